From an optimization exercise on the open Yosys and OpenROAD flow, aimed at small area and a short achievable clock period; shortcuts taken in it are not production practice. RTL that was checked went through simulation tests only; none was proved equivalent to the original. Order is by start time. A run may have started before the one above it ended, and the first run may already hold edits. The series may have gaps, and a smaller design here may also do less where the tests do not look. Function not checked in runs 23 and 24: the RTL went through the layout flow alone.

$ cat flow/design.v
`timescale 10ns/1ns
module div_q15q16 (  
    input signed [15:0] a, b,  
    output signed [15:0] y_s,  
    output [31:0] y_u
);
	reg signed 	[15:0] reg_a_s, reg_b_s;
	reg 		[15:0] reg_a_u, reg_b_u;
	reg signed 	[31:0] reg_y_s;
	reg signed 	[31:0] reg_y_s_correct;
	reg 	 	[31:0] reg_y_u;
	always @* begin
		reg_a_s = a;
		reg_b_s = b;
		reg_a_u = a;
		reg_b_u = b;
	end
	always @* begin
        if (reg_b_u == 0)
            reg_y_u = 32'hFFFFFFFF;     
        else
            reg_y_u = (reg_a_u <<< 16) / reg_b_u;
        if (reg_b_s == 0)	
            reg_y_s = (reg_a_s[15]) ? -32768 : 32767;  
        else
			reg_y_s = (reg_a_s <<< 15) / reg_b_s;
		if (reg_y_s < -32768) 	 
				reg_y_s_correct = -32768;
         else if (reg_y_s > 32767)  
				reg_y_s_correct = 32767;
		else reg_y_s_correct = reg_y_s;
    end
   assign y_u = (reg_y_u > 32'h0000FFFF) ? 16'hFFFF : reg_y_u[15:0];  
	assign y_s = reg_y_s_correct[15:0];
endmodule
module DSP_modules
(
	input 					clk,
	input 					reset,
	output 					done,
	input 			[15:0] 	in_a,
	input 			[15:0] 	in_b,
	output 		 	[31:0] 	out_a,
	output 		 	[31:0] 	out_b
);
	reg		[15:0]	a_r, b_r;
	reg				valid_r;
	reg		[31:0]	out_a_r, out_b_r;
	reg				done_r;
	wire signed	[15:0]	y_s;
	wire		[31:0]	y_u;
	div_q15q16 div_q15q16_inst(
		.a(a_r),
		.b(b_r),
		.y_s(y_s),
		.y_u(y_u)
	);
	always @(posedge clk) begin
		a_r     <= in_a;
		b_r     <= in_b;
		out_a_r <= {{16{y_s[15]}}, y_s};
		out_b_r <= y_u;
		if (reset) begin
			valid_r <= 1'b0;
			done_r  <= 1'b0;
		end else begin
			valid_r <= 1'b1;
			done_r  <= valid_r;
		end
	end
	assign out_a = out_a_r;
	assign out_b = out_b_r;
	assign done  = done_r;
endmodule
$ cat flow/run.sh
#!/bin/bash
# synth_recipe.tcl (not shown) runs the flow's synth.tcl, then flattens the netlist and writes it again
# the make line also repeats each setting of config.mk as NAME=value (left out here)
make -C /OpenROAD-flow-scripts/flow DESIGN_CONFIG=/design/flow/config.mk WORK_HOME=/design/flow/orfs CLKGATE_MAP_FILE= SYNTH_SCRIPT=/design/flow/synth_recipe.tcl finish
$ cat flow/config.mk
export PLATFORM = sky130hd
export DESIGN_NAME = DSP_modules
export DESIGN_NICKNAME = DSP_modules
export VERILOG_FILES = /design/flow/design.v
export SDC_FILE = /design/flow/constraint.sdc
export NUM_CORES = 4
export LEC_CHECK = 0
export CAP_MARGIN = 20
export CORE_MARGIN = 2
export CORE_UTILIZATION = 40
export SLEW_MARGIN = 20
$ cat flow/constraint.sdc
create_clock -name core_clock -period 120.0 [get_ports {clk}]
set_input_delay 24.0000 -clock core_clock [delete_from_list [all_inputs] [get_ports {clk}]]
set_output_delay 24.0000 -clock core_clock [all_outputs]
set_load 0.01 [all_outputs]
==> summary.txt, run 1 <==
Status
  • Status: complete, no violations

Synth
  • Top cell type's share of synthesized area: 0.209
  • Mean Syn Cell Area: 6.87 sq um
  • Mapped Area: 0.0535 sq mm
  • Synth area leaders: ha_1 21%, a21oi_1 7.2%, xnor2_1 5.8%
  • #FFs+latches synth: 66
  • Sequential area share after synthesis: 0.0247
  • Main flop type after synthesis: dfxtp_1
  • Post-synth EDFFs: 0
  • Synth area leader: ha_1
  • Post-synth ARST share: 0
  • Synth cell types: 137
  • Ys Warns: 2
  • Cells after Synth: just under 8000

Placement
  • Dpl hpwl: 139 mm
  • Placed Cells incl. Taps: 9611
  • Port Buffer Count: around 80
  • Routability cong.: about 0.94
  • Pre-CTS setup slack: approximately 1.0 ns
  • Placed Instance Area: around 0.057 sq mm

Final layout
  • Layout Cells excl Fill: 9692
  • Nets: 8849
  • N_diodes: 0
  • Area delta synth->final: 9.04%
  • # fillers: 13800
  • Layout cells sized above 1: 0.0885
  • Finished Cell Area: 0.0583 sq mm
  • Leading cell types in the layout, fill and taps excluded: 892 x ha_1, 747 x a21oi_1, 725 x nor2_1
  • Commonest non-fill, non-tap cell in the layout: ha_1

STA
  • Max Transition Viols Final: 0
  • Final Cycle Share: 0.924
  • Worst-Margin Slew: 1.18 ns
  • Minimum clock period: 110.89 ns
  • Worst slew margin: 0.207
  • Fmax: 9.02 MHz
  • Clock Skews: 0.0323 ns
  • Setup WS post-layout: approximately 9.1 ns
  • Final setup vio count: 0
  • Final Hold Fails: 0
  • WHS: 0.436 ns

Critical path
  • Crit path top cell by count: o21a_1
  • CP peak stage delay: about 0.56 ns
  • Worst path top cell family by delay: compound AO/OA/AOI/OAI gates
  • CP arrival: 111.24 ns
  • Worst path bufs/invs: 22
  • FF-to-FF End: out_a_r[7]
  • Reg2reg path depth: 639
  • Kind of critical path: reg -> reg
  • Critical path's slowest cell: or4_1
  • CP Capture Point: out_a_r[7]
  • R2R Setup Slk: 9.11 ns
  • Worst Path Max Fanout: 53
  • WP depth: 639
  • Worst EP required: about 120 ns
  • Crit path launch: b_r[10]
  • Reg-to-Reg Start: b_r[10]
  • Crit end category: flip-flop
  • Crit start category: flip-flop

GRT
  • Grt total ovfl: 0
  • GRT Util Overall: 0.253
  • Largest net degree at the start of global routing: 54
  • First-pass GRT wire length: 284 mm
  • Vias in the first global route: ~53000
  • Antenna violations before repair: 1

Detailed routing
  • Routed Antenna Nets: 0
  • Via count: 57100
  • Via density: roughly 6
  • Final WL: 180 mm
  • DR pass1 iterations: 5
  • Remaining DRCs: 0
  • DR iter-0 viols: 4243
  • Wire length per cell: 18.6 um

Clock network
  • Worst-Skew Late Latency: 0.46 ns
  • CTS tree: built
  • H-Tree Level Count: 3
  • CTS Sinks: 66
  • Num CTS Buffers: 9
  • CTS root buf: clkbuf_16
  • Deepest clock path buffer count: 2
  • Clock slew seen by the registers of the worst setup and hold paths: 0.08 ns

Min path
  • Hold Crit Start: valid_r
  • Hold Crit Endpoint: done_r
  • Hold path cells: 1
  • Worst Hold Class: reg -> reg

Floorplan
  • # IOs: 99
  • Die width: 370 um
  • Initial Utilization: 0.402
  • Site Rows: 134
  • Die area: 0.137 sq mm
  • Die height: ~370 um
  • Core ar.: 0.133 sq mm

Job
  • Max cap viols: 0
## final cells by class
class                      count  area (sq um)  share of cell area
multi-input combinational   7165         50700               0.869
timing repair buffer         239          2130              0.0366
clock inverter                 4          51.3            0.000880
timing repair inverter         1          5.00           0.0000858
sequential                    66          1330              0.0228
clock buffer                  12           246             0.00423
inverter                     437          1670              0.0286
tap                         1768          2210              0.0379
## repair_timing
item                                    CTS  global route
endpoints found under the hold margin     0             0
endpoints found under the setup margin    0            19
setup buffers                             0            60
hold buffers                              0             0
resized for setup                         0           241
## routing by layer
layer  up-vias  wire, um  track usage
met3       272      9310       0.0220
met5         -         0            0
met2      1509     81900        0.422
met4         0      5280       0.0790
li1      28800         -            -
met1     26600     83600        0.341
## flip-flops by register name (all words and copies together) (netlist names)
name,cells
done_r,1
out_a_r,16
a_r,16
out_b_r,16
b_r,16
valid_r,1
## through the flow
stage               utilization  setup TNS (ns)
finish                    0.438               0
global placement          0.427               0
CTS                       0.429               0
floorplan                     -               0
global route              0.438           -3.15
detailed placement        0.427               0
## logic make-up (layout without fill, tap and decap cells)
logic type | count (synthesis) | after routing | synth area share
compound gates | 2555 | 2555 | 0.305
flops | 66 | 66 | 0.0247
other cells | 2 | 153 | 0.000140
buf+inv | 705 | 693 | 0.0526
fa+ha+maj | 896 | 896 | 0.210
mux | 304 | 304 | 0.0634
xor+xnor | 537 | 537 | 0.0886
simple gates | 2717 | 2720 | 0.255
## cells in the mapped netlist, types with 62 or more instances
| master | n |
|---|---|
| o21bai_1 | 62 |
| xor2_1 | 177 |
| xnor2_1 | 356 |
| a21o_1 | 390 |
| and2_1 | 95 |
| nand3_1 | 230 |
| o31ai_1 | 160 |
| dfxtp_1 | 66 |
| nor3_1 | 278 |
| nand2_1 | 560 |
| nand2b_1 | 277 |
| a21oi_1 | 767 |
| nor2_1 | 732 |
| clkbuf_1 | 179 |
| inv_1 | 433 |
| nor2b_1 | 64 |
| nand4_1 | 132 |
| ha_1 | 894 |
| o21ai_0 | 496 |
| o21a_1 | 238 |
| mux2_2 | 241 |
Power of run 1 is not shown: the default activity estimate is doubtful for this run.
==> run 2: changes to the inputs <==
==> flow/design.v (replaced) <==
module DSP_modules
(
	input			clk,
	input			reset,
	output			done,
	input	[15:0]	in_a,
	input	[15:0]	in_b,
	output	[31:0]	out_a,
	output	[31:0]	out_b
);
	reg [15:0] a_r, b_r;
	always @(posedge clk) begin
		a_r <= in_a;
		b_r <= in_b;
	end
	reg [4:0] vld;
	always @(posedge clk) begin
		if (reset) vld <= 5'd0;
		else vld <= {vld[3:0], 1'b1};
	end
	assign done = vld[4];
	wire a15 = a_r[15];
	wire b15 = b_r[15];
	wire [16:0] uc_c;
	assign uc_c[0] = 1'b1;
	genvar j;
	generate for (j = 0; j < 16; j = j + 1) begin : g_ucmp
		assign uc_c[j+1] = (a_r[j] & ~b_r[j]) | (a_r[j] & uc_c[j]) | (~b_r[j] & uc_c[j]);
	end endgenerate
	wire usat0 = uc_c[16];
	wire e1 = a15 & ~b15;
	wire [16:0] a1;
	wire [16:0] br;
	assign br[0] = e1;
	generate for (j = 0; j < 16; j = j + 1) begin : g_dec
		assign a1[j] = a_r[j] ^ br[j];
		assign br[j+1] = br[j] & ~a_r[j];
	end endgenerate
	assign a1[16] = a15 ^ br[16];
	wire [14:0] a1l = a1[14:0];
	wire inv1 = ~(a15 ^ b15);
	wire [15:0] x1 = b_r ^ {16{inv1}};
	wire [16:0] sc_c;
	assign sc_c[0] = ~a15 & ~b15;
	generate for (j = 0; j < 16; j = j + 1) begin : g_scmp
		assign sc_c[j+1] = (a1[j] & x1[j]) | (a1[j] & sc_c[j]) | (x1[j] & sc_c[j]);
	end endgenerate
	wire ssat0 = ~(a1[16] ^ x1[15] ^ sc_c[16] ^ a15);
	wire [15:0] u1_x = b_r ^ {16{1'b1}};
	wire [16:0] u1_c;
	wire [15:0] u1_r;
	assign u1_c[1] = 1'b1 & ~b_r[0];
	assign u1_r[0] = b_r[0];
	generate for (j = 1; j < 16; j = j + 1) begin : g_u1
		assign u1_r[j] = a_r[j-1] ^ u1_x[j] ^ u1_c[j];
		assign u1_c[j+1] = (a_r[j-1] & u1_x[j]) | (a_r[j-1] & u1_c[j]) | (u1_x[j] & u1_c[j]);
	end endgenerate
	wire u1_inv = ~(a_r[15] ^ 1'b1 ^ u1_c[16]);
	wire [15:0] u2_x = b_r ^ {16{u1_inv}};
	wire [16:0] u2_c;
	wire [15:0] u2_r;
	assign u2_c[1] = u1_inv & ~b_r[0];
	assign u2_r[0] = b_r[0];
	generate for (j = 1; j < 16; j = j + 1) begin : g_u2
		assign u2_r[j] = u1_r[j-1] ^ u2_x[j] ^ u2_c[j];
		assign u2_c[j+1] = (u1_r[j-1] & u2_x[j]) | (u1_r[j-1] & u2_c[j]) | (u2_x[j] & u2_c[j]);
	end endgenerate
	wire u2_inv = ~(u1_r[15] ^ u1_inv ^ u2_c[16]);
	wire [15:0] u3_x = b_r ^ {16{u2_inv}};
	wire [16:0] u3_c;
	wire [15:0] u3_r;
	assign u3_c[1] = u2_inv & ~b_r[0];
	assign u3_r[0] = b_r[0];
	generate for (j = 1; j < 16; j = j + 1) begin : g_u3
		assign u3_r[j] = u2_r[j-1] ^ u3_x[j] ^ u3_c[j];
		assign u3_c[j+1] = (u2_r[j-1] & u3_x[j]) | (u2_r[j-1] & u3_c[j]) | (u3_x[j] & u3_c[j]);
	end endgenerate
	wire u3_inv = ~(u2_r[15] ^ u2_inv ^ u3_c[16]);
	wire [15:0] u4_x = b_r ^ {16{u3_inv}};
	wire [16:0] u4_c;
	wire [15:0] u4_r;
	assign u4_c[1] = u3_inv & ~b_r[0];
	assign u4_r[0] = b_r[0];
	generate for (j = 1; j < 16; j = j + 1) begin : g_u4
		assign u4_r[j] = u3_r[j-1] ^ u4_x[j] ^ u4_c[j];
		assign u4_c[j+1] = (u3_r[j-1] & u4_x[j]) | (u3_r[j-1] & u4_c[j]) | (u4_x[j] & u4_c[j]);
	end endgenerate
	wire u4_inv = ~(u3_r[15] ^ u3_inv ^ u4_c[16]);
	wire [15:0] s1_x = b_r ^ {16{inv1}};
	wire [15:0] s1_c;
	wire [14:0] s1_r;
	assign s1_r[0] = ~b_r[15] ^ s1_x[0];
	assign s1_c[1] = ~b_r[15] & s1_x[0];
	generate for (j = 1; j < 15; j = j + 1) begin : g_s1
		assign s1_r[j] = a1l[j-1] ^ s1_x[j] ^ s1_c[j];
		assign s1_c[j+1] = (a1l[j-1] & s1_x[j]) | (a1l[j-1] & s1_c[j]) | (s1_x[j] & s1_c[j]);
	end endgenerate
	wire s1_inv = ~(a1l[14] ^ inv1 ^ s1_c[15]);
	wire [15:0] s2_x = b_r ^ {16{s1_inv}};
	wire [15:0] s2_c;
	wire [14:0] s2_r;
	assign s2_r[0] = a15 ^ b_r[0];
	assign s2_c[1] = (a15 & s2_x[0]) | (a15 & s1_inv) | (s2_x[0] & s1_inv);
	generate for (j = 1; j < 15; j = j + 1) begin : g_s2
		assign s2_r[j] = s1_r[j-1] ^ s2_x[j] ^ s2_c[j];
		assign s2_c[j+1] = (s1_r[j-1] & s2_x[j]) | (s1_r[j-1] & s2_c[j]) | (s2_x[j] & s2_c[j]);
	end endgenerate
	wire s2_inv = ~(s1_r[14] ^ s1_inv ^ s2_c[15]);
	wire [15:0] s3_x = b_r ^ {16{s2_inv}};
	wire [15:0] s3_c;
	wire [14:0] s3_r;
	assign s3_r[0] = a15 ^ b_r[0];
	assign s3_c[1] = (a15 & s3_x[0]) | (a15 & s2_inv) | (s3_x[0] & s2_inv);
	generate for (j = 1; j < 15; j = j + 1) begin : g_s3
		assign s3_r[j] = s2_r[j-1] ^ s3_x[j] ^ s3_c[j];
		assign s3_c[j+1] = (s2_r[j-1] & s3_x[j]) | (s2_r[j-1] & s3_c[j]) | (s3_x[j] & s3_c[j]);
	end endgenerate
	wire s3_inv = ~(s2_r[14] ^ s2_inv ^ s3_c[15]);
	wire [15:0] s4_x = b_r ^ {16{s3_inv}};
	wire [15:0] s4_c;
	wire [14:0] s4_r;
	assign s4_r[0] = a15 ^ b_r[0];
	assign s4_c[1] = (a15 & s4_x[0]) | (a15 & s3_inv) | (s4_x[0] & s3_inv);
	generate for (j = 1; j < 15; j = j + 1) begin : g_s4
		assign s4_r[j] = s3_r[j-1] ^ s4_x[j] ^ s4_c[j];
		assign s4_c[j+1] = (s3_r[j-1] & s4_x[j]) | (s3_r[j-1] & s4_c[j]) | (s4_x[j] & s4_c[j]);
	end endgenerate
	wire s4_inv = ~(s3_r[14] ^ s3_inv ^ s4_c[15]);
	reg [15:0] p1_ur;
	reg p1_uinv;
	reg p1_uq13;
	reg p1_uq14;
	reg p1_uq15;
	reg p1_usat;
	reg [14:0] p1_sr;
	reg p1_sinv;
	reg p1_sq12;
	reg p1_sq13;
	reg p1_sq14;
	reg p1_ssat;
	reg p1_a15;
	reg [15:0] p1_b;
	always @(posedge clk) begin
		p1_ur <= u4_r;
		p1_uinv <= u4_inv;
		p1_uq13 <= u3_inv;
		p1_uq14 <= u2_inv;
		p1_uq15 <= u1_inv;
		p1_usat <= usat0;
		p1_sr <= s4_r;
		p1_sinv <= s4_inv;
		p1_sq12 <= s3_inv;
		p1_sq13 <= s2_inv;
		p1_sq14 <= s1_inv;
		p1_ssat <= ssat0;
		p1_a15 <= a15;
		p1_b <= b_r;
	end
	wire [15:0] u5_x = p1_b ^ {16{p1_uinv}};
	wire [16:0] u5_c;
	wire [15:0] u5_r;
	assign u5_c[1] = p1_uinv & ~p1_b[0];
	assign u5_r[0] = p1_b[0];
	generate for (j = 1; j < 16; j = j + 1) begin : g_u5
		assign u5_r[j] = p1_ur[j-1] ^ u5_x[j] ^ u5_c[j];
		assign u5_c[j+1] = (p1_ur[j-1] & u5_x[j]) | (p1_ur[j-1] & u5_c[j]) | (u5_x[j] & u5_c[j]);
	end endgenerate
	wire u5_inv = ~(p1_ur[15] ^ p1_uinv ^ u5_c[16]);
	wire [15:0] u6_x = p1_b ^ {16{u5_inv}};
	wire [16:0] u6_c;
	wire [15:0] u6_r;
	assign u6_c[1] = u5_inv & ~p1_b[0];
	assign u6_r[0] = p1_b[0];
	generate for (j = 1; j < 16; j = j + 1) begin : g_u6
		assign u6_r[j] = u5_r[j-1] ^ u6_x[j] ^ u6_c[j];
		assign u6_c[j+1] = (u5_r[j-1] & u6_x[j]) | (u5_r[j-1] & u6_c[j]) | (u6_x[j] & u6_c[j]);
	end endgenerate
	wire u6_inv = ~(u5_r[15] ^ u5_inv ^ u6_c[16]);
	wire [15:0] u7_x = p1_b ^ {16{u6_inv}};
	wire [16:0] u7_c;
	wire [15:0] u7_r;
	assign u7_c[1] = u6_inv & ~p1_b[0];
	assign u7_r[0] = p1_b[0];
	generate for (j = 1; j < 16; j = j + 1) begin : g_u7
		assign u7_r[j] = u6_r[j-1] ^ u7_x[j] ^ u7_c[j];
		assign u7_c[j+1] = (u6_r[j-1] & u7_x[j]) | (u6_r[j-1] & u7_c[j]) | (u7_x[j] & u7_c[j]);
	end endgenerate
	wire u7_inv = ~(u6_r[15] ^ u6_inv ^ u7_c[16]);
	wire [15:0] u8_x = p1_b ^ {16{u7_inv}};
	wire [16:0] u8_c;
	wire [15:0] u8_r;
	assign u8_c[1] = u7_inv & ~p1_b[0];
	assign u8_r[0] = p1_b[0];
	generate for (j = 1; j < 16; j = j + 1) begin : g_u8
		assign u8_r[j] = u7_r[j-1] ^ u8_x[j] ^ u8_c[j];
		assign u8_c[j+1] = (u7_r[j-1] & u8_x[j]) | (u7_r[j-1] & u8_c[j]) | (u8_x[j] & u8_c[j]);
	end endgenerate
	wire u8_inv = ~(u7_r[15] ^ u7_inv ^ u8_c[16]);
	wire [15:0] s5_x = p1_b ^ {16{p1_sinv}};
	wire [15:0] s5_c;
	wire [14:0] s5_r;
	assign s5_r[0] = p1_a15 ^ p1_b[0];
	assign s5_c[1] = (p1_a15 & s5_x[0]) | (p1_a15 & p1_sinv) | (s5_x[0] & p1_sinv);
	generate for (j = 1; j < 15; j = j + 1) begin : g_s5
		assign s5_r[j] = p1_sr[j-1] ^ s5_x[j] ^ s5_c[j];
		assign s5_c[j+1] = (p1_sr[j-1] & s5_x[j]) | (p1_sr[j-1] & s5_c[j]) | (s5_x[j] & s5_c[j]);
	end endgenerate
	wire s5_inv = ~(p1_sr[14] ^ p1_sinv ^ s5_c[15]);
	wire [15:0] s6_x = p1_b ^ {16{s5_inv}};
	wire [15:0] s6_c;
	wire [14:0] s6_r;
	assign s6_r[0] = p1_a15 ^ p1_b[0];
	assign s6_c[1] = (p1_a15 & s6_x[0]) | (p1_a15 & s5_inv) | (s6_x[0] & s5_inv);
	generate for (j = 1; j < 15; j = j + 1) begin : g_s6
		assign s6_r[j] = s5_r[j-1] ^ s6_x[j] ^ s6_c[j];
		assign s6_c[j+1] = (s5_r[j-1] & s6_x[j]) | (s5_r[j-1] & s6_c[j]) | (s6_x[j] & s6_c[j]);
	end endgenerate
	wire s6_inv = ~(s5_r[14] ^ s5_inv ^ s6_c[15]);
	wire [15:0] s7_x = p1_b ^ {16{s6_inv}};
	wire [15:0] s7_c;
	wire [14:0] s7_r;
	assign s7_r[0] = p1_a15 ^ p1_b[0];
	assign s7_c[1] = (p1_a15 & s7_x[0]) | (p1_a15 & s6_inv) | (s7_x[0] & s6_inv);
	generate for (j = 1; j < 15; j = j + 1) begin : g_s7
		assign s7_r[j] = s6_r[j-1] ^ s7_x[j] ^ s7_c[j];
		assign s7_c[j+1] = (s6_r[j-1] & s7_x[j]) | (s6_r[j-1] & s7_c[j]) | (s7_x[j] & s7_c[j]);
	end endgenerate
	wire s7_inv = ~(s6_r[14] ^ s6_inv ^ s7_c[15]);
	wire [15:0] s8_x = p1_b ^ {16{s7_inv}};
	wire [15:0] s8_c;
	wire [14:0] s8_r;
	assign s8_r[0] = p1_a15 ^ p1_b[0];
	assign s8_c[1] = (p1_a15 & s8_x[0]) | (p1_a15 & s7_inv) | (s8_x[0] & s7_inv);
	generate for (j = 1; j < 15; j = j + 1) begin : g_s8
		assign s8_r[j] = s7_r[j-1] ^ s8_x[j] ^ s8_c[j];
		assign s8_c[j+1] = (s7_r[j-1] & s8_x[j]) | (s7_r[j-1] & s8_c[j]) | (s8_x[j] & s8_c[j]);
	end endgenerate
	wire s8_inv = ~(s7_r[14] ^ s7_inv ^ s8_c[15]);
	reg [15:0] p2_ur;
	reg p2_uinv;
	reg p2_uq9;
	reg p2_uq10;
	reg p2_uq11;
	reg p2_uq12;
	reg p2_uq13;
	reg p2_uq14;
	reg p2_uq15;
	reg p2_usat;
	reg [14:0] p2_sr;
	reg p2_sinv;
	reg p2_sq8;
	reg p2_sq9;
	reg p2_sq10;
	reg p2_sq11;
	reg p2_sq12;
	reg p2_sq13;
	reg p2_sq14;
	reg p2_ssat;
	reg p2_a15;
	reg [15:0] p2_b;
	always @(posedge clk) begin
		p2_ur <= u8_r;
		p2_uinv <= u8_inv;
		p2_uq9 <= u7_inv;
		p2_uq10 <= u6_inv;
		p2_uq11 <= u5_inv;
		p2_uq12 <= p1_uinv;
		p2_uq13 <= p1_uq13;
		p2_uq14 <= p1_uq14;
		p2_uq15 <= p1_uq15;
		p2_usat <= p1_usat;
		p2_sr <= s8_r;
		p2_sinv <= s8_inv;
		p2_sq8 <= s7_inv;
		p2_sq9 <= s6_inv;
		p2_sq10 <= s5_inv;
		p2_sq11 <= p1_sinv;
		p2_sq12 <= p1_sq12;
		p2_sq13 <= p1_sq13;
		p2_sq14 <= p1_sq14;
		p2_ssat <= p1_ssat;
		p2_a15 <= p1_a15;
		p2_b <= p1_b;
	end
	wire [15:0] u9_x = p2_b ^ {16{p2_uinv}};
	wire [16:0] u9_c;
	wire [15:0] u9_r;
	assign u9_c[1] = p2_uinv & ~p2_b[0];
	assign u9_r[0] = p2_b[0];
	generate for (j = 1; j < 16; j = j + 1) begin : g_u9
		assign u9_r[j] = p2_ur[j-1] ^ u9_x[j] ^ u9_c[j];
		assign u9_c[j+1] = (p2_ur[j-1] & u9_x[j]) | (p2_ur[j-1] & u9_c[j]) | (u9_x[j] & u9_c[j]);
	end endgenerate
	wire u9_inv = ~(p2_ur[15] ^ p2_uinv ^ u9_c[16]);
	wire [15:0] u10_x = p2_b ^ {16{u9_inv}};
	wire [16:0] u10_c;
	wire [15:0] u10_r;
	assign u10_c[1] = u9_inv & ~p2_b[0];
	assign u10_r[0] = p2_b[0];
	generate for (j = 1; j < 16; j = j + 1) begin : g_u10
		assign u10_r[j] = u9_r[j-1] ^ u10_x[j] ^ u10_c[j];
		assign u10_c[j+1] = (u9_r[j-1] & u10_x[j]) | (u9_r[j-1] & u10_c[j]) | (u10_x[j] & u10_c[j]);
	end endgenerate
	wire u10_inv = ~(u9_r[15] ^ u9_inv ^ u10_c[16]);
	wire [15:0] u11_x = p2_b ^ {16{u10_inv}};
	wire [16:0] u11_c;
	wire [15:0] u11_r;
	assign u11_c[1] = u10_inv & ~p2_b[0];
	assign u11_r[0] = p2_b[0];
	generate for (j = 1; j < 16; j = j + 1) begin : g_u11
		assign u11_r[j] = u10_r[j-1] ^ u11_x[j] ^ u11_c[j];
		assign u11_c[j+1] = (u10_r[j-1] & u11_x[j]) | (u10_r[j-1] & u11_c[j]) | (u11_x[j] & u11_c[j]);
	end endgenerate
	wire u11_inv = ~(u10_r[15] ^ u10_inv ^ u11_c[16]);
	wire [15:0] u12_x = p2_b ^ {16{u11_inv}};
	wire [16:0] u12_c;
	wire [15:0] u12_r;
	assign u12_c[1] = u11_inv & ~p2_b[0];
	assign u12_r[0] = p2_b[0];
	generate for (j = 1; j < 16; j = j + 1) begin : g_u12
		assign u12_r[j] = u11_r[j-1] ^ u12_x[j] ^ u12_c[j];
		assign u12_c[j+1] = (u11_r[j-1] & u12_x[j]) | (u11_r[j-1] & u12_c[j]) | (u12_x[j] & u12_c[j]);
	end endgenerate
	wire u12_inv = ~(u11_r[15] ^ u11_inv ^ u12_c[16]);
	wire [15:0] s9_x = p2_b ^ {16{p2_sinv}};
	wire [15:0] s9_c;
	wire [14:0] s9_r;
	assign s9_r[0] = p2_a15 ^ p2_b[0];
	assign s9_c[1] = (p2_a15 & s9_x[0]) | (p2_a15 & p2_sinv) | (s9_x[0] & p2_sinv);
	generate for (j = 1; j < 15; j = j + 1) begin : g_s9
		assign s9_r[j] = p2_sr[j-1] ^ s9_x[j] ^ s9_c[j];
		assign s9_c[j+1] = (p2_sr[j-1] & s9_x[j]) | (p2_sr[j-1] & s9_c[j]) | (s9_x[j] & s9_c[j]);
	end endgenerate
	wire s9_inv = ~(p2_sr[14] ^ p2_sinv ^ s9_c[15]);
	wire [15:0] s10_x = p2_b ^ {16{s9_inv}};
	wire [15:0] s10_c;
	wire [14:0] s10_r;
	assign s10_r[0] = p2_a15 ^ p2_b[0];
	assign s10_c[1] = (p2_a15 & s10_x[0]) | (p2_a15 & s9_inv) | (s10_x[0] & s9_inv);
	generate for (j = 1; j < 15; j = j + 1) begin : g_s10
		assign s10_r[j] = s9_r[j-1] ^ s10_x[j] ^ s10_c[j];
		assign s10_c[j+1] = (s9_r[j-1] & s10_x[j]) | (s9_r[j-1] & s10_c[j]) | (s10_x[j] & s10_c[j]);
	end endgenerate
	wire s10_inv = ~(s9_r[14] ^ s9_inv ^ s10_c[15]);
	wire [15:0] s11_x = p2_b ^ {16{s10_inv}};
	wire [15:0] s11_c;
	wire [14:0] s11_r;
	assign s11_r[0] = p2_a15 ^ p2_b[0];
	assign s11_c[1] = (p2_a15 & s11_x[0]) | (p2_a15 & s10_inv) | (s11_x[0] & s10_inv);
	generate for (j = 1; j < 15; j = j + 1) begin : g_s11
		assign s11_r[j] = s10_r[j-1] ^ s11_x[j] ^ s11_c[j];
		assign s11_c[j+1] = (s10_r[j-1] & s11_x[j]) | (s10_r[j-1] & s11_c[j]) | (s11_x[j] & s11_c[j]);
	end endgenerate
	wire s11_inv = ~(s10_r[14] ^ s10_inv ^ s11_c[15]);
	wire [15:0] s12_x = p2_b ^ {16{s11_inv}};
	wire [15:0] s12_c;
	wire [14:0] s12_r;
	assign s12_r[0] = p2_a15 ^ p2_b[0];
	assign s12_c[1] = (p2_a15 & s12_x[0]) | (p2_a15 & s11_inv) | (s12_x[0] & s11_inv);
	generate for (j = 1; j < 15; j = j + 1) begin : g_s12
		assign s12_r[j] = s11_r[j-1] ^ s12_x[j] ^ s12_c[j];
		assign s12_c[j+1] = (s11_r[j-1] & s12_x[j]) | (s11_r[j-1] & s12_c[j]) | (s12_x[j] & s12_c[j]);
	end endgenerate
	wire s12_inv = ~(s11_r[14] ^ s11_inv ^ s12_c[15]);
	reg [15:0] p3_ur;
	reg p3_uinv;
	reg p3_uq5;
	reg p3_uq6;
	reg p3_uq7;
	reg p3_uq8;
	reg p3_uq9;
	reg p3_uq10;
	reg p3_uq11;
	reg p3_uq12;
	reg p3_uq13;
	reg p3_uq14;
	reg p3_uq15;
	reg p3_usat;
	reg [14:0] p3_sr;
	reg p3_sinv;
	reg p3_sq4;
	reg p3_sq5;
	reg p3_sq6;
	reg p3_sq7;
	reg p3_sq8;
	reg p3_sq9;
	reg p3_sq10;
	reg p3_sq11;
	reg p3_sq12;
	reg p3_sq13;
	reg p3_sq14;
	reg p3_ssat;
	reg p3_a15;
	reg [15:0] p3_b;
	always @(posedge clk) begin
		p3_ur <= u12_r;
		p3_uinv <= u12_inv;
		p3_uq5 <= u11_inv;
		p3_uq6 <= u10_inv;
		p3_uq7 <= u9_inv;
		p3_uq8 <= p2_uinv;
		p3_uq9 <= p2_uq9;
		p3_uq10 <= p2_uq10;
		p3_uq11 <= p2_uq11;
		p3_uq12 <= p2_uq12;
		p3_uq13 <= p2_uq13;
		p3_uq14 <= p2_uq14;
		p3_uq15 <= p2_uq15;
		p3_usat <= p2_usat;
		p3_sr <= s12_r;
		p3_sinv <= s12_inv;
		p3_sq4 <= s11_inv;
		p3_sq5 <= s10_inv;
		p3_sq6 <= s9_inv;
		p3_sq7 <= p2_sinv;
		p3_sq8 <= p2_sq8;
		p3_sq9 <= p2_sq9;
		p3_sq10 <= p2_sq10;
		p3_sq11 <= p2_sq11;
		p3_sq12 <= p2_sq12;
		p3_sq13 <= p2_sq13;
		p3_sq14 <= p2_sq14;
		p3_ssat <= p2_ssat;
		p3_a15 <= p2_a15;
		p3_b <= p2_b;
	end
	wire [15:0] u13_x = p3_b ^ {16{p3_uinv}};
	wire [16:0] u13_c;
	wire [15:0] u13_r;
	assign u13_c[1] = p3_uinv & ~p3_b[0];
	assign u13_r[0] = p3_b[0];
	generate for (j = 1; j < 16; j = j + 1) begin : g_u13
		assign u13_r[j] = p3_ur[j-1] ^ u13_x[j] ^ u13_c[j];
		assign u13_c[j+1] = (p3_ur[j-1] & u13_x[j]) | (p3_ur[j-1] & u13_c[j]) | (u13_x[j] & u13_c[j]);
	end endgenerate
	wire u13_inv = ~(p3_ur[15] ^ p3_uinv ^ u13_c[16]);
	wire [15:0] u14_x = p3_b ^ {16{u13_inv}};
	wire [16:0] u14_c;
	wire [15:0] u14_r;
	assign u14_c[1] = u13_inv & ~p3_b[0];
	assign u14_r[0] = p3_b[0];
	generate for (j = 1; j < 16; j = j + 1) begin : g_u14
		assign u14_r[j] = u13_r[j-1] ^ u14_x[j] ^ u14_c[j];
		assign u14_c[j+1] = (u13_r[j-1] & u14_x[j]) | (u13_r[j-1] & u14_c[j]) | (u14_x[j] & u14_c[j]);
	end endgenerate
	wire u14_inv = ~(u13_r[15] ^ u13_inv ^ u14_c[16]);
	wire [15:0] u15_x = p3_b ^ {16{u14_inv}};
	wire [16:0] u15_c;
	wire [15:0] u15_r;
	assign u15_c[1] = u14_inv & ~p3_b[0];
	assign u15_r[0] = p3_b[0];
	generate for (j = 1; j < 16; j = j + 1) begin : g_u15
		assign u15_r[j] = u14_r[j-1] ^ u15_x[j] ^ u15_c[j];
		assign u15_c[j+1] = (u14_r[j-1] & u15_x[j]) | (u14_r[j-1] & u15_c[j]) | (u15_x[j] & u15_c[j]);
	end endgenerate
	wire u15_inv = ~(u14_r[15] ^ u14_inv ^ u15_c[16]);
	wire [15:0] u16_x = p3_b ^ {16{u15_inv}};
	wire [16:0] u16_c;
	wire [15:0] u16_r;
	assign u16_c[1] = u15_inv & ~p3_b[0];
	assign u16_r[0] = p3_b[0];
	generate for (j = 1; j < 16; j = j + 1) begin : g_u16
		assign u16_r[j] = u15_r[j-1] ^ u16_x[j] ^ u16_c[j];
		assign u16_c[j+1] = (u15_r[j-1] & u16_x[j]) | (u15_r[j-1] & u16_c[j]) | (u16_x[j] & u16_c[j]);
	end endgenerate
	wire u16_inv = ~(u15_r[15] ^ u15_inv ^ u16_c[16]);
	wire [15:0] s13_x = p3_b ^ {16{p3_sinv}};
	wire [15:0] s13_c;
	wire [14:0] s13_r;
	assign s13_r[0] = p3_a15 ^ p3_b[0];
	assign s13_c[1] = (p3_a15 & s13_x[0]) | (p3_a15 & p3_sinv) | (s13_x[0] & p3_sinv);
	generate for (j = 1; j < 15; j = j + 1) begin : g_s13
		assign s13_r[j] = p3_sr[j-1] ^ s13_x[j] ^ s13_c[j];
		assign s13_c[j+1] = (p3_sr[j-1] & s13_x[j]) | (p3_sr[j-1] & s13_c[j]) | (s13_x[j] & s13_c[j]);
	end endgenerate
	wire s13_inv = ~(p3_sr[14] ^ p3_sinv ^ s13_c[15]);
	wire [15:0] s14_x = p3_b ^ {16{s13_inv}};
	wire [15:0] s14_c;
	wire [14:0] s14_r;
	assign s14_r[0] = p3_a15 ^ p3_b[0];
	assign s14_c[1] = (p3_a15 & s14_x[0]) | (p3_a15 & s13_inv) | (s14_x[0] & s13_inv);
	generate for (j = 1; j < 15; j = j + 1) begin : g_s14
		assign s14_r[j] = s13_r[j-1] ^ s14_x[j] ^ s14_c[j];
		assign s14_c[j+1] = (s13_r[j-1] & s14_x[j]) | (s13_r[j-1] & s14_c[j]) | (s14_x[j] & s14_c[j]);
	end endgenerate
	wire s14_inv = ~(s13_r[14] ^ s13_inv ^ s14_c[15]);
	wire [15:0] s15_x = p3_b ^ {16{s14_inv}};
	wire [15:0] s15_c;
	wire [14:0] s15_r;
	assign s15_r[0] = p3_a15 ^ p3_b[0];
	assign s15_c[1] = (p3_a15 & s15_x[0]) | (p3_a15 & s14_inv) | (s15_x[0] & s14_inv);
	generate for (j = 1; j < 15; j = j + 1) begin : g_s15
		assign s15_r[j] = s14_r[j-1] ^ s15_x[j] ^ s15_c[j];
		assign s15_c[j+1] = (s14_r[j-1] & s15_x[j]) | (s14_r[j-1] & s15_c[j]) | (s15_x[j] & s15_c[j]);
	end endgenerate
	wire s15_inv = ~(s14_r[14] ^ s14_inv ^ s15_c[15]);
	wire neg = p3_a15 ^ p3_b[15];
	wire [14:0] sinvv = {p3_sq14, p3_sq13, p3_sq12, p3_sq11, p3_sq10, p3_sq9, p3_sq8, p3_sq7, p3_sq6, p3_sq5, p3_sq4, p3_sinv, s13_inv, s14_inv, s15_inv};
	wire [15:0] uqv = {p3_uq15, p3_uq14, p3_uq13, p3_uq12, p3_uq11, p3_uq10, p3_uq9, p3_uq8, p3_uq7, p3_uq6, p3_uq5, p3_uinv, u13_inv, u14_inv, u15_inv, u16_inv};
	wire [15:0] sinc;
	assign sinc[0] = neg;
	generate for (j = 1; j < 16; j = j + 1) begin : g_inc
		assign sinc[j] = neg & (&sinvv[j-1:0]);
	end endgenerate
	wire [15:0] smag = {neg, sinvv} ^ sinc;
	wire [15:0] ys = p3_ssat ? {neg, {15{~neg}}} : smag;
	wire [15:0] yu = uqv | {16{p3_usat}};
	reg [15:0] ya_r, yb_r;
	always @(posedge clk) begin
		ya_r <= ys;
		yb_r <= yu;
	end
	assign out_a = {{16{ya_r[15]}}, ya_r};
	assign out_b = {16'd0, yb_r};
endmodule
==> summary.txt, run 2 <==
Final layout
  • Leading cell types in the layout, fill and taps excluded: 421 x fa_1, 299 x xnor2_1, 280 x inv_1
  • Nets: 2485
  • Commonest non-fill, non-tap cell in the layout: fa_1
  • N_diodes: 0
  • Layout cells sized above 1: 0.0723
  • Area delta synth->final: 12.1%

Critical path
  • CP arrival: 28.01 ns
  • Crit path top cell by count: fa_1
  • Worst path top cell family by delay: adder cells
  • Worst path bufs/invs: 12
  • Worst Path Max Fanout: 18
  • WP depth: 84
  • Worst EP required: around 120 ns
  • Crit start category: flip-flop
  • Kind of critical path: reg -> reg
  • CP peak stage delay: 0.91 ns
  • Crit end category: flip-flop
  • Critical path's slowest cell: dfxtp_1
  • Reg2reg path depth: 84

Clock network
  • Clock slew seen by the registers of the worst setup and hold paths: 0.06 ns
  • Post-CTS setup buffers: 0
  • Hold_buf cts: 0
  • CTS tree: built
  • Deepest clock path buffer count: 3
  • H-Tree Level Count: 1
  • PostCTS Resize Cnt: 0
  • Num CTS Buffers: 30
  • CTS root buf: clkbuf_16
  • CTS Sinks: between 200 and 300
  • Worst-Skew Late Latency: 0.57 ns

Synth
  • Post-synthesis adder-cell area fraction: 0.388
  • Post-synth EDFFs: 0
  • Synth top cells by count: 421 x fa_1, 314 x xnor2_1, 280 x inv_1
  • Post-synthesis mux area share: 0.00357
  • Cells after Synth: 1975
  • Mapped Area: 0.0225 sq mm
  • Xor-xnor portion of the synthesized cell area: 0.209
  • Synth area leader: fa_1
  • Synth cell types: 73
  • Cell with the most instances after synthesis: fa_1
  • #FFs+latches synth: 264
  • Sequential area share after synthesis: 0.235
  • Synth Area in Compound Gates: 0.0499
  • Main flop type after synthesis: dfxtp_1
  • Ys Warns: 1
  • Post-synth ARST share: 0
  • Top cell type's share of synthesized area: 0.375
  • Mean Syn Cell Area: about 11 sq um
  • Largest family of logic cells by synthesized area: adder cells
  • Synth Area in Simple Gates: 0.0354
  • Synth area leaders: fa_1 38%, dfxtp_1 24%, xnor2_1 12%

STA
  • Fmax: 36.3 MHz
  • RSZ-0062 raised after global routing: no
  • Minimum clock period: between 20 and 30 ns
  • Clock Skews: 0.0118 ns
  • Worst slew margin: 0.311
  • TNS Setup: 0 ns
  • Final Hold Fails: 0
  • Final setup vio count: 0
  • Final Cycle Share: 0.230
  • Worst-Margin Slew: 1.03 ns
  • WHS: 0.326 ns
  • Max Transition Viols Final: 0

GRT
  • Vias in the first global route: about 14000
  • Antenna violations before repair: 0
  • Met1 Usage GRT: 0.189
  • Grt met2 use: 0.296
  • Grt total ovfl: 0
  • First-pass GRT wire length: just over 70 mm
  • GRT Util Overall: 0.157
  • GR Util met3: 0.0166
  • Largest net degree at the start of global routing: 31
  • GRT busiest layer: met2

Floorplan
  • Site Rows: between 80 and 90
  • # IOs: between 90 and 100
  • Die width: 241 um
  • Die area: 0.0581 sq mm
  • Core ar.: 0.0553 sq mm
  • Initial Utilization: 0.406
  • Die height: 241 um

Detailed routing
  • Remaining DRCs: 0
  • DR pass1 iterations: 5
  • DR iter-0 viols: 378
  • Final WL: 43.5 mm
  • Wire length per cell: 15.7 um
  • Via count: 12700
  • Routed Antenna Nets: 0
  • Via density: ~4.6

Min path
  • Worst Hold Class: reg -> reg
  • Hold path cells: 0

Placement
  • Routability cong.: 0.830
  • Port Buffer Count: 82
  • Dpl hpwl: 34.7 mm

Status
  • Status: complete, no violations

Job
  • Max cap viols: 0
## run 2: cell count changes after synthesis, moves of 219 or more
cell      delta
nand2b_1   -267
a21oi_1    -737
ha_1       -875
nand3_1    -219
o21ai_0    -471
a21o_1     -387
fa_1       +419
mux2_2     -241
nor3_1     -264
nor2_1     -694
nand2_1    -528
o21a_1     -238
## run 2: path summary, 6_finish.rpt
check,slack (ns),from,end
hold / removal,0.33,p2_usat,p3_usat
hold reg to reg,0.33,p2_usat,p3_usat
setup / recovery,92.44,p1_uinv,p2_uinv
setup reg to reg,92.44,p1_uinv,p2_uinv
## run 2: layer usage
metal	up-vias	part of all wire	routed length [um]
met3	67	0.028	1210
met2	172	0.53	23100
met1	6484	0.42	18100
met4	0	0.025	1080
li1	6010	-	-
met5	-	0	0
## run 2: cells by family after synthesis
| group | Yosys count |
|---|---|
| flip-flops | 264 |
| buffers and inverters | 432 |
| XOR/XNOR | 508 |
| AND/OR/NAND/NOR | 159 |
| other | 1 |
| multiplexers | 8 |
| adder cells (fa/ha/maj) | 445 |
| AO/OA/AOI/OAI | 158 |
## run 2: cell type report
| class | count | area [sq um] |
|---|---|---|
| tap | 748 | 936 |
| fill | 5180 | 30100 |
| multi-input combinational | 1294 | 15600 |
| clock inverter | 23 | 308 |
| inverter | 289 | 1080 |
| sequential | 264 | 5290 |
| timing repair buffer | 132 | 1200 |
| clock buffer | 31 | 764 |
## run 2: worst register-to-register path: cells and delay by family, from the launching register on
family     cells  cell delay [ns]
buf+inv       12             1.49
xor+xnor      12             2.15
fa+ha+maj     60            22.93
flops          1             0.91
## run 2: metrics by stage
step | util | setup WS, ns | area, sq um | cells
2_1_floorplan | - | 91.74 | 22500 | 1990
3_3_place_gp | 0.435 | 92.17 | 24100 | 2727
3_5_place_dp | 0.435 | 91.89 | 24100 | 2727
4_1_cts | 0.455 | 91.88 | 25100 | 2781
5_1_grt | 0.455 | 90.98 | 25200 | 2781
6_report | 0.455 | 92.44 | 25200 | 2781
Power of run 2 is left out: the tool's default activity adds up to more than one toggle a clock period on the data nets, which glitch-free logic cannot reach.
==> run 3: changes to the inputs <==
--- a/flow/config.mk
+++ b/flow/config.mk
@@ -9,3 +9,6 @@
 export CORE_MARGIN = 2
 export CORE_UTILIZATION = 40
+export CTS_BUF_LIST = sky130_fd_sc_hd__clkbuf_8
+export CTS_CLUSTER_DIAMETER = 60
+export CTS_CLUSTER_SIZE = 20
 export SLEW_MARGIN = 20
==> summary.txt, run 3 <==
Detailed routing
  • Final WL: 43.4 mm
  • DR iter-0 viols: approximately 380
  • Remaining DRCs: 0
  • Wire length per cell: 15.6 um
  • Via density: 4.58
  • Routed Antenna Nets: 0
  • Via count: 12700
  • DR pass1 iterations: 5

STA
  • Final setup vio count: 0
  • TNS Setup: 0 ns
  • Worst-Margin Slew: 1.06 ns
  • Final Cycle Share: 0.230
  • Minimum clock period: 27.57 ns
  • RSZ-0062 raised after global routing: no
  • Clock Skews: 0.0224 ns
  • Max Transition Viols Final: 0
  • Final Hold Fails: 0
  • Fmax: between 30 and 40 MHz
  • Worst slew margin: 0.290

Critical path
  • R2R Setup Slk: just over 90 ns
  • CP arrival: around 28 ns
  • Critical path's slowest cell: dfxtp_1
  • FF-to-FF End: p2_uinv
  • Reg2reg path depth: 84
  • Reg-to-Reg Start: p1_uinv
  • Worst Path Max Fanout: 18
  • Crit end category: flip-flop
  • CP peak stage delay: just over 0.9 ns
  • Crit start category: flip-flop
  • Worst EP required: 120.55 ns
  • Crit path top cell by count: fa_1
  • Kind of critical path: reg -> reg

Min path
  • Hold path cells: 0
  • Hold Crit Endpoint: p3_ssat
  • Hold Crit Start: p2_ssat
  • Worst Hold Class: reg -> reg

Final layout
  • Nets: about 2500
  • Layout cells sized above 1: 0.0709
  • # fillers: between 5000 and 6000
  • N_diodes: 0
  • Commonest non-fill, non-tap cell in the layout: fa_1
  • Multi-input logic area: about 0.016 sq mm
  • Area delta synth->final: 10.4%
  • Register area: about 0.0053 sq mm
  • Leading cell types in the layout, fill and taps excluded: 421 x fa_1, 299 x xnor2_1, 281 x inv_1

Synth
  • Top cell type's share of synthesized area: 0.375
  • #FFs+latches synth: ~260
  • Synth area leaders: fa_1 38%, dfxtp_1 24%, xnor2_1 12%
  • Post-synth ARST share: 0
  • Cell with the most instances after synthesis: fa_1
  • Ys Warns: 1
  • Mapped Area: 0.0225 sq mm
  • Post-synth EDFFs: 0
  • Synth top cells by count: 421 x fa_1, 314 x xnor2_1, 280 x inv_1
  • Mean Syn Cell Area: ~11 sq um
  • Sequential area share after synthesis: 0.235
  • Synth cell types: 73
  • Main flop type after synthesis: dfxtp_1
  • Cells after Synth: 1975
  • Synth area leader: fa_1

Clock network
  • Clock slew seen by the registers of the worst setup and hold paths: between 0.1 and 0.15 ns
  • Num CTS Buffers: 28
  • Post-CTS setup buffers: 0
  • Hold_buf cts: 0
  • CTS Sinks: 264
  • Worst-Skew Late Latency: 0.62 ns
  • CTS root buf: clkbuf_8
  • PostCTS Resize Cnt: 0
  • Deepest clock path buffer count: 3
  • CTS tree: built
  • H-Tree Level Count: 1

Floorplan
  • Core ar.: about 0.055 sq mm
  • Die area: 0.0581 sq mm
  • Die width: 241 um
  • Die height: between 200 and 250 um
  • Initial Utilization: 0.406
  • # IOs: just under 100
  • Site Rows: 86

Status
  • Status: complete, no violations

GRT
  • Vias in the first global route: 14100
  • Largest net degree at the start of global routing: 31
  • Grt total ovfl: 0
  • First-pass GRT wire length: 72.1 mm
  • GRT Util Overall: 0.157
  • Antenna violations before repair: 0

Placement
  • Dpl hpwl: 34.7 mm
  • Routability cong.: 0.830
  • Port Buffer Count: 82

Job
  • Max cap viols: 0
run 3: worst max-delay path: cells and delay by family (launching register included):
kind | cells | cell delay [ns]
DFF | 1 | 0.93
buffers and inverters | 12 | 1.50
xor gates and xnor gates | 12 | 2.17
adders and majority gates | 60 | 22.94
run 3: how the worst max path moves through the flow:
stage                     slack [ns]     from       to
after CTS                      91.86  p2_uinv  p3_uinv
after detailed placement       91.89  b_r[15]  p1_sinv
after floorplan                91.74  b_r[15]  p1_sinv
final                          92.43  p1_uinv  p2_uinv
after global routing           90.96  b_r[15]  p1_sinv
after global placement         92.17  b_r[15]  p1_sinv
run 3: per-layer routing:
metal,GRT usage,vias to the layer above,part of all wire
li1,-,6005,-
met1,0.190,6486,0.42
met2,0.295,172,0.53
met3,0.0151,63,0.028
met4,0.0445,0,0.024
met5,0,-,0
run 3: through the flow:
stage	hold slack [ns]	util	setup slack, ns	instance area, sq um	cells
after floorplan	0.310	-	91.74	22500	1990
after global placement	0.312	0.435	92.17	24100	2727
after detailed placement	0.312	0.435	91.89	24100	2727
after CTS	0.326	0.448	91.86	24800	2779
after global routing	0.327	0.448	90.96	24800	2779
final	0.323	0.448	92.43	24800	2779
run 3: logic make-up (layout without fill, tap and decap cells):
kind of cell | Yosys count | count (layout) | synth area share
AO/OA/AOI/OAI | 158 | 158 | 0.0499
XOR/XNOR | 508 | 508 | 0.209
adder cells (fa/ha/maj) | 445 | 445 | 0.388
buffers and inverters | 432 | 473 | 0.0790
flip-flops | 264 | 264 | 0.235
multiplexers | 8 | 8 | 0.00357
other | 1 | 16 | 0.000167
AND/OR/NAND/NOR | 159 | 159 | 0.0354
run 3: area by class of cell:
class,instances,share of cell area
multi-input cells,1294,0.629
flip-flops and latches,264,0.213
repair buffers,132,0.0483
inverters,289,0.0438
well taps,748,0.0378
clock buffers,30,0.0167
clock inverters,22,0.0111
Power of run 3 is left out for the same reason.
==> run 4: changes to the inputs <==
==> flow/flow/run.sh (new file) <==
#!/bin/bash
# Own flow: the standard layout, unchanged (probe run).
bash standard.sh > standard.log 2>&1
==> flow/standard.sh (new file) <==
#!/bin/bash
# synth_recipe.tcl (not shown) runs the flow's synth.tcl, then flattens the netlist and writes it again
# the make line also repeats each setting of config.mk as NAME=value (left out here)
make -C /OpenROAD-flow-scripts/flow DESIGN_CONFIG=/design/flow/config.mk WORK_HOME=/design/flow/orfs CLKGATE_MAP_FILE= SYNTH_SCRIPT=/design/flow/synth_recipe.tcl "${@:-finish}"
--- a/flow/config.mk
+++ b/flow/config.mk
@@ -9,6 +9,3 @@
 export CORE_MARGIN = 2
 export CORE_UTILIZATION = 40
-export CTS_BUF_LIST = sky130_fd_sc_hd__clkbuf_8
-export CTS_CLUSTER_DIAMETER = 60
-export CTS_CLUSTER_SIZE = 20
 export SLEW_MARGIN = 20
removed: flow/run.sh
==> summary.txt, run 4 <==
Floorplan
  • Initial Utilization: 0.406
  • Core ar.: 0.0553 sq mm
  • Die height: approximately 240 um
  • Die area: between 0.05 and 0.06 sq mm
  • Site Rows: between 80 and 90
  • Die width: 241 um
  • # IOs: 99

Clock network
  • PostCTS Resize Cnt: 0
  • CTS Sinks: roughly 260
  • Hold_buf cts: 0
  • CTS root buf: clkbuf_16
  • CTS tree: built
  • Clock slew seen by the registers of the worst setup and hold paths: about 0.060 ns
  • Post-CTS setup buffers: 0
  • Deepest clock path buffer count: 3
  • H-Tree Level Count: 1
  • Worst-Skew Late Latency: ~0.57 ns
  • Num CTS Buffers: 30

STA
  • Worst-Margin Slew: 1.03 ns
  • Worst slew margin: 0.311
  • Final Hold Fails: 0
  • Max Transition Viols Final: 0
  • TNS Setup: 0 ns
  • Final setup vio count: 0
  • Minimum clock period: 27.56 ns
  • Final Cycle Share: 0.230
  • Clock Skews: 0.0118 ns
  • Fmax: 36.3 MHz
  • RSZ-0062 raised after global routing: no

Critical path
  • Crit start category: flip-flop
  • Worst Path Max Fanout: 18
  • Crit end category: flip-flop
  • CP peak stage delay: 0.91 ns
  • CP arrival: 28.01 ns
  • Worst EP required: 120.45 ns
  • Kind of critical path: reg -> reg
  • Reg-to-Reg Start: p1_uinv
  • Crit path launch: p1_uinv
  • Critical path's slowest cell: dfxtp_1
  • Worst path bufs/invs: 12
  • Worst path top cell family by delay: adder cells
  • Crit path top cell by count: fa_1

Synth
  • Mean Syn Cell Area: 11.4 sq um
  • Post-synth EDFFs: 0
  • Post-synth ARST share: 0
  • Synth cell types: between 70 and 80
  • Synth area leaders: fa_1 38%, dfxtp_1 24%, xnor2_1 12%
  • Sequential area share after synthesis: 0.235
  • Mapped Area: 0.0225 sq mm
  • Synth top cells by count: 421 x fa_1, 314 x xnor2_1, 280 x inv_1
  • #FFs+latches synth: 264
  • Cells after Synth: 1975
  • Cell with the most instances after synthesis: fa_1
  • Ys Warns: 1
  • Main flop type after synthesis: dfxtp_1
  • Top cell type's share of synthesized area: 0.375
  • Synth area leader: fa_1

Final layout
  • N_diodes: 0
  • Finished Cell Area: approximately 0.025 sq mm
  • Leading cell types in the layout, fill and taps excluded: 421 x fa_1, 299 x xnor2_1, 280 x inv_1
  • Area delta synth->final: 12.1%
  • Layout cells sized above 1: 0.0723
  • Layout Cells excl Fill: 2781
  • Nets: 2485
  • Commonest non-fill, non-tap cell in the layout: fa_1

Status
  • Status: complete, no violations

Detailed routing
  • DR pass1 iterations: 5
  • Routed Antenna Nets: 0
  • DR iter-0 viols: 378
  • Final WL: 43.5 mm
  • Wire length per cell: ~16 um
  • Via count: 12700
  • Remaining DRCs: 0
  • Via density: 4.58

GRT
  • Antenna violations before repair: 0
  • Largest net degree at the start of global routing: 31
  • First-pass GRT wire length: roughly 72 mm
  • Grt total ovfl: 0
  • GRT Util Overall: 0.157
  • Vias in the first global route: 14100

Job
  • Max cap viols: 0

Placement
  • Placed Instance Area: 0.0241 sq mm
  • Routability cong.: 0.830
  • Placed Cells incl. Taps: between 2000 and 3000
  • Dpl hpwl: 34.7 mm
  • Port Buffer Count: 82

Min path
  • Hold Crit Start: p2_usat
  • Worst Hold Class: reg -> reg
run 4: cell counts after synthesis:
Identical to the previous run, type by type.
run 4: metal layers:
layer	global-route usage	vias to the layer above	share of wire
li1	-	6010	-
met1	0.189	6484	0.42
met2	0.296	172	0.53
met3	0.0166	67	0.028
met4	0.0451	0	0.025
met5	0	-	0
run 4: cell families (layout without fill, tap and decap cells):
| kind of cell | count (synthesis) | count (layout) | synth area share |
|---|---|---|---|
| flops | 264 | 264 | 0.235 |
| simple gates | 159 | 159 | 0.0354 |
| fa+ha+maj | 445 | 445 | 0.388 |
| mux | 8 | 8 | 0.00357 |
| xor+xnor | 508 | 508 | 0.209 |
| buf+inv | 432 | 475 | 0.0790 |
| other cells | 1 | 16 | 0.000167 |
| compound gates | 158 | 158 | 0.0499 |
run 4: path summary, 6_finish.rpt:
check / to / slack (ns) / depth (start not counted)
min reg2reg: p3_usat / 0.33 / 0
min: p3_usat / 0.33 / 0
max reg2reg: p2_uinv / 92.44 / 84
max: p2_uinv / 92.44 / 84
run 4: final cells by class:
class	instances	area, sq um
well taps	748	936
fillers	5180	30100
repair buffers	132	1200
inverters	289	1080
multi-input cells	1294	15600
clock inverters	23	308
clock buffers	31	764
flip-flops and latches	264	5290
run 4: per-stage QoR:
step	hold WS [ns]	setup slack, ns	utilization
final	0.326	92.44	0.455
after global routing	0.331	90.98	0.455
after CTS	0.327	91.88	0.455
after detailed placement	0.312	91.89	0.435
after global placement	0.312	92.17	0.435
after floorplan	0.310	91.74	-
Power of run 4 is left out for the same reason.
--- run 5: outline of the changes from run 4 ---
flow/design.v: 515 -> 3585 lines; modules unchanged: 0
  DSP_modules: edited, 515 -> 3585 lines, shown in part
==> module DSP_modules as of run 5, first 135 of 3585 lines <==
module DSP_modules
(
	input			clk,
	input			reset,
	output			done,
	input	[15:0]	in_a,
	input	[15:0]	in_b,
	output	[31:0]	out_a,
	output	[31:0]	out_b
);
	reg [15:0] a_r, b_r;
	always @(posedge clk) begin
		a_r <= in_a;
		b_r <= in_b;
	end
	reg [4:0] vld;
	always @(posedge clk) begin
		if (reset) vld <= 5'd0;
		else vld <= {vld[3:0], 1'b1};
	end
	assign done = vld[4];
	wire ucc0;
	wire ucc1;
	wire ucc2;
	wire ucc3;
	wire ucc4;
	wire ucc5;
	wire ucc6;
	wire ucc7;
	wire ucc8;
	wire ucc9;
	wire ucc10;
	wire ucc11;
	wire ucc12;
	wire ucc13;
	wire ucc14;
	wire ucc15;
	wire ucc16;
	wire usat;
	wire e1;
	wire br0;
	wire a1_0;
	wire br1;
	wire a1_1;
	wire br2;
	wire a1_2;
	wire br3;
	wire a1_3;
	wire br4;
	wire a1_4;
	wire br5;
	wire a1_5;
	wire br6;
	wire a1_6;
	wire br7;
	wire a1_7;
	wire br8;
	wire a1_8;
	wire br9;
	wire a1_9;
	wire br10;
	wire a1_10;
	wire br11;
	wire a1_11;
	wire br12;
	wire a1_12;
	wire br13;
	wire a1_13;
	wire br14;
	wire a1_14;
	wire br15;
	wire a1_15;
	wire br16;
	wire a1_16;
	wire inv1;
	wire x1_0;
	wire x1_1;
	wire x1_2;
	wire x1_3;
	wire x1_4;
	wire x1_5;
	wire x1_6;
	wire x1_7;
	wire x1_8;
	wire x1_9;
	wire x1_10;
	wire x1_11;
	wire x1_12;
	wire x1_13;
	wire x1_14;
	wire x1_15;
	wire scc0;
	wire scc1;
	wire scc2;
	wire scc3;
	wire scc4;
	wire scc5;
	wire scc6;
	wire scc7;
	wire scc8;
	wire scc9;
	wire scc10;
	wire scc11;
	wire scc12;
	wire scc13;
	wire scc14;
	wire scc15;
	wire scc16;
	wire ssat;
	wire u1_x1;
	wire u1_s1;
	wire u1_x2;
	wire u1_s2;
	wire u1_x3;
	wire u1_s3;
	wire u1_x4;
	wire u1_s4;
	wire u1_x5;
	wire u1_s5;
	wire u1_x6;
	wire u1_s6;
	wire u1_x7;
	wire u1_s7;
	wire u1_x8;
	wire u1_s8;
	wire u1_x9;
	wire u1_s9;
	wire u1_x10;
	wire u1_s10;
	wire u1_x11;
	wire u1_s11;
	wire u1_x12;
	wire u1_s12;
	wire u1_x13;
	wire u1_s13;
removed: flow/flow/run.sh
removed: flow/standard.sh
==> flow/run.sh (new file) <==
#!/bin/bash
# synth_recipe.tcl (not shown) runs the flow's synth.tcl, then flattens the netlist and writes it again
# the make line also repeats each setting of config.mk as NAME=value (left out here)
make -C /OpenROAD-flow-scripts/flow DESIGN_CONFIG=/design/flow/config.mk WORK_HOME=/design/flow/orfs CLKGATE_MAP_FILE= SYNTH_SCRIPT=/design/flow/synth_recipe.tcl finish
--- a/flow/config.mk
+++ b/flow/config.mk
@@ -9,3 +9,6 @@
 export CORE_MARGIN = 2
 export CORE_UTILIZATION = 40
+export CTS_BUF_LIST = sky130_fd_sc_hd__clkbuf_8
+export CTS_CLUSTER_DIAMETER = 60
+export CTS_CLUSTER_SIZE = 20
 export SLEW_MARGIN = 20
==> summary.txt, run 5 <==
Floorplan
  • Die width: 238 um
  • Core ar.: between 0.05 and 0.06 sq mm
  • Initial Utilization: 0.406
  • Die height: 238 um
  • Site Rows: 85
  • # IOs: 99
  • Die area: 0.0568 sq mm

GRT
  • Largest net degree at the start of global routing: 24
  • Antenna violations before repair: 0
  • Grt total ovfl: 0
  • Vias in the first global route: 13600
  • GRT Util Overall: 0.148
  • First-pass GRT wire length: 67.7 mm

STA
  • Fmax: 38.1 MHz
  • Worst slew margin: 0.381
  • RSZ-0062 raised after global routing: no
  • TNS Setup: 0 ns
  • WHS: around 0.32 ns
  • Worst-Margin Slew: 0.927 ns
  • Clock Skews: roughly 0.055 ns
  • Final setup vio count: 0
  • Setup WS post-layout: 93.77 ns
  • Final Cycle Share: 0.219
  • Max Transition Viols Final: 0
  • Minimum clock period: between 20 and 30 ns
  • Final Hold Fails: 0

Synth
  • Cell with the most instances after synthesis: fa_1
  • Synth area leader: fa_1
  • Mean Syn Cell Area: 11.6 sq um
  • Largest family of logic cells by synthesized area: adder cells
  • Xor-xnor portion of the synthesized cell area: 0.207
  • Post-synth EDFFs: 0
  • Post-synthesis mux area share: 0.00325
  • Synth Area in Compound Gates: 0.0348
  • Top cell type's share of synthesized area: 0.384
  • Synth cell types: 64
  • Main flop type after synthesis: dfxtp_1
  • Mapped Area: between 0.02 and 0.025 sq mm
  • Ys Warns: 1
  • Sequential area share after synthesis: 0.241
  • Post-synth ARST share: 0
  • Synth area leaders: fa_1 38%, dfxtp_1 24%, xnor2_1 12%
  • Synth top cells by count: 421 x fa_1, 309 x inv_1, 303 x xnor2_1
  • #FFs+latches synth: 264
  • Synth Area in Simple Gates: 0.0219
  • Post-synthesis adder-cell area fraction: 0.409
  • Cells after Synth: 1897

Status
  • Status: complete, no violations

Final layout
  • N_diodes: 0
  • Commonest non-fill, non-tap cell in the layout: fa_1
  • Layout cells sized above 1: 0.0770
  • # fillers: a little over 5000
  • Leading cell types in the layout, fill and taps excluded: 421 x fa_1, 310 x inv_1, 285 x xnor2_1
  • Multi-input logic area: approximately 0.015 sq mm
  • Area delta synth->final: 10.5%
  • Register area: 0.00529 sq mm
  • Nets: ~2400

Critical path
  • CP arrival: 26.76 ns
  • Crit start category: flip-flop
  • R2R Setup Slk: about 94 ns
  • Worst EP required: roughly 120 ns
  • Crit end category: flip-flop
  • Critical path's slowest cell: dfxtp_1
  • CP peak stage delay: 0.93 ns
  • Kind of critical path: reg -> reg
  • Worst Path Max Fanout: 18
  • Crit path top cell by count: fa_1

Placement
  • Port Buffer Count: 82
  • Routability cong.: roughly 0.86
  • Pre-CTS setup slack: approximately 93 ns
  • Dpl hpwl: ~32 mm

Clock network
  • Num CTS Buffers: 29
  • Deepest clock path buffer count: 3
  • CTS tree: built
  • Worst-Skew Late Latency: 0.64 ns
  • CTS Sinks: 264
  • Post-CTS setup buffers: 0
  • Hold_buf cts: 0
  • PostCTS Resize Cnt: 0
  • H-Tree Level Count: 1
  • CTS root buf: clkbuf_8
  • Clock slew seen by the registers of the worst setup and hold paths: between 0.1 and 0.15 ns

Detailed routing
  • Wire length per cell: 14.9 um
  • DR pass1 iterations: 7
  • DR iter-0 viols: 319
  • Routed Antenna Nets: 0
  • Remaining DRCs: 0
  • Via density: 4.51
  • Final WL: 39.6 mm
  • Via count: approximately 12000

Min path
  • Worst Hold Class: reg -> reg

Job
  • Max cap viols: 0
## run 5: worst paths after layout
| check | startpoint | end | cells after the start |
|---|---|---|---|
| max | r1_u4_inv | r2_u8_inv | 85 |
| min | r2_s1_inv | r3_s1_inv | 0 |
| max reg2reg | r1_u4_inv | r2_u8_inv | 85 |
| min reg2reg | r2_s1_inv | r3_s1_inv | 0 |
## run 5: metal layers
metal,up-vias,GRT usage,part of all wire
met1,6129,0.172,0.40
met3,77,0.0170,0.029
li1,5613,-,-
met4,0,0.0473,0.030
met5,-,0,0
met2,162,0.282,0.54
## run 5: worst max-delay path: cells and delay by family, from the launching register on
family,cells,cell delay [ns]
adders and majority gates,60,21.27
DFF,1,0.93
xor gates and xnor gates,12,2.52
buffers and inverters,13,1.34
## run 5: kinds of logic (layout without fill, tap and decap cells)
family                   after synthesis  count (layout)
AO/OA/AOI/OAI                        116             116
XOR/XNOR                             502             502
adder cells (fa/ha/maj)              468             468
buffers and inverters                444             492
flip-flops                           264             264
multiplexers                           7               7
other                                  1              16
AND/OR/NAND/NOR                       95              95
## run 5: area by class of cell
| type | count | share of cell area |
|---|---|---|
| Inverter | 310 | 0.0480 |
| Clock buffer | 30 | 0.0170 |
| Tap cell | 696 | 0.0359 |
| Clock inverter | 23 | 0.0120 |
| Timing Repair Buffer | 129 | 0.0484 |
| Multi-Input combinational cell | 1204 | 0.621 |
| Sequential cell | 264 | 0.218 |
## run 5: through the flow
| stage | cells | utilization | area (sq um) |
|---|---|---|---|
| after global placement | 2603 | 0.436 | 23500 |
| after CTS | 2656 | 0.449 | 24200 |
| final | 2656 | 0.449 | 24300 |
| after detailed placement | 2603 | 0.436 | 23500 |
| after floorplan | 1912 | - | 22000 |
| after global routing | 2656 | 0.449 | 24300 |
Power of run 5 is left out for the same reason.
==> run 6: changes to the inputs <==
==> flow/flow/run.sh (new file) <==
#!/bin/bash
# Own layout flow: the standard flow, with one netlist clean-up between
# synthesis and floorplan (flow/netopt.py: full-adder carry onto the CIN pin,
# a pure permutation of the adder's interchangeable inputs).
set -euo pipefail
R=$PWD/orfs/results/sky130hd/DSP_modules/base
bash standard.sh synth > synth.log 2>&1
cp $R/1_2_yosys.v $R/1_2_yosys.std.v
python3 flow/netopt.py $R/1_2_yosys.std.v $R/1_2_yosys.v --no-polarity > netopt.log 2>&1
touch $R/1_2_yosys.v
bash standard.sh > layout.log 2>&1
==> flow/flow/netopt.py (new file) <==
#!/usr/bin/env python3
"""Post-synthesis netlist clean-up for sky130hd full adders.

usage: netopt.py IN.v OUT.v [--no-polarity]

1. Polarity: a full adder is self-dual, FA(~a,~b,~c) = (~sum, ~cout), and
   xor2/xnor2 swap into each other when an input or the output is inverted.
   Greedily flip cells where that removes inverters.
2. Pin order: the three inputs of a full adder are interchangeable; put the
   input that comes from another adder's carry on CIN, the fastest pin.
Only combinational cells are touched; every flip-flop keeps its name, cell
and connections.
"""
import re, sys, collections

src = open(sys.argv[1]).read()
do_pol = '--no-polarity' not in sys.argv

# --- parse (yosys write_verilog -noattr style) ---
m = re.search(r'module\s+(\w+)', src)
head_end = None
cell_re = re.compile(r'\n(\s*)(sky130_fd_sc_hd__\w+)\s+(\S+)\s*\((.*?)\);', re.S)
cells = []          # dict(type, name, pins(OrderedDict))
spans = []
for mm in cell_re.finditer(src):
    pins = collections.OrderedDict((p, n.strip()) for p, n in re.findall(r'\.(\w+)\(([^()]*)\)', mm.group(4)))
    cells.append({'type': mm.group(2), 'name': mm.group(3), 'pins': pins})
    spans.append((mm.start(), mm.end()))
pre = src[:spans[0][0]]
post = src[spans[-1][1]:]
# text between cells (assigns etc.) kept in order
between = [src[spans[i][1]:spans[i + 1][0]] for i in range(len(spans) - 1)]
assert all(b.strip() == '' for b in between), 'unexpected text between cells'

OUTS = {'X', 'Y', 'Q', 'Q_N', 'COUT', 'SUM', 'HI', 'LO'}
def T(c): return c['type'][len('sky130_fd_sc_hd__'):]

alive = [True] * len(cells)
def rebuild():
    global drv, loads
    drv = {}
    loads = collections.defaultdict(list)
    for i, c in enumerate(cells):
        if not alive[i]:
            continue
        for p, n in c['pins'].items():
            if p in OUTS:
                drv[n] = (i, p)
            else:
                loads[n].append((i, p))
rebuild()

protected = set()
for line in re.findall(r'(?:input|output|inout)\s+(?:\[[^\]]*\]\s*)?([^;]+);', pre):
    for n in line.split(','):
        protected.add(n.strip())
for a, b in re.findall(r'assign\s+(.*?)\s*=\s*(.*?);', post + pre):
    protected.add(a.strip()); protected.add(b.strip())
def is_port(net):
    base = net.split('[')[0].strip()
    return base in protected or net in protected

newid = [0]
def fresh():
    newid[0] += 1
    return '_netopt_%d_' % newid[0]
inv_new = [0]

def is_inv(i):
    return alive[i] and T(cells[i]) in ('inv_1', 'clkinv_1', 'inv_2')

def flip_cost_delta(i):
    """Change in inverter count if cell i (fa / xor / xnor) is complemented on all
    inputs and outputs (fa) -- evaluated on the current netlist."""
    c = cells[i]
    d = 0
    for p, n in c['pins'].items():
        if p in OUTS:
            continue
        di = drv.get(n)
        if di and is_inv(di[0]):
            # net is ~m: we could take m directly; inverter dies if this is its only load
            if len(loads[n]) == 1:
                d -= 1
        else:
            d += 1  # need a new inverter (could share, ignore)
    for p, n in c['pins'].items():
        if p not in OUTS:
            continue
        ls = loads[n]
        if is_port(n):
            return 99
        if all(is_inv(j) for j, _ in ls) and ls:
            d -= len(ls)   # all loads are inverters: they vanish (their loads take our new output)
        else:
            d += 1         # need one inverter to restore
    return d

def complement_fa(i):
    c = cells[i]
    for p in list(c['pins']):
        n = c['pins'][p]
        if p in OUTS:
            continue
        di = drv.get(n)
        if di and is_inv(di[0]):
            c['pins'][p] = cells[di[0]]['pins']['A']
        else:
            nn = fresh()
            cells.append({'type': 'sky130_fd_sc_hd__inv_1', 'name': '_netopt_inv_%d_' % len(cells), 'pins': collections.OrderedDict([('A', n), ('Y', nn)])})
            alive.append(True)
            c['pins'][p] = nn
    for p in list(c['pins']):
        n = c['pins'][p]
        if p not in OUTS:
            continue
        ls = loads[n]
        if ls and all(is_inv(j) for j, _ in ls):
            # our output becomes the complement: the inverters' outputs are now our output
            keep = cells[ls[0][0]]['pins']['Y']
            c['pins'][p] = keep
            for j, _ in ls:
                y = cells[j]['pins']['Y']
                alive[j] = False
                if y != keep:
                    # merge net y into keep
                    for k, q in loads[y]:
                        cells[k]['pins'][q] = keep
            # old net n now has no driver and no loads
        else:
            nn = fresh()
            c['pins'][p] = nn
            cells.append({'type': 'sky130_fd_sc_hd__inv_1', 'name': '_netopt_inv_%d_' % len(cells), 'pins': collections.OrderedDict([('A', nn), ('Y', n)])})
            alive.append(True)
    rebuild()

def absorb_xor():
    """xor2/xnor2: drop inverters on inputs or on a sole-inverter output by swapping the type."""
    changed = False
    for i, c in enumerate(cells):
        if not alive[i] or T(c) not in ('xor2_1', 'xnor2_1'):
            continue
        for p in ('A', 'B'):
            n = c['pins'][p]
            di = drv.get(n)
            if di and is_inv(di[0]):
                c['pins'][p] = cells[di[0]]['pins']['A']
                c['type'] = 'sky130_fd_sc_hd__' + ('xnor2_1' if T(c) == 'xor2_1' else 'xor2_1')
                outp = 'X' if T(c) == 'xor2_1' else 'Y'
                # rename output pin
                pins = collections.OrderedDict()
                for q, v in c['pins'].items():
                    pins[{'X': 'Y', 'Y': 'X'}.get(q, q) if q in ('X', 'Y') else q] = v
                c['pins'] = pins
                changed = True
                rebuild()
                if len(loads[n]) == 0 and not is_port(n):
                    alive[di[0]] = False
                    rebuild()
        outp = 'X' if T(c) == 'xor2_1' else 'Y'
        n = c['pins'][outp]
        ls = loads[n]
        if len(ls) == 1 and is_inv(ls[0][0]) and not is_port(n):
            j = ls[0][0]
            c['pins'][outp] = cells[j]['pins']['Y']
            alive[j] = False
            c['type'] = 'sky130_fd_sc_hd__' + ('xnor2_1' if T(c) == 'xor2_1' else 'xor2_1')
            pins = collections.OrderedDict()
            for q, v in c['pins'].items():
                pins[{'X': 'Y', 'Y': 'X'}.get(q, q) if q in ('X', 'Y') else q] = v
            c['pins'] = pins
            changed = True
            rebuild()
    return changed

def remove_double_inv():
    changed = False
    for i, c in enumerate(cells):
        if not is_inv(i):
            continue
        a = c['pins']['A']
        di = drv.get(a)
        if di and is_inv(di[0]):
            src_net = cells[di[0]]['pins']['A']
            y = c['pins']['Y']
            if is_port(y):
                continue
            for k, q in loads[y]:
                cells[k]['pins'][q] = src_net
            alive[i] = False
            changed = True
            rebuild()
            if not loads[a] and not is_port(a):
                alive[di[0]] = False
                rebuild()
    return changed

def count_inv():
    return sum(1 for i in range(len(cells)) if is_inv(i))

before = count_inv()
if do_pol:
    for it in range(20):
        ch = False
        for i in range(len(cells)):
            if alive[i] and T(cells[i]) == 'fa_1':
                if flip_cost_delta(i) < 0:
                    complement_fa(i)
                    ch = True
        ch |= absorb_xor()
        ch |= remove_double_inv()
        if not ch:
            break
after = count_inv()

# --- pin order: carry onto CIN ---
def from_carry(n):
    d = drv.get(n)
    if not d:
        return False
    i, p = d
    if T(cells[i]) == 'fa_1' and p == 'COUT':
        return True
    return False
swaps = 0
for i, c in enumerate(cells):
    if not alive[i] or T(c) != 'fa_1':
        continue
    pins = c['pins']
    if from_carry(pins['CIN']):
        continue
    for p in ('A', 'B'):
        if from_carry(pins[p]):
            pins[p], pins['CIN'] = pins['CIN'], pins[p]
            swaps += 1
            break
rebuild()

# --- write ---
wires = set()
for i, c in enumerate(cells):
    if alive[i]:
        for n in c['pins'].values():
            if n.startswith('_netopt_'):
                wires.add(n)
out = [pre.rstrip('\n') + '\n']
for n in sorted(wires):
    out.append('  wire %s;\n' % n)
for i, c in enumerate(cells):
    if not alive[i]:
        continue
    out.append('  %s %s (\n%s\n  );\n' % (c['type'], c['name'], ',\n'.join('    .%s(%s%s)' % (p, n, ' ' if n.startswith('\\') else '') for p, n in c['pins'].items())))
out.append(post.lstrip('\n') if post.strip().startswith('endmodule') else post)
open(sys.argv[2], 'w').write(''.join(out))
sys.stderr.write('netopt: inverters %d -> %d, carry pin swaps %d\n' % (before, after, swaps))
==> flow/standard.sh (new file) <==
#!/bin/bash
# synth_recipe.tcl (not shown) runs the flow's synth.tcl, then flattens the netlist and writes it again
# the make line also repeats each setting of config.mk as NAME=value (left out here)
make -C /OpenROAD-flow-scripts/flow DESIGN_CONFIG=/design/flow/config.mk WORK_HOME=/design/flow/orfs CLKGATE_MAP_FILE= SYNTH_SCRIPT=/design/flow/synth_recipe.tcl "${@:-finish}"
removed: flow/run.sh
==> summary.txt, run 6 <==
Floorplan
  • Die area: 0.0568 sq mm
  • Core ar.: 0.0540 sq mm
  • Die width: 238 um
  • Site Rows: 85
  • # IOs: slightly below 100
  • Die height: between 200 and 250 um
  • Initial Utilization: 0.406

Job
  • Max cap viols: 0

Min path
  • Hold Crit Start: r1_usat
  • Worst Hold Class: reg -> reg
  • Hold Crit Endpoint: r2_usat
  • Hold path cells: 0

Clock network
  • Clock slew seen by the registers of the worst setup and hold paths: 0.10 ns
  • CTS tree: built
  • Deepest clock path buffer count: 3
  • H-Tree Level Count: 1
  • CTS Sinks: 264
  • PostCTS Resize Cnt: 0
  • Hold_buf cts: 0
  • Post-CTS setup buffers: 0
  • Num CTS Buffers: 26
  • Worst-Skew Late Latency: 0.62 ns
  • CTS root buf: clkbuf_8

Critical path
  • Kind of critical path: reg -> out
  • CP peak stage delay: about 0.63 ns
  • FF-to-FF End: r3_u12_inv
  • Reg2reg path depth: 86
  • Worst path top cell family by delay: buffers and inverters
  • Worst Path Max Fanout: 17
  • Crit path cell chain: clkdlybuf4s50_1
  • Critical path's slowest cell: clkdlybuf4s50_1
  • Worst EP required: approximately 96 ns
  • Crit end category: output port
  • Worst path bufs/invs: 1
  • Reg-to-Reg Start: r2_u8_inv
  • Crit start category: flip-flop
  • CP arrival: 1.84 ns
  • R2R Setup Slk: 94.92 ns

STA
  • Final Hold Fails: 0
  • Minimum clock period: 25.84 ns
  • TNS Setup: 0 ns
  • Fmax: 38.7 MHz
  • Final Cycle Share: 0.215
  • Max Transition Viols Final: 0
  • Worst slew margin: 0.313
  • RSZ-0062 raised after global routing: no
  • Worst-Margin Slew: a little over 1 ns
  • WHS: 0.329 ns
  • Final setup vio count: 0
  • Clock Skews: 0.0409 ns

Detailed routing
  • Routed Antenna Nets: 0
  • Via count: 11800
  • DR pass1 iterations: 4
  • DR iter-0 viols: 310
  • Remaining DRCs: 0
  • Final WL: 38.2 mm
  • Via density: 4.47
  • Wire length per cell: 14.5 um

Placement
  • Port Buffer Count: 82
  • Dpl hpwl: approximately 32 mm
  • Placed Cells incl. Taps: 2586
  • Routability cong.: 0.842

Synth
  • Post-synth ARST share: 0
  • Synth area leaders: fa_1 38%, dfxtp_1 24%, xnor2_1 12%
  • Post-synth EDFFs: 0
  • Synth cell types: 64
  • Ys Warns: 1
  • Cells after Synth: 1897
  • Main flop type after synthesis: dfxtp_1
  • Synth area leader: fa_1
  • Sequential area share after synthesis: 0.241
  • Top cell type's share of synthesized area: 0.384
  • Mapped Area: between 0.02 and 0.025 sq mm
  • Cell with the most instances after synthesis: fa_1
  • Mean Syn Cell Area: 11.6 sq um
  • #FFs+latches synth: about 260
  • Synth top cells by count: 421 x fa_1, 309 x inv_1, 303 x xnor2_1

Final layout
  • N_diodes: 0
  • Commonest non-fill, non-tap cell in the layout: fa_1
  • Layout cells sized above 1: 0.0671
  • Layout Cells excl Fill: 2634
  • Nets: around 2400
  • Area delta synth->final: 9.34%
  • Leading cell types in the layout, fill and taps excluded: 421 x fa_1, 309 x inv_1, 285 x xnor2_1

GRT
  • Antenna violations before repair: 0
  • GRT Util Overall: 0.144
  • First-pass GRT wire length: between 60 and 70 mm
  • Grt total ovfl: 0
  • GR Util met3: 0.0152
  • GRT busiest layer: met2
  • Vias in the first global route: 13600
  • Grt met2 use: 0.286
  • Met1 Usage GRT: 0.162
  • Largest net degree at the start of global routing: 24

Status
  • Status: complete, no violations
run 6: how the worst max path moves through the flow:
| stage | depth (start not counted) | to | slack, ns | start |
|---|---|---|---|---|
| 6_report | 1 | out_a[29] | 94.16 | ya_r[15] |
| 3_3_place_gp | 1 | out_a[15] | 94.84 | ya_r[15] |
| 4_1_cts | 1 | out_a[29] | 94.09 | ya_r[15] |
| 5_1_grt | 86 | r3_u12_inv | 93.58 | r2_u8_inv |
| 3_5_place_dp | 85 | r1_s4_inv | 94.71 | b_r[15] |
| 2_1_floorplan | 83 | r1_u4_inv | 94.50 | b_r[0] |
run 6: cells by family (layout without fill, tap and decap cells):
family,after synthesis,count (layout),share of synthesized area
xor gates and xnor gates,502,502,0.207
adders and majority gates,468,468,0.409
buffers and inverters,444,470,0.0831
DFF,264,264,0.241
AOI/OAI and AO/OA,116,116,0.0348
and+or+nand+nor,95,95,0.0219
muxes,7,7,0.00325
other,1,16,0.000171
run 6: final cells by class:
type | count | area [sq um]
Tap cell | 696 | 871
Inverter | 310 | 1160
Clock inverter | 21 | 231
Fill cell | 5052 | 30000
Multi-Input combinational cell | 1204 | 15000
Sequential cell | 264 | 5290
Timing Repair Buffer | 112 | 1050
Clock buffer | 27 | 372
run 6: through the flow:
| step | cell area (sq um) | setup slack (ns) | util |
|---|---|---|---|
| after CTS | 24000 | 94.09 | 0.444 |
| after global placement | 23400 | 94.84 | 0.433 |
| after detailed placement | 23400 | 94.71 | 0.433 |
| after global routing | 24000 | 93.58 | 0.444 |
| after floorplan | 22000 | 94.50 | - |
| final | 24000 | 94.16 | 0.444 |
run 6: routing by layer:
layer  routed length (um)  vias to the layer above
li1                     -                     5572
met1                15200                     6037
met2                21000                      103
met3                  762                       51
met4                 1200                        0
met5                    0                        -
Power of run 6 is left out for the same reason.
==> run 7: changes to the inputs <==
==> flow/flow/run.sh (replaced) <==
#!/bin/bash
# Own layout flow: the standard flow (standard.sh) with two changes.
#  1. Between synthesis and floorplan, flow/netopt.py puts each full adder's
#     carry input on the adder's fast CIN pin (the three adder inputs are
#     interchangeable, so the logic is unchanged).
#  2. Ports are buffered with sky130_fd_sc_hd__buf_1 instead of the cell
#     buffer_ports picks by default (every port still gets its own buffer).
# Each step's full output goes to its own log file here.
set -euo pipefail
R=$PWD/orfs/results/sky130hd/DSP_modules/base
bash standard.sh synth > synth.log 2>&1
cp $R/1_2_yosys.v $R/1_2_yosys.std.v
python3 flow/netopt.py $R/1_2_yosys.std.v $R/1_2_yosys.v --no-polarity > netopt.log 2>&1
touch $R/1_2_yosys.v
bash standard.sh BUFFER_PORTS_ARGS="-buffer_cell sky130_fd_sc_hd__buf_1" finish > layout.log 2>&1
==> summary.txt, run 7 <==
Status
  • Status: complete, no violations

Min path
  • Hold Crit Start: r2_s6_inv
  • Hold Crit Endpoint: r3_s6_inv
  • Worst Hold Class: reg -> reg
  • Hold path cells: 0

Critical path
  • Worst path bufs/invs: 1
  • FF-to-FF End: r3_u12_inv
  • Crit end category: output port
  • Worst Path Max Fanout: 17
  • Worst path top cell family by delay: flip-flops
  • R2R Setup Slk: 94.96 ns
  • Critical path's slowest cell: dfxtp_1
  • CP peak stage delay: 0.57 ns
  • CP arrival: ~1.4 ns
  • Crit path cell chain: buf_1
  • Reg-to-Reg Start: r2_u8_inv
  • Crit start category: flip-flop
  • Kind of critical path: reg -> out
  • Crit path launch: ya_r[15]
  • Reg2reg path depth: 86
  • Worst EP required: 96.00 ns

Clock network
  • Hold_buf cts: 0
  • Clock slew seen by the registers of the worst setup and hold paths: between 0.1 and 0.15 ns
  • Worst-Skew Late Latency: between 0.6 and 0.7 ns
  • PostCTS Resize Cnt: 0
  • CTS Sinks: 264
  • CTS root buf: clkbuf_8
  • CTS tree: built
  • Post-CTS setup buffers: 0
  • Deepest clock path buffer count: 3
  • H-Tree Level Count: 1
  • Num CTS Buffers: 26

Synth
  • Synth cell types: 64
  • #FFs+latches synth: 264
  • Sequential area share after synthesis: 0.241
  • Synth area leader: fa_1
  • Synth top cells by count: 421 x fa_1, 309 x inv_1, 303 x xnor2_1
  • Top cell type's share of synthesized area: 0.384
  • Synth area leaders: fa_1 38%, dfxtp_1 24%, xnor2_1 12%
  • Mean Syn Cell Area: 11.6 sq um
  • Cell with the most instances after synthesis: fa_1
  • Post-synth ARST share: 0
  • Post-synth EDFFs: 0
  • Cells after Synth: 1897
  • Ys Warns: 1
  • Mapped Area: 0.0220 sq mm
  • Main flop type after synthesis: dfxtp_1

Final layout
  • Layout cells sized above 1: 0.0661
  • N_diodes: 0
  • # fillers: 5097
  • Final Util: 0.436
  • Commonest non-fill, non-tap cell in the layout: fa_1
  • Area delta synth->final: 7.28%
  • Leading cell types in the layout, fill and taps excluded: 421 x fa_1, 309 x inv_1, 285 x xnor2_1
  • Nets: 2405

STA
  • Fmax: 39.4 MHz
  • Worst slew margin: 0.342
  • Max Transition Viols Final: 0
  • Worst-Margin Slew: 0.985 ns
  • TNS Setup: 0 ns
  • Final setup vio count: 0
  • Final Hold Fails: 0
  • Clock Skews: between 0.02 and 0.03 ns
  • Minimum clock period: approximately 25 ns
  • Final Cycle Share: 0.211
  • RSZ-0062 raised after global routing: no

GRT
  • Vias in the first global route: roughly 14000
  • Grt total ovfl: 0
  • First-pass GRT wire length: 67.8 mm
  • Largest net degree at the start of global routing: 24
  • Antenna violations before repair: 0
  • GRT Util Overall: 0.147

Detailed routing
  • Via count: ~12000
  • Final WL: 38.9 mm
  • DR iter-0 viols: 392
  • DR pass1 iterations: 5
  • Via density: 4.50
  • Wire length per cell: 14.8 um
  • Remaining DRCs: 0
  • Routed Antenna Nets: 0

Placement
  • Dpl hpwl: approximately 32 mm
  • Routability cong.: 0.837
  • Port Buffer Count: 82

Floorplan
  • Initial Utilization: 0.406
  • Die width: roughly 240 um
  • Die area: 0.0568 sq mm
  • Die height: 238 um
  • Site Rows: 85
  • # IOs: 99
  • Core ar.: between 0.05 and 0.06 sq mm

Job
  • Max cap viols: 0
[run 7: cell families (layout without fill, tap and decap cells)]
kind of cell	after synthesis	after routing	synth area share
xor+xnor	502	502	0.207
fa+ha+maj	468	468	0.409
buf+inv	444	468	0.0831
flops	264	264	0.241
compound gates	116	116	0.0348
simple gates	95	95	0.0219
mux	7	7	0.00325
other cells	1	16	0.000171
[run 7: how the worst max path moves through the flow]
stage                 endpoint  slack (ns)  depth (start not counted)
floorplan            r1_u4_inv       94.50                         83
global placement     r1_s4_inv       95.14                         84
detailed placement  r3_u12_inv       94.90                         86
CTS                  out_a[25]       94.54                          1
global route        r3_u12_inv       93.71                         86
finish               out_a[20]       94.63                          1
[run 7: through the flow]
step	instances	instance area, sq um	setup slack [ns]	hold WS [ns]
floorplan	1912	22000	94.50	0.310
global placement	2585	22900	95.14	0.313
detailed placement	2585	22900	94.90	0.313
CTS	2632	23600	94.54	0.326
global route	2632	23600	93.71	0.331
finish	2632	23600	94.63	0.324
[run 7: layer usage]
| metal | global-route usage | vias up | part of all wire | wire (um) |
|---|---|---|---|---|
| li1 | - | 5570 | - | - |
| met1 | 0.167 | 6092 | 0.40 | 15600 |
| met2 | 0.292 | 134 | 0.55 | 21600 |
| met3 | 0.0185 | 48 | 0.025 | 957 |
| met4 | 0.0297 | 0 | 0.020 | 789 |
| met5 | 0 | - | 0 | 0 |
[run 7: area by class of cell]
class | instances | area (sq um) | area share
sequential | 264 | 5290 | 0.224
inverter | 310 | 1160 | 0.0494
tap | 696 | 871 | 0.0370
multi-input combinational | 1204 | 15000 | 0.638
clock inverter | 18 | 273 | 0.0116
clock buffer | 29 | 399 | 0.0169
timing repair buffer | 111 | 526 | 0.0223
Power of run 7 is left out for the same reason.
==> run 8: changes to the inputs <==
==> flow/flow/run.sh (replaced) <==
#!/bin/bash
set -euo pipefail
R=$PWD/orfs/results/sky130hd/DSP_modules/base
bash standard.sh synth > synth.log 2>&1
cp $R/1_2_yosys.v $R/1_2_yosys.std.v
python3 flow/netopt.py $R/1_2_yosys.std.v $R/1_2_yosys.v > netopt.log 2>&1
touch $R/1_2_yosys.v
bash standard.sh BUFFER_PORTS_ARGS="-buffer_cell sky130_fd_sc_hd__buf_1" finish > layout.log 2>&1
==> flow/flow/netopt.py (replaced) <==
#!/usr/bin/env python3
"""Post-synthesis netlist clean-up for sky130hd full-adder arrays.

usage: netopt2.py IN.v OUT.v [--no-polarity] [--seed N]

Synthesis maps the adders to sky130_fd_sc_hd__fa_1 cells before the last
technology-mapping pass, which cannot see through them, so inverters and
buffers pile up around the adders. This pass:
 1. Collapses inverter/buffer chains into (source, parity) pairs.
 2. Chooses a polarity for every full adder (self-dual: FA(~a,~b,~c) =
    (~cout, ~sum)) and every xor/xnor cell (an inverted input or output only
    swaps xor2 <-> xnor2) so that as few inverters as possible are needed, then
    puts back one inverter per signal that still needs its complement.
    Buffers are left to the layout flow's repair_design.
 3. Puts each full adder's carry input on the fast CIN pin (the inputs are
    interchangeable).
Flip-flops, ports and every other cell keep their function and connections.
"""
import re, sys, collections, random

args = []
_skip = False
for _a in sys.argv[1:]:
    if _skip:
        _skip = False
        continue
    if _a in ('--seed', '--carry-weight', '--split'):
        _skip = True
        continue
    if _a.startswith('--'):
        continue
    args.append(_a)
do_pol = '--no-polarity' not in sys.argv
seed = 1
for i, a in enumerate(sys.argv):
    if a == '--seed':
        seed = int(sys.argv[i + 1])
random.seed(seed)
CARRY_W = 3
for i, a in enumerate(sys.argv):
    if a == "--carry-weight":
        CARRY_W = int(sys.argv[i + 1])
src = open(args[0]).read()

cell_re = re.compile(r'\n(\s*)(sky130_fd_sc_hd__\w+)\s+(\S+)\s*\((.*?)\);', re.S)
cells = []
spans = []
for mm in cell_re.finditer(src):
    pins = collections.OrderedDict((p, n.strip()) for p, n in re.findall(r'\.(\w+)\(([^()]*)\)', mm.group(4)))
    cells.append({'type': mm.group(2), 'name': mm.group(3), 'pins': pins})
    spans.append((mm.start(), mm.end()))
pre = src[:spans[0][0]]
post = src[spans[-1][1]:]
for i in range(len(spans) - 1):
    assert src[spans[i][1]:spans[i + 1][0]].strip() == '', 'unexpected text between cells'

OUTS = {'X', 'Y', 'Q', 'Q_N', 'COUT', 'SUM', 'HI', 'LO'}
def T(c): return c['type'][len('sky130_fd_sc_hd__'):]
def kind(c):
    t = T(c)
    if re.match(r'(clk)?inv_\d+$', t): return 'inv'
    if re.match(r'(clk)?buf_\d+$', t): return 'buf'
    if re.match(r'fa_\d+$', t): return 'fa'
    if re.match(r'x(n)?or[23]_\d+$', t): return 'xor'
    return 'fixed'

protected = set()
for decl in re.findall(r'\b(?:input|output|inout)\b([^;]*);', pre):
    for n in re.sub(r'\[[^\]]*\]', ' ', decl).replace(',', ' ').split():
        protected.add(n)
for a, b in re.findall(r'assign\s+(.*?)\s*=\s*(.*?);', pre + post):
    for n in re.findall(r'\\\S+|[A-Za-z_][\w$]*', a + ' ' + b):
        protected.add(n)
def is_prot(net):
    base = net.split('[')[0].strip() if not net.startswith('\\') else net.split(' ')[0]
    if base.startswith('\\'):
        base2 = base[1:].split('[')[0]
        return base in protected or base2 in protected
    return base in protected

drv = {}
loads = collections.defaultdict(list)
for i, c in enumerate(cells):
    for p, n in c['pins'].items():
        if p in OUTS:
            drv[n] = (i, p)
        else:
            loads[n].append((i, p))

# transparent cells: non-protected inverters and buffers
def transparent(i):
    c = cells[i]
    k = kind(c)
    if k not in ('inv', 'buf'):
        return False
    out = c['pins']['Y' if k == 'inv' else 'X']
    return not is_prot(out) and not is_prot(c['pins']['A'])

root_cache = {}
def root(n):
    if n in root_cache:
        return root_cache[n]
    d = drv.get(n)
    if d and transparent(d[0]):
        c = cells[d[0]]
        r, e = root(c['pins']['A'])
        res = (r, e ^ (1 if kind(c) == 'inv' else 0))
    else:
        res = (n, 0)
    root_cache[n] = res
    return res

# load list: (cell idx, pin, root, parity) for every non-transparent cell input
L = []
for i, c in enumerate(cells):
    if transparent(i):
        continue
    for p, n in c['pins'].items():
        if p in OUTS:
            continue
        r, e = root(n)
        L.append((i, p, r, e))
var = {}  # cell idx -> current flip
for i, c in enumerate(cells):
    if kind(c) in ('fa', 'xor'):
        outs = [n for p, n in c['pins'].items() if p in OUTS]
        if any(is_prot(n) for n in outs):
            continue
        # a transparent chain may lead from this output to a protected net: then keep it fixed
        var[i] = 0

loads_by_root = collections.defaultdict(list)
for (i, p, r, e) in L:
    loads_by_root[r].append((i, p, e))
# also protected nets reached through transparent chains act as loads needing their parity
for n in list(drv):
    pass
# root -> driving cell idx (or None)
def src_cell(r):
    d = drv.get(r)
    return d[0] if d else None
# any transparent chain ending at a protected/port net? transparent() excludes those, so a
# protected net is always a root or driven by a non-transparent cell: fine.

def p_of(i):
    return var.get(i, 0)
def need(r, i, e):
    """1 if load (cell i) on root r needs the complement of what r will carry."""
    if kind(cells[i]) == 'xor':
        return 0
    s = src_cell(r)
    return e ^ p_of(i) ^ (p_of(s) if s is not None else 0)
def cost(r):
    for (i, p, e) in loads_by_root[r]:
        if need(r, i, e):
            return 1
    return 0
roots_of_cell_in = collections.defaultdict(set)
for (i, p, r, e) in L:
    roots_of_cell_in[i].add(r)
roots_of_cell_out = collections.defaultdict(set)
for r in loads_by_root:
    s = src_cell(r)
    if s is not None:
        roots_of_cell_out[s].add(r)
def affected(i):
    a = set(roots_of_cell_out[i])
    if kind(cells[i]) == 'fa':
        a |= roots_of_cell_in[i]
    return a
def total():
    return sum(cost(r) for r in loads_by_root)

# groups: full adders joined by carry edges (COUT -> input of another adder)
parent = {}
def find(x):
    while parent.setdefault(x, x) != x:
        parent[x] = parent.setdefault(parent[x], parent[x])
        x = parent[x]
    return x
for (i, p, r, e) in L:
    s = src_cell(r)
    if s is not None and kind(cells[i]) == 'fa' and kind(cells[s]) == 'fa' and drv[r][1] == 'COUT' \
            and i in var and s in var:
        parent[find(i)] = find(s)
groups = collections.defaultdict(list)
for i in var:
    if kind(cells[i]) == 'fa':
        groups[find(i)].append(i)
group_list = [g for g in groups.values() if len(g) > 1]

def try_group(g):
    aff = set()
    for i in g:
        aff |= affected(i)
    before = sum(cost(r) for r in aff)
    for i in g:
        var[i] ^= 1
    after = sum(cost(r) for r in aff)
    if after < before:
        return True
    for i in g:
        var[i] ^= 1
    return False

start = total()
if do_pol:
    # weighted parity union-find: satisfy as many "no inverter" constraints as
    # possible, carry edges first (they are on the critical path)
    uf = {}
    par = {}
    def ufind(x):
        if uf.setdefault(x, x) == x:
            par.setdefault(x, 0)
            return x, 0
        r, pr = ufind(uf[x])
        par[x] ^= pr
        uf[x] = r
        return r, par[x]
    # chain position of every adder (number of adders before it along carries)
    carry_pred = {}
    for (i, p, r, e) in L:
        s = src_cell(r)
        if s is not None and kind(cells[i]) == 'fa' and kind(cells[s]) == 'fa' and drv[r][1] == 'COUT':
            carry_pred[i] = s
    pos_cache = {}
    def cpos(i):
        if i in pos_cache:
            return pos_cache[i]
        k = 0
        j = i
        while j in carry_pred and k < 64:
            j = carry_pred[j]
            k += 1
        pos_cache[i] = k
        return k
    SPLIT = None
    for ii, a in enumerate(sys.argv):
        if a == '--split':
            SPLIT = [int(x) for x in sys.argv[ii + 1].split(',')]
    edges = []
    for (i, p, r, e) in L:
        if kind(cells[i]) == 'xor':
            continue
        s = src_cell(r)
        u = i if i in var else 'ZERO'
        v = s if (s is not None and s in var) else 'ZERO'
        if u == v:
            continue
        w = 4 if 'ZERO' in (u, v) else 1
        if s is not None and kind(cells[s]) == 'fa' and drv[r][1] == 'COUT' and kind(cells[i]) == 'fa':
            w = int(CARRY_W)
            if SPLIT and cpos(i) in SPLIT:
                w = 5
                e ^= 1
        elif s is not None and kind(cells[s]) == 'fa' and kind(cells[i]) == 'fa':
            w = 2
        edges.append((w, u, v, e))
    edges.sort(key=lambda t: -t[0])
    for (w, u, v, e) in edges:
        ru, pu = ufind(u)
        rv, pv = ufind(v)
        if ru == rv:
            continue
        if ru == 'ZERO':
            ru, rv, pu, pv = rv, ru, pv, pu
        uf[ru] = rv
        par[ru] = pu ^ pv ^ e
    for i in var:
        r, pr = ufind(i)
        zr, zp = ufind('ZERO')
        var[i] = pr ^ zp if r == zr else pr
    for rnd in range(0 if SPLIT else 20):
        ch = False
        for g in group_list:
            ch |= try_group(g)
        for i in list(var):
            ch |= try_group([i])
        if not ch:
            break
    order = list(var)
    for rnd in range(0 if SPLIT else 60):
        improved = False
        random.shuffle(order)
        for i in order:
            aff = affected(i)
            before = sum(cost(r) for r in aff)
            var[i] ^= 1
            after = sum(cost(r) for r in aff)
            if after < before or (after == before and rnd < 40 and random.random() < 0.3):
                if after < before:
                    improved = True
            else:
                var[i] ^= 1
        if not improved and rnd >= 40:
            break
end = total()

# ---- rebuild ----
new_cells = []
inv_net = {}
wires = []
cnt = [0]
def inverted(r):
    if r not in inv_net:
        cnt[0] += 1
        nn = '_netopt_n%d_' % cnt[0]
        inv_net[r] = nn
        wires.append(nn)
        new_cells.append({'type': 'sky130_fd_sc_hd__inv_1', 'name': '_netopt_i%d_' % cnt[0],
                          'pins': collections.OrderedDict([('A', r), ('Y', nn)])})
    return inv_net[r]
xor_flip = collections.Counter()
for (i, p, r, e) in L:
    c = cells[i]
    s = src_cell(r)
    ps = p_of(s) if s is not None else 0
    if kind(c) == 'xor':
        c['pins'][p] = r
        xor_flip[i] ^= e ^ ps
    else:
        c['pins'][p] = inverted(r) if (e ^ p_of(i) ^ ps) else r
for i, c in enumerate(cells):
    if kind(c) == 'xor' and (xor_flip[i] ^ p_of(i)):
        t = T(c)
        m = re.match(r'(x(n)?or)([23])_(\d+)$', t)
        base, isn, nin, drive = m.group(1), m.group(2), m.group(3), m.group(4)
        nt = ('xor' if isn else 'xnor') + nin + '_' + drive
        # output pin names: xor2 X, xnor2 Y, xor3 X, xnor3 X
        oldout = [p for p in c['pins'] if p in OUTS][0]
        newout = 'Y' if nt.startswith('xnor2') else 'X'
        pins = collections.OrderedDict()
        for q, v in c['pins'].items():
            pins[newout if q == oldout else q] = v
        c['type'] = 'sky130_fd_sc_hd__' + nt
        c['pins'] = pins
out_cells = [c for i, c in enumerate(cells) if not transparent(i)] + new_cells

# ---- carry onto CIN ----
drv2 = {}
for i, c in enumerate(out_cells):
    for p, n in c['pins'].items():
        if p in OUTS:
            drv2[n] = (i, p)
def from_carry(n):
    d = drv2.get(n)
    if not d:
        return False
    i, p = d
    c = out_cells[i]
    if kind(c) == 'fa' and p == 'COUT':
        return True
    if kind(c) == 'inv':   # carry through one inverter still counts
        d2 = drv2.get(c['pins']['A'])
        return bool(d2) and kind(out_cells[d2[0]]) == 'fa' and d2[1] == 'COUT'
    return False
swaps = 0
for c in out_cells:
    if kind(c) != 'fa':
        continue
    pins = c['pins']
    if from_carry(pins['CIN']):
        continue
    for p in ('A', 'B'):
        if from_carry(pins[p]):
            pins[p], pins['CIN'] = pins['CIN'], pins[p]
            swaps += 1
            break

ninv0 = sum(1 for c in cells if kind(c) == 'inv')
nbuf0 = sum(1 for c in cells if kind(c) == 'buf')
ninv1 = sum(1 for c in out_cells if kind(c) == 'inv')
nbuf1 = sum(1 for c in out_cells if kind(c) == 'buf')

# ---- write ----
o = [pre.rstrip('\n') + '\n']
for n in wires:
    o.append('  wire %s;\n' % n)
for c in out_cells:
    o.append('  %s %s (\n%s\n  );\n' % (c['type'], c['name'], ',\n'.join(
        '    .%s(%s%s)' % (p, n, ' ' if n.startswith('\\') else '') for p, n in c['pins'].items())))
o.append(post.lstrip('\n'))
open(args[1], 'w').write(''.join(o))
sys.stderr.write('netopt2: inverters %d -> %d, buffers %d -> %d (cost %d -> %d), carry pin swaps %d\n'
                 % (ninv0, ninv1, nbuf0, nbuf1, start, end, swaps))
==> summary.txt, run 8 <==
Final layout
  • Final Util: 0.444
  • Multi-input logic area: about 0.015 sq mm
  • # fillers: 4768
  • Finished Cell Area: 0.0228 sq mm
  • Commonest non-fill, non-tap cell in the layout: fa_1
  • Area delta synth->final: 9.73%
  • Register area: 0.00529 sq mm
  • Leading cell types in the layout, fill and taps excluded: 421 x fa_1, 372 x xor2_1, 264 x dfxtp_1
  • N_diodes: 0
  • Layout cells sized above 1: 0.0723
  • Layout Cells excl Fill: 2408
  • Nets: 2197

Detailed routing
  • Via density: 4.57
  • Remaining DRCs: 0
  • DR pass1 iterations: 6
  • Wire length per cell: 15.4 um
  • Final WL: 37.1 mm
  • Via count: between 10000 and 15000
  • DR iter-0 viols: 290
  • Routed Antenna Nets: 0

GRT
  • First-pass GRT wire length: approximately 63 mm
  • Antenna violations before repair: 0
  • Grt total ovfl: 0
  • Vias in the first global route: between 10000 and 15000
  • GRT Util Overall: 0.146
  • Largest net degree at the start of global routing: 24

Clock network
  • Clock slew seen by the registers of the worst setup and hold paths: 0.11 ns
  • H-Tree Level Count: 1
  • CTS Sinks: roughly 260
  • CTS root buf: clkbuf_8
  • Deepest clock path buffer count: 3
  • Worst-Skew Late Latency: 0.61 ns
  • Post-CTS setup buffers: 0
  • Hold_buf cts: 0
  • CTS tree: built
  • Num CTS Buffers: 26
  • PostCTS Resize Cnt: 0

Critical path
  • Worst EP required: 120.47 ns
  • Critical path's slowest cell: dfxtp_1
  • Reg-to-Reg Start: r2_u8_inv
  • Crit end category: flip-flop
  • FF-to-FF End: r3_u12_inv
  • Kind of critical path: reg -> reg
  • Crit path top cell by count: fa_1
  • CP arrival: 29.32 ns
  • CP Capture Point: r3_u12_inv
  • CP peak stage delay: 0.97 ns
  • Crit path launch: r2_u8_inv
  • Worst Path Max Fanout: 18
  • Reg2reg path depth: 73
  • R2R Setup Slk: 91.15 ns
  • Crit start category: flip-flop

Floorplan
  • Site Rows: 83
  • Initial Utilization: 0.405
  • Die width: 232 um
  • Die area: 0.0537 sq mm
  • Core ar.: 0.0513 sq mm
  • Die height: 232 um
  • # IOs: 99

Synth
  • Mapped Area: 0.0208 sq mm
  • Mean Syn Cell Area: 13.1 sq um
  • Ys Warns: 1
  • Cells after Synth: 1589

Min path
  • Worst Hold Class: reg -> reg

Placement
  • Routability cong.: between 0.7 and 0.8
  • Dpl hpwl: 30.2 mm
  • Port Buffer Count: 82
  • Placed Instance Area: 0.0221 sq mm
  • Placed Cells incl. Taps: approximately 2400

STA
  • Worst slew margin: 0.324
  • RSZ-0062 raised after global routing: no
  • Final Hold Fails: 0
  • Final Cycle Share: 0.240
  • Worst-Margin Slew: 1.01 ns
  • TNS Setup: 0 ns
  • Max Transition Viols Final: 0
  • Final setup vio count: 0
  • Clock Skews: 0.0295 ns
  • Fmax: roughly 35 MHz
  • Minimum clock period: 28.85 ns

Job
  • Max cap viols: 0

Status
  • Status: complete, no violations
## run 8: worst min-delay path by stage
stage	startpoint	slack (ns)	to	depth (start not counted)
6_report	r2_s6_inv	0.33	r3_s6_inv	0
5_1_grt	r2_s2_inv	0.35	r3_s2_inv	0
4_1_cts	r2_s6_inv	0.33	r3_s6_inv	0
3_5_place_dp	r2_s1_inv	0.31	r3_s1_inv	0
3_3_place_gp	r2_usat	0.31	r3_usat	0
2_1_floorplan	r1_s1_inv	0.31	r2_s1_inv	0
## run 8: worst max-delay path: cells and delay by family (launching register included)
kind                       cells  cell delay, ns
adders and majority gates     60           23.78
xor gates and xnor gates      12            3.67
DFF                            1            0.97
buffers and inverters          1            0.28
## run 8: layout make-up
class                      count  share of cell area
sequential                   264               0.232
multi-input combinational   1204               0.661
tap                          680              0.0373
clock inverter                20              0.0137
timing repair buffer         109              0.0224
inverter                     104              0.0171
clock buffer                  27              0.0163
## run 8: through the flow
stage	hold slack, ns	worst slack [ns]
global placement	0.312	91.60
CTS	0.329	91.00
global route	0.345	89.94
detailed placement	0.312	91.01
floorplan	0.310	91.07
finish	0.325	91.15
## run 8: metal layers
metal,up-vias,wire length (um),global-route usage
met5,-,0,0
met4,0,627,0.0256
met3,36,738,0.0168
met2,100,20400,0.284
met1,5721,15300,0.173
li1,5146,-,-
Power of run 8 is left out for the same reason.
==> run 9: changes to the inputs <==
==> flow/flow/run.sh (replaced) <==
#!/bin/bash
set -euo pipefail
R=$PWD/orfs/results/sky130hd/DSP_modules/base
bash standard.sh synth > synth.log 2>&1
cp $R/1_2_yosys.v $R/1_2_yosys.std.v
python3 flow/netopt.py $R/1_2_yosys.std.v $R/1_2_yosys.v --carry-weight 1 --split 7 > netopt.log 2>&1
touch $R/1_2_yosys.v
bash standard.sh BUFFER_PORTS_ARGS="-buffer_cell sky130_fd_sc_hd__buf_1" finish > layout.log 2>&1
==> summary.txt, run 9 <==
Detailed routing
  • Met1 Wirelength: 15.5 mm
  • Wire length per cell: between 10 and 15 um
  • WL met2: 19.8 mm
  • Via density: 4.54
  • Via count: 11400
  • Max Used Layer: met4
  • WL met3: approximately 830 um
  • Final WL: 37.4 mm
  • DR pass1 iterations: 7
  • Remaining DRCs: 0
  • Routed Antenna Nets: 0
  • DR iter-0 viols: 309

Min path
  • Hold path cells: 0
  • Hold Crit Start: r2_usat
  • Hold Crit Endpoint: r3_usat
  • Worst Hold Class: reg -> reg

Placement
  • Placed Cells incl. Taps: 2466
  • Pre-CTS setup slack: 92.95 ns
  • Port Buffer Count: between 80 and 90
  • Dpl hpwl: 30.6 mm
  • Routability cong.: 0.812

Floorplan
  • Die width: 234 um
  • # IOs: 99
  • Die area: 0.0546 sq mm
  • Die height: around 230 um
  • Core ar.: 0.0523 sq mm
  • Initial Utilization: 0.403
  • Site Rows: 84

GRT
  • Grt total ovfl: 0
  • Antenna violations before repair: 0
  • Largest net degree at the start of global routing: 24
  • Vias in the first global route: 13100
  • GRT Util Overall: 0.146
  • First-pass GRT wire length: between 60 and 70 mm

Clock network
  • Post-CTS setup buffers: 0
  • CTS tree: built
  • H-Tree Level Count: 1
  • PostCTS Resize Cnt: 0
  • CTS root buf: clkbuf_8
  • Num CTS Buffers: 28
  • CTS Sinks: roughly 260
  • Deepest clock path buffer count: 3
  • Worst-Skew Late Latency: 0.63 ns
  • Clock slew seen by the registers of the worst setup and hold paths: 0.11 ns
  • Hold_buf cts: 0

Status
  • Status: complete, no violations

Synth
  • Mean Syn Cell Area: 12.5 sq um
  • Mapped Area: about 0.021 sq mm
  • Cells after Synth: 1683
  • Ys Warns: 1

Final layout
  • Layout Cells excl Fill: roughly 2500
  • Nets: between 2000 and 2500
  • Area delta synth->final: 9.71%
  • # fillers: 4855
  • Layout cells sized above 1: 0.0722
  • Commonest non-fill, non-tap cell in the layout: fa_1
  • N_diodes: 0
  • Leading cell types in the layout, fill and taps excluded: 421 x fa_1, 319 x xor2_1, 264 x dfxtp_1

STA
  • Clock Skews: 0.0275 ns
  • Final Cycle Share: 0.224
  • WHS: 0.324 ns
  • Worst slew margin: 0.495
  • Setup WS post-layout: 93.07 ns
  • RSZ-0062 raised after global routing: no
  • Minimum clock period: 26.93 ns
  • Final setup vio count: 0
  • TNS Setup: 0 ns
  • Final Hold Fails: 0
  • Fmax: 37.1 MHz
  • Worst-Margin Slew: 0.758 ns
  • Max Transition Viols Final: 0

Critical path
  • Critical path's slowest cell: dfxtp_1
  • CP arrival: between 20 and 30 ns
  • Crit start category: flip-flop
  • Worst path top cell family by delay: adder cells
  • R2R Setup Slk: 93.07 ns
  • Worst EP required: between 100 and 150 ns
  • CP peak stage delay: 0.75 ns
  • WP depth: 84
  • Reg-to-Reg Start: b_r[0]
  • Worst path bufs/invs: 14
  • Worst Path Max Fanout: 18
  • Reg2reg path depth: 84
  • FF-to-FF End: r1_u4_inv
  • Kind of critical path: reg -> reg
  • Crit path top cell by count: fa_1
  • Crit end category: flip-flop

Job
  • Max cap viols: 0
[run 9: area by class of cell]
class / count / area (sq um) / share of cell area
multi-input cells: 1204 / 15000 / 0.649
flip-flops and latches: 264 / 5290 / 0.228
well taps: 688 / 861 / 0.0372
inverters: 198 / 743 / 0.0321
repair buffers: 112 / 533 / 0.0230
clock buffers: 29 / 399 / 0.0172
clock inverters: 22 / 307 / 0.0132
[run 9: worst max path at each step]
| stage | startpoint | to | slack, ns |
|---|---|---|---|
| 5_1_grt | b_r[0] | r1_u4_inv | 91.79 |
| 2_1_floorplan | r2_u8_inv | r3_u12_inv | 91.82 |
| 4_1_cts | b_r[0] | r1_u4_inv | 92.92 |
| 6_report | b_r[0] | r1_u4_inv | 93.07 |
| 3_3_place_gp | b_r[0] | r1_u4_inv | 93.24 |
| 3_5_place_dp | b_r[0] | r1_u4_inv | 92.95 |
[run 9: layer usage]
| layer | global-route usage | vias to the layer above |
|---|---|---|
| met2 | 0.278 | 133 |
| met4 | 0.0429 | 0 |
| met3 | 0.0173 | 62 |
| li1 | - | 5359 |
| met5 | 0 | - |
| met1 | 0.173 | 5880 |
[run 9: through the flow]
step           area [sq um]  utilization
3_5_place_dp          22500        0.429
4_1_cts               23200        0.443
3_3_place_gp          22500        0.429
2_1_floorplan         21200            -
5_1_grt               23200        0.443
6_report              23200        0.443
[run 9: worst reg2reg max path: cells and delay by family (launching register included)]
kind / cells / cell delay, ns
xor+xnor: 9 / 1.54
fa+ha+maj: 60 / 22.50
buf+inv: 14 / 1.92
flops: 1 / 0.75
simple gates: 1 / 0.12
Power of run 9 is left out for the same reason.
==> run 10: changes to the inputs <==
==> flow/flow/run.sh (replaced) <==
#!/bin/bash
set -euo pipefail
R=$PWD/orfs/results/sky130hd/DSP_modules/base
bash standard.sh synth > synth.log 2>&1
cp $R/1_2_yosys.v $R/1_2_yosys.std.v
python3 flow/netopt.py $R/1_2_yosys.std.v $R/1_2_yosys.v --no-polarity --upsize-ff 14 > netopt.log 2>&1
touch $R/1_2_yosys.v
bash standard.sh BUFFER_PORTS_ARGS="-buffer_cell sky130_fd_sc_hd__buf_1" \
  CTS_ARGS="-sink_clustering_enable -repair_clock_nets -dont_use_dummy_load -buf_list sky130_fd_sc_hd__clkbuf_8 -sink_clustering_size 20 -sink_clustering_max_diameter 60" \
  finish > layout.log 2>&1
--- a/flow/flow/netopt.py
+++ b/flow/flow/netopt.py
@@ -25,5 +25,5 @@
         _skip = False
         continue
-    if _a in ('--seed', '--carry-weight', '--split'):
+    if _a in ('--seed', '--carry-weight', '--split', '--upsize-ff'):
         _skip = True
         continue
@@ -31,5 +31,5 @@
         continue
     args.append(_a)
-do_pol = '--no-polarity' not in sys.argv
+do_pol = '--no-polarity' not in sys.argv and '--pin-only' not in sys.argv
 seed = 1
 for i, a in enumerate(sys.argv):
@@ -89,5 +89,8 @@
 
 # transparent cells: non-protected inverters and buffers
+PIN_ONLY = '--pin-only' in sys.argv
 def transparent(i):
+    if PIN_ONLY:
+        return False
     c = cells[i]
     k = kind(c)
@@ -251,4 +254,7 @@
         if s is not None and kind(cells[s]) == 'fa' and drv[r][1] == 'COUT' and kind(cells[i]) == 'fa':
             w = int(CARRY_W)
+            if '--keep-chains' in sys.argv:
+                w = 10
+                e = 0
             if SPLIT and cpos(i) in SPLIT:
                 w = 5
@@ -271,5 +277,5 @@
         zr, zp = ufind('ZERO')
         var[i] = pr ^ zp if r == zr else pr
-    for rnd in range(0 if SPLIT else 20):
+    for rnd in range(0 if (SPLIT or '--keep-chains' in sys.argv) else 20):
         ch = False
         for g in group_list:
@@ -280,5 +286,5 @@
             break
     order = list(var)
-    for rnd in range(0 if SPLIT else 60):
+    for rnd in range(0 if (SPLIT or '--keep-chains' in sys.argv) else 60):
         improved = False
         random.shuffle(order)
@@ -368,4 +374,23 @@
             break
 
+# ---- flip-flops driving many loads: a stronger drive of the same cell ----
+UPSIZE = 0
+for ii, a in enumerate(sys.argv):
+    if a == '--upsize-ff':
+        UPSIZE = int(sys.argv[ii + 1])
+if UPSIZE:
+    fo = collections.Counter()
+    for c in out_cells:
+        for p, n in c['pins'].items():
+            if p not in OUTS:
+                fo[n] += 1
+    nup = 0
+    for c in out_cells:
+        if T(c) == 'dfxtp_1':
+            q = c['pins'].get('Q')
+            if q is not None and fo[q] >= UPSIZE:
+                c['type'] = 'sky130_fd_sc_hd__dfxtp_4' if fo[q] >= 2 * UPSIZE else 'sky130_fd_sc_hd__dfxtp_2'
+                nup += 1
+    sys.stderr.write('netopt2: upsized %d flip-flops\n' % nup)
 ninv0 = sum(1 for c in cells if kind(c) == 'inv')
 nbuf0 = sum(1 for c in cells if kind(c) == 'buf')
==> summary.txt, run 10 <==
GRT
  • GRT Util Overall: 0.143
  • Largest net degree at the start of global routing: 24
  • Antenna violations before repair: 1
  • Vias in the first global route: 13600
  • First-pass GRT wire length: ~65 mm
  • Grt total ovfl: 0

STA
  • Worst slew margin: 0.494
  • Max Transition Viols Final: 0
  • Final setup vio count: 0
  • RSZ-0062 raised after global routing: no
  • Final Cycle Share: 0.210
  • Worst-Margin Slew: 0.759 ns
  • TNS Setup: 0 ns
  • Final Hold Fails: 0
  • Fmax: 39.6 MHz
  • Clock Skews: 0.0749 ns
  • Minimum clock period: 25.23 ns

Synth
  • Ys Warns: 1
  • Cells after Synth: 1793
  • Mapped Area: 0.0215 sq mm
  • Mean Syn Cell Area: 12.0 sq um

Final layout
  • Layout Cells excl Fill: about 2600
  • Layout cells sized above 1: 0.0592
  • Nets: 2400
  • Commonest non-fill, non-tap cell in the layout: fa_1
  • Leading cell types in the layout, fill and taps excluded: 421 x fa_1, 308 x inv_1, 254 x dfxtp_1
  • Final Util: 0.434
  • Multi-input logic area: 0.0150 sq mm
  • N_diodes: 0
  • Area delta synth->final: 7.90%
  • Register area: 0.00530 sq mm
  • # fillers: 5083

Critical path
  • Worst Path Max Fanout: 17
  • Kind of critical path: reg -> out
  • Worst path bufs/invs: 1
  • WP depth: 1
  • Worst EP required: roughly 96 ns
  • Reg-to-Reg Start: r2_u8_inv
  • Crit end category: output port
  • R2R Setup Slk: 95.46 ns
  • FF-to-FF End: r3_u12_inv
  • CP peak stage delay: about 0.45 ns
  • Crit path cell chain: buf_1
  • Worst path top cell family by delay: flip-flops
  • Critical path's slowest cell: dfxtp_2
  • CP arrival: 1.23 ns
  • Crit start category: flip-flop
  • Reg2reg path depth: 86

Clock network
  • Deepest clock path buffer count: 3
  • Clock slew seen by the registers of the worst setup and hold paths: roughly 0.10 ns
  • Worst-Skew Late Latency: 0.63 ns
  • Num CTS Buffers: 29
  • Post-CTS setup buffers: 0
  • PostCTS Resize Cnt: 0
  • CTS root buf: clkbuf_8
  • CTS tree: built
  • H-Tree Level Count: 1
  • Hold_buf cts: 0
  • CTS Sinks: 264

Placement
  • Placed Cells incl. Taps: 2577
  • Port Buffer Count: 82
  • Routability cong.: approximately 0.84
  • Dpl hpwl: 31.0 mm

Floorplan
  • Core ar.: ~0.053 sq mm
  • Die area: 0.0557 sq mm
  • # IOs: 99
  • Die height: 236 um
  • Die width: roughly 240 um
  • Initial Utilization: 0.403
  • Site Rows: 85

Job
  • Max cap viols: 0

Min path
  • Worst Hold Class: reg -> reg
  • Hold path cells: 0
  • Hold Crit Endpoint: r2_u1_inv
  • Hold Crit Start: r1_u1_inv

Detailed routing
  • Final WL: between 30 and 40 mm
  • Via density: roughly 4.5
  • DR pass1 iterations: 6
  • Routed Antenna Nets: 0
  • DR iter-0 viols: 343
  • Wire length per cell: roughly 14 um
  • Via count: 11700
  • Remaining DRCs: 0

Status
  • Status: complete, no violations
[run 10: how the worst max path moves through the flow]
stage | startpoint | end | slack (ns)
finish | ya_r[15] | out_a[17] | 94.77
global route | b_r[1] | r1_u4_inv | 94.14
global placement | ya_r[15] | out_a[15] | 95.40
detailed placement | r2_u8_inv | r3_u12_inv | 95.36
CTS | ya_r[15] | out_a[30] | 94.69
floorplan | b_r[1] | r1_u4_inv | 94.64
[run 10: layout make-up]
class                   instances  area share
multi-input cells            1204       0.647
well taps                     696      0.0375
clock buffers                  29      0.0172
repair buffers                105      0.0207
flip-flops and latches        264       0.228
inverters                     308      0.0497
[run 10: per-layer routing]
metal / part of all wire / global-route usage / vias to the layer above / wire, um
li1: - / - / 5536 / -
met1: 0.40 / 0.164 / 5981 / 14900
met2: 0.55 / 0.277 / 117 / 20200
met3: 0.023 / 0.0179 / 67 / 858
met4: 0.027 / 0.0355 / 0 / 986
met5: 0 / 0 / - / 0
[run 10: through the flow]
step                      setup WS (ns)  area, sq um  hold WS, ns
after detailed placement          95.36        22800        0.312
after global routing              94.14        23200        0.287
after global placement            95.40        22800        0.311
after floorplan                   94.64        21600        0.310
final                             94.77        23200        0.276
after CTS                         94.69        23200        0.273
Power of run 10 is left out for the same reason.
==> run 11: changes to the inputs <==
--- a/flow/flow/run.sh
+++ b/flow/flow/run.sh
@@ -4,5 +4,5 @@
 bash standard.sh synth > synth.log 2>&1
 cp $R/1_2_yosys.v $R/1_2_yosys.std.v
-python3 flow/netopt.py $R/1_2_yosys.std.v $R/1_2_yosys.v --no-polarity --upsize-ff 14 > netopt.log 2>&1
+python3 flow/netopt.py $R/1_2_yosys.std.v $R/1_2_yosys.v --pin-only --upsize-ff 14 > netopt.log 2>&1
 touch $R/1_2_yosys.v
 bash standard.sh BUFFER_PORTS_ARGS="-buffer_cell sky130_fd_sc_hd__buf_1" \
==> summary.txt, run 11 <==
Floorplan
  • Site Rows: 85
  • Initial Utilization: 0.406
  • Die width: 238 um
  • Die height: about 240 um
  • Die area: 0.0568 sq mm
  • Core ar.: 0.0540 sq mm
  • # IOs: 99

Synth
  • #FFs+latches synth: 264
  • Post-synth ARST share: 0
  • Synth cell types: 64
  • Sequential area share after synthesis: 0.241
  • Ys Warns: 1
  • Mean Syn Cell Area: between 10 and 15 sq um
  • Mapped Area: 0.0220 sq mm
  • Synth top cells by count: 421 x fa_1, 309 x inv_1, 303 x xnor2_1
  • Cells after Synth: 1897
  • Cell with the most instances after synthesis: fa_1
  • Synth area leader: fa_1
  • Main flop type after synthesis: dfxtp_1
  • Post-synth EDFFs: 0
  • Top cell type's share of synthesized area: 0.384
  • Synth area leaders: fa_1 38%, dfxtp_1 24%, xnor2_1 12%

Critical path
  • Worst path bufs/invs: 1
  • Worst path top cell family by delay: flip-flops
  • Crit path cell chain: buf_1
  • CP arrival: 1.24 ns
  • Critical path's slowest cell: dfxtp_2
  • Crit start category: flip-flop
  • Worst EP required: 96.00 ns
  • Worst Path Max Fanout: 17
  • CP peak stage delay: 0.46 ns
  • Kind of critical path: reg -> out
  • Crit end category: output port

Placement
  • Dpl hpwl: between 30 and 40 mm
  • Placed Cells incl. Taps: 2586
  • Port Buffer Count: 82
  • Routability cong.: between 0.8 and 0.9

Detailed routing
  • Wire length per cell: 14.7 um
  • Remaining DRCs: 0
  • Via count: 11700
  • Routed Antenna Nets: 0
  • Via density: 4.48
  • DR iter-0 viols: 358
  • Final WL: 38.3 mm
  • DR pass1 iterations: 4

STA
  • Clock Skews: about 0.060 ns
  • Worst-Margin Slew: 1.02 ns
  • Final Hold Fails: 0
  • Max Transition Viols Final: 0
  • Minimum clock period: 25.24 ns
  • TNS Setup: 0 ns
  • RSZ-0062 raised after global routing: no
  • Final Cycle Share: 0.210
  • Fmax: 39.6 MHz
  • Final setup vio count: 0
  • Worst slew margin: 0.320

GRT
  • First-pass GRT wire length: around 66 mm
  • Grt total ovfl: 0
  • Antenna violations before repair: 0
  • Largest net degree at the start of global routing: 24
  • GRT Util Overall: 0.143
  • Vias in the first global route: 13400

Clock network
  • Num CTS Buffers: 25
  • PostCTS Resize Cnt: 0
  • Worst-Skew Late Latency: 0.60 ns
  • Hold_buf cts: 0
  • CTS root buf: clkbuf_8
  • Post-CTS setup buffers: 0
  • CTS tree: built
  • H-Tree Level Count: 1
  • CTS Sinks: 264
  • Deepest clock path buffer count: 3
  • Clock slew seen by the registers of the worst setup and hold paths: roughly 0.10 ns

Final layout
  • Commonest non-fill, non-tap cell in the layout: fa_1
  • Area delta synth->final: 5.82%
  • Layout Cells excl Fill: 2611
  • Layout cells sized above 1: 0.0564
  • Nets: 2405
  • Leading cell types in the layout, fill and taps excluded: 421 x fa_1, 309 x inv_1, 285 x xnor2_1
  • N_diodes: 0

Job
  • Max cap viols: 0

Status
  • Status: complete, no violations

Min path
  • Worst Hold Class: reg -> reg
==> run 11: layout make-up <==
cell class,instances,area (sq um)
fillers,5124,30800
multi-input cells,1204,15000
inverters,310,1160
flip-flops and latches,264,5290
repair buffers,112,533
clock buffers,25,344
well taps,696,871
==> run 11: worst register-to-register path: cells and delay by family (launching register included) <==
| family | cells | cell delay, ns |
|---|---|---|
| adder cells (fa/ha/maj) | 60 | 19.56 |
| XOR/XNOR | 12 | 2.39 |
| flip-flops | 1 | 1.00 |
| buffers and inverters | 14 | 1.57 |
==> run 11: worst paths after layout <==
check | end | from | slack [ns] | depth (start not counted)
worst max-delay path | out_a[19] | ya_r[15] | 94.76 | 1
worst min register to register | r2_u2_inv | r1_u2_inv | 0.32 | 0
worst min-delay path | r2_u2_inv | r1_u2_inv | 0.32 | 0
worst max register to register | r3_u12_inv | r2_u8_inv | 95.34 | 86
==> run 11: cells by family (layout without fill, tap and decap cells) <==
group                    count (synthesis)  count (layout)  synth area share
other                                    1              16          0.000171
AO/OA/AOI/OAI                          116             116            0.0348
adder cells (fa/ha/maj)                468             468             0.409
multiplexers                             7               7           0.00325
AND/OR/NAND/NOR                         95              95            0.0219
buffers and inverters                  444             447            0.0831
flip-flops                             264             264             0.241
XOR/XNOR                               502             502             0.207
==> run 11: through the flow <==
step / area (sq um) / worst slack (ns) / hold WS, ns / utilization
final: 23200 / 94.76 / 0.317 / 0.430
after global routing: 23200 / 94.10 / 0.328 / 0.430
after CTS: 23200 / 94.69 / 0.313 / 0.430
after detailed placement: 22900 / 95.22 / 0.312 / 0.424
after global placement: 22900 / 95.39 / 0.314 / 0.424
after floorplan: 22000 / 94.70 / 0.310 / -
==> run 11: metal layers <==
| metal | GRT usage | vias to the layer above | wire, um |
|---|---|---|---|
| met5 | 0 | - | 0 |
| met4 | 0.0345 | 0 | 989 |
| met3 | 0.0171 | 45 | 784 |
| met2 | 0.284 | 102 | 21100 |
| met1 | 0.162 | 6023 | 15400 |
| li1 | - | 5538 | - |
Power of run 11 is left out for the same reason.
==> run 12: changes to the inputs <==
--- a/flow/flow/run.sh
+++ b/flow/flow/run.sh
@@ -1,8 +1,21 @@
 #!/bin/bash
+# Own layout flow: the standard flow (standard.sh, unchanged synthesis)
+# with these changes:
+#  1. Between synthesis and floorplan, flow/netopt.py (see its header)
+#     - puts each full adder's carry input on the fast CIN pin (the three
+#       adder inputs are interchangeable),
+#     - drops buffers and double inverters that synthesis left around the
+#       adder cells (repair_design re-buffers as it needs),
+#     - uses a stronger drive of the same flip-flop cell for flip-flops that
+#       drive 14 or more pins.
+#     The logic and every register (name, cell type) stay as synthesized.
+#  2. Every port gets its own sky130_fd_sc_hd__buf_1 port buffer.
+#  3. Clock tree: clkbuf_8 buffers, no dummy load cells.
+# Each tool's full output goes to its own log file in this folder.
 set -euo pipefail
 R=$PWD/orfs/results/sky130hd/DSP_modules/base
 bash standard.sh synth > synth.log 2>&1
 cp $R/1_2_yosys.v $R/1_2_yosys.std.v
-python3 flow/netopt.py $R/1_2_yosys.std.v $R/1_2_yosys.v --pin-only --upsize-ff 14 > netopt.log 2>&1
+python3 flow/netopt.py $R/1_2_yosys.std.v $R/1_2_yosys.v --no-polarity --upsize-ff 14 > netopt.log 2>&1
 touch $R/1_2_yosys.v
 bash standard.sh BUFFER_PORTS_ARGS="-buffer_cell sky130_fd_sc_hd__buf_1" \
==> summary.txt, run 12 <==
Critical path
  • Critical path's slowest cell: dfxtp_2
  • Crit end category: output port
  • Reg-to-Reg Start: r2_u8_inv
  • Kind of critical path: reg -> out
  • Crit start category: flip-flop
  • CP arrival: 1.23 ns
  • Worst path top cell family by delay: flip-flops
  • Worst EP required: between 90 and 100 ns
  • Worst Path Max Fanout: 17
  • CP peak stage delay: 0.45 ns
  • Crit path launch: ya_r[15]
  • Crit path cell chain: buf_1
  • Worst path bufs/invs: 1

Final layout
  • Nets: 2400
  • Leading cell types in the layout, fill and taps excluded: 421 x fa_1, 308 x inv_1, 254 x dfxtp_1
  • Layout cells sized above 1: 0.0592
  • Final Util: 0.434
  • Area delta synth->final: 7.90%
  • Commonest non-fill, non-tap cell in the layout: fa_1
  • N_diodes: 0

Clock network
  • PostCTS Resize Cnt: 0
  • H-Tree Level Count: 1
  • Worst-Skew Late Latency: 0.63 ns
  • CTS Sinks: about 260
  • Post-CTS setup buffers: 0
  • Clock slew seen by the registers of the worst setup and hold paths: 0.10 ns
  • CTS tree: built
  • Hold_buf cts: 0
  • Num CTS Buffers: 29
  • Deepest clock path buffer count: 3
  • CTS root buf: clkbuf_8

Floorplan
  • Initial Utilization: 0.403
  • # IOs: 99
  • Core ar.: 0.0535 sq mm
  • Die area: 0.0557 sq mm
  • Site Rows: 85
  • Die width: 236 um
  • Die height: 236 um

GRT
  • Largest net degree at the start of global routing: 24
  • First-pass GRT wire length: 65.5 mm
  • Vias in the first global route: about 14000
  • Grt total ovfl: 0
  • GRT Util Overall: 0.143
  • Antenna violations before repair: 1

Synth
  • Cells after Synth: 1793
  • Ys Warns: 1
  • Mean Syn Cell Area: 12.0 sq um
  • Mapped Area: 0.0215 sq mm

Job
  • Max cap viols: 0

Detailed routing
  • Wire length per cell: 14.2 um
  • DR pass1 iterations: 6
  • Remaining DRCs: 0
  • Final WL: 37.0 mm
  • Routed Antenna Nets: 0
  • DR iter-0 viols: around 340
  • Via density: 4.49
  • Via count: roughly 12000

STA
  • RSZ-0062 raised after global routing: no
  • Max Transition Viols Final: 0
  • Final Cycle Share: 0.210
  • Worst slew margin: 0.494
  • Minimum clock period: 25.23 ns
  • Final Hold Fails: 0
  • Worst-Margin Slew: 0.759 ns
  • Fmax: 39.6 MHz
  • TNS Setup: 0 ns
  • WHS: 0.276 ns
  • Clock Skews: 0.0749 ns
  • Final setup vio count: 0

Placement
  • Dpl hpwl: 31.0 mm
  • Routability cong.: 0.841
  • Port Buffer Count: 82

Status
  • Status: complete, no violations

Min path
  • Hold Crit Start: r1_u1_inv
  • Worst Hold Class: reg -> reg
## run 12: through the flow
stage               setup WS (ns)  cells  area, sq um
CTS                         94.69   2606        23200
global placement            95.40   2577        22800
global route                94.14   2606        23200
detailed placement          95.36   2577        22800
finish                      94.77   2606        23200
floorplan                   94.64   1808        21600
## run 12: worst reg2reg max path: cells and delay by family (launching register included)
| family | cells | cell delay [ns] |
|---|---|---|
| XOR/XNOR | 12 | 2.40 |
| adder cells (fa/ha/maj) | 60 | 19.82 |
| buffers and inverters | 14 | 1.56 |
| flip-flops | 1 | 0.68 |
## run 12: worst paths after layout
path | cells past startpoint | slack (ns) | end
worst min-delay path | 0 | 0.28 | r2_u1_inv
worst min register to register | 0 | 0.28 | r2_u1_inv
worst max-delay path | 1 | 94.77 | out_a[17]
worst max register to register | 86 | 95.46 | r3_u12_inv
## run 12: metal layers
layer  wire, um  track usage  vias up
met5          0            0        -
met4        986       0.0355        0
met3        858       0.0179       67
met2      20200        0.277      117
met1      14900        0.164     5981
li1           -            -     5536
## run 12: cell type report
type	count	area [sq um]
clock buffer	29	399
inverter	308	1160
tap	696	871
fill	5083	30300
timing repair buffer	105	480
sequential	264	5300
multi-input combinational	1204	15000
Power of run 12 is left out for the same reason.
==> run 13: changes to the inputs <==
--- a/flow/flow/run.sh
+++ b/flow/flow/run.sh
@@ -17,5 +17,5 @@
 bash standard.sh synth > synth.log 2>&1
 cp $R/1_2_yosys.v $R/1_2_yosys.std.v
-python3 flow/netopt.py $R/1_2_yosys.std.v $R/1_2_yosys.v --no-polarity --upsize-ff 14 > netopt.log 2>&1
+python3 flow/netopt.py $R/1_2_yosys.std.v $R/1_2_yosys.v --no-polarity --upsize-ff 14 --downsize-xor > netopt.log 2>&1
 touch $R/1_2_yosys.v
 bash standard.sh BUFFER_PORTS_ARGS="-buffer_cell sky130_fd_sc_hd__buf_1" \
--- a/flow/flow/netopt.py
+++ b/flow/flow/netopt.py
@@ -390,7 +390,15 @@
             q = c['pins'].get('Q')
             if q is not None and fo[q] >= UPSIZE:
-                c['type'] = 'sky130_fd_sc_hd__dfxtp_4' if fo[q] >= 2 * UPSIZE else 'sky130_fd_sc_hd__dfxtp_2'
+                c['type'] = 'sky130_fd_sc_hd__dfxtp_4' if fo[q] >= UPSIZE + 3 else 'sky130_fd_sc_hd__dfxtp_2'
                 nup += 1
     sys.stderr.write('netopt2: upsized %d flip-flops\n' % nup)
+if '--downsize-xor' in sys.argv:
+    nd = 0
+    for c in out_cells:
+        m = re.match(r'(x(n)?or2)_[248]$', T(c))
+        if m:
+            c['type'] = 'sky130_fd_sc_hd__' + m.group(1) + '_1'
+            nd += 1
+    sys.stderr.write('netopt2: downsized %d xor/xnor cells\n' % nd)
 ninv0 = sum(1 for c in cells if kind(c) == 'inv')
 nbuf0 = sum(1 for c in cells if kind(c) == 'buf')
==> summary.txt, run 13 <==
Placement
  • Placed Cells incl. Taps: 2577
  • Routability cong.: 0.792
  • Port Buffer Count: 82
  • Placed Instance Area: 0.0228 sq mm
  • Dpl hpwl: between 30 and 40 mm

Detailed routing
  • Final WL: about 37 mm
  • Via count: 11700
  • DR iter-0 viols: 283
  • Via density: 4.49
  • DR pass1 iterations: 7
  • Routed Antenna Nets: 0
  • Remaining DRCs: 0
  • Wire length per cell: approximately 14 um

Critical path
  • Critical path's slowest cell: dfxtp_2
  • Crit start category: flip-flop
  • Crit end category: output port
  • FF-to-FF End: r1_s4_inv
  • R2R Setup Slk: 95.25 ns
  • Kind of critical path: reg -> out
  • CP arrival: between 1 and 1.5 ns
  • Reg2reg path depth: 84
  • Worst path top cell family by delay: flip-flops
  • Crit path cell chain: buf_1
  • Reg-to-Reg Start: b_r[15]
  • Worst EP required: 96.00 ns
  • Worst Path Max Fanout: 17
  • CP peak stage delay: 0.45 ns
  • Worst path bufs/invs: 1

Final layout
  • Layout Cells excl Fill: 2607
  • N_diodes: 0
  • Area delta synth->final: 8.08%
  • Nets: 2401
  • Layout cells sized above 1: 0.0586
  • Final Util: 0.435
  • Leading cell types in the layout, fill and taps excluded: 421 x fa_1, 308 x inv_1, 254 x dfxtp_1
  • # fillers: slightly above 5000
  • Commonest non-fill, non-tap cell in the layout: fa_1
  • Finished Cell Area: 0.0233 sq mm

GRT
  • Grt total ovfl: 0
  • Antenna violations before repair: 0
  • First-pass GRT wire length: approximately 66 mm
  • GRT Util Overall: 0.143
  • Largest net degree at the start of global routing: 24
  • Vias in the first global route: about 14000

Floorplan
  • Initial Utilization: 0.402
  • Die height: 236 um
  • Site Rows: 85
  • Core ar.: 0.0535 sq mm
  • Die width: 236 um
  • Die area: 0.0557 sq mm
  • # IOs: a little under 100

Min path
  • Hold Crit Start: r2_u5_inv
  • Hold Crit Endpoint: r3_u5_inv
  • Worst Hold Class: reg -> reg
  • Hold path cells: 0

STA
  • Clock Skews: roughly 0.064 ns
  • Final Cycle Share: 0.210
  • Worst slew margin: 0.349
  • Final setup vio count: 0
  • Minimum clock period: ~25 ns
  • RSZ-0062 raised after global routing: no
  • TNS Setup: 0 ns
  • Final Hold Fails: 0
  • Max Transition Viols Final: 0
  • Worst-Margin Slew: 0.969 ns
  • Fmax: 39.7 MHz

Status
  • Status: complete, no violations

Clock network
  • Clock slew seen by the registers of the worst setup and hold paths: 0.11 ns
  • Post-CTS setup buffers: 0
  • Hold_buf cts: 0
  • Num CTS Buffers: 30
  • Deepest clock path buffer count: 3
  • CTS tree: built
  • Worst-Skew Late Latency: 0.62 ns
  • CTS root buf: clkbuf_8
  • H-Tree Level Count: 1
  • CTS Sinks: about 260
  • PostCTS Resize Cnt: 0

Synth
  • Cells after Synth: about 1800
  • Mean Syn Cell Area: between 10 and 15 sq um
  • Mapped Area: 0.0215 sq mm
  • Ys Warns: 1

Job
  • Max cap viols: 0
[run 13: cell type report]
type | count | area (sq um) | share of cell area
well taps | 696 | 871 | 0.0374
inverters | 308 | 1160 | 0.0497
repair buffers | 105 | 480 | 0.0207
clock buffers | 30 | 413 | 0.0178
multi-input cells | 1204 | 15000 | 0.646
flip-flops and latches | 264 | 5320 | 0.229
[run 13: worst max path at each step]
stage          slack, ns  cells past startpoint  startpoint         to
6_report           94.79                      1    ya_r[15]  out_a[29]
5_1_grt            93.92                     84     b_r[15]  r1_s4_inv
4_1_cts            94.71                      1    ya_r[15]  out_a[29]
3_5_place_dp       95.03                     84     b_r[15]  r1_s4_inv
3_3_place_gp       95.26                     84     b_r[15]  r1_s4_inv
2_1_floorplan      94.12                     79      b_r[1]  r1_u4_inv
[run 13: layer usage]
metal / wire, um / global-route usage / share of wire
met1: 14800 / 0.163 / 0.40
met2: 20300 / 0.282 / 0.55
met3: 754 / 0.0163 / 0.021
met4: 843 / 0.0320 / 0.023
met5: 0 / 0 / 0
[run 13: per-stage QoR]
step                setup slack (ns)  hold WS [ns]
finish                         94.79         0.257
global route                   93.92         0.264
CTS                            94.71         0.261
detailed placement             95.03         0.312
global placement               95.26         0.311
floorplan                      94.12         0.309
Power of run 13 is left out for the same reason.
==> run 14: changes to the inputs <==
--- a/flow/flow/run.sh
+++ b/flow/flow/run.sh
@@ -17,5 +17,5 @@
 bash standard.sh synth > synth.log 2>&1
 cp $R/1_2_yosys.v $R/1_2_yosys.std.v
-python3 flow/netopt.py $R/1_2_yosys.std.v $R/1_2_yosys.v --no-polarity --upsize-ff 14 --downsize-xor > netopt.log 2>&1
+python3 flow/netopt.py $R/1_2_yosys.std.v $R/1_2_yosys.v --no-polarity --upsize-ff 14 > netopt.log 2>&1
 touch $R/1_2_yosys.v
 bash standard.sh BUFFER_PORTS_ARGS="-buffer_cell sky130_fd_sc_hd__buf_1" \
--- a/flow/config.mk
+++ b/flow/config.mk
@@ -8,7 +8,5 @@
 export CAP_MARGIN = 20
 export CORE_MARGIN = 2
-export CORE_UTILIZATION = 40
-export CTS_BUF_LIST = sky130_fd_sc_hd__clkbuf_8
-export CTS_CLUSTER_DIAMETER = 60
-export CTS_CLUSTER_SIZE = 20
+export CORE_UTILIZATION = 60
+export PLACE_DENSITY = 0.75
 export SLEW_MARGIN = 20
==> summary.txt, run 14 <==
Detailed routing
  • WL met3: about 710 um
  • Via density: 4.92
  • Routed Antenna Nets: 0
  • Max Used Layer: met4
  • WL met2: 20.2 mm
  • Wire length per cell: 14.8 um
  • Final WL: 35.1 mm
  • Remaining DRCs: 0
  • DR iter-0 viols: around 300
  • Via count: between 10000 and 15000
  • DR pass1 iterations: 4
  • Met1 Wirelength: 13.3 mm

Clock network
  • Post-CTS setup buffers: 0
  • CTS Sinks: 264
  • PostCTS Resize Cnt: 0
  • Hold_buf cts: 0
  • Clock slew seen by the registers of the worst setup and hold paths: 0.11 ns
  • Deepest clock path buffer count: 3
  • CTS tree: built
  • H-Tree Level Count: 1
  • CTS root buf: clkbuf_8
  • Num CTS Buffers: 25
  • Worst-Skew Late Latency: 0.60 ns

Synth
  • Mapped Area: 0.0216 sq mm
  • Mean Syn Cell Area: 12.0 sq um
  • Cells after Synth: 1793
  • Ys Warns: 1

Critical path
  • R2R Setup Slk: 95.26 ns
  • FF-to-FF End: r1_u4_inv
  • Crit end category: output port
  • Worst Path Max Fanout: 17
  • Reg2reg path depth: 82
  • Worst path top cell family by delay: flip-flops
  • Reg-to-Reg Start: b_r[1]
  • Crit path cell chain: buf_1
  • Critical path's slowest cell: dfxtp_2
  • Worst EP required: about 96 ns
  • CP peak stage delay: ~0.47 ns
  • CP arrival: 1.25 ns
  • Crit start category: flip-flop
  • Kind of critical path: reg -> out
  • Worst path bufs/invs: 1

Final layout
  • Commonest non-fill, non-tap cell in the layout: fa_1
  • Layout cells sized above 1: 0.0567
  • Nets: 2395
  • # fillers: 2776
  • Leading cell types in the layout, fill and taps excluded: 421 x fa_1, 308 x inv_1, 254 x dfxtp_1
  • Area delta synth->final: 6.24%
  • N_diodes: 0

Floorplan
  • Die width: just under 200 um
  • Die height: 194 um
  • Site Rows: 69
  • # IOs: 99
  • Core ar.: 0.0355 sq mm
  • Die area: 0.0375 sq mm
  • Initial Utilization: 0.608

Min path
  • Worst Hold Class: reg -> reg
  • Hold Crit Start: r2_u6_inv
  • Hold path cells: 0
  • Hold Crit Endpoint: r3_u6_inv

STA
  • Fmax: between 30 and 40 MHz
  • Final Cycle Share: 0.210
  • RSZ-0062 raised after global routing: no
  • Minimum clock period: between 20 and 30 ns
  • Clock Skews: 0.0691 ns
  • Worst-Margin Slew: 0.763 ns
  • TNS Setup: 0 ns
  • Final setup vio count: 0
  • Worst slew margin: 0.491
  • Max Transition Viols Final: 0
  • Final Hold Fails: 0

GRT
  • Grt total ovfl: 0
  • First-pass GRT wire length: 63.6 mm
  • Vias in the first global route: about 14000
  • Antenna violations before repair: 0
  • GRT Util Overall: 0.206
  • Largest net degree at the start of global routing: 24

Job
  • Max cap viols: 0

Status
  • Status: complete, no violations

Placement
  • Dpl hpwl: 29.4 mm
  • Port Buffer Count: 82
  • Routability cong.: between 0.7 and 0.8
==> run 14: cell count changes in the layout (fill, tap and decap cells not counted) <==
cell      delta
xor2_2       +1
xor2_1       -1
buf_4        -1
xnor2_1      -1
xnor2_2      +1
clkbuf_8     -5
==> run 14: layout make-up <==
class / instances / area, sq um / share of cell area
timing repair buffer: 104 / 473 / 0.0206
multi-input combinational: 1204 / 15000 / 0.657
sequential: 264 / 5320 / 0.232
clock buffer: 25 / 344 / 0.0150
inverter: 308 / 1160 / 0.0505
tap: 461 / 577 / 0.0252
==> run 14: worst max-delay path by stage <==
stage | startpoint | to | cells past startpoint
3_3_place_gp | ya_r[15] | out_a[19] | 1
4_1_cts | ya_r[15] | out_a[16] | 1
6_report | ya_r[15] | out_a[16] | 1
3_5_place_dp | b_r[1] | r1_u4_inv | 82
2_1_floorplan | b_r[1] | r1_u4_inv | 79
5_1_grt | b_r[0] | r1_u4_inv | 82
==> run 14: routing by layer <==
layer  GRT usage  vias up
met2       0.417      122
li1            -     5519
met5           0        -
met4      0.0503        0
met3      0.0230       50
met1       0.226     5943
==> run 14: metrics by stage <==
step,std cells,cell area [sq um],hold slack (ns),setup slack [ns],util
final,2366,22900,0.269,94.75,0.646
after global routing,2366,22900,0.267,94.00,0.646
after CTS,2366,22900,0.261,94.70,0.646
after detailed placement,2341,22600,0.312,95.18,0.636
after global placement,2341,22600,0.312,95.39,0.636
after floorplan,1808,21600,0.309,94.64,-
Power of run 14 is left out for the same reason.
==> run 15: changes to the inputs <==
--- a/flow/config.mk
+++ b/flow/config.mk
@@ -6,7 +6,6 @@
 export NUM_CORES = 4
 export LEC_CHECK = 0
-export CAP_MARGIN = 20
+export CAP_MARGIN = 0
 export CORE_MARGIN = 2
-export CORE_UTILIZATION = 60
-export PLACE_DENSITY = 0.75
-export SLEW_MARGIN = 20
+export CORE_UTILIZATION = 40
+export SLEW_MARGIN = 0
==> summary.txt, run 15 <==
Synth
  • Mean Syn Cell Area: 12.0 sq um
  • Ys Warns: 1
  • Cells after Synth: 1793
  • Mapped Area: about 0.022 sq mm

Detailed routing
  • Via density: roughly 4.5
  • Routed Antenna Nets: 0
  • DR iter-0 viols: around 320
  • Final WL: 36.8 mm
  • DR pass1 iterations: 4
  • Wire length per cell: 14.1 um
  • Remaining DRCs: 0
  • Via count: between 10000 and 15000

Final layout
  • Commonest non-fill, non-tap cell in the layout: fa_1
  • # fillers: about 5000
  • N_diodes: 0
  • Final Util: 0.434
  • Layout Cells excl Fill: between 2000 and 3000
  • Leading cell types in the layout, fill and taps excluded: 421 x fa_1, 308 x inv_1, 254 x dfxtp_1
  • Area delta synth->final: 7.89%
  • Nets: 2400
  • Finished Cell Area: 0.0233 sq mm
  • Layout cells sized above 1: 0.0592

STA
  • Clock Skews: roughly 0.08 ns
  • Worst slew margin: 0.404
  • TNS Setup: 0 ns
  • RSZ-0062 raised after global routing: no
  • Minimum clock period: 25.23 ns
  • Fmax: 39.6 MHz
  • Final setup vio count: 0
  • Final Cycle Share: 0.210
  • Worst-Margin Slew: 0.893 ns
  • Max Transition Viols Final: 0
  • Final Hold Fails: 0

Clock network
  • Worst-Skew Late Latency: approximately 0.63 ns
  • H-Tree Level Count: 1
  • Num CTS Buffers: 29
  • Clock slew seen by the registers of the worst setup and hold paths: around 0.11 ns
  • Hold_buf cts: 0
  • CTS tree: built
  • CTS root buf: clkbuf_8
  • CTS Sinks: 264
  • Post-CTS setup buffers: 0
  • PostCTS Resize Cnt: 0
  • Deepest clock path buffer count: 3

Critical path
  • CP peak stage delay: 0.45 ns
  • CP arrival: between 1 and 1.5 ns
  • Crit end category: output port
  • Kind of critical path: reg -> out
  • Critical path's slowest cell: dfxtp_2
  • Worst Path Max Fanout: 17
  • Crit path cell chain: buf_1
  • Worst path top cell family by delay: flip-flops
  • Crit start category: flip-flop
  • Worst path bufs/invs: 1
  • Worst EP required: 96.00 ns

Floorplan
  • Die area: 0.0558 sq mm
  • Die height: 236 um
  • Core ar.: 0.0536 sq mm
  • # IOs: 99
  • Site Rows: 85
  • Die width: 236 um
  • Initial Utilization: 0.402

Placement
  • Placed Instance Area: 0.0229 sq mm
  • Placed Cells incl. Taps: ~2600
  • Dpl hpwl: around 31 mm
  • Port Buffer Count: 82
  • Routability cong.: 0.797

GRT
  • Grt total ovfl: 0
  • Antenna violations before repair: 0
  • First-pass GRT wire length: ~65 mm
  • Largest net degree at the start of global routing: 24
  • Vias in the first global route: approximately 14000
  • GRT Util Overall: 0.142

Min path
  • Worst Hold Class: reg -> reg

Job
  • Max cap viols: 0

Status
  • Status: complete, no violations
run 15: layout make-up:
cell class,instances,area [sq um],area share
Clock buffer,29,399,0.0172
Inverter,308,1160,0.0497
Multi-Input combinational cell,1204,15000,0.647
Sequential cell,264,5320,0.228
Tap cell,696,871,0.0374
Timing Repair Buffer,105,480,0.0207
run 15: per-stage QoR:
stage	hold slack, ns	setup slack [ns]
3_3_place_gp	0.311	95.26
5_1_grt	0.244	93.99
2_1_floorplan	0.309	94.64
4_1_cts	0.247	94.68
6_report	0.248	94.77
3_5_place_dp	0.312	95.06
run 15: path summary, 6_finish.rpt:
kind | from | endpoint | slack (ns) | cells past startpoint
max | ya_r[15] | out_a[24] | 94.77 | 1
min | r2_u5_inv | r3_u5_inv | 0.25 | 0
max reg2reg | b_r[15] | r1_s4_inv | 95.33 | 84
min reg2reg | r2_u5_inv | r3_u5_inv | 0.25 | 0
run 15: metal layers:
| metal | routed length [um] | share of wire | global-route usage |
|---|---|---|---|
| met5 | 0 | 0 | 0 |
| met4 | 1080 | 0.029 | 0.0403 |
| met3 | 912 | 0.025 | 0.0167 |
| met2 | 20100 | 0.55 | 0.274 |
| met1 | 14700 | 0.40 | 0.164 |
Power of run 15 is left out for the same reason.
==> run 16: changes to the inputs <==
--- a/flow/flow/run.sh
+++ b/flow/flow/run.sh
@@ -20,4 +20,4 @@
 touch $R/1_2_yosys.v
 bash standard.sh BUFFER_PORTS_ARGS="-buffer_cell sky130_fd_sc_hd__buf_1" \
-  CTS_ARGS="-sink_clustering_enable -repair_clock_nets -dont_use_dummy_load -buf_list sky130_fd_sc_hd__clkbuf_8 -sink_clustering_size 20 -sink_clustering_max_diameter 60" \
+  CTS_ARGS="-sink_clustering_enable -repair_clock_nets -dont_use_dummy_load -buf_list sky130_fd_sc_hd__clkbuf_16 -sink_clustering_size 30 -sink_clustering_max_diameter 100" \
   finish > layout.log 2>&1
--- a/flow/config.mk
+++ b/flow/config.mk
@@ -6,6 +6,9 @@
 export NUM_CORES = 4
 export LEC_CHECK = 0
-export CAP_MARGIN = 0
+export CAP_MARGIN = 20
 export CORE_MARGIN = 2
 export CORE_UTILIZATION = 40
-export SLEW_MARGIN = 0
+export CTS_BUF_LIST = sky130_fd_sc_hd__clkbuf_8
+export CTS_CLUSTER_DIAMETER = 60
+export CTS_CLUSTER_SIZE = 20
+export SLEW_MARGIN = 20
==> summary.txt, run 16 <==
Final layout
  • Finished Cell Area: 0.0233 sq mm
  • Multi-input logic area: 0.0150 sq mm
  • # fillers: 5101
  • Area delta synth->final: 8.25%
  • N_diodes: 0
  • Leading cell types in the layout, fill and taps excluded: 421 x fa_1, 308 x inv_1, 254 x dfxtp_1
  • Register area: 0.00532 sq mm
  • Commonest non-fill, non-tap cell in the layout: fa_1
  • Nets: 2390
  • Layout cells sized above 1: 0.0542
  • Layout Cells excl Fill: 2596

Critical path
  • Crit path cell chain: buf_1
  • Worst path top cell family by delay: flip-flops
  • Worst Path Max Fanout: 17
  • Worst path bufs/invs: 1
  • Crit start category: flip-flop
  • Kind of critical path: reg -> out
  • CP peak stage delay: 0.45 ns
  • Critical path's slowest cell: dfxtp_2
  • Crit end category: output port
  • Worst EP required: between 90 and 100 ns
  • CP arrival: 1.12 ns

Floorplan
  • Die height: 236 um
  • Die area: 0.0558 sq mm
  • Initial Utilization: 0.402
  • Die width: ~240 um
  • Core ar.: 0.0536 sq mm
  • # IOs: 99
  • Site Rows: 85

STA
  • Minimum clock period: 25.12 ns
  • Clock Skews: ~0.065 ns
  • Worst-Margin Slew: 0.899 ns
  • Final Cycle Share: 0.209
  • Fmax: 39.8 MHz
  • RSZ-0062 raised after global routing: no
  • TNS Setup: 0 ns
  • Final Hold Fails: 0
  • Max Transition Viols Final: 0
  • Worst slew margin: 0.401
  • Final setup vio count: 0

Min path
  • Worst Hold Class: reg -> reg

Placement
  • Placed Cells incl. Taps: 2577
  • Dpl hpwl: 30.9 mm
  • Routability cong.: 0.797
  • Port Buffer Count: 82
  • Placed Instance Area: 0.0229 sq mm

Clock network
  • Clock slew seen by the registers of the worst setup and hold paths: around 0.10 ns
  • Post-CTS setup buffers: 0
  • CTS Sinks: between 200 and 300
  • PostCTS Resize Cnt: 0
  • Hold_buf cts: 0
  • CTS tree: built
  • Worst-Skew Late Latency: 0.54 ns
  • Deepest clock path buffer count: 3
  • CTS root buf: clkbuf_16
  • Num CTS Buffers: 19
  • H-Tree Level Count: 1

Detailed routing
  • DR iter-0 viols: 301
  • DR pass1 iterations: 5
  • Final WL: 37.0 mm
  • Via density: between 4 and 5
  • Wire length per cell: 14.3 um
  • Remaining DRCs: 0
  • Via count: 11700
  • Routed Antenna Nets: 0

GRT
  • Vias in the first global route: between 10000 and 15000
  • Grt met2 use: 0.279
  • GR Util met3: 0.0156
  • Grt total ovfl: 0
  • GRT Util Overall: 0.143
  • GRT busiest layer: met2
  • Antenna violations before repair: 0
  • Largest net degree at the start of global routing: 31
  • Met1 Usage GRT: 0.166
  • First-pass GRT wire length: around 66 mm

Job
  • Max cap viols: 0

Synth
  • Mapped Area: 0.0216 sq mm
  • Mean Syn Cell Area: 12.0 sq um
  • Ys Warns: 1
  • Cells after Synth: 1793

Status
  • Status: complete, no violations
run 16: final timing paths:
check	start	endpoint	slack [ns]	cells after the start
hold reg to reg	r2_usat	r3_usat	0.30	0
hold / removal	r2_usat	r3_usat	0.30	0
setup reg to reg	b_r[15]	r1_s4_inv	95.31	84
setup / recovery	ya_r[15]	out_a[24]	94.88	1
run 16: per-stage QoR:
stage               hold WS [ns]  worst slack [ns]  utilization
floorplan                  0.309             94.64            -
global placement           0.311             95.26        0.427
detailed placement         0.312             95.06        0.427
CTS                        0.302             94.84        0.435
global route               0.303             94.00        0.435
finish                     0.304             94.88        0.435
run 16: cell type report:
cell class | instances | area share
clock buffer | 19 | 0.0204
multi-input combinational | 1204 | 0.644
inverter | 308 | 0.0495
tap | 696 | 0.0373
timing repair buffer | 105 | 0.0206
sequential | 264 | 0.228
run 16: worst reg2reg max path, delay by kind of cell (launching register included):
kind / cells / cell delay, ns
flip-flops: 1 / 0.69
buffers and inverters: 14 / 1.76
AND/OR/NAND/NOR: 2 / 0.45
adder cells (fa/ha/maj): 57 / 19.76
XOR/XNOR: 11 / 1.95
run 16: per-layer routing:
metal / vias up / part of all wire / wire, um
li1: 5525 / - / -
met1: 6035 / 0.40 / 14900
met3: 48 / 0.021 / 791
met5: - / 0 / 0
met4: 0 / 0.024 / 889
met2: 129 / 0.55 / 20400
Power of run 16 is left out for the same reason.
==> run 17: changes to the inputs <==
--- a/flow/flow/run.sh
+++ b/flow/flow/run.sh
@@ -17,7 +17,7 @@
 bash standard.sh synth > synth.log 2>&1
 cp $R/1_2_yosys.v $R/1_2_yosys.std.v
-python3 flow/netopt.py $R/1_2_yosys.std.v $R/1_2_yosys.v --no-polarity --upsize-ff 14 > netopt.log 2>&1
+python3 flow/netopt.py $R/1_2_yosys.std.v $R/1_2_yosys.v --band 8 --carry-weight 3 --upsize-ff 14 > netopt.log 2>&1
 touch $R/1_2_yosys.v
 bash standard.sh BUFFER_PORTS_ARGS="-buffer_cell sky130_fd_sc_hd__buf_1" \
-  CTS_ARGS="-sink_clustering_enable -repair_clock_nets -dont_use_dummy_load -buf_list sky130_fd_sc_hd__clkbuf_16 -sink_clustering_size 30 -sink_clustering_max_diameter 100" \
+  CTS_ARGS="-sink_clustering_enable -repair_clock_nets -dont_use_dummy_load -buf_list sky130_fd_sc_hd__clkbuf_8 -sink_clustering_size 20 -sink_clustering_max_diameter 60" \
   finish > layout.log 2>&1
--- a/flow/flow/netopt.py
+++ b/flow/flow/netopt.py
@@ -25,5 +25,5 @@
         _skip = False
         continue
-    if _a in ('--seed', '--carry-weight', '--split', '--upsize-ff'):
+    if _a in ('--seed', '--carry-weight', '--split', '--upsize-ff', '--band'):
         _skip = True
         continue
@@ -208,4 +208,17 @@
 
 start = total()
+if '--chain-groups' in sys.argv:
+    # keep every carry edge as it is (timing): only flip whole carry-connected
+    # groups of adders, and xor output polarities, when that saves inverters
+    do_pol = False
+    xors = [i for i in var if kind(cells[i]) == 'xor']
+    for rnd in range(30):
+        ch = False
+        for g in group_list + [[i] for i in var if kind(cells[i]) == 'fa' and find(i) == i and len(groups[find(i)]) == 1]:
+            ch |= try_group(g)
+        for i in xors:
+            ch |= try_group([i])
+        if not ch:
+            break
 if do_pol:
     # weighted parity union-find: satisfy as many "no inverter" constraints as
@@ -277,5 +290,43 @@
         zr, zp = ufind('ZERO')
         var[i] = pr ^ zp if r == zr else pr
-    for rnd in range(0 if (SPLIT or '--keep-chains' in sys.argv) else 20):
+    BAND = None
+    for ii, a in enumerate(sys.argv):
+        if a == '--band':
+            BAND = int(sys.argv[ii + 1])
+    if BAND is not None:
+        # flip a diagonal band of every adder array (cells with chain position
+        # minus row >= BAND): the carry chain of each row then changes polarity
+        # once, near its middle, so no row's carry ripples all-falling; sum
+        # edges run along the diagonals and need no inverter.
+        sum_pred = {}
+        for (i, p, r, e) in L:
+            s_ = src_cell(r)
+            if s_ is not None and kind(cells[i]) == 'fa' and kind(cells[s_]) == 'fa' and drv[r][1] == 'SUM':
+                sum_pred[i] = s_
+        row_cache = {}
+        def crow(i):
+            if i in row_cache:
+                return row_cache[i]
+            k = 0
+            j = i
+            while j in sum_pred and k < 64:
+                j = sum_pred[j]
+                k += 1
+            row_cache[i] = k
+            return k
+        nb = 0
+        for i in var:
+            if kind(cells[i]) == 'fa' and cpos(i) - crow(i) >= BAND:
+                var[i] ^= 1
+                nb += 1
+        sys.stderr.write('netopt2: band %d flips %d adders\n' % (BAND, nb))
+        for rnd in range(10):
+            ch = False
+            for i in var:
+                if kind(cells[i]) == 'xor':
+                    ch |= try_group([i])
+            if not ch:
+                break
+    for rnd in range(0 if (SPLIT or '--keep-chains' in sys.argv or '--band' in sys.argv) else 20):
         ch = False
         for g in group_list:
@@ -286,5 +337,5 @@
             break
     order = list(var)
-    for rnd in range(0 if (SPLIT or '--keep-chains' in sys.argv) else 60):
+    for rnd in range(0 if (SPLIT or '--keep-chains' in sys.argv or '--band' in sys.argv) else 60):
         improved = False
         random.shuffle(order)
==> summary.txt, run 17 <==
Clock network
  • Worst-Skew Late Latency: 0.63 ns
  • Num CTS Buffers: 27
  • CTS tree: built
  • Clock slew seen by the registers of the worst setup and hold paths: approximately 0.090 ns
  • CTS root buf: clkbuf_8
  • H-Tree Level Count: 1
  • Hold_buf cts: 0
  • CTS Sinks: 264
  • Post-CTS setup buffers: 0
  • PostCTS Resize Cnt: 0
  • Deepest clock path buffer count: 3

STA
  • Final Hold Fails: 0
  • Clock Skews: between 0.08 and 0.09 ns
  • Final setup vio count: 0
  • Worst-Margin Slew: between 0.8 and 0.9 ns
  • Max Transition Viols Final: 0
  • Fmax: 39.6 MHz
  • Final Cycle Share: 0.210
  • RSZ-0062 raised after global routing: no
  • Minimum clock period: 25.23 ns
  • Worst slew margin: 0.411
  • TNS Setup: 0 ns

Floorplan
  • Die area: about 0.055 sq mm
  • Die height: 234 um
  • Core ar.: about 0.052 sq mm
  • Initial Utilization: 0.404
  • Site Rows: 84
  • Die width: 234 um
  • # IOs: 99

Synth
  • Ys Warns: 1
  • Mapped Area: 0.0212 sq mm
  • Mean Syn Cell Area: 12.5 sq um
  • Cells after Synth: 1694

Final layout
  • Commonest non-fill, non-tap cell in the layout: fa_1
  • N_diodes: 0
  • Leading cell types in the layout, fill and taps excluded: 421 x fa_1, 254 x dfxtp_1, 249 x xor2_1
  • Layout Cells excl Fill: about 2500
  • Nets: about 2300
  • Layout cells sized above 1: 0.0614
  • Area delta synth->final: 7.85%

Critical path
  • Worst Path Max Fanout: 17
  • Critical path's slowest cell: dfxtp_2
  • Crit start category: flip-flop
  • CP peak stage delay: 0.45 ns
  • Worst path top cell family by delay: flip-flops
  • Reg-to-Reg Start: b_r[15]
  • Crit path cell chain: buf_1
  • Worst EP required: 96.00 ns
  • Crit end category: output port
  • Worst path bufs/invs: 1
  • Crit path launch: ya_r[15]
  • CP arrival: ~1.2 ns
  • Kind of critical path: reg -> out

Detailed routing
  • Wire length per cell: 14.0 um
  • Routed Antenna Nets: 0
  • Via density: ~4.5
  • Via count: 11200
  • Remaining DRCs: 0
  • DR pass1 iterations: 6
  • Final WL: 35.0 mm
  • DR iter-0 viols: between 300 and 400

Placement
  • Port Buffer Count: 82
  • Placed Cells incl. Taps: 2470
  • Dpl hpwl: roughly 30 mm
  • Routability cong.: between 0.7 and 0.8

GRT
  • Grt total ovfl: 0
  • First-pass GRT wire length: 62.8 mm
  • Largest net degree at the start of global routing: 24
  • Vias in the first global route: 13200
  • Antenna violations before repair: 0
  • GRT Util Overall: 0.139

Status
  • Status: complete, no violations

Min path
  • Worst Hold Class: reg -> reg
  • Hold Crit Start: r2_s6_inv

Job
  • Max cap viols: 0
## run 17: final timing paths
check	end	slack, ns	cells past startpoint
max	out_a[15]	94.77	1
min	r3_s6_inv	0.31	0
max reg2reg	r1_s4_s14	96.14	78
min reg2reg	r3_s6_inv	0.31	0
## run 17: area by class of cell
cell class              count  area, sq um
well taps                 688          861
flip-flops and latches    264         5320
clock buffers              27          372
repair buffers            105          480
multi-input cells        1204        15000
fillers                  4937        29600
inverters                 209          785
## run 17: layer usage
metal	GRT usage	wire (um)
met1	0.160	14100
met2	0.273	19300
met3	0.0173	832
met4	0.0320	831
met5	0	0
## run 17: through the flow
| step | util | hold slack (ns) | setup slack (ns) | instance area [sq um] |
|---|---|---|---|---|
| floorplan | - | 0.309 | 95.37 | 21200 |
| global placement | 0.429 | 0.313 | 95.40 | 22500 |
| detailed placement | 0.429 | 0.312 | 95.38 | 22500 |
| CTS | 0.436 | 0.320 | 94.69 | 22900 |
| global route | 0.436 | 0.334 | 94.63 | 22900 |
| finish | 0.436 | 0.313 | 94.77 | 22900 |
Power of run 17 is left out for the same reason.
==> run 18: changes to the inputs <==
--- a/flow/flow/run.sh
+++ b/flow/flow/run.sh
@@ -17,5 +17,5 @@
 bash standard.sh synth > synth.log 2>&1
 cp $R/1_2_yosys.v $R/1_2_yosys.std.v
-python3 flow/netopt.py $R/1_2_yosys.std.v $R/1_2_yosys.v --band 8 --carry-weight 3 --upsize-ff 14 > netopt.log 2>&1
+python3 flow/netopt.py $R/1_2_yosys.std.v $R/1_2_yosys.v --band 6 --carry-weight 3 --upsize-ff 14 > netopt.log 2>&1
 touch $R/1_2_yosys.v
 bash standard.sh BUFFER_PORTS_ARGS="-buffer_cell sky130_fd_sc_hd__buf_1" \
==> summary.txt, run 18 <==
GRT
  • Largest net degree at the start of global routing: 24
  • Grt total ovfl: 0
  • Vias in the first global route: between 10000 and 15000
  • First-pass GRT wire length: 63.7 mm
  • Antenna violations before repair: 0
  • GRT Util Overall: 0.137

STA
  • RSZ-0062 raised after global routing: no
  • Minimum clock period: approximately 25 ns
  • Clock Skews: 0.0982 ns
  • TNS Setup: 0 ns
  • Final Cycle Share: 0.210
  • Max Transition Viols Final: 0
  • Worst-Margin Slew: around 0.87 ns
  • WHS: 0.276 ns
  • Setup WS post-layout: ~95 ns
  • Worst slew margin: 0.423
  • Fmax: 39.6 MHz
  • Final Hold Fails: 0
  • Final setup vio count: 0

Floorplan
  • # IOs: 99
  • Initial Utilization: 0.405
  • Site Rows: 84
  • Die width: 235 um
  • Core ar.: 0.0526 sq mm
  • Die height: about 230 um
  • Die area: 0.0551 sq mm

Detailed routing
  • Final WL: 35.2 mm
  • DR iter-0 viols: 277
  • DR pass1 iterations: 6
  • Wire length per cell: about 14 um
  • Via density: 4.50
  • Routed Antenna Nets: 0
  • Remaining DRCs: 0
  • Via count: 11400

Clock network
  • CTS Sinks: 264
  • Worst-Skew Late Latency: 0.63 ns
  • Clock slew seen by the registers of the worst setup and hold paths: approximately 0.10 ns
  • CTS tree: built
  • Deepest clock path buffer count: 3
  • Hold_buf cts: 0
  • Post-CTS setup buffers: 0
  • PostCTS Resize Cnt: 0
  • Num CTS Buffers: 28
  • H-Tree Level Count: 1
  • CTS root buf: clkbuf_8

Critical path
  • Worst EP required: 96.00 ns
  • Worst path top cell family by delay: flip-flops
  • CP arrival: 1.26 ns
  • Crit start category: flip-flop
  • Reg2reg path depth: 78
  • Worst path bufs/invs: 1
  • Reg-to-Reg Start: b_r[15]
  • Kind of critical path: reg -> out
  • R2R Setup Slk: just under 100 ns
  • Crit path cell chain: buf_1
  • FF-to-FF End: r1_s4_s14
  • Crit end category: output port
  • Critical path's slowest cell: dfxtp_2
  • CP peak stage delay: 0.46 ns
  • Worst Path Max Fanout: 17

Final layout
  • Layout Cells excl Fill: 2526
  • Commonest non-fill, non-tap cell in the layout: fa_1
  • Area delta synth->final: 7.88%
  • Nets: 2328
  • Leading cell types in the layout, fill and taps excluded: 421 x fa_1, 254 x dfxtp_1, 251 x xnor2_1
  • N_diodes: 0
  • Layout cells sized above 1: 0.0609

Min path
  • Worst Hold Class: reg -> reg
  • Hold Crit Start: r2_s6_inv
  • Hold path cells: 0
  • Hold Crit Endpoint: r3_s6_inv

Synth
  • Mean Syn Cell Area: 12.4 sq um
  • Mapped Area: 0.0213 sq mm
  • Ys Warns: 1
  • Cells after Synth: about 1700

Placement
  • Routability cong.: 0.761
  • Pre-CTS setup slack: between 90 and 100 ns
  • Dpl hpwl: 29.6 mm
  • Placed Cells incl. Taps: 2498
  • Port Buffer Count: 82

Job
  • Max cap viols: 0

Status
  • Status: complete, no violations
-- run 18: changes by cell type in the layout (fill, tap and decap cells not counted) --
| cell | change |
|---|---|
| clkbuf_8 | +1 |
| xnor2_1 | +28 |
| xor2_1 | -28 |
| inv_1 | +28 |
-- run 18: cell type report --
| cell class | count | area [sq um] |
|---|---|---|
| fill | 4937 | 29600 |
| multi-input combinational | 1204 | 15000 |
| sequential | 264 | 5320 |
| inverter | 237 | 890 |
| tap | 688 | 861 |
| timing repair buffer | 105 | 480 |
| clock buffer | 28 | 385 |
-- run 18: how the worst max path moves through the flow --
stage,from,end,slack (ns),cells after the start
6_report,ya_r[15],out_a[26],94.74,1
3_3_place_gp,ya_r[15],out_a[15],95.39,1
3_5_place_dp,ya_r[15],out_a[26],95.37,1
5_1_grt,ya_r[15],out_a[21],94.64,1
4_1_cts,ya_r[15],out_a[26],94.67,1
2_1_floorplan,ya_r[15],out_a[16],95.37,1
-- run 18: metrics by stage --
step	instance area, sq um	utilization
global route	23000	0.437
CTS	23000	0.437
detailed placement	22600	0.430
global placement	22600	0.430
floorplan	21400	-
finish	23000	0.437
-- run 18: layer usage --
metal,GRT usage,up-vias,wire length [um],part of all wire
li1,-,5387,-,-
met1,0.157,5817,14300,0.41
met2,0.268,103,19400,0.55
met3,0.0172,50,771,0.022
met4,0.0290,0,708,0.020
met5,0,-,0,0
Power of run 18 is left out for the same reason.
==> run 19: changes to the inputs <==
--- a/flow/flow/run.sh
+++ b/flow/flow/run.sh
@@ -17,5 +17,5 @@
 bash standard.sh synth > synth.log 2>&1
 cp $R/1_2_yosys.v $R/1_2_yosys.std.v
-python3 flow/netopt.py $R/1_2_yosys.std.v $R/1_2_yosys.v --band 6 --carry-weight 3 --upsize-ff 14 > netopt.log 2>&1
+python3 flow/netopt.py $R/1_2_yosys.std.v $R/1_2_yosys.v --band 10 --carry-weight 3 --upsize-ff 14 > netopt.log 2>&1
 touch $R/1_2_yosys.v
 bash standard.sh BUFFER_PORTS_ARGS="-buffer_cell sky130_fd_sc_hd__buf_1" \
--- a/flow/flow/netopt.py
+++ b/flow/flow/netopt.py
@@ -441,5 +441,5 @@
             q = c['pins'].get('Q')
             if q is not None and fo[q] >= UPSIZE:
-                c['type'] = 'sky130_fd_sc_hd__dfxtp_4' if fo[q] >= UPSIZE + 3 else 'sky130_fd_sc_hd__dfxtp_2'
+                c['type'] = 'sky130_fd_sc_hd__dfxtp_4' if fo[q] >= UPSIZE + 2 else 'sky130_fd_sc_hd__dfxtp_2'
                 nup += 1
     sys.stderr.write('netopt2: upsized %d flip-flops\n' % nup)
==> summary.txt, run 19 <==
Synth
  • Mapped Area: about 0.021 sq mm
  • Cells after Synth: 1665
  • Ys Warns: 1
  • Mean Syn Cell Area: roughly 13 sq um

Clock network
  • CTS tree: built
  • Post-CTS setup buffers: 0
  • H-Tree Level Count: 1
  • Worst-Skew Late Latency: 0.61 ns
  • CTS Sinks: 264
  • PostCTS Resize Cnt: 0
  • Clock slew seen by the registers of the worst setup and hold paths: 0.11 ns
  • CTS root buf: clkbuf_8
  • Num CTS Buffers: 25
  • Deepest clock path buffer count: 3
  • Hold_buf cts: 0

Final layout
  • Leading cell types in the layout, fill and taps excluded: 421 x fa_1, 279 x xor2_1, 254 x dfxtp_1
  • Commonest non-fill, non-tap cell in the layout: fa_1
  • Finished Cell Area: ~0.023 sq mm
  • Layout cells sized above 1: 0.0618
  • # fillers: between 4000 and 5000
  • Layout Cells excl Fill: ~2500
  • Final Util: 0.434
  • Area delta synth->final: 7.85%
  • Nets: about 2300
  • N_diodes: 0

Floorplan
  • Core ar.: 0.0523 sq mm
  • Site Rows: 84
  • # IOs: 99
  • Die height: 234 um
  • Die width: 234 um
  • Die area: approximately 0.055 sq mm
  • Initial Utilization: 0.403

Min path
  • Hold Crit Endpoint: r3_u6_inv
  • Worst Hold Class: reg -> reg
  • Hold path cells: 0
  • Hold Crit Start: r2_u6_inv

Detailed routing
  • DR pass1 iterations: 4
  • Routed Antenna Nets: 0
  • DR iter-0 viols: 292
  • Final WL: ~36 mm
  • Via density: around 4.5
  • Via count: ~11000
  • Wire length per cell: ~15 um
  • Remaining DRCs: 0

STA
  • Final setup vio count: 0
  • Worst-Margin Slew: 0.882 ns
  • Final Hold Fails: 0
  • TNS Setup: 0 ns
  • Final Cycle Share: 0.214
  • Fmax: 38.9 MHz
  • Minimum clock period: 25.72 ns
  • Clock Skews: 0.0831 ns
  • Worst slew margin: 0.412
  • Max Transition Viols Final: 0
  • RSZ-0062 raised after global routing: no

Placement
  • Placed Instance Area: 0.0224 sq mm
  • Port Buffer Count: 82
  • Routability cong.: 0.796
  • Placed Cells incl. Taps: 2442
  • Dpl hpwl: 30.4 mm

Job
  • Max cap viols: 0

Critical path
  • CP arrival: 26.20 ns
  • FF-to-FF End: r1_s4_s14
  • Kind of critical path: reg -> reg
  • Critical path's slowest cell: ha_1
  • Crit path top cell by count: fa_1
  • Crit start category: flip-flop
  • Reg-to-Reg Start: a_r[15]
  • R2R Setup Slk: 94.28 ns
  • Reg2reg path depth: 77
  • Worst Path Max Fanout: 18
  • CP peak stage delay: 0.95 ns
  • Worst EP required: 120.48 ns
  • Crit end category: flip-flop

GRT
  • Largest net degree at the start of global routing: 24
  • Vias in the first global route: between 10000 and 15000
  • GRT Util Overall: 0.143
  • Antenna violations before repair: 0
  • Grt total ovfl: 0
  • First-pass GRT wire length: roughly 63 mm

Status
  • Status: complete, no violations
-- run 19: cell types whose count changed in the layout (fill, tap and decap cells not counted) --
cell	delta
buf_4	+1
clkbuf_8	-3
dfxtp_2	-2
dfxtp_4	+2
inv_1	-57
xnor2_1	-58
xnor2_2	-1
xnor2_4	+1
xor2_1	+58
-- run 19: per-stage QoR --
| stage | hold WS, ns | setup WS [ns] |
|---|---|---|
| 3_5_place_dp | 0.312 | 94.13 |
| 2_1_floorplan | 0.309 | 93.88 |
| 6_report | 0.296 | 94.28 |
| 4_1_cts | 0.296 | 94.06 |
| 5_1_grt | 0.297 | 92.91 |
| 3_3_place_gp | 0.312 | 94.10 |
-- run 19: per-layer routing --
metal,track usage,wire (um)
met1,0.167,14800
met2,0.279,20100
met3,0.0170,835
met4,0.0273,716
met5,0,0
-- run 19: worst max path at each step --
stage,startpoint,endpoint,cells past startpoint
3_3_place_gp,a_r[15],r1_s4_s14,77
6_report,a_r[15],r1_s4_s14,77
4_1_cts,a_r[15],r1_s4_inv,78
2_1_floorplan,b_r[15],r1_s4_inv,76
5_1_grt,a_r[15],r1_s4_inv,78
3_5_place_dp,a_r[15],r1_s4_inv,78
-- run 19: area by class of cell --
class,count,area (sq um),share of cell area
well taps,688,861,0.0379
inverters,180,676,0.0297
clock buffers,25,344,0.0151
repair buffers,106,488,0.0215
multi-input cells,1204,15100,0.662
flip-flops and latches,264,5320,0.234
-- run 19: worst max-delay path: cells and delay by family, from the launching register on --
| kind | cells | cell delay (ns) |
|---|---|---|
| flops | 1 | 0.72 |
| xor+xnor | 7 | 1.59 |
| compound gates | 2 | 0.34 |
| buf+inv | 9 | 1.33 |
| simple gates | 2 | 0.45 |
| fa+ha+maj | 57 | 21.17 |
Power of run 19 is left out for the same reason.
==> run 20: changes to the inputs <==
--- a/flow/flow/run.sh
+++ b/flow/flow/run.sh
@@ -17,5 +17,5 @@
 bash standard.sh synth > synth.log 2>&1
 cp $R/1_2_yosys.v $R/1_2_yosys.std.v
-python3 flow/netopt.py $R/1_2_yosys.std.v $R/1_2_yosys.v --band 10 --carry-weight 3 --upsize-ff 14 > netopt.log 2>&1
+python3 flow/netopt.py $R/1_2_yosys.std.v $R/1_2_yosys.v --band 8 --carry-weight 3 --upsize-ff 14 > netopt.log 2>&1
 touch $R/1_2_yosys.v
 bash standard.sh BUFFER_PORTS_ARGS="-buffer_cell sky130_fd_sc_hd__buf_1" \
==> summary.txt, run 20 <==
Final layout
  • Leading cell types in the layout, fill and taps excluded: 421 x fa_1, 254 x dfxtp_1, 249 x xor2_1
  • Nets: 2299
  • N_diodes: 0
  • Layout cells sized above 1: 0.0614
  • # fillers: 4915
  • Area delta synth->final: 7.85%
  • Commonest non-fill, non-tap cell in the layout: fa_1

GRT
  • First-pass GRT wire length: 62.9 mm
  • Met1 Usage GRT: 0.157
  • Vias in the first global route: 13200
  • GRT busiest layer: met2
  • Grt met2 use: 0.277
  • Antenna violations before repair: 0
  • Largest net degree at the start of global routing: 24
  • GRT Util Overall: 0.140
  • Grt total ovfl: 0
  • GR Util met3: 0.0191

STA
  • Final Hold Fails: 0
  • Fmax: 39.7 MHz
  • Max Transition Viols Final: 0
  • Minimum clock period: 25.21 ns
  • Clock Skews: 0.0982 ns
  • RSZ-0062 raised after global routing: no
  • Final setup vio count: 0
  • Worst slew margin: 0.440
  • TNS Setup: 0 ns
  • Final Cycle Share: 0.210
  • Worst-Margin Slew: roughly 0.84 ns

Critical path
  • CP peak stage delay: roughly 0.42 ns
  • Crit path cell chain: buf_1
  • Worst EP required: 96.00 ns
  • Worst path bufs/invs: 1
  • R2R Setup Slk: 96.23 ns
  • Worst Path Max Fanout: 17
  • Worst path top cell family by delay: flip-flops
  • Reg2reg path depth: 79
  • Crit end category: output port
  • Critical path's slowest cell: dfxtp_4
  • Crit start category: flip-flop
  • FF-to-FF End: r1_s4_inv
  • Kind of critical path: reg -> out
  • Reg-to-Reg Start: b_r[15]
  • CP arrival: 1.21 ns

Synth
  • Mapped Area: roughly 0.021 sq mm
  • Mean Syn Cell Area: about 13 sq um
  • Cells after Synth: approximately 1700
  • Ys Warns: 1

Clock network
  • CTS tree: built
  • Clock slew seen by the registers of the worst setup and hold paths: 0.11 ns
  • Post-CTS setup buffers: 0
  • CTS root buf: clkbuf_8
  • Deepest clock path buffer count: 3
  • Num CTS Buffers: 27
  • CTS Sinks: 264
  • Worst-Skew Late Latency: 0.63 ns
  • PostCTS Resize Cnt: 0
  • Hold_buf cts: 0
  • H-Tree Level Count: 1

Detailed routing
  • Wire length per cell: around 14 um
  • DR pass1 iterations: 4
  • Routed Antenna Nets: 0
  • Final WL: 35.6 mm
  • DR iter-0 viols: approximately 300
  • Via count: 11300
  • Via density: 4.53
  • Remaining DRCs: 0

Min path
  • Hold Crit Start: r2_u5_inv
  • Hold path cells: 0
  • Worst Hold Class: reg -> reg
  • Hold Crit Endpoint: r3_u5_inv

Floorplan
  • Site Rows: 84
  • Die area: 0.0548 sq mm
  • Core ar.: 0.0524 sq mm
  • Die height: 234 um
  • Initial Utilization: 0.404
  • # IOs: 99
  • Die width: 234 um

Placement
  • Port Buffer Count: 82
  • Routability cong.: 0.781
  • Dpl hpwl: 30.0 mm

Job
  • Max cap viols: 0

Status
  • Status: complete, no violations
==> run 20: layer usage <==
layer / vias up / routed length, um
li1: 5326 / -
met1: 5827 / 14200
met2: 111 / 19700
met3: 45 / 868
met4: 0 / 876
met5: - / 0
==> run 20: final cells by class <==
type	count	area, sq um	area share
flip-flops and latches	264	5320	0.233
inverters	209	785	0.0343
well taps	688	861	0.0377
multi-input cells	1204	15000	0.658
repair buffers	105	480	0.0210
clock buffers	27	372	0.0163
==> run 20: how the worst max path moves through the flow <==
stage | to | cells past startpoint | start
global placement | out_a[21] | 1 | ya_r[15]
finish | out_a[17] | 1 | ya_r[15]
global route | out_a[15] | 1 | ya_r[15]
CTS | out_a[17] | 1 | ya_r[15]
floorplan | out_a[16] | 1 | ya_r[15]
detailed placement | out_a[17] | 1 | ya_r[15]
==> run 20: per-stage QoR <==
stage / area (sq um) / setup slack [ns] / hold slack (ns) / std cells / util
2_1_floorplan: 21300 / 95.45 / 0.309 / 1709 / -
3_3_place_gp: 22500 / 95.44 / 0.313 / 2470 / 0.429
3_5_place_dp: 22500 / 95.43 / 0.312 / 2470 / 0.429
4_1_cts: 22900 / 94.72 / 0.300 / 2497 / 0.436
5_1_grt: 22900 / 94.66 / 0.306 / 2497 / 0.436
6_report: 22900 / 94.79 / 0.285 / 2497 / 0.436
Power of run 20 is left out for the same reason.
==> run 21: changes to the inputs <==
--- a/flow/flow/run.sh
+++ b/flow/flow/run.sh
@@ -20,4 +20,4 @@
 touch $R/1_2_yosys.v
 bash standard.sh BUFFER_PORTS_ARGS="-buffer_cell sky130_fd_sc_hd__buf_1" \
-  CTS_ARGS="-sink_clustering_enable -repair_clock_nets -dont_use_dummy_load -buf_list sky130_fd_sc_hd__clkbuf_8 -sink_clustering_size 20 -sink_clustering_max_diameter 60" \
+  CTS_ARGS="-sink_clustering_enable -repair_clock_nets -dont_use_dummy_load -root_buf sky130_fd_sc_hd__clkbuf_16 -buf_list sky130_fd_sc_hd__clkbuf_8 -sink_clustering_size 20 -sink_clustering_max_diameter 60" \
   finish > layout.log 2>&1
==> summary.txt, run 21 <==
Detailed routing
  • Remaining DRCs: 0
  • Wire length per cell: 14.3 um
  • Final WL: 35.6 mm
  • Via count: ~11000
  • DR iter-0 viols: approximately 300
  • Routed Antenna Nets: 0
  • DR pass1 iterations: 6
  • Via density: roughly 4.5

Final layout
  • Area delta synth->final: 8.01%
  • Leading cell types in the layout, fill and taps excluded: 421 x fa_1, 254 x dfxtp_1, 249 x xor2_1
  • Layout cells sized above 1: 0.0614
  • # fillers: 4914
  • Commonest non-fill, non-tap cell in the layout: fa_1
  • Nets: 2299
  • N_diodes: 0

STA
  • Clock Skews: slightly above 0.08 ns
  • Worst-Margin Slew: between 0.8 and 0.9 ns
  • Final Hold Fails: 0
  • Worst slew margin: 0.439
  • Fmax: 39.8 MHz
  • Minimum clock period: 25.13 ns
  • RSZ-0062 raised after global routing: no
  • Max Transition Viols Final: 0
  • Final setup vio count: 0
  • TNS Setup: 0 ns
  • Final Cycle Share: 0.209

Critical path
  • CP arrival: 1.13 ns
  • Worst Path Max Fanout: 17
  • Worst path top cell family by delay: flip-flops
  • Crit path cell chain: buf_1
  • CP peak stage delay: approximately 0.42 ns
  • Critical path's slowest cell: dfxtp_4
  • Kind of critical path: reg -> out
  • Worst path bufs/invs: 1
  • Crit start category: flip-flop
  • Crit end category: output port
  • Worst EP required: 96.00 ns

Clock network
  • CTS Sinks: 264
  • H-Tree Level Count: 1
  • Hold_buf cts: 0
  • CTS root buf: clkbuf_16
  • PostCTS Resize Cnt: 0
  • Num CTS Buffers: 27
  • Deepest clock path buffer count: 3
  • Post-CTS setup buffers: 0
  • CTS tree: built
  • Worst-Skew Late Latency: 0.55 ns
  • Clock slew seen by the registers of the worst setup and hold paths: 0.11 ns

Job
  • Max cap viols: 0

GRT
  • Antenna violations before repair: 0
  • Vias in the first global route: 13200
  • Largest net degree at the start of global routing: 24
  • First-pass GRT wire length: 63.0 mm
  • Grt total ovfl: 0
  • GRT Util Overall: 0.140

Floorplan
  • Initial Utilization: 0.404
  • Die height: 234 um
  • Site Rows: between 80 and 90
  • Die area: ~0.055 sq mm
  • Core ar.: around 0.052 sq mm
  • # IOs: 99
  • Die width: approximately 230 um

Synth
  • Mapped Area: 0.0212 sq mm
  • Mean Syn Cell Area: between 10 and 15 sq um
  • Ys Warns: 1
  • Cells after Synth: 1694

Placement
  • Dpl hpwl: 30.0 mm
  • Port Buffer Count: 82
  • Routability cong.: roughly 0.8

Min path
  • Worst Hold Class: reg -> reg

Status
  • Status: complete, no violations
## run 21: cell count changes in the layout (fill, tap and decap cells not counted)
cell,delta
clkbuf_16,+3
clkbuf_8,-3
## run 21: final cells by class
cell class / count / area [sq um] / share of cell area
flip-flops and latches: 264 / 5320 / 0.232
inverters: 209 / 785 / 0.0343
well taps: 688 / 861 / 0.0376
repair buffers: 105 / 480 / 0.0210
multi-input cells: 1204 / 15000 / 0.657
clock buffers: 27 / 405 / 0.0177
## run 21: through the flow
stage	instances	hold WS [ns]	setup slack, ns	area, sq um	utilization
after detailed placement	2470	0.312	95.43	22500	0.429
after CTS	2497	0.313	94.82	22900	0.436
after global placement	2470	0.313	95.44	22500	0.429
after global routing	2497	0.317	94.76	22900	0.436
after floorplan	1709	0.309	95.45	21300	-
final	2497	0.301	94.87	22900	0.436
## run 21: metal layers
metal,global-route usage,vias to the layer above,wire [um]
met5,0,-,0
met4,0.0324,0,819
met1,0.157,5815,14200
met2,0.278,116,19700
li1,-,5327,-
met3,0.0196,44,903
## run 21: final timing paths
kind,start,endpoint,slack [ns],cells after the start
min,r2_u5_inv,r3_u5_inv,0.30,0
max,ya_r[15],out_a[17],94.87,1
max reg2reg,b_r[15],r1_s4_inv,96.22,79
min reg2reg,r2_u5_inv,r3_u5_inv,0.30,0
Power of run 21 is left out for the same reason.
==> run 22: changes to the inputs <==
--- a/flow/flow/run.sh
+++ b/flow/flow/run.sh
@@ -20,4 +20,4 @@
 touch $R/1_2_yosys.v
 bash standard.sh BUFFER_PORTS_ARGS="-buffer_cell sky130_fd_sc_hd__buf_1" \
-  CTS_ARGS="-sink_clustering_enable -repair_clock_nets -dont_use_dummy_load -root_buf sky130_fd_sc_hd__clkbuf_16 -buf_list sky130_fd_sc_hd__clkbuf_8 -sink_clustering_size 20 -sink_clustering_max_diameter 60" \
+  CTS_ARGS="-sink_clustering_enable -repair_clock_nets -dont_use_dummy_load -buf_list {sky130_fd_sc_hd__clkbuf_8 sky130_fd_sc_hd__clkbuf_16} -sink_clustering_size 20 -sink_clustering_max_diameter 60" \
   finish > layout.log 2>&1
==> summary.txt, run 22 <==
Min path
  • Worst Hold Class: reg -> reg
  • Hold Crit Start: r2_u5_inv

Clock network
  • Worst-Skew Late Latency: 0.57 ns
  • Deepest clock path buffer count: 3
  • Clock slew seen by the registers of the worst setup and hold paths: 0.08 ns
  • Hold_buf cts: 0
  • Post-CTS setup buffers: 0
  • CTS Sinks: 264
  • CTS root buf: clkbuf_16
  • H-Tree Level Count: 1
  • Num CTS Buffers: 27
  • PostCTS Resize Cnt: 0
  • CTS tree: built

GRT
  • Grt total ovfl: 0
  • First-pass GRT wire length: 63.2 mm
  • Antenna violations before repair: 0
  • GRT Util Overall: 0.141
  • Vias in the first global route: roughly 13000
  • Largest net degree at the start of global routing: 24

STA
  • Final Cycle Share: 0.210
  • Worst-Margin Slew: 0.841 ns
  • TNS Setup: 0 ns
  • Final Hold Fails: 0
  • Worst slew margin: 0.439
  • RSZ-0062 raised after global routing: no
  • Final setup vio count: 0
  • Max Transition Viols Final: 0
  • Fmax: 39.8 MHz
  • Clock Skews: 0.0635 ns
  • Minimum clock period: 25.14 ns

Final layout
  • N_diodes: 0
  • Area delta synth->final: 9.29%
  • Layout Cells excl Fill: roughly 2500
  • Commonest non-fill, non-tap cell in the layout: fa_1
  • Layout cells sized above 1: 0.0614
  • Nets: 2299
  • Leading cell types in the layout, fill and taps excluded: 421 x fa_1, 254 x dfxtp_1, 249 x xor2_1

Placement
  • Port Buffer Count: 82
  • Routability cong.: 0.781
  • Dpl hpwl: roughly 30 mm
  • Placed Cells incl. Taps: 2470

Detailed routing
  • Via density: 4.54
  • Final WL: ~36 mm
  • DR iter-0 viols: 271
  • Via count: 11300
  • DR pass1 iterations: 6
  • Wire length per cell: 14.3 um
  • Routed Antenna Nets: 0
  • Remaining DRCs: 0

Critical path
  • Crit start category: flip-flop
  • CP peak stage delay: between 0.4 and 0.5 ns
  • Worst path bufs/invs: 1
  • Crit path cell chain: buf_1
  • CP arrival: 1.14 ns
  • Critical path's slowest cell: dfxtp_4
  • Crit path launch: ya_r[15]
  • Reg-to-Reg Start: b_r[15]
  • Crit end category: output port
  • Worst Path Max Fanout: 17
  • Worst path top cell family by delay: flip-flops
  • Worst EP required: between 90 and 100 ns
  • Kind of critical path: reg -> out

Synth
  • Mapped Area: 0.0212 sq mm
  • Mean Syn Cell Area: ~13 sq um
  • Cells after Synth: between 1500 and 2000
  • Ys Warns: 1

Floorplan
  • Die width: ~230 um
  • Site Rows: 84
  • Die height: 234 um
  • Die area: 0.0548 sq mm
  • # IOs: 99
  • Core ar.: 0.0524 sq mm
  • Initial Utilization: 0.404

Status
  • Status: complete, no violations

Job
  • Max cap viols: 0
run 22: cell types whose count changed in the layout (fill, tap and decap cells not counted):
cell       previous run  this run
clkbuf_16             3        27
clkbuf_8             24         0
run 22: through the flow:
stage | setup WS [ns] | util | hold WS [ns] | area, sq um
after CTS | 94.81 | 0.442 | 0.305 | 23200
after detailed placement | 95.43 | 0.429 | 0.312 | 22500
final | 94.86 | 0.442 | 0.294 | 23200
after global routing | 94.75 | 0.442 | 0.311 | 23200
after global placement | 95.44 | 0.429 | 0.313 | 22500
after floorplan | 95.45 | - | 0.309 | 21300
run 22: layer usage:
layer | GRT usage | up-vias | share of wire
met4 | 0.0342 | 0 | 0.026
met5 | 0 | - | 0
met3 | 0.0184 | 49 | 0.023
li1 | - | 5338 | -
met2 | 0.280 | 118 | 0.56
met1 | 0.157 | 5841 | 0.39
run 22: layout make-up:
type                            count  area (sq um)
Fill cell                        4868         29300
Multi-Input combinational cell   1204         15000
Sequential cell                   264          5320
Tap cell                          688           861
Inverter                          209           785
Clock buffer                       27           676
Timing Repair Buffer              105           480
run 22: final timing paths:
kind / endpoint / slack (ns) / cells after the start
setup / recovery: out_a[17] / 94.86 / 1
hold / removal: r3_u5_inv / 0.29 / 0
setup reg to reg: r1_s4_inv / 96.23 / 79
hold reg to reg: r3_u5_inv / 0.29 / 0
Power of run 22 is left out for the same reason.
==> run 23: changes to the inputs <==
--- a/flow/design.v
+++ b/flow/design.v
@@ -1119,4 +1119,7 @@
 	wire ys15;
 	wire yu15;
+	wire sall;
+	wire sgn1;
+	wire sgn2;
 	wire u1_c1;
 	wire u1_c2;
@@ -3576,10 +3579,16 @@
 	assign ys15 = r3_ssat ? neg : smag15;
 	assign yu15 = r3_u1_inv | r3_usat;
+	assign sall = s15_inv & s14_inv & s13_inv & r3_s12_inv & r3_s11_inv & r3_s10_inv & r3_s9_inv & r3_s8_inv & r3_s7_inv & r3_s6_inv & r3_s5_inv & r3_s4_inv & r3_s3_inv & r3_s2_inv & r3_s1_inv;
+	assign sgn1 = neg & (r3_ssat | ~sall);
+	assign sgn2 = (r3_ssat & neg) | (neg & ~sall);
 	reg [15:0] ya_r, yb_r;
+	reg sg1_r, sg2_r;
 	always @(posedge clk) begin
 		ya_r <= {ys15, ys14, ys13, ys12, ys11, ys10, ys9, ys8, ys7, ys6, ys5, ys4, ys3, ys2, ys1, ys0};
 		yb_r <= {yu15, yu14, yu13, yu12, yu11, yu10, yu9, yu8, yu7, yu6, yu5, yu4, yu3, yu2, yu1, yu0};
+		sg1_r <= sgn1;
+		sg2_r <= sgn2;
 	end
-	assign out_a = {{16{ya_r[15]}}, ya_r};
+	assign out_a = {{5{sg2_r}}, {6{sg1_r}}, {5{ya_r[15]}}, ya_r};
 	assign out_b = {16'd0, yb_r};
 endmodule
--- a/flow/flow/run.sh
+++ b/flow/flow/run.sh
@@ -17,7 +17,7 @@
 bash standard.sh synth > synth.log 2>&1
 cp $R/1_2_yosys.v $R/1_2_yosys.std.v
-python3 flow/netopt.py $R/1_2_yosys.std.v $R/1_2_yosys.v --band 8 --carry-weight 3 --upsize-ff 14 > netopt.log 2>&1
+python3 flow/netopt.py $R/1_2_yosys.std.v $R/1_2_yosys.v --band 7 --carry-weight 3 --upsize-ff 14 > netopt.log 2>&1
 touch $R/1_2_yosys.v
 bash standard.sh BUFFER_PORTS_ARGS="-buffer_cell sky130_fd_sc_hd__buf_1" \
-  CTS_ARGS="-sink_clustering_enable -repair_clock_nets -dont_use_dummy_load -buf_list {sky130_fd_sc_hd__clkbuf_8 sky130_fd_sc_hd__clkbuf_16} -sink_clustering_size 20 -sink_clustering_max_diameter 60" \
+  CTS_ARGS="-sink_clustering_enable -repair_clock_nets -dont_use_dummy_load -root_buf sky130_fd_sc_hd__clkbuf_16 -buf_list sky130_fd_sc_hd__clkbuf_8 -sink_clustering_size 20 -sink_clustering_max_diameter 60" \
   finish > layout.log 2>&1
==> summary.txt, run 23 <==
Clock network
  • CTS root buf: clkbuf_16
  • Clock slew seen by the registers of the worst setup and hold paths: ~0.09 ns
  • PostCTS Resize Cnt: 0
  • Worst-Skew Late Latency: 0.53 ns
  • CTS tree: built
  • Num CTS Buffers: 27
  • Hold_buf cts: 0
  • Post-CTS setup buffers: 0
  • H-Tree Level Count: 1
  • CTS Sinks: 266
  • Deepest clock path buffer count: 3

STA
  • Fmax: 39.9 MHz
  • RSZ-0062 raised after global routing: no
  • Clock Skews: 0.0631 ns
  • Final Hold Fails: 0
  • Worst slew margin: 0.335
  • Final setup vio count: 0
  • Max Transition Viols Final: 0
  • Worst-Margin Slew: 0.984 ns
  • Minimum clock period: roughly 25 ns
  • TNS Setup: 0 ns
  • Final Cycle Share: 0.209

Floorplan
  • Die area: 0.0560 sq mm
  • Initial Utilization: 0.403
  • Die height: approximately 240 um
  • Site Rows: 85
  • # IOs: a little under 100
  • Die width: 237 um
  • Core ar.: 0.0537 sq mm

Critical path
  • Kind of critical path: reg -> out
  • Worst path bufs/invs: 1
  • WP depth: 1
  • Crit path cell chain: buf_1
  • Crit start category: flip-flop
  • CP peak stage delay: 0.40 ns
  • Worst Path Max Fanout: 6
  • CP arrival: 1.07 ns
  • Worst EP required: 96.00 ns
  • Crit end category: output port
  • Reg2reg path depth: 79
  • Worst path top cell family by delay: flip-flops
  • Critical path's slowest cell: dfxtp_1

Detailed routing
  • DR iter-0 viols: between 300 and 400
  • Wire length per cell: between 10 and 15 um
  • Via count: 12100
  • Routed Antenna Nets: 0
  • Remaining DRCs: 0
  • Final WL: about 37 mm
  • DR pass1 iterations: 4
  • Via density: 4.65

Synth
  • Ys Warns: 1
  • Mean Syn Cell Area: 12.1 sq um
  • Cells after Synth: 1787
  • Mapped Area: 0.0217 sq mm

Status
  • Status: complete, no violations

Placement
  • Routability cong.: ~0.76
  • Dpl hpwl: 31.3 mm
  • Port Buffer Count: 82

Min path
  • Worst Hold Class: reg -> reg
  • Hold path cells: 0

Final layout
  • Commonest non-fill, non-tap cell in the layout: fa_1
  • Register area: 0.00536 sq mm
  • Layout cells sized above 1: 0.0551
  • N_diodes: 0
  • Area delta synth->final: 7.78%
  • Nets: around 2400
  • Multi-input logic area: 0.0153 sq mm
  • Final Util: 0.435
  • Leading cell types in the layout, fill and taps excluded: 421 x fa_1, 255 x dfxtp_1, 238 x xnor2_1
  • # fillers: 5034

GRT
  • Antenna violations before repair: 2
  • First-pass GRT wire length: 66.3 mm
  • Largest net degree at the start of global routing: 24
  • Grt total ovfl: 0
  • Vias in the first global route: 13800
  • GRT Util Overall: 0.143

Job
  • Max cap viols: 0
## run 23: worst paths after layout
path	to	startpoint	slack (ns)
hold / removal	r3_u2_inv	r2_u2_inv	0.32
setup / recovery	out_a[25]	sg1_r	94.93
setup reg to reg	r2_u8_inv	r1_b1	97.37
hold reg to reg	r3_u2_inv	r2_u2_inv	0.32
## run 23: stage by stage
| stage | instances | setup slack [ns] | area, sq um | hold slack, ns |
|---|---|---|---|---|
| 2_1_floorplan | 1802 | 95.43 | 21700 | 0.309 |
| 3_3_place_gp | 2573 | 95.46 | 22900 | 0.311 |
| 3_5_place_dp | 2573 | 95.44 | 22900 | 0.312 |
| 4_1_cts | 2600 | 94.87 | 23300 | 0.317 |
| 5_1_grt | 2600 | 94.85 | 23300 | 0.330 |
| 6_report | 2600 | 94.93 | 23300 | 0.319 |
## run 23: layout make-up
cell class	instances	area share
multi-input cells	1275	0.658
flip-flops and latches	266	0.230
well taps	696	0.0373
inverters	229	0.0368
repair buffers	107	0.0212
clock buffers	27	0.0174
## run 23: per-layer routing
metal / routed length (um) / part of all wire / GRT usage / up-vias
li1: - / - / - / 5673
met1: 15000 / 0.40 / 0.164 / 6173
met3: 960 / 0.026 / 0.0182 / 62
met5: 0 / 0 / 0 / -
met2: 20400 / 0.55 / 0.278 / 173
met4: 922 / 0.025 / 0.0330 / 0
Power of run 23 is left out for the same reason.
==> run 24: changes to the inputs <==
--- a/flow/flow/run.sh
+++ b/flow/flow/run.sh
@@ -17,5 +17,5 @@
 bash standard.sh synth > synth.log 2>&1
 cp $R/1_2_yosys.v $R/1_2_yosys.std.v
-python3 flow/netopt.py $R/1_2_yosys.std.v $R/1_2_yosys.v --band 7 --carry-weight 3 --upsize-ff 14 > netopt.log 2>&1
+python3 flow/netopt.py $R/1_2_yosys.std.v $R/1_2_yosys.v --band 8 --carry-weight 3 --upsize-ff 14 > netopt.log 2>&1
 touch $R/1_2_yosys.v
 bash standard.sh BUFFER_PORTS_ARGS="-buffer_cell sky130_fd_sc_hd__buf_1" \
==> summary.txt, run 24 <==
Min path
  • Worst Hold Class: reg -> reg
  • Hold path cells: 0

GRT
  • First-pass GRT wire length: about 66 mm
  • Antenna violations before repair: 1
  • GRT Util Overall: 0.144
  • Largest net degree at the start of global routing: 24
  • Grt total ovfl: 0
  • Vias in the first global route: between 10000 and 15000

STA
  • WHS: 0.289 ns
  • Minimum clock period: approximately 25 ns
  • Final Cycle Share: 0.209
  • TNS Setup: 0 ns
  • RSZ-0062 raised after global routing: no
  • Worst-Margin Slew: 1.04 ns
  • Fmax: 39.8 MHz
  • Final Hold Fails: 0
  • Max Transition Viols Final: 0
  • Final setup vio count: 0
  • Worst slew margin: 0.295
  • Clock Skews: approximately 0.08 ns

Synth
  • Ys Warns: 1
  • Mapped Area: 0.0216 sq mm
  • Cells after Synth: 1769
  • Mean Syn Cell Area: around 12 sq um

Final layout
  • N_diodes: 0
  • Leading cell types in the layout, fill and taps excluded: 421 x fa_1, 255 x dfxtp_1, 247 x xor2_1
  • Nets: 2377
  • # fillers: 5049
  • Commonest non-fill, non-tap cell in the layout: fa_1
  • Layout cells sized above 1: 0.0562
  • Area delta synth->final: 7.90%

Clock network
  • CTS root buf: clkbuf_16
  • CTS tree: built
  • Worst-Skew Late Latency: between 0.5 and 0.6 ns
  • CTS Sinks: between 200 and 300
  • PostCTS Resize Cnt: 0
  • Num CTS Buffers: 29
  • Hold_buf cts: 0
  • Post-CTS setup buffers: 0
  • Deepest clock path buffer count: 3
  • Clock slew seen by the registers of the worst setup and hold paths: roughly 0.11 ns
  • H-Tree Level Count: 1

Detailed routing
  • Routed Antenna Nets: 0
  • DR iter-0 viols: 348
  • Remaining DRCs: 0
  • DR pass1 iterations: 4
  • Final WL: 37.6 mm
  • Wire length per cell: 14.6 um
  • Via density: 4.61
  • Via count: 11900

Placement
  • Port Buffer Count: 82
  • Routability cong.: 0.748
  • Dpl hpwl: between 30 and 40 mm

Critical path
  • Worst EP required: about 96 ns
  • Critical path's slowest cell: dfxtp_1
  • Reg2reg path depth: 79
  • Worst path bufs/invs: 1
  • Worst Path Max Fanout: 6
  • Worst path top cell family by delay: flip-flops
  • Crit path cell chain: buf_1
  • CP peak stage delay: 0.40 ns
  • Kind of critical path: reg -> out
  • Crit start category: flip-flop
  • CP arrival: 1.10 ns
  • WP depth: 1
  • Crit end category: output port

Status
  • Status: complete, no violations

Floorplan
  • Die height: 236 um
  • Die width: ~240 um
  • Core ar.: 0.0536 sq mm
  • Initial Utilization: 0.403
  • Die area: 0.0558 sq mm
  • # IOs: 99
  • Site Rows: 85

Job
  • Max cap viols: 0
run 24: path summary, 6_finish.rpt:
check	slack, ns	from	endpoint
max reg2reg	96.77	r2_b0	r3_u12_inv
max	94.90	sg1_r	out_a[25]
min reg2reg	0.29	r2_s6_inv	r3_s6_inv
min	0.29	r2_s6_inv	r3_s6_inv
run 24: area by class of cell:
| cell class | count | area [sq um] | share of cell area |
|---|---|---|---|
| clock buffers | 29 | 433 | 0.0186 |
| inverters | 211 | 792 | 0.0340 |
| multi-input cells | 1275 | 15300 | 0.659 |
| flip-flops and latches | 266 | 5360 | 0.230 |
| well taps | 696 | 871 | 0.0374 |
| repair buffers | 106 | 488 | 0.0210 |
run 24: metrics by stage:
stage / instances / worst slack, ns / area, sq um / utilization
4_1_cts: 2583 / 94.86 / 23300 / 0.434
5_1_grt: 2583 / 94.83 / 23300 / 0.435
2_1_floorplan: 1784 / 95.43 / 21600 / -
6_report: 2583 / 94.90 / 23300 / 0.435
3_3_place_gp: 2554 / 95.47 / 22800 / 0.426
3_5_place_dp: 2554 / 95.44 / 22800 / 0.426
run 24: per-layer routing:
layer / wire (um) / part of all wire / GRT usage / vias up
met5: 0 / 0 / 0 / -
met4: 957 / 0.025 / 0.0355 / 0
met3: 1000 / 0.027 / 0.0167 / 59
met2: 20500 / 0.55 / 0.279 / 167
met1: 15100 / 0.40 / 0.166 / 6057
li1: - / - / - / 5623
Power of run 24 is left out for the same reason.
==> run 25: changes to the inputs <==
--- a/flow/design.v
+++ b/flow/design.v
@@ -1119,7 +1119,4 @@
 	wire ys15;
 	wire yu15;
-	wire sall;
-	wire sgn1;
-	wire sgn2;
 	wire u1_c1;
 	wire u1_c2;
@@ -3579,16 +3576,10 @@
 	assign ys15 = r3_ssat ? neg : smag15;
 	assign yu15 = r3_u1_inv | r3_usat;
-	assign sall = s15_inv & s14_inv & s13_inv & r3_s12_inv & r3_s11_inv & r3_s10_inv & r3_s9_inv & r3_s8_inv & r3_s7_inv & r3_s6_inv & r3_s5_inv & r3_s4_inv & r3_s3_inv & r3_s2_inv & r3_s1_inv;
-	assign sgn1 = neg & (r3_ssat | ~sall);
-	assign sgn2 = (r3_ssat & neg) | (neg & ~sall);
 	reg [15:0] ya_r, yb_r;
-	reg sg1_r, sg2_r;
 	always @(posedge clk) begin
 		ya_r <= {ys15, ys14, ys13, ys12, ys11, ys10, ys9, ys8, ys7, ys6, ys5, ys4, ys3, ys2, ys1, ys0};
 		yb_r <= {yu15, yu14, yu13, yu12, yu11, yu10, yu9, yu8, yu7, yu6, yu5, yu4, yu3, yu2, yu1, yu0};
-		sg1_r <= sgn1;
-		sg2_r <= sgn2;
 	end
-	assign out_a = {{5{sg2_r}}, {6{sg1_r}}, {5{ya_r[15]}}, ya_r};
+	assign out_a = {{16{ya_r[15]}}, ya_r};
 	assign out_b = {16'd0, yb_r};
 endmodule
==> flow/flow/run.sh (replaced) <==
#!/bin/bash
# Own layout flow: the standard flow (standard.sh, with its synthesis
# unchanged) plus these changes:
#  1. Between synthesis and floorplan, flow/netopt.py rewrites the synthesized
#     netlist without changing its logic or any register (name, cell type):
#     - full adders are self-dual, so it chooses each adder's polarity (and
#       swaps xor2/xnor2 to absorb inversions) to drop most of the inverters
#       that synthesis left between adder cells, keeping one polarity change
#       in the middle of every carry chain (a diagonal band of the adder
#       array, --band 8) so no carry ripples through a long run of slow
#       falling edges;
#     - drops the buffers synthesis put in (repair_design re-buffers);
#     - puts each adder's carry input on the fast CIN pin (the three inputs
#       are interchangeable);
#     - uses a stronger drive of the same flip-flop cell (dfxtp_2/_4) for
#       flip-flops that drive 14 or more pins.
#  2. Every port gets its own sky130_fd_sc_hd__buf_1 port buffer.
#  3. Clock tree: clkbuf_16 root, clkbuf_8 buffers, no dummy load cells.
# Each tool's full output goes to its own log file in this folder.
set -euo pipefail
R=$PWD/orfs/results/sky130hd/DSP_modules/base
bash standard.sh synth > synth.log 2>&1
cp $R/1_2_yosys.v $R/1_2_yosys.std.v
python3 flow/netopt.py $R/1_2_yosys.std.v $R/1_2_yosys.v --band 8 --carry-weight 3 --upsize-ff 14 > netopt.log 2>&1
touch $R/1_2_yosys.v
bash standard.sh BUFFER_PORTS_ARGS="-buffer_cell sky130_fd_sc_hd__buf_1" \
  CTS_ARGS="-sink_clustering_enable -repair_clock_nets -dont_use_dummy_load -root_buf sky130_fd_sc_hd__clkbuf_16 -buf_list sky130_fd_sc_hd__clkbuf_8 -sink_clustering_size 20 -sink_clustering_max_diameter 60" \
  finish > layout.log 2>&1
==> summary.txt, run 25 <==
Placement
  • Routability cong.: 0.781
  • Port Buffer Count: 82
  • Placed Cells incl. Taps: roughly 2500
  • Dpl hpwl: 30.0 mm

STA
  • Final Hold Fails: 0
  • Worst slew margin: 0.439
  • Minimum clock period: roughly 25 ns
  • Clock Skews: approximately 0.083 ns
  • Fmax: 39.8 MHz
  • Worst-Margin Slew: 0.841 ns
  • TNS Setup: 0 ns
  • Final Cycle Share: 0.209
  • RSZ-0062 raised after global routing: no
  • WHS: 0.301 ns
  • Final setup vio count: 0
  • Max Transition Viols Final: 0

Synth
  • Mapped Area: 0.0212 sq mm
  • Cells after Synth: 1694
  • Mean Syn Cell Area: 12.5 sq um
  • Ys Warns: 1

Critical path
  • Worst Path Max Fanout: 17
  • CP peak stage delay: ~0.42 ns
  • Crit path cell chain: buf_1
  • Worst path top cell family by delay: flip-flops
  • Kind of critical path: reg -> out
  • Worst path bufs/invs: 1
  • Critical path's slowest cell: dfxtp_4
  • CP arrival: 1.13 ns
  • Worst EP required: 96.00 ns
  • Crit start category: flip-flop
  • Crit end category: output port

Min path
  • Worst Hold Class: reg -> reg

Final layout
  • Layout cells sized above 1: 0.0614
  • Area delta synth->final: 8.01%
  • Nets: about 2300
  • Multi-input logic area: between 0.015 and 0.02 sq mm
  • Register area: 0.00532 sq mm
  • Layout Cells excl Fill: ~2500
  • Commonest non-fill, non-tap cell in the layout: fa_1
  • Leading cell types in the layout, fill and taps excluded: 421 x fa_1, 254 x dfxtp_1, 249 x xor2_1
  • N_diodes: 0
  • # fillers: just under 5000

Detailed routing
  • Remaining DRCs: 0
  • Via count: 11300
  • Routed Antenna Nets: 0
  • Final WL: 35.6 mm
  • Via density: 4.53
  • DR pass1 iterations: 6
  • Wire length per cell: 14.3 um
  • DR iter-0 viols: 306

Job
  • Max cap viols: 0

Clock network
  • Num CTS Buffers: 27
  • H-Tree Level Count: 1
  • CTS Sinks: 264
  • Worst-Skew Late Latency: 0.55 ns
  • CTS tree: built
  • Post-CTS setup buffers: 0
  • Clock slew seen by the registers of the worst setup and hold paths: 0.11 ns
  • Deepest clock path buffer count: 3
  • CTS root buf: clkbuf_16
  • PostCTS Resize Cnt: 0
  • Hold_buf cts: 0

Floorplan
  • Site Rows: 84
  • Core ar.: 0.0524 sq mm
  • Die width: 234 um
  • # IOs: between 90 and 100
  • Die area: 0.0548 sq mm
  • Die height: 234 um
  • Initial Utilization: 0.404

GRT
  • Vias in the first global route: roughly 13000
  • Antenna violations before repair: 0
  • First-pass GRT wire length: 63.0 mm
  • GRT Util Overall: 0.140
  • Grt total ovfl: 0
  • Largest net degree at the start of global routing: 24

Status
  • Status: complete, no violations
run 25: path summary, 6_finish.rpt:
check             from        end  slack, ns  depth (start not counted)
max reg2reg    b_r[15]  r1_s4_inv      96.22                         79
min reg2reg  r2_u5_inv  r3_u5_inv       0.30                          0
min          r2_u5_inv  r3_u5_inv       0.30                          0
max           ya_r[15]  out_a[17]      94.87                          1
run 25: routing by layer:
metal | wire length, um | global-route usage
met1 | 14200 | 0.157
met2 | 19700 | 0.278
met3 | 903 | 0.0196
met4 | 819 | 0.0324
met5 | 0 | 0
run 25: final cells by class:
type,count,share of cell area
inverter,209,0.0343
tap,688,0.0376
multi-input combinational,1204,0.657
timing repair buffer,105,0.0210
clock buffer,27,0.0177
sequential,264,0.232
run 25: stage by stage:
stage	util	setup slack, ns	area [sq um]
5_1_grt	0.436	94.76	22900
3_5_place_dp	0.429	95.43	22500
3_3_place_gp	0.429	95.44	22500
6_report	0.436	94.87	22900
4_1_cts	0.436	94.82	22900
2_1_floorplan	-	95.45	21300
Power of run 25 is left out for the same reason.
==> run 26: changes to the inputs <==
--- a/flow/config.mk
+++ b/flow/config.mk
@@ -6,9 +6,7 @@
 export NUM_CORES = 4
 export LEC_CHECK = 0
+export ABC_AREA = 1
 export CAP_MARGIN = 20
 export CORE_MARGIN = 2
 export CORE_UTILIZATION = 40
-export CTS_BUF_LIST = sky130_fd_sc_hd__clkbuf_8
-export CTS_CLUSTER_DIAMETER = 60
-export CTS_CLUSTER_SIZE = 20
 export SLEW_MARGIN = 20
==> summary.txt, run 26 <==
Critical path
  • CP arrival: 1.08 ns
  • Reg2reg path depth: 78
  • Crit path launch: ya_r[15]
  • Worst path top cell family by delay: flip-flops
  • Worst Path Max Fanout: 17
  • Reg-to-Reg Start: r1_b0
  • Kind of critical path: reg -> out
  • Critical path's slowest cell: dfxtp_4
  • FF-to-FF End: r2_s8_inv
  • Crit start category: flip-flop
  • Worst path bufs/invs: 1
  • Crit end category: output port
  • WP depth: 1
  • Crit path cell chain: buf_1
  • Worst EP required: about 96 ns
  • CP peak stage delay: 0.40 ns
  • R2R Setup Slk: 96.45 ns
  • CP Capture Point: out_a[31]

GRT
  • Antenna violations before repair: 0
  • GRT Util Overall: 0.142
  • Vias in the first global route: approximately 13000
  • First-pass GRT wire length: 63.4 mm
  • Grt total ovfl: 0
  • Largest net degree at the start of global routing: 22

Final layout
  • Layout cells sized above 1: 0.0521
  • Nets: 2487
  • Area delta synth->final: 7.47%
  • N_diodes: 0
  • Final Util: 0.437
  • Commonest non-fill, non-tap cell in the layout: fa_1
  • Leading cell types in the layout, fill and taps excluded: 421 x fa_1, 296 x inv_1, 257 x xor2_1
  • Finished Cell Area: 0.0231 sq mm

Floorplan
  • # IOs: 99
  • Die height: 236 um
  • Initial Utilization: 0.407
  • Core ar.: ~0.053 sq mm
  • Die area: about 0.056 sq mm
  • Die width: 236 um
  • Site Rows: 84

Detailed routing
  • DR iter-0 viols: 289
  • Remaining DRCs: 0
  • Wire length per cell: 13.8 um
  • Routed Antenna Nets: 0
  • Via count: approximately 12000
  • Via density: 4.46
  • DR pass1 iterations: 4
  • Final WL: 37.0 mm

Clock network
  • Post-CTS setup buffers: 0
  • CTS root buf: clkbuf_16
  • PostCTS Resize Cnt: 0
  • Worst-Skew Late Latency: 0.55 ns
  • Hold_buf cts: 0
  • Num CTS Buffers: 31
  • CTS tree: built
  • CTS Sinks: 264
  • Deepest clock path buffer count: 3
  • Clock slew seen by the registers of the worst setup and hold paths: 0.08 ns
  • H-Tree Level Count: 1

Synth
  • Ys Warns: 1
  • Mean Syn Cell Area: 11.4 sq um
  • Mapped Area: about 0.021 sq mm
  • Cells after Synth: 1887

STA
  • Worst-Margin Slew: 1.07 ns
  • Fmax: 39.9 MHz
  • Worst slew margin: 0.284
  • Final Cycle Share: 0.209
  • RSZ-0062 raised after global routing: no
  • WHS: 0.305 ns
  • Final Hold Fails: 0
  • Final setup vio count: 0
  • Max Transition Viols Final: 0
  • Clock Skews: ~0.061 ns
  • TNS Setup: 0 ns
  • Minimum clock period: between 20 and 30 ns

Placement
  • Dpl hpwl: 31.4 mm
  • Port Buffer Count: 82
  • Routability cong.: 0.860
  • Placed Instance Area: 0.0226 sq mm

Min path
  • Worst Hold Class: reg -> reg

Job
  • Max cap viols: 0

Status
  • Status: complete, no violations
-- run 26: per-layer routing --
| metal | part of all wire | track usage |
|---|---|---|
| met5 | 0 | 0 |
| met4 | 0.034 | 0.0446 |
| met3 | 0.026 | 0.0177 |
| met2 | 0.52 | 0.265 |
| met1 | 0.42 | 0.169 |
-- run 26: final cells by class --
cell class | instances | area (sq um)
clock buffers | 31 | 460
fillers | 5026 | 29700
inverters | 296 | 1110
multi-input cells | 1310 | 14900
flip-flops and latches | 264 | 5320
well taps | 688 | 861
repair buffers | 96 | 413
-- run 26: worst reg2reg max path, delay by kind of cell, from the launching register on --
| kind | cells | cell delay (ns) |
|---|---|---|
| adder cells (fa/ha/maj) | 56 | 18.30 |
| AND/OR/NAND/NOR | 4 | 0.73 |
| XOR/XNOR | 8 | 2.45 |
| buffers and inverters | 8 | 0.83 |
| flip-flops | 1 | 0.73 |
| AO/OA/AOI/OAI | 2 | 0.35 |
-- run 26: through the flow --
stage	setup WS, ns	instances
finish	94.92	2685
global route	94.86	2685
global placement	95.44	2654
floorplan	95.45	1902
detailed placement	95.43	2654
CTS	94.88	2685
-- run 26: worst min path at each step --
stage	start	endpoint	cells after the start
after floorplan	r2_ssat	r3_ssat	0
after global placement	r2_usat	r3_usat	0
after detailed placement	r2_u6_inv	r3_u6_inv	0
after CTS	r1_s1_inv	r2_s1_inv	0
after global routing	r1_s1_inv	r2_s1_inv	0
final	r1_s1_inv	r2_s1_inv	0
Power of run 26 is left out for the same reason.
==> run 27: changes to the inputs <==
--- a/flow/flow/run.sh
+++ b/flow/flow/run.sh
@@ -24,5 +24,5 @@
 python3 flow/netopt.py $R/1_2_yosys.std.v $R/1_2_yosys.v --band 8 --carry-weight 3 --upsize-ff 14 > netopt.log 2>&1
 touch $R/1_2_yosys.v
-bash standard.sh BUFFER_PORTS_ARGS="-buffer_cell sky130_fd_sc_hd__buf_1" \
+bash standard.sh SKIP_REPAIR_TIE_FANOUT=1 BUFFER_PORTS_ARGS="-buffer_cell sky130_fd_sc_hd__buf_1" \
   CTS_ARGS="-sink_clustering_enable -repair_clock_nets -dont_use_dummy_load -root_buf sky130_fd_sc_hd__clkbuf_16 -buf_list sky130_fd_sc_hd__clkbuf_8 -sink_clustering_size 20 -sink_clustering_max_diameter 60" \
   finish > layout.log 2>&1
--- a/flow/config.mk
+++ b/flow/config.mk
@@ -6,7 +6,9 @@
 export NUM_CORES = 4
 export LEC_CHECK = 0
-export ABC_AREA = 1
 export CAP_MARGIN = 20
 export CORE_MARGIN = 2
 export CORE_UTILIZATION = 40
+export CTS_BUF_LIST = sky130_fd_sc_hd__clkbuf_8
+export CTS_CLUSTER_DIAMETER = 60
+export CTS_CLUSTER_SIZE = 20
 export SLEW_MARGIN = 20
==> summary.txt, run 27 <==
GRT
  • Largest net degree at the start of global routing: 24
  • Grt total ovfl: 0
  • First-pass GRT wire length: 62.7 mm
  • GRT Util Overall: 0.140
  • Antenna violations before repair: 0
  • Vias in the first global route: 13100

Critical path
  • CP peak stage delay: 0.43 ns
  • Crit path cell chain: buf_1
  • Worst path top cell family by delay: flip-flops
  • Worst Path Max Fanout: 17
  • Worst EP required: 96.00 ns
  • Crit start category: flip-flop
  • CP arrival: between 1 and 1.5 ns
  • Worst path bufs/invs: 1
  • Critical path's slowest cell: dfxtp_4
  • Crit end category: output port
  • Kind of critical path: reg -> out

STA
  • Minimum clock period: ~25 ns
  • Final Hold Fails: 0
  • Max Transition Viols Final: 0
  • Clock Skews: roughly 0.098 ns
  • Final Cycle Share: 0.210
  • TNS Setup: 0 ns
  • RSZ-0062 raised after global routing: no
  • Fmax: 39.8 MHz
  • Worst slew margin: 0.421
  • Final setup vio count: 0
  • Worst-Margin Slew: 0.869 ns

Final layout
  • N_diodes: 0
  • Leading cell types in the layout, fill and taps excluded: 421 x fa_1, 254 x dfxtp_1, 249 x xor2_1
  • Finished Cell Area: 0.0228 sq mm
  • Commonest non-fill, non-tap cell in the layout: fa_1
  • # fillers: 4944
  • Layout cells sized above 1: 0.0608
  • Layout Cells excl Fill: roughly 2500
  • Nets: 2282
  • Area delta synth->final: 7.65%

Detailed routing
  • DR pass1 iterations: 4
  • Routed Antenna Nets: 0
  • Remaining DRCs: 0
  • Via density: about 4.6
  • Wire length per cell: 14.4 um
  • Via count: 11400
  • Final WL: between 30 and 40 mm
  • DR iter-0 viols: approximately 270

Synth
  • Cells after Synth: 1694
  • Ys Warns: 1
  • Mean Syn Cell Area: 12.5 sq um
  • Mapped Area: around 0.021 sq mm

Floorplan
  • # IOs: slightly below 100
  • Die area: 0.0548 sq mm
  • Die width: 234 um
  • Core ar.: ~0.052 sq mm
  • Initial Utilization: 0.404
  • Site Rows: 84
  • Die height: around 230 um

Clock network
  • Deepest clock path buffer count: 3
  • CTS Sinks: 264
  • Clock slew seen by the registers of the worst setup and hold paths: around 0.11 ns
  • Worst-Skew Late Latency: 0.54 ns
  • H-Tree Level Count: 1
  • CTS tree: built
  • PostCTS Resize Cnt: 0
  • Hold_buf cts: 0
  • Num CTS Buffers: 26
  • Post-CTS setup buffers: 0
  • CTS root buf: clkbuf_16

Min path
  • Worst Hold Class: reg -> reg

Status
  • Status: complete, no violations

Placement
  • Placed Instance Area: 0.0224 sq mm
  • Placed Cells incl. Taps: 2454
  • Port Buffer Count: 82
  • Dpl hpwl: 29.9 mm
  • Routability cong.: 0.778

Job
  • Max cap viols: 0
-- run 27: metal layers --
metal	share of wire	global-route usage	wire [um]	up-vias
met4	0.021	0.0299	755	0
met1	0.40	0.158	14200	5901
met3	0.023	0.0174	828	53
met2	0.56	0.276	19800	123
met5	0	0	0	-
li1	-	-	-	5306
-- run 27: final timing paths --
path | from | endpoint | slack (ns) | depth (start not counted)
hold / removal | r2_ssat | r3_ssat | 0.33 | 0
setup / recovery | ya_r[15] | out_a[29] | 94.85 | 1
setup reg to reg | a_r[15] | r1_s4_inv | 96.19 | 79
hold reg to reg | r2_ssat | r3_ssat | 0.33 | 0
-- run 27: per-stage QoR --
step                      utilization  hold slack (ns)  worst slack, ns
after global routing            0.435            0.343            94.74
after detailed placement        0.428            0.312            95.43
after CTS                       0.435            0.330            94.81
after floorplan                     -            0.309            95.45
final                           0.435            0.330            94.85
after global placement          0.428            0.312            95.44
-- run 27: area by class of cell --
| class | count | area, sq um | area share |
|---|---|---|---|
| multi-input combinational | 1189 | 15000 | 0.657 |
| sequential | 264 | 5320 | 0.233 |
| tap | 688 | 861 | 0.0377 |
| inverter | 209 | 785 | 0.0344 |
| timing repair buffer | 104 | 473 | 0.0207 |
| clock buffer | 26 | 392 | 0.0172 |
Power of run 27 is left out for the same reason.
==> run 28: changes to the inputs <==
--- a/flow/flow/run.sh
+++ b/flow/flow/run.sh
@@ -17,4 +17,5 @@
 #  2. Every port gets its own sky130_fd_sc_hd__buf_1 port buffer.
 #  3. Clock tree: clkbuf_16 root, clkbuf_8 buffers, no dummy load cells.
+#  4. The 16 constant-0 outputs share one tie cell (SKIP_REPAIR_TIE_FANOUT).
 # Each tool's full output goes to its own log file in this folder.
 set -euo pipefail
==> summary.txt, run 28 <==
Job
  • Max cap viols: 0

Critical path
  • Worst path top cell family by delay: flip-flops
  • Crit start category: flip-flop
  • Reg2reg path depth: 79
  • CP arrival: 1.15 ns
  • Critical path's slowest cell: dfxtp_4
  • Worst EP required: around 96 ns
  • CP peak stage delay: 0.43 ns
  • Reg-to-Reg Start: a_r[15]
  • R2R Setup Slk: about 96 ns
  • FF-to-FF End: r1_s4_inv
  • Worst path bufs/invs: 1
  • Crit path cell chain: buf_1
  • Worst Path Max Fanout: 17
  • Kind of critical path: reg -> out
  • Crit end category: output port

STA
  • Final Hold Fails: 0
  • Fmax: between 30 and 40 MHz
  • Max Transition Viols Final: 0
  • TNS Setup: 0 ns
  • Clock Skews: a little under 0.1 ns
  • Final setup vio count: 0
  • RSZ-0062 raised after global routing: no
  • Final Cycle Share: 0.210
  • Worst slew margin: 0.421
  • Worst-Margin Slew: 0.869 ns
  • Minimum clock period: ~25 ns

GRT
  • Largest net degree at the start of global routing: 24
  • Grt total ovfl: 0
  • GRT Util Overall: 0.140
  • Vias in the first global route: roughly 13000
  • First-pass GRT wire length: 62.7 mm
  • Antenna violations before repair: 0

Final layout
  • Commonest non-fill, non-tap cell in the layout: fa_1
  • Register area: 0.00532 sq mm
  • Leading cell types in the layout, fill and taps excluded: 421 x fa_1, 254 x dfxtp_1, 249 x xor2_1
  • Multi-input logic area: between 0.01 and 0.015 sq mm
  • # fillers: approximately 4900
  • Nets: 2282
  • N_diodes: 0
  • Area delta synth->final: 7.65%
  • Layout cells sized above 1: 0.0608

Floorplan
  • Die width: 234 um
  • Die area: about 0.055 sq mm
  • Initial Utilization: 0.404
  • # IOs: 99
  • Die height: 234 um
  • Site Rows: 84
  • Core ar.: 0.0524 sq mm

Status
  • Status: complete, no violations

Clock network
  • Hold_buf cts: 0
  • Clock slew seen by the registers of the worst setup and hold paths: about 0.11 ns
  • H-Tree Level Count: 1
  • PostCTS Resize Cnt: 0
  • Worst-Skew Late Latency: ~0.54 ns
  • CTS Sinks: ~260
  • CTS root buf: clkbuf_16
  • Num CTS Buffers: 26
  • Post-CTS setup buffers: 0
  • CTS tree: built
  • Deepest clock path buffer count: 3

Detailed routing
  • Final WL: around 36 mm
  • DR iter-0 viols: 267
  • Routed Antenna Nets: 0
  • Remaining DRCs: 0
  • Wire length per cell: 14.4 um
  • DR pass1 iterations: 4
  • Via count: 11400
  • Via density: 4.59

Min path
  • Hold Crit Start: r2_ssat
  • Worst Hold Class: reg -> reg
  • Hold Crit Endpoint: r3_ssat
  • Hold path cells: 0

Synth
  • Ys Warns: 1
  • Mapped Area: 0.0212 sq mm
  • Mean Syn Cell Area: ~13 sq um
  • Cells after Synth: 1694

Placement
  • Port Buffer Count: 82
  • Dpl hpwl: 29.9 mm
  • Routability cong.: 0.778
==> run 28: cell type report <==
class,instances,area share
multi-input combinational,1189,0.657
tap,688,0.0377
timing repair buffer,104,0.0207
sequential,264,0.233
clock buffer,26,0.0172
inverter,209,0.0344
==> run 28: through the flow <==
stage	setup slack, ns	utilization	hold slack, ns	instances	area (sq um)
finish	94.85	0.435	0.330	2480	22800
global route	94.74	0.435	0.343	2480	22800
CTS	94.81	0.435	0.330	2480	22800
detailed placement	95.43	0.428	0.312	2454	22400
global placement	95.44	0.428	0.312	2454	22400
floorplan	95.45	-	0.309	1694	21200
==> run 28: worst max path at each step <==
| stage | startpoint | endpoint | slack, ns | depth (start not counted) |
|---|---|---|---|---|
| global placement | ya_r[15] | out_a[28] | 95.44 | 1 |
| finish | ya_r[15] | out_a[29] | 94.85 | 1 |
| CTS | ya_r[15] | out_a[18] | 94.81 | 1 |
| floorplan | ya_r[15] | out_a[16] | 95.45 | 1 |
| detailed placement | ya_r[15] | out_a[18] | 95.43 | 1 |
| global route | ya_r[15] | out_a[28] | 94.74 | 1 |
==> run 28: layer usage <==
metal / vias to the layer above / global-route usage / part of all wire
met5: - / 0 / 0
met4: 0 / 0.0299 / 0.021
met3: 53 / 0.0174 / 0.023
met2: 123 / 0.276 / 0.56
met1: 5901 / 0.158 / 0.40
li1: 5306 / - / -
Power of run 28 is left out for the same reason.
==> run 29: changes to the inputs <==
--- a/flow/flow/run.sh
+++ b/flow/flow/run.sh
@@ -23,5 +23,5 @@
 bash standard.sh synth > synth.log 2>&1
 cp $R/1_2_yosys.v $R/1_2_yosys.std.v
-python3 flow/netopt.py $R/1_2_yosys.std.v $R/1_2_yosys.v --band 8 --carry-weight 3 --upsize-ff 14 > netopt.log 2>&1
+python3 flow/netopt.py $R/1_2_yosys.std.v $R/1_2_yosys.v --band 9 --carry-weight 3 --upsize-ff 14 --upsize-port-ff-only > netopt.log 2>&1
 touch $R/1_2_yosys.v
 bash standard.sh SKIP_REPAIR_TIE_FANOUT=1 BUFFER_PORTS_ARGS="-buffer_cell sky130_fd_sc_hd__buf_1" \
--- a/flow/flow/netopt.py
+++ b/flow/flow/netopt.py
@@ -427,4 +427,5 @@
 # ---- flip-flops driving many loads: a stronger drive of the same cell ----
 UPSIZE = 0
+PORTS_ONLY = '--upsize-port-ff-only' in sys.argv
 for ii, a in enumerate(sys.argv):
     if a == '--upsize-ff':
@@ -440,5 +441,5 @@
         if T(c) == 'dfxtp_1':
             q = c['pins'].get('Q')
-            if q is not None and fo[q] >= UPSIZE:
+            if q is not None and fo[q] >= UPSIZE and (not PORTS_ONLY or is_prot(q)):
                 c['type'] = 'sky130_fd_sc_hd__dfxtp_4' if fo[q] >= UPSIZE + 2 else 'sky130_fd_sc_hd__dfxtp_2'
                 nup += 1
==> summary.txt, run 29 <==
Critical path
  • Critical path's slowest cell: dfxtp_4
  • Crit start category: flip-flop
  • Reg2reg path depth: 78
  • Reg-to-Reg Start: b_r[0]
  • Crit path launch: ya_r[15]
  • Kind of critical path: reg -> out
  • CP arrival: 1.14 ns
  • CP Capture Point: out_a[29]
  • Worst path top cell family by delay: flip-flops
  • Worst EP required: ~96 ns
  • Worst path bufs/invs: 1
  • Crit end category: output port
  • R2R Setup Slk: 95.55 ns
  • Worst Path Max Fanout: 17
  • Crit path cell chain: buf_1
  • WP depth: 1
  • FF-to-FF End: r1_u4_inv
  • CP peak stage delay: 0.43 ns

Floorplan
  • Initial Utilization: 0.403
  • Die width: between 200 and 250 um
  • Site Rows: 84
  • # IOs: 99
  • Core ar.: 0.0523 sq mm
  • Die height: roughly 230 um
  • Die area: 0.0546 sq mm

Placement
  • Dpl hpwl: 30.5 mm
  • Port Buffer Count: 82
  • Placed Cells incl. Taps: 2446
  • Routability cong.: 0.791

Clock network
  • CTS Sinks: 264
  • CTS tree: built
  • Worst-Skew Late Latency: 0.55 ns
  • Post-CTS setup buffers: 0
  • Num CTS Buffers: 27
  • Deepest clock path buffer count: 3
  • CTS root buf: clkbuf_16
  • Clock slew seen by the registers of the worst setup and hold paths: between 0.1 and 0.15 ns
  • Hold_buf cts: 0
  • H-Tree Level Count: 1
  • PostCTS Resize Cnt: 0

Synth
  • Mapped Area: 0.0211 sq mm
  • Mean Syn Cell Area: 12.6 sq um
  • Cells after Synth: about 1700
  • Ys Warns: 1

Final layout
  • Register area: 0.00529 sq mm
  • Leading cell types in the layout, fill and taps excluded: 421 x fa_1, 264 x xor2_1, 263 x dfxtp_1
  • # fillers: 4904
  • N_diodes: 0
  • Nets: 2275
  • Layout cells sized above 1: 0.0605
  • Multi-input logic area: 0.0150 sq mm
  • Commonest non-fill, non-tap cell in the layout: fa_1
  • Layout Cells excl Fill: 2473
  • Area delta synth->final: 7.99%

Detailed routing
  • Remaining DRCs: 0
  • DR pass1 iterations: 5
  • WL met3: 1.02 mm
  • Routed Antenna Nets: 0
  • WL met2: between 20 and 25 mm
  • Met1 Wirelength: roughly 15 mm
  • DR iter-0 viols: approximately 300
  • Wire length per cell: 14.8 um
  • Max Used Layer: met4
  • Final WL: 36.6 mm
  • Via count: 11300
  • Via density: 4.58

STA
  • Clock Skews: just under 0.08 ns
  • Worst-Margin Slew: 0.809 ns
  • TNS Setup: 0 ns
  • Final Hold Fails: 0
  • WHS: about 0.3 ns
  • Minimum clock period: 25.14 ns
  • Fmax: 39.8 MHz
  • Worst slew margin: 0.461
  • Max Transition Viols Final: 0
  • Final Cycle Share: 0.209
  • RSZ-0062 raised after global routing: no
  • Final setup vio count: 0

GRT
  • Antenna violations before repair: 0
  • Vias in the first global route: approximately 13000
  • Grt total ovfl: 0
  • GRT Util Overall: 0.144
  • First-pass GRT wire length: 63.8 mm
  • Largest net degree at the start of global routing: 24

Job
  • Max cap viols: 0

Status
  • Status: complete, no violations

Min path
  • Worst Hold Class: reg -> reg
## run 29: worst min-delay path by stage
| stage | start | to | slack [ns] | cells past startpoint |
|---|---|---|---|---|
| floorplan | r1_s1_inv | r2_s1_inv | 0.31 | 0 |
| detailed placement | r2_u3_inv | r3_u3_inv | 0.31 | 0 |
| global placement | r2_u3_inv | r3_u3_inv | 0.31 | 0 |
| finish | r1_ssat | r2_ssat | 0.31 | 0 |
| CTS | r1_ssat | r2_ssat | 0.31 | 0 |
| global route | r1_ssat | r2_ssat | 0.31 | 0 |
## run 29: cell type report
class,instances,area share
inverter,194,0.0319
tap,688,0.0378
sequential,264,0.232
timing repair buffer,111,0.0231
multi-input combinational,1189,0.657
clock buffer,27,0.0178
## run 29: stage by stage
| stage | cell area (sq um) | setup WS, ns | utilization |
|---|---|---|---|
| floorplan | 21100 | 94.71 | - |
| global placement | 22400 | 95.44 | 0.428 |
| detailed placement | 22400 | 95.29 | 0.428 |
| CTS | 22800 | 94.81 | 0.435 |
| global route | 22800 | 94.27 | 0.435 |
| finish | 22800 | 94.86 | 0.435 |
## run 29: routing by layer
layer | up-vias | GRT usage
met5 | - | 0
met4 | 0 | 0.0368
met3 | 57 | 0.0205
met2 | 138 | 0.277
met1 | 5839 | 0.167
li1 | 5287 | -
Power of run 29 is left out for the same reason.
==> run 30: changes to the inputs <==
--- a/flow/flow/run.sh
+++ b/flow/flow/run.sh
@@ -26,4 +26,4 @@
 touch $R/1_2_yosys.v
 bash standard.sh SKIP_REPAIR_TIE_FANOUT=1 BUFFER_PORTS_ARGS="-buffer_cell sky130_fd_sc_hd__buf_1" \
-  CTS_ARGS="-sink_clustering_enable -repair_clock_nets -dont_use_dummy_load -root_buf sky130_fd_sc_hd__clkbuf_16 -buf_list sky130_fd_sc_hd__clkbuf_8 -sink_clustering_size 20 -sink_clustering_max_diameter 60" \
+  CTS_ARGS="-sink_clustering_enable -repair_clock_nets -dont_use_dummy_load -root_buf sky130_fd_sc_hd__clkbuf_16 -buf_list sky130_fd_sc_hd__clkbuf_4 -sink_clustering_size 10 -sink_clustering_max_diameter 40" \
   finish > layout.log 2>&1
==> summary.txt, run 30 <==
Status
  • Status: complete, no violations

STA
  • Clock Skews: just under 0.07 ns
  • Final Cycle Share: 0.209
  • Final setup vio count: 0
  • Fmax: between 30 and 40 MHz
  • RSZ-0062 raised after global routing: no
  • Minimum clock period: 25.08 ns
  • TNS Setup: 0 ns
  • Final Hold Fails: 0
  • Worst slew margin: 0.460
  • Max Transition Viols Final: 0
  • Worst-Margin Slew: a little over 0.8 ns
  • WHS: 0.276 ns

Detailed routing
  • DR pass1 iterations: 4
  • Remaining DRCs: 0
  • Via density: ~4.6
  • Wire length per cell: around 15 um
  • DR iter-0 viols: between 200 and 300
  • Final WL: 36.8 mm
  • Via count: 11500
  • Routed Antenna Nets: 0

Min path
  • Hold Crit Endpoint: r2_ssat
  • Hold path cells: 0
  • Hold Crit Start: r1_ssat
  • Worst Hold Class: reg -> reg

Final layout
  • Commonest non-fill, non-tap cell in the layout: fa_1
  • Nets: 2290
  • # fillers: 4919
  • Layout cells sized above 1: 0.0683
  • Area delta synth->final: 7.98%
  • Leading cell types in the layout, fill and taps excluded: 421 x fa_1, 264 x xor2_1, 263 x dfxtp_1
  • N_diodes: 0

Floorplan
  • Core ar.: ~0.052 sq mm
  • Site Rows: 84
  • Initial Utilization: 0.403
  • # IOs: 99
  • Die width: around 230 um
  • Die height: 234 um
  • Die area: 0.0546 sq mm

Clock network
  • Num CTS Buffers: 42
  • Post-CTS setup buffers: 0
  • Deepest clock path buffer count: 3
  • Worst-Skew Late Latency: 0.53 ns
  • Hold_buf cts: 0
  • CTS tree: built
  • Clock slew seen by the registers of the worst setup and hold paths: 0.10 ns
  • H-Tree Level Count: 2
  • PostCTS Resize Cnt: 0
  • CTS Sinks: 264
  • CTS root buf: clkbuf_16

GRT
  • GRT Util Overall: 0.147
  • Grt total ovfl: 0
  • Vias in the first global route: 13200
  • Largest net degree at the start of global routing: 24
  • First-pass GRT wire length: 64.3 mm
  • Antenna violations before repair: 2

Critical path
  • WP depth: 1
  • Worst path bufs/invs: 1
  • Crit start category: flip-flop
  • Worst EP required: 96.00 ns
  • Worst path top cell family by delay: flip-flops
  • Crit path cell chain: buf_1
  • CP peak stage delay: approximately 0.41 ns
  • Reg2reg path depth: 78
  • Critical path's slowest cell: dfxtp_4
  • Kind of critical path: reg -> out
  • FF-to-FF End: r1_u4_inv
  • R2R Setup Slk: 95.48 ns
  • Worst Path Max Fanout: 17
  • CP arrival: approximately 1.1 ns
  • Crit end category: output port
  • Reg-to-Reg Start: b_r[0]

Placement
  • Port Buffer Count: approximately 80
  • Routability cong.: 0.791
  • Dpl hpwl: 30.5 mm

Synth
  • Mean Syn Cell Area: 12.6 sq um
  • Ys Warns: 1
  • Cells after Synth: 1679
  • Mapped Area: 0.0211 sq mm

Job
  • Max cap viols: 0
==> run 30: cell types whose count changed in the layout (fill, tap and decap cells not counted), sizes merged <==
cell,delta
clkbuf,+15
==> run 30: worst max-delay path by stage <==
stage | to | startpoint | slack [ns]
floorplan | r1_s4_inv | b_r[15] | 94.71
global placement | out_a[15] | ya_r[15] | 95.44
detailed placement | r1_u4_inv | b_r[0] | 95.29
CTS | out_a[29] | ya_r[15] | 94.87
global route | r1_u4_inv | b_r[0] | 94.22
finish | out_a[29] | ya_r[15] | 94.92
==> run 30: per-stage QoR <==
stage	util	area, sq um	std cells	worst slack [ns]
global placement	0.428	22400	2446	95.44
global route	0.435	22800	2488	94.22
finish	0.435	22800	2488	94.92
detailed placement	0.428	22400	2446	95.29
floorplan	-	21100	1679	94.71
CTS	0.435	22800	2488	94.87
==> run 30: layer usage <==
metal | vias up | share of wire | wire, um | track usage
met5 | - | 0.00065 | 24 | 0
li1 | 5333 | - | - | -
met2 | 165 | 0.55 | 20200 | 0.279
met1 | 5881 | 0.39 | 14300 | 0.165
met3 | 75 | 0.032 | 1180 | 0.0228
met4 | 4 | 0.030 | 1090 | 0.0538
==> run 30: layout make-up <==
cell class	instances	area, sq um	area share
multi-input combinational	1189	15000	0.657
timing repair buffer	111	526	0.0231
inverter	194	728	0.0320
tap	688	861	0.0378
sequential	264	5290	0.232
clock buffer	42	403	0.0177
Power of run 30 is left out for the same reason.
==> run 31: changes to the inputs <==
--- a/flow/flow/run.sh
+++ b/flow/flow/run.sh
@@ -8,13 +8,14 @@
 #       that synthesis left between adder cells, keeping one polarity change
 #       in the middle of every carry chain (a diagonal band of the adder
-#       array, --band 8) so no carry ripples through a long run of slow
+#       array, --band 9) so no carry ripples through a long run of slow
 #       falling edges;
 #     - drops the buffers synthesis put in (repair_design re-buffers);
 #     - puts each adder's carry input on the fast CIN pin (the three inputs
 #       are interchangeable);
-#     - uses a stronger drive of the same flip-flop cell (dfxtp_2/_4) for
-#       flip-flops that drive 14 or more pins.
+#     - uses a stronger drive of the same flip-flop cell (dfxtp_4) for the
+#       flip-flop that drives the 17 sign pins of out_a.
 #  2. Every port gets its own sky130_fd_sc_hd__buf_1 port buffer.
-#  3. Clock tree: clkbuf_16 root, clkbuf_8 buffers, no dummy load cells.
+#  3. Clock tree: clkbuf_16 root, clkbuf_4 leaf buffers (clusters of up to
+#     10 flip-flops), no dummy load cells.
 #  4. The 16 constant-0 outputs share one tie cell (SKIP_REPAIR_TIE_FANOUT).
 # Each tool's full output goes to its own log file in this folder.
--- a/flow/flow/netopt.py
+++ b/flow/flow/netopt.py
@@ -2,18 +2,34 @@
 """Post-synthesis netlist clean-up for sky130hd full-adder arrays.
 
-usage: netopt2.py IN.v OUT.v [--no-polarity] [--seed N]
+usage: netopt.py IN.v OUT.v [options]
 
-Synthesis maps the adders to sky130_fd_sc_hd__fa_1 cells before the last
+Synthesis maps the adders to sky130_fd_sc_hd__fa_1 cells before its last
 technology-mapping pass, which cannot see through them, so inverters and
-buffers pile up around the adders. This pass:
- 1. Collapses inverter/buffer chains into (source, parity) pairs.
- 2. Chooses a polarity for every full adder (self-dual: FA(~a,~b,~c) =
-    (~cout, ~sum)) and every xor/xnor cell (an inverted input or output only
-    swaps xor2 <-> xnor2) so that as few inverters as possible are needed, then
-    puts back one inverter per signal that still needs its complement.
-    Buffers are left to the layout flow's repair_design.
- 3. Puts each full adder's carry input on the fast CIN pin (the inputs are
-    interchangeable).
-Flip-flops, ports and every other cell keep their function and connections.
+buffers pile up around the adders. This pass rewrites the netlist without
+changing its logic; flip-flops keep their names, cell type and connections
+(only --upsize-* changes their drive strength), ports are untouched.
+
+Always:
+ - inverter and buffer chains are collapsed into (source, parity) pairs and
+   rebuilt with at most one inverter per signal; buffers are dropped (the
+   layout flow's repair_design adds what it needs);
+ - each full adder's carry input goes on its fast CIN pin (the three inputs
+   of a full adder are interchangeable).
+Polarity (default on; --no-polarity / --pin-only turn it off): full adders
+are self-dual, FA(~a,~b,~c) = (~cout, ~sum), and an inverted input or output
+of an xor/xnor only swaps xor <-> xnor, so a polarity is chosen for every
+adder and xor cell (weighted parity union-find: register edges, then carry
+edges, then sum edges) to need as few inverters as possible.
+Options:
+ --band D      then flip the adders with (chain position - row) >= D: every
+               row's carry chain changes polarity once (one inverter) so no
+               carry ripples through a long run of slow falling edges; the
+               band follows the array's diagonals, so sum edges need none.
+ --carry-weight W   union-find weight of carry edges (default 3).
+ --upsize-ff N      flip-flops driving N or more pins get dfxtp_2 (N+2 or
+               more: dfxtp_4); with --upsize-port-ff-only only those whose
+               output is a port.
+ --pin-only    only the CIN pin swap (no collapsing, no polarity).
+ --split, --keep-chains, --chain-groups, --downsize-xor, --seed: experiments.
 """
 import re, sys, collections, random
==> summary.txt, run 31 <==
Synth
  • Cells after Synth: 1679
  • Mean Syn Cell Area: 12.6 sq um
  • Mapped Area: 0.0211 sq mm
  • Ys Warns: 1

GRT
  • Grt total ovfl: 0
  • Antenna violations before repair: 2
  • GRT Util Overall: 0.147
  • First-pass GRT wire length: 64.3 mm
  • Vias in the first global route: about 13000
  • Largest net degree at the start of global routing: 24

Final layout
  • Nets: 2290
  • Commonest non-fill, non-tap cell in the layout: fa_1
  • Area delta synth->final: 7.98%
  • Layout cells sized above 1: 0.0683
  • Leading cell types in the layout, fill and taps excluded: 421 x fa_1, 264 x xor2_1, 263 x dfxtp_1
  • N_diodes: 0
  • Layout Cells excl Fill: 2488

Floorplan
  • Site Rows: between 80 and 90
  • # IOs: 99
  • Initial Utilization: 0.403
  • Die area: between 0.05 and 0.06 sq mm
  • Die height: between 200 and 250 um
  • Core ar.: ~0.052 sq mm
  • Die width: ~230 um

Critical path
  • Worst Path Max Fanout: 17
  • Worst path bufs/invs: 1
  • CP arrival: around 1.1 ns
  • Crit path cell chain: buf_1
  • Crit start category: flip-flop
  • CP peak stage delay: 0.41 ns
  • Worst path top cell family by delay: flip-flops
  • Crit end category: output port
  • Critical path's slowest cell: dfxtp_4
  • Worst EP required: 96.00 ns
  • Kind of critical path: reg -> out

Clock network
  • CTS root buf: clkbuf_16
  • PostCTS Resize Cnt: 0
  • CTS tree: built
  • H-Tree Level Count: 2
  • Worst-Skew Late Latency: 0.53 ns
  • Deepest clock path buffer count: 3
  • Hold_buf cts: 0
  • Clock slew seen by the registers of the worst setup and hold paths: 0.10 ns
  • Post-CTS setup buffers: 0
  • Num CTS Buffers: 42
  • CTS Sinks: 264

STA
  • Final setup vio count: 0
  • Final Hold Fails: 0
  • Max Transition Viols Final: 0
  • RSZ-0062 raised after global routing: no
  • Worst-Margin Slew: 0.809 ns
  • Minimum clock period: around 25 ns
  • Clock Skews: 0.0674 ns
  • Fmax: 39.9 MHz
  • Final Cycle Share: 0.209
  • Worst slew margin: 0.460
  • TNS Setup: 0 ns

Placement
  • Routability cong.: 0.791
  • Placed Cells incl. Taps: 2446
  • Port Buffer Count: ~80
  • Dpl hpwl: 30.5 mm

Detailed routing
  • Wire length per cell: 14.8 um
  • Via density: about 4.6
  • Via count: 11500
  • Routed Antenna Nets: 0
  • Remaining DRCs: 0
  • DR iter-0 viols: between 200 and 300
  • Final WL: 36.8 mm
  • DR pass1 iterations: 4

Status
  • Status: complete, no violations

Job
  • Max cap viols: 0

Min path
  • Worst Hold Class: reg -> reg
[run 31: cell counts in the layout (fill, tap and decap cells not counted)]
Identical to the previous run, type by type.
[run 31: area by class of cell]
type | count | area [sq um]
tap | 688 | 861
timing repair buffer | 111 | 526
multi-input combinational | 1189 | 15000
fill | 4919 | 29500
sequential | 264 | 5290
inverter | 194 | 728
clock buffer | 42 | 403
[run 31: worst paths after layout]
check / startpoint / end / slack (ns) / cells after the start
worst min-delay path: r1_ssat / r2_ssat / 0.28 / 0
worst max register to register: b_r[0] / r1_u4_inv / 95.48 / 78
worst min register to register: r1_ssat / r2_ssat / 0.28 / 0
worst max-delay path: ya_r[15] / out_a[29] / 94.92 / 1
[run 31: per-stage QoR]
stage / hold WS, ns / util / cell area (sq um) / setup slack [ns]
floorplan: 0.310 / - / 21100 / 94.71
global placement: 0.313 / 0.428 / 22400 / 95.44
detailed placement: 0.313 / 0.428 / 22400 / 95.29
CTS: 0.277 / 0.435 / 22800 / 94.87
global route: 0.271 / 0.435 / 22800 / 94.22
finish: 0.276 / 0.435 / 22800 / 94.92
[run 31: metal layers]
layer | up-vias | GRT usage | wire, um
met5 | - | 0 | 24
met4 | 4 | 0.0538 | 1090
met3 | 75 | 0.0228 | 1180
met2 | 165 | 0.279 | 20200
met1 | 5881 | 0.165 | 14300
li1 | 5333 | - | -
Power of run 31 is left out for the same reason.

## static timing again, ports no longer ideal
In the flow no input, the clock included, has a driving cell. The finished layouts below were timed again as built, in two steps. Step 1: set_driving_cell puts a clkbuf_16 on clk and a buf_2 on each other input, an assumption about the parent block. Step 2 moves the port delays by t, midway between the first and last clock arrival at a register: inputs arrive t later, outputs are due t later. That takes back most of the time a late clock gives input paths. a / b / c = ideal ports / drivers / drivers and shift; a / b = the first two.
run	shift t [ns]	setup WS [ns]	worst setup path at the end
run 1	0.509	9.114 / 9.114 / 9.114	register to register
run 2	0.622	92.436 / 92.436 / 92.436	register to register
run 3	0.657	92.426 / 92.426 / 92.426	register to register
run 4	0.622	92.436 / 92.436 / 92.436	register to register
run 5	0.664	93.765 / 93.765 / 93.765	register to register
run 6	0.645	94.163 / 94.114 / 94.759	register to output
run 7	0.647	94.628 / 94.580 / 94.959	register to register
run 8	0.641	91.148 / 91.148 / 91.148	register to register
run 9	0.656	93.066 / 93.066 / 93.066	register to register
run 10	0.637	94.767 / 94.718 / 95.355	register to output
run 11	0.615	94.758 / 94.710 / 95.326	register to output
run 12	0.637	94.767 / 94.718 / 95.355	register to output
run 13	0.645	94.788 / 94.735 / 95.247	register to register
run 14	0.601	94.753 / 94.708 / 95.258	register to register
run 15	0.639	94.768 / 94.717 / 95.334	register to register
run 16	0.563	94.882 / 94.827 / 95.311	register to register
run 17	0.623	94.771 / 94.726 / 95.350	register to output
run 18	0.635	94.742 / 94.694 / 95.329	register to output
run 19	0.603	94.281 / 94.281 / 94.281	register to register
run 20	0.631	94.786 / 94.738 / 95.369	register to output
run 21	0.558	94.871 / 94.819 / 95.377	register to output
run 22	0.591	94.856 / 94.804 / 95.395	register to output
run 23	0.549	94.925 / 94.872 / 95.421	register to output
run 24	0.568	94.905 / 94.855 / 95.422	register to output
run 25	0.558	94.871 / 94.819 / 95.377	register to output
run 26	0.575	94.924 / 94.870 / 95.444	register to output
run 27	0.548	94.854 / 94.801 / 95.349	register to output
run 28	0.548	94.854 / 94.801 / 95.349	register to output
run 29	0.565	94.861 / 94.808 / 95.373	register to output
run 30	0.549	94.922 / 94.868 / 95.417	register to output
run 31	0.549	94.922 / 94.868 / 95.417	register to output
After both steps every run listed still meets setup and hold.
